What follows belongs to an exercise in optimizing a design on an open flow for small area; a production flow would make more cautious choices.
Only simulation tests tie the RTL to the original design; equivalence was not proved.
Runs are listed by start time; runs that overlapped did not see each other's results, and the first one shown may already differ from the original design.
The series may have gaps, and a smaller design here may also do less where the tests do not look.

==> run.sh <==
#!/bin/bash
# synth_recipe.tcl (not shown) runs the flow's synth.tcl, then flattens the netlist and writes it again
# the make line also repeats each setting of config.mk as NAME=value (left out here)
make -C /OpenROAD-flow-scripts/flow DESIGN_CONFIG=/design/flow/config.mk WORK_HOME=/design/flow/orfs CLKGATE_MAP_FILE= SYNTH_SCRIPT=/design/flow/synth_recipe.tcl finish
==> config.mk <==
export PLATFORM = sky130hd
export DESIGN_NAME = aurora_rx_lane
export DESIGN_NICKNAME = aurora_rx_lane
export VERILOG_FILES = /design/flow/design.v
export SDC_FILE = /design/flow/constraint.sdc
export NUM_CORES = 4
export LEC_CHECK = 0
export CAP_MARGIN = 20
export CORE_MARGIN = 2
export CORE_UTILIZATION = 40
export SLEW_MARGIN = 20
==> constraint.sdc <==
create_clock -name core_clock -period 5.0 [get_ports {clk_rx_i}]
set_input_delay 1.0000 -clock core_clock [delete_from_list [all_inputs] [get_ports {clk_rx_i}]]
set_output_delay 1.0000 -clock core_clock [all_outputs]
set_load 0.01 [all_outputs]
==> design.v <==
module descrambler #
(
    parameter RX_DATA_WIDTH = 64
)
(
    data_in,
    data_out,
    enable,
    sync_info,
    clk, 
    rst
);
    input   [0:(RX_DATA_WIDTH+1)] data_in;   
    input                         enable;
    output  [(RX_DATA_WIDTH-1):0] data_out;
    output [1:0] sync_info;
    input              clk; 
    input              rst; 
    reg     [57:0]  descrambler;
    integer                            i;
    reg     [((RX_DATA_WIDTH*2)-7):0]  poly;
    reg     [0:(RX_DATA_WIDTH-1)]      tempData;
    reg     [(RX_DATA_WIDTH-1):0]      unscrambled_data_i;
    reg                                xorBit;
    wire    [0:63]                     data_scram;
    assign data_scram = data_in[2:65];
    assign sync_info = data_in[0:1];
    always @(descrambler,data_scram)
    begin
        poly = descrambler;
        for (i=0;i<=(RX_DATA_WIDTH-1);i=i+1)
        begin
            xorBit = data_scram[i] ^ poly[38] ^ poly[57];
            poly = {poly[((RX_DATA_WIDTH*2)-8):0],data_scram[i]};
            tempData[i] = xorBit;
        end
    end
    always @(posedge clk)
    begin
        if (rst) begin
            unscrambled_data_i <= 'h0;
            descrambler        <= {122{1'b1}};  
        end
        else if (enable) begin
            unscrambled_data_i <= tempData;
            descrambler        <= poly;
        end
    end
    assign data_out = unscrambled_data_i;
endmodule
module gearbox32to66 (
    input  wire        rst_i,
    input  wire        clk_i,
    input  wire [31:0] data32_i,
    input  wire        data32_valid_i,
    input  wire        slip_i,
    output reg  [65:0] data66_o,
    output reg         data66_valid_o
);
    reg [7:0]   gearbox_cnt;
    reg         shift_cnt;
    reg [127:0] buffer128;
    wire [6:0] lsb = 7'd62 - {1'b0, gearbox_cnt[4:0], 1'b0};
    always @(posedge clk_i or posedge rst_i) begin
        if (rst_i) begin
            buffer128      <= 128'd0;
            gearbox_cnt    <= 8'd0;
            data66_valid_o <= 1'b0;
            data66_o       <= 66'd0;
            shift_cnt      <= 1'b0;
        end else begin
            data66_valid_o <= 1'b0;
            if (data32_valid_i) begin
                shift_cnt <= ~shift_cnt;
                buffer128 <= {buffer128[95:0], data32_i};
                data66_o  <= buffer128[lsb +: 66];
                if (shift_cnt) begin
                    if (slip_i) begin
                        gearbox_cnt    <= gearbox_cnt;
                        data66_valid_o <= 1'b1;
                    end else if (gearbox_cnt == 8'd32) begin
                        gearbox_cnt    <= 8'd0;
                        data66_valid_o <= 1'b0;
                    end else begin
                        gearbox_cnt    <= gearbox_cnt + 8'd1;
                        data66_valid_o <= 1'b1;
                    end
                end
            end
        end
    end
endmodule
module aurora_rx_lane (
    input  wire        rst_n_i,
    input  wire        clk_rx_i,
    input  wire [1:0]  serdes_data_i,
    input  wire [1:0]  serdes_valid_i,
    input  wire        serdes_lock_i,
    input  wire        inv_rx_data,
    output reg  [63:0] rx_data_o,
    output reg  [1:0]  rx_header_o,
    output reg         rx_valid_o,
    output reg  [7:0]  rx_stat_o
);
    localparam [7:0] c_SLIP_SERDES_MAX = 8'd1;
    localparam [1:0] c_DATA_HEADER = 2'b01;
    localparam [1:0] c_CMD_HEADER  = 2'b10;
    localparam [7:0] c_SYNC_MAX    = 8'd32;
    localparam [7:0] c_VALID_WAIT  = 8'd16;
    wire rst = ~rst_n_i;
    reg         serdes_slip;
    reg  [32:0] serdes_data32_shift;
    reg  [31:0] serdes_data32;
    reg         serdes_data32_valid;
    reg  [5:0]  serdes_cnt;
    wire [31:0] serdes_data32_mask;
    wire [65:0] gearbox_data66;
    wire        gearbox_data66_valid;
    reg         gearbox_data66_valid_d;
    reg         gearbox_slip;
    reg  [65:0] scrambled_data66;
    reg         scrambled_data_valid;
    reg         scrambled_data_valid_d;
    wire [63:0] descrambled_data;
    wire [1:0]  descrambled_header;
    reg         descrambled_data_valid;
    reg  [7:0]  sync_cnt;
    reg  [3:0]  slip_cnt;
    reg  [7:0]  valid_cnt;
    always @(posedge clk_rx_i or negedge rst_n_i) begin
        if (!rst_n_i) begin
            serdes_data32       <= 32'd0;
            serdes_data32_shift <= 33'd0;
            serdes_data32_valid <= 1'b0;
            serdes_cnt          <= 6'd0;
        end else begin
            serdes_data32_valid <= 1'b0;
            if (serdes_valid_i == 2'b01) begin
                serdes_data32_shift <= {serdes_data32_shift[31:0], serdes_data_i[0]};
                serdes_cnt <= serdes_cnt + 6'd1;
            end else if (serdes_valid_i == 2'b11) begin
                serdes_data32_shift <= {serdes_data32_shift[30:0], serdes_data_i[0], serdes_data_i[1]};
                serdes_cnt <= serdes_cnt + 6'd2;
            end
            if (serdes_cnt == 6'd31) begin
                serdes_data32       <= serdes_data32_shift[31:0];
                serdes_data32_valid <= 1'b1;
                if (serdes_valid_i == 2'b11)
                    serdes_cnt <= 6'd1;
                else
                    serdes_cnt <= 6'd0;
            end else if (serdes_cnt == 6'd32) begin
                serdes_data32       <= serdes_data32_shift[32:1];
                serdes_data32_valid <= 1'b1;
                if (serdes_valid_i == 2'b11)
                    serdes_cnt <= 6'd2;
                else
                    serdes_cnt <= 6'd1;
            end
            if (serdes_slip)
                serdes_cnt <= serdes_cnt;
        end
    end
    assign serdes_data32_mask = inv_rx_data ? ~serdes_data32 : serdes_data32;
    gearbox32to66 gearbox32to66_cmp (
        .rst_i          (rst),
        .clk_i          (clk_rx_i),
        .data32_i       (serdes_data32_mask),
        .data32_valid_i (serdes_data32_valid),
        .slip_i         (gearbox_slip),
        .data66_o       (gearbox_data66),
        .data66_valid_o (gearbox_data66_valid)
    );
    always @(posedge clk_rx_i or negedge rst_n_i) begin
        if (!rst_n_i) begin
            sync_cnt             <= 8'd0;
            slip_cnt             <= 4'd0;
            serdes_slip          <= 1'b0;
            valid_cnt            <= 8'd0;
            scrambled_data66     <= 66'd0;
            scrambled_data_valid <= 1'b0;
            gearbox_slip         <= 1'b0;
        end else begin
            serdes_slip          <= 1'b0;
            scrambled_data_valid <= 1'b0;
            if (gearbox_data66_valid) begin
                gearbox_slip <= 1'b0;  
                if (valid_cnt < c_VALID_WAIT)
                    valid_cnt <= valid_cnt + 8'd1;
                if ((gearbox_data66[65:64] == c_DATA_HEADER) ||
                    (gearbox_data66[65:64] == c_CMD_HEADER)) begin
                    if (sync_cnt < c_SYNC_MAX)
                        sync_cnt <= sync_cnt + 8'd1;
                end else if (valid_cnt == c_VALID_WAIT) begin
                    sync_cnt <= 8'd0;
                    if ({4'd0, slip_cnt} == c_SLIP_SERDES_MAX) begin
                        gearbox_slip <= 1'b1;
                        serdes_slip  <= 1'b0;
                        slip_cnt     <= 4'd0;
                    end else begin
                        serdes_slip <= 1'b1;
                        slip_cnt    <= slip_cnt + 4'd1;
                    end
                    valid_cnt <= 8'd0;
                end
                if (sync_cnt == c_SYNC_MAX) begin
                    scrambled_data66     <= gearbox_data66;
                    scrambled_data_valid <= 1'b1;
                end
            end
        end
    end
    descrambler descrambler_cmp (
        .data_in   (scrambled_data66),
        .data_out  (descrambled_data),
        .enable    (scrambled_data_valid),
        .sync_info (descrambled_header),
        .clk       (clk_rx_i),
        .rst       (rst)
    );
    always @(posedge clk_rx_i or negedge rst_n_i) begin
        if (!rst_n_i) begin
            descrambled_data_valid <= 1'b0;
            scrambled_data_valid_d <= 1'b0;
            gearbox_data66_valid_d <= 1'b0;
            rx_data_o              <= 64'd0;
            rx_header_o            <= 2'b00;
            rx_valid_o             <= 1'b0;
        end else begin
            gearbox_data66_valid_d <= gearbox_data66_valid;
            if (gearbox_data66_valid_d)
                scrambled_data_valid_d <= scrambled_data_valid;
            descrambled_data_valid <= scrambled_data_valid & scrambled_data_valid_d;
            if (descrambled_data_valid) begin
                rx_data_o   <= descrambled_data;
                rx_header_o <= descrambled_header;
            end
            rx_valid_o <= descrambled_data_valid;
        end
    end
    always @(posedge clk_rx_i or negedge rst_n_i) begin
        if (!rst_n_i) begin
            rx_stat_o <= 8'd0;
        end else begin
            rx_stat_o    <= 8'd0;
            rx_stat_o[0] <= serdes_lock_i;  
            if (sync_cnt == c_SYNC_MAX)
                rx_stat_o[1] <= 1'b1;  
        end
    end
endmodule
==> impl_metrics.tcl, run 1 <==
set metrics [dict create \
    hold_buffers 0 \
    grt_max_degree 115 \
    use_met1_pct 28.1 \
    cts_inserted_buffers 61 \
    grt_pass1_vias 19700 \
    drt_iter0_drc 1717 \
    place_ws_ns 1.87 \
    dieArea_mm2 0.0766 \
    r2r_cells 6 \
    grt_setup_unrepaired "false" \
    ys_seq_area_share_pct 45.0 \
    avgSynthCellArea_um2 11.6 \
    grt.busiest_layer "met2" \
    cp_num_cells 6 \
    critPathMaxStageDelay_ns 1.07 \
    clk_latency_ns 0.64 \
    arrival_ns 3.65 \
    fmax_mhz 316 \
    maxSlewHeadroom_pct 30.9 \
    antenna_found_initial 1 \
    worstPathCellList "inv_2 -> buf_4 -> mux4_2 -> nor2_1 -> a311o_1 -> o221ai_1" \
    tritoncts "yes" \
    mostFrequentLayoutCells "430 x dfrtp_1, 294 x mux2_2, 264 x nand2_1" \
    endpoint_kind "flip-flop" \
    ant_nets 0 \
    post-cts-setup-buffers 0 \
    finalSetupViolations 0 \
    fin_crit_ns 3.16 \
    start_util_pct 40.6 \
    dp_hpwl_um 55500 \
    vias_per_cell 5.61 \
    netlist_area_mm2 0.0297 \
    async_flop_share_pct 78.2 \
    yosys_warnings 3 \
    timing.final.crit_share_pct 63.2 \
    num_vias 20000 \
    synth_edf_count 0 \
    endpoint "gearbox32to66_cmp.data66_o[56]$_DFFE_PN0P_" \
    ios 83 \
    std_cell_rows 99 \
    io_buffers 76 \
    crit_start "gearbox32to66_cmp.gearbox_cnt[1]$_DFFE_PN0P_" \
    run_status "complete, no violations" \
    area_growth_syn_to_layout_pct 11.9 \
    drive_gt1_share_pct 22.7 \
    synth.distinct_cells 69 \
    final_max_slew_viol_count 0 \
    grtUsageMet2_pct 32.9 \
    cts_root_buf "clkbuf_16" \
    cts.sinks 559 \
    wire_per_inst_um 21.9 \
    critPathRequiredTime_ns 5.49 \
    htree_levels 2 \
    fin_skew_ns 0.0373 \
    worst-setup-path-type "flip-flop to flip-flop" \
    timing.final.hold_violations 0 \
    hp-class "input port to async pin" \
    critPathSlowestCell "dfrtp_4" \
    cp_max_fo 81 \
    synth_cells 2566 \
    cap_viol_max_count 0 \
    tightest_slew_ns 1.04 \
    path_delay_family "flip-flops" \
    worst-path-buf-inv 2 \
    final_common_cell "dfrtp_1" \
    place.gp.congestion 0.892 \
    synth_seq_cells 559 \
    clk_pin_slew_worst_paths_ns 0.06 \
    nets 2564 \
    cts_buffer_depth 3 \
    final_core_util_pct 45.4 \
    fin_ws_ns 1.84 \
    setup.worst_path.start_class "flip-flop" \
    fin_tns_setup_ns 0 \
    grtUsageMet3_pct 3.11 \
    grt_pass1_wl_um 123000 \
    reg2reg_to "gearbox32to66_cmp.data66_o[56]$_DFFE_PN0P_" \
    grt_usage_pct 20.3 \
    synth_top_flop_cell "dfrtp_1" \
    die_w_um 277 \
    totalWireLength_um 78000 \
    r2r_slack_ns 1.84 \
    reg2reg_from "gearbox32to66_cmp.gearbox_cnt[1]$_DFFE_PN0P_" \
    first_pass_iters 7 \
    coreArea_mm2 0.0733 \
    overflow 0 \
    drc_errors 0 \
    cts_resized 0 \
    die_y_um 277 \
]
-- cells in the mapped netlist, types with 40 or more instances --
library cell  instances  area [µm²]
a21oi_1              92         460
buf_2                40         200
clkbuf_1            101         379
dfrtp_1             437       10900
dfxtp_1             122        2440
mux2_2              294        3310
mux2i_1             250        2500
mux4_2              129        2910
nand2_1             265         995
nor2_1              168         631
nor2b_1              80         500
o21ai_0              60         300
xnor2_1             171        1500
-- worst reg2reg max path: cells and delay by family (launching register included) --
family	cells	cell delay, ns
multiplexers	1	0.53
AO/OA/AOI/OAI	2	0.34
buffers and inverters	2	0.93
flip-flops	1	1.07
AND/OR/NAND/NOR	1	0.14
-- worst min-delay path by stage --
stage                                startpoint                   endpoint  slack (ns)  cells past startpoint
3_5_place_dp           valid_cnt[5]$_DFFE_PN0P_   valid_cnt[5]$_DFFE_PN0P_        0.36                      0
6_report                                rst_n_i  rx_data_o[30]$_DFFE_PN0P_        0.37                      1
3_3_place_gp           valid_cnt[5]$_DFFE_PN0P_   valid_cnt[5]$_DFFE_PN0P_        0.36                      0
4_1_cts                valid_cnt[7]$_DFFE_PN0P_   valid_cnt[7]$_DFFE_PN0P_        0.37                      0
2_1_floorplan  descrambled_data_valid$_DFF_PN0_       rx_valid_o$_DFF_PN0_        0.39                      0
5_1_grt                valid_cnt[5]$_DFFE_PN0P_   valid_cnt[5]$_DFFE_PN0P_        0.38                      0
-- state kept, by name, indices dropped and copies added (netlist names), 2 cells and up --
register                            flops
gearbox32to66_cmp.buffer128           128
gearbox32to66_cmp.data66_o             66
scrambled_data66                       66
descrambler_cmp.unscrambled_data_i     64
rx_data_o                              64
descrambler_cmp.descrambler            58
serdes_data32_shift                    33
serdes_data32                          32
gearbox32to66_cmp.gearbox_cnt           8
sync_cnt                                8
valid_cnt                               8
serdes_cnt                              6
slip_cnt                                4
rx_header_o                             2
rx_stat_o                               2
-- layer usage --
metal | routed length [µm] | vias up
met4 | 2210 | 0
met3 | 4290 | 122
met5 | 0 | -
met1 | 34700 | 9979
met2 | 36900 | 650
li1 | - | 9231
-- layout make-up --
cell class,instances,area (µm²)
multi-input combinational,1781,15200
timing repair buffer,115,1160
tap,959,1200
sequential,559,13400
antenna,1,2.50
clock buffer,90,1800
clock inverter,26,378
fill,6724,40000
inverter,29,109
-- cells by family after synthesis --
family | Yosys count | share of synthesized area (%)
compound gates | 336 | 7.36
xor+xnor | 178 | 5.24
fa+ha+maj | 9 | 0.379
buf+inv | 231 | 3.87
flops | 559 | 45.0
mux | 684 | 29.8
other cells | 1 | 0.0126
simple gates | 568 | 8.33
-- through the flow --
stage               instances  hold slack, ns  area [µm²]
finish                   3560           0.371       33300
global placement         3440           0.359       31000
detailed placement       3442           0.361       31100
floorplan                2571           0.389       29800
global route             3559           0.385       33300
CTS                      3558           0.375       33300
Power of run 1 is not shown: the default activity estimate is doubtful for this run.
==> run 2, diff against run 1 <==
==> design.v (replaced) <==
module aurora_rx_lane (
    input  wire        rst_n_i,
    input  wire        clk_rx_i,
    input  wire [1:0]  serdes_data_i,
    input  wire [1:0]  serdes_valid_i,
    input  wire        serdes_lock_i,
    input  wire        inv_rx_data,
    output wire [63:0] rx_data_o,
    output wire [1:0]  rx_header_o,
    output wire        rx_valid_o,
    output wire [7:0]  rx_stat_o
);
    reg  [32:0] sd_shift;
    reg  [5:0]  sd_cnt;
    reg         serdes_slip;
    wire em = (sd_cnt == 6'd31) || (sd_cnt == 6'd32);    
    always @(posedge clk_rx_i) begin
        if (serdes_valid_i == 2'b01)
            sd_shift <= {sd_shift[31:0], serdes_data_i[0]};
        else if (serdes_valid_i == 2'b11)
            sd_shift <= {sd_shift[30:0], serdes_data_i[0], serdes_data_i[1]};
    end
    always @(posedge clk_rx_i or negedge rst_n_i) begin
        if (!rst_n_i) begin
            sd_cnt <= 6'd0;
        end else begin
            if (serdes_valid_i == 2'b01)
                sd_cnt <= sd_cnt + 6'd1;
            else if (serdes_valid_i == 2'b11)
                sd_cnt <= sd_cnt + 6'd2;
            if (sd_cnt == 6'd31)
                sd_cnt <= (serdes_valid_i == 2'b11) ? 6'd1 : 6'd0;
            else if (sd_cnt == 6'd32)
                sd_cnt <= (serdes_valid_i == 2'b11) ? 6'd2 : 6'd1;
            if (serdes_slip)
                sd_cnt <= sd_cnt;
        end
    end
    reg  [32:0] wr;       
    reg         wsh;
    reg         winv;
    reg         act;      
    reg  [4:0]  q;        
    wire first = act && (q[3:0] == 4'd15);     
    wire evw   = act && (q == 5'd31);          
    always @(posedge clk_rx_i) begin
        if (em) begin
            wr  <= sd_shift;
            wsh <= (sd_cnt == 6'd32);
        end else begin
            wr  <= {wr[30:0], 2'b00};
        end
        if (first)
            winv <= inv_rx_data;
    end
    always @(posedge clk_rx_i or negedge rst_n_i) begin
        if (!rst_n_i) begin
            act <= 1'b0;
            q   <= 5'd15;
        end else begin
            if (act) begin
                q <= q + 5'd1;
                if (q[3:0] == 4'd14)
                    act <= 1'b0;
            end
            if (em)
                act <= 1'b1;
        end
    end
    wire       pinv = first ? inv_rx_data : winv;
    wire [1:0] pair = (wsh ? wr[32:31] : wr[31:30]) ^ {pinv, pinv};
    reg [129:0] sw;
    always @(posedge clk_rx_i) begin
        if (act)
            sw[129:30] <= sw[127:28];
    end
    always @(posedge clk_rx_i or negedge rst_n_i) begin
        if (!rst_n_i)
            sw[29:28] <= 2'b00;
        else if (act)
            sw[29:28] <= sw[27:26];
    end
    always @(posedge clk_rx_i) begin
        if (act)
            sw[27:0] <= {sw[25:0], pair};
    end
    reg  [5:0] gcnt;
    reg        g_valid;
    reg        gearbox_slip;
    always @(posedge clk_rx_i or negedge rst_n_i) begin
        if (!rst_n_i) begin
            gcnt    <= 6'd0;
            g_valid <= 1'b0;
        end else begin
            g_valid <= 1'b0;
            if (evw) begin
                if (gearbox_slip) begin
                    g_valid <= 1'b1;
                end else if (gcnt == 6'd32) begin
                    gcnt    <= 6'd0;
                end else begin
                    gcnt    <= gcnt + 6'd1;
                    g_valid <= 1'b1;
                end
            end
        end
    end
    reg  [1:0] hdr;
    reg        h1, h2, h3;
    wire       hcap = act && (q == gcnt[4:0]);
    always @(posedge clk_rx_i or negedge rst_n_i) begin
        if (!rst_n_i)
            hdr <= 2'b00;
        else if (hcap)
            hdr <= sw[65:64];
    end
    always @(posedge clk_rx_i) begin
        if (act) begin
            h1 <= hcap;
            h2 <= h1;
            h3 <= h2;
        end
    end
    wire ld = act && h3;
    reg  [65:0] outr;
    integer i;
    always @(posedge clk_rx_i) begin
        if (ld) begin
            outr[65:64] <= sw[71:70];
            for (i = 0; i < 64; i = i + 1)
                outr[63-i] <= sw[69-i] ^ sw[(i >= 39) ? (108-i) : (110-i)]
                                      ^ sw[(i >= 58) ? (127-i) : (129-i)];
        end
    end
    reg  [5:0] sync_cnt;
    reg        slip_cnt;
    reg  [4:0] valid_cnt;
    reg        dlv_prev;
    reg        vflag;
    reg  [1:0] stat;
    wire sync32 = (sync_cnt == 6'd32);
    always @(posedge clk_rx_i or negedge rst_n_i) begin
        if (!rst_n_i) begin
            sync_cnt     <= 6'd0;
            slip_cnt     <= 1'b0;
            serdes_slip  <= 1'b0;
            valid_cnt    <= 5'd0;
            gearbox_slip <= 1'b0;
            dlv_prev     <= 1'b0;
            vflag        <= 1'b0;
            stat         <= 2'b00;
        end else begin
            serdes_slip <= 1'b0;
            if (q == 5'd3)
                vflag <= 1'b0;
            if (g_valid) begin
                gearbox_slip <= 1'b0;
                dlv_prev     <= sync32;
                vflag        <= sync32 & dlv_prev;
                if (valid_cnt != 5'd16)
                    valid_cnt <= valid_cnt + 5'd1;
                if (hdr[1] ^ hdr[0]) begin
                    if (!sync32)
                        sync_cnt <= sync_cnt + 6'd1;
                end else if (valid_cnt == 5'd16) begin
                    sync_cnt <= 6'd0;
                    if (slip_cnt) begin
                        gearbox_slip <= 1'b1;
                        slip_cnt     <= 1'b0;
                    end else begin
                        serdes_slip <= 1'b1;
                        slip_cnt    <= 1'b1;
                    end
                    valid_cnt <= 5'd0;
                end
            end
            stat <= {sync32, serdes_lock_i};
        end
    end
    assign rx_data_o   = outr[63:0];
    assign rx_header_o = outr[65:64];
    assign rx_valid_o  = vflag & (q == 5'd3);
    assign rx_stat_o   = {6'd0, stat};
endmodule
==> run 2 against run 1 <==
Still clean. Sequential cell count down 253. First-iteration DRC count is 79% lower. Clock skew shrank 0.019 ns. Cell count down 66%. Via count is 72% lower. Critical path type is now flip-flop to output port.
==> impl_metrics.tcl, run 2 <==
set metrics [dict create \
    mostFrequentLayoutCells "231 x edfxtp_1, 137 x xnor2_1, 75 x clkdlybuf4s50_1" \
    num_vias 5598 \
    totalWireLength_um 18600 \
    arrival_ns 2.15 \
    ios 83 \
    dpl_cell_area_mm2 0.0131 \
    fin_crit_ns 3.15 \
    cts_root_buf "clkbuf_16" \
    tightest_slew_ns 0.934 \
    grt_setup_unrepaired "false" \
    ys_seq_area_share_pct 72.3 \
    maxSlewHeadroom_pct 37.7 \
    path_delay_family "flip-flops" \
    clk_latency_ns 0.57 \
    synth_xor_area_share_pct 10.8 \
    setup.worst_path.start_class "flip-flop" \
    cts_resized 0 \
    synth_area_leader_cell "edfxtp_1" \
    worst-path-buf-inv 1 \
    netlist.area_leader.share_pct 58.0 \
    synth_top_family_by_area "XOR/XNOR gates" \
    synth_cells 704 \
    area_growth_syn_to_layout_pct 18.6 \
    yosys-mux-area-fraction_pct 8.02 \
    die_w_um 177 \
    std_cell_rows 63 \
    final_max_slew_viol_count 0 \
    critPathMaxStageDelay_ns 0.58 \
    fin_area_mm2 0.0142 \
    worst-setup-path-type "flip-flop to output port" \
    hp-class "input port to async pin" \
    netlist_area_mm2 0.0120 \
    fin_tns_setup_ns 0 \
    antenna_found_initial 0 \
    overflow 0 \
    timing.final.hold_violations 0 \
    fin_ws_ns 1.85 \
    final_common_cell "edfxtp_1" \
    largest_reg_flops 130 \
    netlist_top_cells_count "231 x edfxtp_1, 137 x xnor2_1, 38 x mux2_1, 37 x dfrtp_1, 34 x dfxtp_1" \
    cp_max_fo 5 \
    async_flop_share_pct 13.4 \
    drc_errors 0 \
    worstPathCellList "ha_1 -> and4b_1 -> clkdlybuf4s50_1" \
    hold_buffers 0 \
    grt_max_degree 77 \
    critPathSlowestCell "dfstp_2" \
    fill_cells 2591 \
    start_util_pct 40.5 \
    run_status "complete, no violations" \
    fmax_mhz 317 \
    grt_pass1_wl_um 29800 \
    cts_buffer_depth 3 \
    first_pass_iters 4 \
    synth_seq_cells 306 \
    endpoint_kind "output port" \
    clk_pin_slew_worst_paths_ns 0.06 \
    synth_area_leaders "edfxtp_1 58%, xnor2_1 10%, dfrtp_1 7.7%, dfxtp_1 5.7%, mux2_1 3.6%" \
    drt_iter0_drc 369 \
    synth_top_flop_cell "edfxtp_1" \
    regMostFlops "sw" \
    num_antenna_cells 0 \
    yosys.cell_count.top_type "edfxtp_1" \
    drive_gt1_share_pct 12.5 \
    post-cts-setup-buffers 0 \
    yosys_warnings 1 \
    synth_compound_area_share_pct 2.07 \
    dieArea_mm2 0.0313 \
    coreArea_mm2 0.0296 \
    place_ws_ns 2.06 \
    finalSetupViolations 0 \
    die_y_um 177 \
    cts_inserted_buffers 31 \
    avgSynthCellArea_um2 17.0 \
    synth.distinct_cells 56 \
    wire_per_inst_um 15.3 \
    synth-simple-area-share_pct 3.62 \
    critPathRequiredTime_ns 4.00 \
    cts.sinks 306 \
    timing.final.crit_share_pct 63.0 \
    fin_skew_ns 0.0180 \
    grt_usage_pct 12.2 \
    hold_slack_ns 0.387 \
    grt_pass1_vias 5545 \
    cap_viol_max_count 0 \
    io_buffers 76 \
    vias_per_cell 4.61 \
    synthAdderAreaFrac_pct 1.36 \
    tritoncts "yes" \
    dp_hpwl_um 12200 \
    htree_levels 1 \
    top_regs "sw (130), outr (66)" \
    nets 820 \
    ant_nets 0 \
    place.gp.congestion 0.739 \
    synth_edf_count 231 \
]
-- run 2: path summary, 6_finish.rpt --
kind | start | endpoint | slack (ns) | cells after the start
min in group core_clock | sw[4]$_DFFE_PP_ | sw[6]$_DFFE_PP_ | 0.41 | 0
worst min register to register | sw[4]$_DFFE_PP_ | sw[6]$_DFFE_PP_ | 0.41 | 0
max in group asynchronous | rst_n_i | q[1]$_DFFE_PN1P_ | 4.05 | 2
worst max register to register | act$_DFF_PN0_ | outr[47]$_DFFE_PP_ | 2.26 | 2
worst max-delay path | q[1]$_DFFE_PN1P_ | rx_valid_o | 1.85 | 3
worst min-delay path | rst_n_i | sync_cnt[0]$_DFFE_PN0P_ | 0.39 | 1
-- run 2: per-stage QoR --
| stage | std cells | utilization (%) |
|---|---|---|
| after CTS | 1213 | 47.9 |
| after detailed placement | 1155 | 44.4 |
| after global placement | 1155 | 44.4 |
| after global routing | 1214 | 48.0 |
| after floorplan | 709 | - |
| final | 1214 | 48.0 |
-- run 2: cell families after synthesis --
group / count (synthesis)
flops: 306
compound gates: 38
simple gates: 79
xor+xnor: 147
mux: 77
buf+inv: 43
other cells: 1
fa+ha+maj: 13
-- run 2: cell type report --
type / count / area, µm² / area share (%)
Sequential cell: 306 / 8650 / 61.0
Multi-Input combinational cell: 360 / 3110 / 21.9
Clock buffer: 40 / 860 / 6.06
Timing Repair Buffer: 82 / 813 / 5.73
Tap cell: 390 / 488 / 3.44
Clock inverter: 18 / 188 / 1.32
Inverter: 18 / 72.6 / 0.512
-- run 2: per-layer routing --
metal	track usage, %	share of wire, %	vias up
li1	-	-	2720
met1	16.5	45	2749
met2	20.0	48	100
met3	2.28	4.2	29
met4	3.37	2.1	0
met5	0	0	-
Power of run 2 is not shown: the default activity estimate is doubtful for this run.
==> run 3, diff against run 2 <==
--- a/config.mk
+++ b/config.mk
@@ -9,3 +9,5 @@
 export CORE_MARGIN = 2
-export CORE_UTILIZATION = 40
+export CORE_UTILIZATION = 65
+export CTS_BUF_LIST = sky130_fd_sc_hd__clkbuf_8
+export CTS_CLUSTER_SIZE = 20
 export SLEW_MARGIN = 20
==> run 3 against run 2 <==
Non-clock buffer count fell by 1. Design area fell by 2.6%. Die area fell by 38%. Via count rose by 4.4%. Worst hold slack improved by 0.034 ns. Register-to-register slack improved by 0.02 ns. Clock skew rose by 0.00070 ns. Utilization rose by 29 points. Global-route usage rose by 8.4 points. Sequential cell count did not move. Critical endpoint unchanged. Largest cell class unchanged.
==> impl_metrics.tcl, run 3 <==
set metrics [dict create \
    fin_tns_setup_ns 0 \
    tritoncts "yes" \
    wire_per_inst_um 18.0 \
    final_common_cell "edfxtp_1" \
    run_status "complete, no violations" \
    overflow 0 \
    drive_gt1_share_pct 13.1 \
    crit_start "q[1]$_DFFE_PN1P_" \
    synth_area_leaders "edfxtp_1 58%, xnor2_1 10%, dfrtp_1 7.7%, dfxtp_1 5.7%, mux2_1 3.6%" \
    async_flop_share_pct 13.4 \
    synthAdderAreaFrac_pct 1.36 \
    yosys.cell_count.top_type "edfxtp_1" \
    largest_reg_flops 130 \
    cap_viol_max_count 0 \
    reg2reg_from "act$_DFF_PN0_" \
    fmax_mhz 321 \
    cp_max_fo 5 \
    arrival_ns 2.11 \
    hold_buffers 0 \
    avgSynthCellArea_um2 17.0 \
    synth_top_flop_cell "edfxtp_1" \
    synth-simple-area-share_pct 3.62 \
    cts.sinks 306 \
    dp_hpwl_um 12400 \
    htree_levels 2 \
    post-cts-setup-buffers 0 \
    timing.final.crit_share_pct 62.2 \
    cts_root_buf "clkbuf_8" \
    final_max_slew_viol_count 0 \
    reg2reg_to "outr[24]$_DFFE_PP_" \
    r2r_cells 2 \
    dieArea_mm2 0.0195 \
    cts_inserted_buffers 47 \
    fill_cells 1076 \
    std_cell_rows 49 \
    totalWireLength_um 19400 \
    ios 83 \
    hold_slack_ns 0.421 \
    synth_compound_area_share_pct 2.07 \
    fin_skew_ns 0.0187 \
    worstHoldEndpoint "sw[3]$_DFFE_PP_" \
    finalSetupViolations 0 \
    grt_usage_pct 20.5 \
    worst-setup-path-type "flip-flop to output port" \
    endpoint_kind "output port" \
    hold_depth 0 \
    place.gp.congestion 0.777 \
    grt_pass1_vias 6099 \
    start_util_pct 66.3 \
    synth_top_family_by_area "XOR/XNOR gates" \
    critPathRequiredTime_ns 4.00 \
    min-delay-start "sw[1]$_DFFE_PP_" \
    netlist.area_leader.share_pct 58.0 \
    top_regs "sw (130), outr (66)" \
    synth_area_leader_cell "edfxtp_1" \
    die_w_um 140 \
    synth_edf_count 231 \
    io_buffers 76 \
    hp-class "flip-flop to flip-flop" \
    die_y_um 140 \
    ant_nets 0 \
    synth_xor_area_share_pct 10.8 \
    num_vias 5842 \
    netlist_top_cells_count "231 x edfxtp_1, 137 x xnor2_1, 38 x mux2_1, 37 x dfrtp_1, 34 x dfxtp_1" \
    grt_pass1_wl_um 31400 \
    area_growth_syn_to_layout_pct 15.6 \
    maxSlewHeadroom_pct 36.3 \
    r2r_slack_ns 2.28 \
    fin_crit_ns 3.11 \
    yosys_warnings 1 \
    tightest_slew_ns 0.955 \
    timing.final.hold_violations 0 \
    regMostFlops "sw" \
    grt_setup_unrepaired "false" \
    grt_max_degree 76 \
    coreArea_mm2 0.0180 \
    drt_iter0_drc 429 \
    cts_resized 0 \
    antenna_found_initial 0 \
    nets 835 \
    multi_input_area_mm2 0.00311 \
    drc_errors 0 \
    setup.worst_path.start_class "flip-flop" \
    mostFrequentLayoutCells "231 x edfxtp_1, 137 x xnor2_1, 75 x clkdlybuf4s50_1" \
    vias_per_cell 5.41 \
    ys_seq_area_share_pct 72.3 \
    netlist_area_mm2 0.0120 \
    num_antenna_cells 0 \
    cts_buffer_depth 3 \
    clk_pin_slew_worst_paths_ns 0.06 \
    yosys-mux-area-fraction_pct 8.02 \
    synth.distinct_cells 56 \
    first_pass_iters 7 \
    seq_area_mm2 0.00865 \
    synth_cells 704 \
    synth_seq_cells 306 \
    clk_latency_ns 0.54 \
]
[run 3: cell type report]
cell class                 instances  area share (%)
inverter                          18           0.525
tap                              229            2.07
clock buffer                      53            5.28
timing repair buffer              81            5.74
clock inverter                    32            1.28
sequential                       306            62.6
multi-input combinational        360            22.5
[run 3: how the worst max path moves through the flow]
stage	end	depth (start not counted)
after detailed placement	sd_cnt[5]$_DFFE_PN0P_	6
after global placement	sd_cnt[5]$_DFFE_PN0P_	6
final	rx_valid_o	3
after global routing	rx_valid_o	3
after floorplan	outr[0]$_DFFE_PP_	2
after CTS	rx_valid_o	3
[run 3: cell families after synthesis]
| logic type | count (synthesis) |
|---|---|
| adder cells (fa/ha/maj) | 13 |
| XOR/XNOR | 147 |
| buffers and inverters | 43 |
| flip-flops | 306 |
| AO/OA/AOI/OAI | 38 |
| multiplexers | 77 |
| other | 1 |
| AND/OR/NAND/NOR | 79 |
[run 3: layer usage]
| metal | vias up | GRT usage (%) | part of all wire [%] |
|---|---|---|---|
| met3 | 31 | 3.89 | 4.3 |
| met2 | 141 | 35.6 | 52 |
| li1 | 2754 | - | - |
| met5 | - | 0 | 0 |
| met1 | 2916 | 26.3 | 42 |
| met4 | 0 | 7.11 | 1.7 |
[run 3: critical path, stage by stage, from the launching register on]
cell and delay, ns:
dfstp_2 0.58, ha_1 0.25, and4b_1 0.22, clkdlybuf4s50_1 0.53
[run 3: metrics by stage]
stage	worst slack, ns	util, %	instances	area [µm²]
after detailed placement	2.00	71.7	994	12900
after global routing	1.81	76.7	1079	13800
after floorplan	0.749	-	709	12000
after CTS	1.85	76.7	1079	13800
final	1.89	76.7	1079	13800
after global placement	2.10	71.7	994	12900
Power of run 3 is not shown: the default activity estimate is doubtful for this run.
==> run 4, diff against run 3 <==
--- a/config.mk
+++ b/config.mk
@@ -10,4 +10,5 @@
 export CORE_UTILIZATION = 65
-export CTS_BUF_LIST = sky130_fd_sc_hd__clkbuf_8
-export CTS_CLUSTER_SIZE = 20
+export CTS_BUF_LIST = sky130_fd_sc_hd__clkbuf_16 sky130_fd_sc_hd__clkbuf_4
+export CTS_CLUSTER_DIAMETER = 60
+export CTS_CLUSTER_SIZE = 12
 export SLEW_MARGIN = 20
==> run 4 against run 3 <==
Setup slack better by 0.022 ns. Clock skew grew 0.0034 ns. First-iteration DRC count grew 2.6%. Critical path type unchanged.
==> impl_metrics.tcl, run 4 <==
set metrics [dict create \
    run_status "complete, no violations" \
    critPathRequiredTime_ns 4.00 \
    grt_pass1_vias 5920 \
    r2r_slack_ns 2.28 \
    synth_top_family_by_area "XOR/XNOR gates" \
    avgSynthCellArea_um2 17.0 \
    start_util_pct 66.3 \
    synth_top_flop_cell "edfxtp_1" \
    totalWireLength_um 19200 \
    hold_buffers 0 \
    std_cell_rows 49 \
    reg2reg_from "act$_DFF_PN0_" \
    fin_tns_setup_ns 0 \
    clk_pin_slew_worst_paths_ns 0.06 \
    yosys-mux-area-fraction_pct 8.02 \
    vias_per_cell 5.45 \
    htree_levels 1 \
    cts_buffer_depth 3 \
    yosys_warnings 1 \
    crit_start "q[0]$_DFFE_PN1P_" \
    grt_setup_unrepaired "false" \
    overflow 0 \
    multi_input_area_mm2 0.00311 \
    grt_pass1_wl_um 30900 \
    drc_errors 0 \
    antenna_found_initial 0 \
    critPathSlowestCell "dfstp_2" \
    tightest_slew_ns 0.929 \
    cts.sinks 306 \
    final_max_slew_viol_count 0 \
    finalSetupViolations 0 \
    fill_cells 1074 \
    io_buffers 76 \
    synth_seq_cells 306 \
    grt_max_degree 76 \
    final_common_cell "edfxtp_1" \
    top_regs "sw (130), outr (66)" \
    seq_area_mm2 0.00865 \
    worst-setup-path-type "flip-flop to output port" \
    wire_per_inst_um 18.3 \
    netlist_area_mm2 0.0120 \
    synth_area_leaders "edfxtp_1 58%, xnor2_1 10%, dfrtp_1 7.7%, dfxtp_1 5.7%, mux2_1 3.6%" \
    cts_root_buf "clkbuf_16" \
    maxSlewHeadroom_pct 38.1 \
    num_antenna_cells 0 \
    timing.final.hold_violations 0 \
    grt_usage_pct 20.0 \
    cap_viol_max_count 0 \
    fin_skew_ns 0.0220 \
    critPathMaxStageDelay_ns 0.58 \
    fin_crit_ns 3.09 \
    mostFrequentLayoutCells "231 x edfxtp_1, 137 x xnor2_1, 75 x clkdlybuf4s50_1" \
    die_w_um 140 \
    drt_iter0_drc 440 \
    regMostFlops "sw" \
    endpoint_kind "output port" \
    synthAdderAreaFrac_pct 1.36 \
    drive_gt1_share_pct 13.0 \
    endpoint "rx_valid_o" \
    reg2reg_to "outr[55]$_DFFE_PP_" \
    cts_inserted_buffers 29 \
    synth_area_leader_cell "edfxtp_1" \
    synth_compound_area_share_pct 2.07 \
    largest_reg_flops 130 \
    r2r_cells 2 \
    num_vias 5711 \
    hp-class "flip-flop to flip-flop" \
    async_flop_share_pct 13.4 \
    nets 817 \
    synth_edf_count 231 \
    synth_xor_area_share_pct 10.8 \
    area_growth_syn_to_layout_pct 15.6 \
    ys_seq_area_share_pct 72.3 \
    post-cts-setup-buffers 0 \
    fmax_mhz 324 \
    arrival_ns 2.09 \
    synth_cells 704 \
    cts_resized 0 \
    place.gp.congestion 0.777 \
    yosys.cell_count.top_type "edfxtp_1" \
    netlist.area_leader.share_pct 58.0 \
    worstPathCellList "ha_1 -> and4b_1 -> clkdlybuf4s50_1" \
    first_pass_iters 4 \
    die_y_um 140 \
    dp_hpwl_um 12400 \
    coreArea_mm2 0.0180 \
    dieArea_mm2 0.0195 \
    synth-simple-area-share_pct 3.62 \
    timing.final.crit_share_pct 61.8 \
    clk_latency_ns 0.54 \
    ios 83 \
    synth.distinct_cells 56 \
    setup.worst_path.start_class "flip-flop" \
    cp_max_fo 5 \
    netlist_top_cells_count "231 x edfxtp_1, 137 x xnor2_1, 38 x mux2_1, 37 x dfrtp_1, 34 x dfxtp_1" \
    ant_nets 0 \
    tritoncts "yes" \
]
## run 4: cell counts after synthesis
Identical to the previous run, type by type.
## run 4: cell families after synthesis
family                   Yosys count
adder cells (fa/ha/maj)           13
buffers and inverters             43
multiplexers                      77
flip-flops                       306
AND/OR/NAND/NOR                   79
other                              1
XOR/XNOR                         147
AO/OA/AOI/OAI                     38
## run 4: critical path, delay by kind of cell (launching register included)
family	cells	cell delay [ns]
flops	1	0.58
fa+ha+maj	1	0.24
simple gates	1	0.21
buf+inv	1	0.53
## run 4: layout make-up
class | instances | share of cell area (%)
flip-flops and latches | 306 | 62.6
multi-input cells | 360 | 22.5
clock inverters | 2 | 0.118
inverters | 18 | 0.525
well taps | 229 | 2.07
repair buffers | 81 | 5.74
clock buffers | 51 | 6.44
## run 4: layer usage
layer	wire (µm)	share of wire, %	track usage, %
met4	226	1.2	4.05
met1	8140	42	26.1
met5	0	0	0
met2	10100	53	35.9
met3	717	3.7	3.20
## run 4: worst min path at each step
stage                     slack [ns]              end             from  cells past startpoint
after detailed placement        0.41  sw[6]$_DFFE_PP_  sw[4]$_DFFE_PP_                      0
after global placement          0.41  sw[3]$_DFFE_PP_  sw[1]$_DFFE_PP_                      0
final                           0.42  sw[6]$_DFFE_PP_  sw[4]$_DFFE_PP_                      0
after floorplan                 0.40     h2$_DFFE_PP_     h1$_DFFE_PP_                      0
after global routing            0.44  sw[6]$_DFFE_PP_  sw[4]$_DFFE_PP_                      0
after CTS                       0.42  sw[6]$_DFFE_PP_  sw[4]$_DFFE_PP_                      0
## run 4: metrics by stage
step | setup slack (ns) | area (µm²) | hold WS (ns) | util [%] | instances
detailed placement | 2.00 | 12900 | 0.408 | 71.7 | 994
CTS | 1.87 | 13800 | 0.422 | 76.7 | 1047
global placement | 2.10 | 12900 | 0.407 | 71.7 | 994
finish | 1.91 | 13800 | 0.419 | 76.7 | 1047
floorplan | 0.749 | 12000 | 0.400 | - | 709
global route | 1.82 | 13800 | 0.438 | 76.7 | 1047
Power of run 4 is not shown: the default activity estimate is doubtful for this run.
==> run 5, diff against run 4 <==
--- a/design.v
+++ b/design.v
@@ -12,3 +12,4 @@
 );
-    reg  [32:0] sd_shift;
+    reg  [16:0] sd0, sd1;
+    reg         sd_par;
     reg  [5:0]  sd_cnt;
@@ -16,7 +17,11 @@
     wire em = (sd_cnt == 6'd31) || (sd_cnt == 6'd32);    
+    wire two  = (serdes_valid_i == 2'b11);
+    wire one  = (serdes_valid_i == 2'b01);
+    wire en0  = two || (one && !sd_par);
+    wire en1  = two || (one &&  sd_par);
+    wire in0  = (two && sd_par)  ? serdes_data_i[1] : serdes_data_i[0];
+    wire in1  = (two && !sd_par) ? serdes_data_i[1] : serdes_data_i[0];
     always @(posedge clk_rx_i) begin
-        if (serdes_valid_i == 2'b01)
-            sd_shift <= {sd_shift[31:0], serdes_data_i[0]};
-        else if (serdes_valid_i == 2'b11)
-            sd_shift <= {sd_shift[30:0], serdes_data_i[0], serdes_data_i[1]};
+        if (en0) sd0 <= {sd0[15:0], in0};
+        if (en1) sd1 <= {sd1[15:0], in1};
     end
@@ -25,11 +30,14 @@
             sd_cnt <= 6'd0;
+            sd_par <= 1'b0;
         end else begin
-            if (serdes_valid_i == 2'b01)
+            if (one)
+                sd_par <= ~sd_par;
+            if (one)
                 sd_cnt <= sd_cnt + 6'd1;
-            else if (serdes_valid_i == 2'b11)
+            else if (two)
                 sd_cnt <= sd_cnt + 6'd2;
             if (sd_cnt == 6'd31)
-                sd_cnt <= (serdes_valid_i == 2'b11) ? 6'd1 : 6'd0;
+                sd_cnt <= two ? 6'd1 : 6'd0;
             else if (sd_cnt == 6'd32)
-                sd_cnt <= (serdes_valid_i == 2'b11) ? 6'd2 : 6'd1;
+                sd_cnt <= two ? 6'd2 : 6'd1;
             if (serdes_slip)
@@ -38,4 +46,5 @@
     end
-    reg  [32:0] wr;       
-    reg         wsh;
+    reg  [16:0] wr0, wr1;
+    reg         wa_is1;
+    reg         woff;
     reg         winv;
@@ -47,6 +56,9 @@
         if (em) begin
-            wr  <= sd_shift;
-            wsh <= (sd_cnt == 6'd32);
+            wr0    <= sd0;
+            wr1    <= sd1;
+            wa_is1 <= ~sd_par ^ (sd_cnt == 6'd32);
+            woff   <= (sd_cnt == 6'd32);
         end else begin
-            wr  <= {wr[30:0], 2'b00};
+            wr0 <= {wr0[15:0], 1'b0};
+            wr1 <= {wr1[15:0], 1'b0};
         end
@@ -69,4 +81,7 @@
     end
+    wire wb_top0 = woff ? wr0[16] : wr0[15];
+    wire wb_top1 = woff ? wr1[16] : wr1[15];
+    wire [1:0] wpair = wa_is1 ? {wb_top0, wr1[15]} : {wb_top1, wr0[15]};
     wire       pinv = first ? inv_rx_data : winv;
-    wire [1:0] pair = (wsh ? wr[32:31] : wr[31:30]) ^ {pinv, pinv};
+    wire [1:0] pair = wpair ^ {pinv, pinv};
     reg [129:0] sw;
==> flow/run.sh (new file) <==
#!/bin/bash
# Own flow: the standard layout (standard.sh), with two changes made through
# ORFS's own variables: the port buffers are sky130_fd_sc_hd__buf_1, and the
# clock tree uses smaller clock buffers with larger sink clusters and no dummy
# loads. Each ORFS step logs to orfs/logs/; make's output goes to flow_make.log.
set -euo pipefail
export BUFFER_PORTS_ARGS="-buffer_cell sky130_fd_sc_hd__buf_1"
export CTS_ARGS="-sink_clustering_enable -repair_clock_nets -buf_list sky130_fd_sc_hd__clkbuf_8 -sink_clustering_size ${CTS_SIZE:-20} -sink_clustering_max_diameter ${CTS_DIAM:-60} -dont_use_dummy_load"
bash standard.sh > flow_make.log 2>&1
==> standard.sh (new file) <==
#!/bin/bash
# synth_recipe.tcl (not shown) runs the flow's synth.tcl, then flattens the netlist and writes it again
# the make line also repeats each setting of config.mk as NAME=value (left out here)
make -C /OpenROAD-flow-scripts/flow DESIGN_CONFIG=/design/flow/config.mk WORK_HOME=/design/flow/orfs CLKGATE_MAP_FILE= SYNTH_SCRIPT=/design/flow/synth_recipe.tcl "${@:-finish}"
--- a/config.mk
+++ b/config.mk
@@ -10,5 +10,2 @@
 export CORE_UTILIZATION = 65
-export CTS_BUF_LIST = sky130_fd_sc_hd__clkbuf_16 sky130_fd_sc_hd__clkbuf_4
-export CTS_CLUSTER_DIAMETER = 60
-export CTS_CLUSTER_SIZE = 12
 export SLEW_MARGIN = 20
removed: run.sh
==> run 5 against run 4 <==
Still clean on timing, DRC and antenna. Die area shrank 2.4%. Register-to-register slack worse by 0.09 ns. Worst hold slack improved by 0.0036 ns. Utilization down 5.2 points. Setup slack better by 0.28 ns. Sequential share of layout area is 7.8 points higher. First-iteration DRC count shrank 25%. Fmax is 9.8% higher. Clock skew increased by 0.0095 ns. Synthesized cell count fell by 3.1%. Global-route usage fell by 1.1 points. Routed wire length shrank 8.1%.
==> impl_metrics.tcl, run 5 <==
set metrics [dict create \
    dp.cells 971 \
    fin_tns_setup_ns 0 \
    run_status "complete, no violations" \
    totalWireLength_um 17600 \
    fin_skew_ns 0.0315 \
    reg2reg_to "outr[50]$_DFFE_PP_" \
    netlist_area_mm2 0.0117 \
    endpoint_kind "flip-flop" \
    clk_pin_slew_worst_paths_ns 0.12 \
    final_common_cell "edfxtp_1" \
    overflow 0 \
    fin_crit_ns 2.81 \
    die_y_um 138 \
    synth_seq_cells 310 \
    async_flop_share_pct 13.5 \
    cts.sinks 310 \
    ant_nets 0 \
    drc_errors 0 \
    std_cell_rows 48 \
    seq_area_mm2 0.00876 \
    hold_buffers 0 \
    clk_latency_ns 0.53 \
    regMostFlops "sw" \
    synth_edf_count 233 \
    arrival_ns 3.02 \
    worst-setup-path-type "flip-flop to flip-flop" \
    largest_reg_flops 130 \
    synth_area_leader_cell "edfxtp_1" \
    dpl_cell_area_mm2 0.0122 \
    worstHoldEndpoint "sw[6]$_DFFE_PP_" \
    first_pass_iters 5 \
    fin_area_mm2 0.0124 \
    synth.distinct_cells 56 \
    dieArea_mm2 0.0190 \
    finalSetupViolations 0 \
    reg2reg_from "act$_DFF_PN0_" \
    drive_gt1_share_pct 6.01 \
    cts_buffer_depth 3 \
    multi_input_area_mm2 0.00275 \
    yosys_warnings 1 \
    netlist_top_cells_count "233 x edfxtp_1, 138 x xnor2_1, 38 x dfrtp_1, 35 x dfxtp_1, 32 x mux2_1" \
    top_regs "sw (130), outr (66)" \
    start_util_pct 66.9 \
    synth_top_flop_cell "edfxtp_1" \
    wire_per_inst_um 17.8 \
    num_vias 5440 \
    grt_max_degree 76 \
    drt_iter0_drc 330 \
    synth_area_leaders "edfxtp_1 60%, xnor2_1 10%, dfrtp_1 8.2%, dfxtp_1 6.0%, mux2_1 3.1%" \
    final_max_slew_viol_count 0 \
    mostFrequentLayoutCells "233 x edfxtp_1, 138 x xnor2_1, 75 x buf_1" \
    post-cts-setup-buffers 0 \
    grt_pass1_wl_um 27700 \
    critPathRequiredTime_ns 5.21 \
    timing.final.crit_share_pct 56.2 \
    hp-class "flip-flop to flip-flop" \
    hold_depth 0 \
    avgSynthCellArea_um2 17.1 \
    grt_setup_unrepaired "false" \
    crit_start "act$_DFF_PN0_" \
    ios 83 \
    place.gp.congestion 0.773 \
    htree_levels 1 \
    num_antenna_cells 0 \
    tritoncts "yes" \
    cts_root_buf "clkbuf_8" \
    setup.worst_path.start_class "flip-flop" \
    yosys.cell_count.top_type "edfxtp_1" \
    cp_max_fo 75 \
    r2r_slack_ns 2.19 \
    netlist.area_leader.share_pct 60.0 \
    tightest_slew_ns 1.02 \
    grt_pass1_vias 5481 \
    dp_hpwl_um 11700 \
    maxSlewHeadroom_pct 31.9 \
    fin_cells 991 \
    synth_cells 682 \
    cts_resized 0 \
    r2r_cells 2 \
    grt_usage_pct 18.9 \
    timing.final.hold_violations 0 \
    vias_per_cell 5.49 \
    min-delay-start "sw[4]$_DFFE_PP_" \
    io_buffers 76 \
    hold_slack_ns 0.422 \
    fmax_mhz 356 \
    die_w_um 138 \
    ys_seq_area_share_pct 75.1 \
    nets 789 \
    antenna_found_initial 0 \
    area_growth_syn_to_layout_pct 6.74 \
    cts_inserted_buffers 20 \
    cap_viol_max_count 0 \
    coreArea_mm2 0.0174 \
    fill_cells 1126 \
]
==> run 5: per-layer routing <==
metal | global-route usage (%) | routed length [µm] | part of all wire (%)
met1 | 25.1 | 7530 | 43
met2 | 33.7 | 9190 | 52
met3 | 2.81 | 689 | 3.9
met4 | 3.51 | 208 | 1.2
met5 | 0 | 0 | 0
==> run 5: cell families (layout without fill, tap and decap cells) <==
group / Yosys count / after routing / share of synthesized area [%]
flip-flops: 310 / 310 / 75.1
XOR/XNOR: 148 / 148 / 11.1
AND/OR/NAND/NOR: 84 / 84 / 3.79
multiplexers: 48 / 48 / 4.78
AO/OA/AOI/OAI: 40 / 40 / 2.30
buffers and inverters: 38 / 117 / 1.52
adder cells (fa/ha/maj): 13 / 13 / 1.40
other: 1 / 6 / 0.0322
==> run 5: area by class of cell <==
class	instances	area share [%]
flip-flops and latches	310	70.4
clock buffers	20	2.21
multi-input cells	339	22.1
inverters	17	0.513
repair buffers	80	2.56
well taps	225	2.26
==> run 5: worst max-delay path: stages (launching register included) <==
cell	delay (ns)
dfrtp_4	1.03
and2_2	0.98
buf_4	0.46
==> run 5: worst max path at each step <==
stage                         end  slack, ns  cells after the start
6_report       outr[50]$_DFFE_PP_       2.19                      2
5_1_grt        outr[32]$_DFFE_PP_       1.96                      2
3_5_place_dp   outr[32]$_DFFE_PP_       2.11                      2
2_1_floorplan   outr[0]$_DFFE_PP_       0.77                      2
3_3_place_gp   outr[32]$_DFFE_PP_       2.23                      2
4_1_cts        outr[52]$_DFFE_PP_       2.13                      2
==> run 5: per-stage QoR <==
| step | util, % | worst slack [ns] |
|---|---|---|
| 2_1_floorplan | - | 0.768 |
| 3_3_place_gp | 69.9 | 2.23 |
| 3_5_place_dp | 69.9 | 2.11 |
| 4_1_cts | 71.4 | 2.13 |
| 5_1_grt | 71.5 | 1.96 |
| 6_report | 71.5 | 2.19 |
Power of run 5 is not shown: the default activity estimate is doubtful for this run.
==> run 6, diff against run 5 <==
--- a/flow/run.sh
+++ b/flow/run.sh
@@ -7,3 +7,3 @@
 export BUFFER_PORTS_ARGS="-buffer_cell sky130_fd_sc_hd__buf_1"
-export CTS_ARGS="-sink_clustering_enable -repair_clock_nets -buf_list sky130_fd_sc_hd__clkbuf_8 -sink_clustering_size ${CTS_SIZE:-20} -sink_clustering_max_diameter ${CTS_DIAM:-60} -dont_use_dummy_load"
+export CTS_ARGS="-sink_clustering_enable -repair_clock_nets -buf_list sky130_fd_sc_hd__clkbuf_8 -sink_clustering_size ${CTS_SIZE:-16} -sink_clustering_max_diameter ${CTS_DIAM:-50} -dont_use_dummy_load"
 bash standard.sh > flow_make.log 2>&1
==> run 6 against run 5 <==
Routed wire length increased by 0.97%. Sequential cell count unchanged. Via count is 1.1% higher. Critical endpoint is now outr[33]$_DFFE_PP_. Clock skew rose by 0.00080 ns. Cell count increased by 0.71%.
==> impl_metrics.tcl, run 6 <==
set metrics [dict create \
    regMostFlops "sw" \
    worst-path-buf-inv 1 \
    area_growth_syn_to_layout_pct 7.54 \
    finalSetupViolations 0 \
    grt_usage_pct 19.1 \
    maxSlewHeadroom_pct 32.0 \
    arrival_ns 3.07 \
    timing.final.hold_violations 0 \
    synth_area_leader_cell "edfxtp_1" \
    path_delay_family "flip-flops" \
    grt_pass1_wl_um 28000 \
    final_core_util_pct 72.0 \
    critPathRequiredTime_ns 5.21 \
    antenna_found_initial 0 \
    setup.worst_path.start_class "flip-flop" \
    post-cts-setup-buffers 0 \
    wire_per_inst_um 17.8 \
    worst-setup-path-type "flip-flop to flip-flop" \
    fin_ws_ns 2.14 \
    synth_seq_cells 310 \
    endpoint_kind "flip-flop" \
    ant_nets 0 \
    dieArea_mm2 0.0190 \
    cts_resized 0 \
    num_vias 5500 \
    clk_latency_ns 0.56 \
    netlist_top_cells_count "233 x edfxtp_1, 138 x xnor2_1, 38 x dfrtp_1, 35 x dfxtp_1, 32 x mux2_1" \
    top_regs "sw (130), outr (66)" \
    first_pass_iters 4 \
    synth_top_flop_cell "edfxtp_1" \
    grt_max_degree 76 \
    place.gp.congestion 0.773 \
    drc_errors 0 \
    overflow 0 \
    synth.distinct_cells 56 \
    fin_crit_ns 2.86 \
    die_y_um 138 \
    synth_edf_count 233 \
    htree_levels 1 \
    grt_pass1_vias 5535 \
    dp_hpwl_um 11700 \
    drive_gt1_share_pct 6.86 \
    vias_per_cell 5.51 \
    final_max_slew_viol_count 0 \
    cp_max_fo 75 \
    totalWireLength_um 17800 \
    tritoncts "yes" \
    tightest_slew_ns 1.02 \
    multi_input_area_mm2 0.00275 \
    cts_root_buf "clkbuf_8" \
    largest_reg_flops 130 \
    grtUsageMet3_pct 3.03 \
    timing.final.crit_share_pct 57.2 \
    drt_iter0_drc 354 \
    dpl_cell_area_mm2 0.0122 \
    yosys_warnings 1 \
    mostFrequentLayoutCells "233 x edfxtp_1, 138 x xnor2_1, 75 x buf_1" \
    async_flop_share_pct 13.5 \
    std_cell_rows 48 \
    netlist.area_leader.share_pct 60.0 \
    fill_cells 1125 \
    nets 796 \
    use_met1_pct 25.2 \
    fmax_mhz 349 \
    place_ws_ns 2.11 \
    fin_tns_setup_ns 0 \
    run_status "complete, no violations" \
    grtUsageMet2_pct 33.7 \
    ios 83 \
    hp-class "flip-flop to flip-flop" \
    hold_buffers 0 \
    start_util_pct 66.9 \
    cts_inserted_buffers 27 \
    final_common_cell "edfxtp_1" \
    critPathSlowestCell "dfrtp_4" \
    synth_cells 682 \
    ys_seq_area_share_pct 75.1 \
    clk_pin_slew_worst_paths_ns 0.09 \
    fin_area_mm2 0.0125 \
    coreArea_mm2 0.0174 \
    cts.sinks 310 \
    yosys.cell_count.top_type "edfxtp_1" \
    io_buffers 76 \
    cap_viol_max_count 0 \
    worstPathCellList "and2_2 -> buf_4" \
    seq_area_mm2 0.00876 \
    die_w_um 138 \
    cts_buffer_depth 3 \
    grt_setup_unrepaired "false" \
    grt.busiest_layer "met2" \
    num_antenna_cells 0 \
    netlist_area_mm2 0.0117 \
    critPathMaxStageDelay_ns 1.02 \
    fin_skew_ns 0.0323 \
    synth_area_leaders "edfxtp_1 60%, xnor2_1 10%, dfrtp_1 8.2%, dfxtp_1 6.0%, mux2_1 3.1%" \
    avgSynthCellArea_um2 17.1 \
]
[run 6: cell counts after synthesis]
Identical to the previous run, type by type.
[run 6: kinds of logic (layout without fill, tap and decap cells)]
kind of cell	Yosys count	after routing	share of synthesized area, %
DFF	310	310	75.1
and+or+nand+nor	84	84	3.79
other	1	6	0.0322
xor gates and xnor gates	148	148	11.1
adders and majority gates	13	13	1.40
buffers and inverters	38	124	1.52
muxes	48	48	4.78
AOI/OAI and AO/OA	40	40	2.30
[run 6: final timing paths]
check | start | endpoint | slack, ns | depth (start not counted)
worst max-delay path | act$_DFF_PN0_ | outr[33]$_DFFE_PP_ | 2.14 | 2
worst max register to register | act$_DFF_PN0_ | outr[33]$_DFFE_PP_ | 2.14 | 2
min in group asynchronous | rst_n_i | sync_cnt[5]$_DFFE_PN0P_ | 0.60 | 1
worst min-delay path | wr0[4]$_DFF_P_ | wr0[5]$_DFF_P_ | 0.41 | 1
max in group asynchronous | rst_n_i | act$_DFF_PN0_ | 3.70 | 1
worst min register to register | wr0[4]$_DFF_P_ | wr0[5]$_DFF_P_ | 0.41 | 1
[run 6: layout make-up]
class	count	area share, %
Sequential cell	310	69.8
Multi-Input combinational cell	339	21.9
Clock buffer	27	2.96
Timing Repair Buffer	80	2.52
Tap cell	225	2.25
Inverter	17	0.509
[run 6: stage by stage]
stage	std cells	hold slack, ns
6_report	998	0.406
5_1_grt	998	0.394
4_1_cts	998	0.396
3_5_place_dp	971	0.407
3_3_place_gp	971	0.405
2_1_floorplan	687	0.400
[run 6: layer usage]
layer | up-vias | wire length [µm]
li1 | 2598 | -
met1 | 2750 | 7520
met2 | 126 | 9090
met3 | 26 | 805
met4 | 0 | 366
met5 | - | 0
Power of run 6 is not shown: the default activity estimate is doubtful for this run.
==> run 7, diff against run 6 <==
--- a/design.v
+++ b/design.v
@@ -86,6 +86,6 @@
     wire [1:0] pair = wpair ^ {pinv, pinv};
-    reg [129:0] sw;
-    always @(posedge clk_rx_i) begin
-        if (act)
-            sw[129:30] <= sw[127:28];
+    reg [65:0] sw;
+    always @(posedge clk_rx_i) begin
+        if (act)
+            sw[65:30] <= sw[63:28];
     end
@@ -138,12 +138,19 @@
     end
+    reg  [5:0] bc;
+    always @(posedge clk_rx_i) begin
+        if (act)
+            bc <= (hcap && !gcnt[5]) ? 6'd31 : (bc == 6'd32) ? 6'd0 : bc + 6'd1;
+    end
+    wire d0 = sw[5] ^ ((bc <= 6'd20) ? sw[46] : sw[44]) ^ ((bc <= 6'd29) ? sw[65] : sw[63]);
+    wire d1 = sw[4] ^ ((bc <= 6'd19) ? sw[45] : sw[43]) ^ ((bc <= 6'd29) ? sw[64] : sw[62]);
+    reg [65:0] ds;
+    always @(posedge clk_rx_i) begin
+        if (act)
+            ds <= {ds[63:0], (bc == 6'd0) ? sw[5:4] : {d0, d1}};
+    end
     wire ld = act && h3;
     reg  [65:0] outr;
-    integer i;
-    always @(posedge clk_rx_i) begin
-        if (ld) begin
-            outr[65:64] <= sw[71:70];
-            for (i = 0; i < 64; i = i + 1)
-                outr[63-i] <= sw[69-i] ^ sw[(i >= 39) ? (108-i) : (110-i)]
-                                      ^ sw[(i >= 58) ? (127-i) : (129-i)];
-        end
+    always @(posedge clk_rx_i) begin
+        if (ld)
+            outr <= ds;
     end
--- a/flow/run.sh
+++ b/flow/run.sh
@@ -7,3 +7,3 @@
 export BUFFER_PORTS_ARGS="-buffer_cell sky130_fd_sc_hd__buf_1"
-export CTS_ARGS="-sink_clustering_enable -repair_clock_nets -buf_list sky130_fd_sc_hd__clkbuf_8 -sink_clustering_size ${CTS_SIZE:-16} -sink_clustering_max_diameter ${CTS_DIAM:-50} -dont_use_dummy_load"
+export CTS_ARGS="-sink_clustering_enable -repair_clock_nets -buf_list sky130_fd_sc_hd__clkbuf_8 -sink_clustering_size ${CTS_SIZE:-20} -sink_clustering_max_diameter ${CTS_DIAM:-60} -dont_use_dummy_load"
 bash standard.sh > flow_make.log 2>&1
==> run 7 against run 6 <==
Register-to-register slack lost 0.07 ns. Area after synthesis shrank 4.0%. Still clean. Largest cell class unchanged. Cell count shrank 1.4%. Routed wire length shrank 10%. Sequential share of layout area grew 5.5 points. Non-clock buffer count grew 1. Die area shrank 3.9%. Critical endpoint is now sd_cnt[4]$_DFFE_PN0P_. Design area shrank 4.7%. Setup slack lost 0.066 ns. Global-route usage shrank 1.2 points.
==> impl_metrics.tcl, run 7 <==
set metrics [dict create \
    synthAdderAreaFrac_pct 1.90 \
    endpoint_kind "flip-flop" \
    dp_hpwl_um 10100 \
    grt_max_degree 92 \
    grt_setup_unrepaired "false" \
    synth_area_leader_cell "edfxtp_1" \
    clk_pin_slew_worst_paths_ns 0.11 \
    cts.sinks 318 \
    worstPathCellList "ha_1 -> and3_1 -> nand3_2 -> nor2b_4 -> inv_2 -> or4_1 -> o21ai_1" \
    worst-path-buf-inv 1 \
    synth_top_flop_cell "edfxtp_1" \
    worst-setup-path-type "flip-flop to flip-flop" \
    drive_gt1_share_pct 5.76 \
    fin_crit_ns 2.93 \
    hold_buffers 0 \
    cts_root_buf "clkbuf_8" \
    start_util_pct 67.0 \
    synth_seq_cells 318 \
    ant_nets 0 \
    fin_skew_ns 0.0719 \
    coreArea_mm2 0.0167 \
    fmax_mhz 342 \
    hp-class "flip-flop to flip-flop" \
    antenna_found_initial 0 \
    area_growth_syn_to_layout_pct 6.67 \
    tritoncts "yes" \
    netlist.area_leader.share_pct 64.6 \
    synth_edf_count 241 \
    cts_inserted_buffers 20 \
    drt_iter0_drc 396 \
    finalSetupViolations 0 \
    maxSlewHeadroom_pct 47.8 \
    cap_viol_max_count 0 \
    synth-simple-area-share_pct 8.15 \
    ios 83 \
    die_y_um 135 \
    dieArea_mm2 0.0183 \
    min-delay-start "sw[30]$_DFFE_PP_" \
    final_common_cell "edfxtp_1" \
    critPathMaxStageDelay_ns 0.67 \
    overflow 0 \
    top_regs "ds (66), outr (66), sw (66)" \
    mostFrequentLayoutCells "241 x edfxtp_1, 121 x nand2_1, 75 x buf_1" \
    synth_area_leaders "edfxtp_1 65%, dfrtp_1 8.5%, dfxtp_1 6.3%, nand2_1 4.1%, ha_1 1.9%" \
    synth_top_family_by_area "simple AND/OR/NAND/NOR gates" \
    num_antenna_cells 0 \
    fin_tns_setup_ns 0 \
    crit_start "sd_cnt[1]$_DFFE_PN0P_" \
    reg2reg_from "sd_cnt[1]$_DFFE_PN0P_" \
    arrival_ns 3.34 \
    yosys_warnings 1 \
    yosys.cell_count.top_type "edfxtp_1" \
    first_pass_iters 4 \
    totalWireLength_um 16000 \
    hold_slack_ns 0.377 \
    die_w_um 135 \
    post-cts-setup-buffers 0 \
    critPathSlowestCell "nor2b_4" \
    wire_per_inst_um 16.3 \
    synth_xor_area_share_pct 2.03 \
    num_vias 5400 \
    netlist_area_mm2 0.0112 \
    synth_cells 685 \
    tightest_slew_ns 0.781 \
    ys_seq_area_share_pct 80.3 \
    yosys-mux-area-fraction_pct 1.82 \
    cts_resized 0 \
    synth_compound_area_share_pct 3.41 \
    grt_usage_pct 17.9 \
    clk_latency_ns 0.53 \
    nets 791 \
    run_status "complete, no violations" \
    async_flop_share_pct 13.2 \
    place.gp.congestion 0.793 \
    critPathRequiredTime_ns 5.41 \
    std_cell_rows 47 \
    timing.final.crit_share_pct 58.6 \
    io_buffers 76 \
    grt_pass1_wl_um 26100 \
    path_delay_family "simple AND/OR/NAND/NOR gates" \
    netlist_top_cells_count "241 x edfxtp_1, 121 x nand2_1, 38 x dfrtp_1, 35 x dfxtp_1, 24 x inv_1" \
    timing.final.hold_violations 0 \
    grt_pass1_vias 5157 \
    htree_levels 1 \
    vias_per_cell 5.49 \
    setup.worst_path.start_class "flip-flop" \
    drc_errors 0 \
    cts_buffer_depth 3 \
    synth.distinct_cells 61 \
    avgSynthCellArea_um2 16.3 \
    cp_max_fo 41 \
    final_max_slew_viol_count 0 \
    fin_cells 984 \
    dp.cells 963 \
]
[run 7: worst paths after layout]
path                                    endpoint  slack [ns]  cells after the start
setup / recovery           sd_cnt[4]$_DFFE_PN0P_        2.07                      7
hold / removal                  sw[32]$_DFFE_PP_        0.38                      0
setup reg to reg           sd_cnt[4]$_DFFE_PN0P_        2.07                      7
hold reg to reg                 sw[32]$_DFFE_PP_        0.38                      0
max in group asynchronous       q[3]$_DFFE_PN1P_        4.04                      2
min in group asynchronous     sd_par$_DFFE_PN0P_        0.52                      2
[run 7: per-layer routing]
| layer | wire length, µm | global-route usage, % | part of all wire [%] |
|---|---|---|---|
| met5 | 0 | 0 | 0 |
| met4 | 215 | 3.82 | 1.3 |
| met3 | 790 | 2.66 | 4.9 |
| met2 | 7510 | 28.0 | 47 |
| met1 | 7490 | 27.5 | 47 |
[run 7: area by class of cell]
cell class              instances  area [µm²]
clock buffers                  20         275
fillers                      1076        4760
inverters                      26        97.6
multi-input cells             319        1960
flip-flops and latches        318        9000
well taps                     220         275
repair buffers                 81         337
[run 7: worst reg2reg max path, cell delays in order, from the launching register on]
cell and delay [ns]:
dfrtp_1 0.45, ha_1 0.24, and3_1 0.20, nand3_2 0.11, nor2b_4 0.67, inv_2 0.50, or4_1 0.60, o21ai_1 0.09
[run 7: cell families (layout without fill, tap and decap cells)]
kind of cell / count (synthesis) / in the layout
DFF: 318 / 318
xor gates and xnor gates: 26 / 26
AOI/OAI and AO/OA: 61 / 61
buffers and inverters: 53 / 127
muxes: 18 / 18
other: 1 / 6
and+or+nand+nor: 191 / 191
adders and majority gates: 17 / 17
[run 7: per-stage QoR]
step	utilization [%]	worst slack, ns	area, µm²
detailed placement	69.7	2.06	11600
floorplan	-	0.679	11200
global route	71.5	1.79	11900
CTS	71.4	2.03	11900
global placement	69.7	2.16	11600
finish	71.5	2.07	11900
Power of run 7 is not shown: the default activity estimate is doubtful for this run.
==> run 8, diff against run 7 <==
--- a/design.v
+++ b/design.v
@@ -123,3 +123,2 @@
     reg  [1:0] hdr;
-    reg        h1, h2, h3;
     wire       hcap = act && (q == gcnt[4:0]);
@@ -130,9 +129,2 @@
             hdr <= sw[65:64];
-    end
-    always @(posedge clk_rx_i) begin
-        if (act) begin
-            h1 <= hcap;
-            h2 <= h1;
-            h3 <= h2;
-        end
     end
@@ -150,3 +142,3 @@
     end
-    wire ld = act && h3;
+    wire ld = act && (bc == 6'd0);
     reg  [65:0] outr;
==> run 8 against run 7 <==
Still clean. First-iteration DRC count rose by 16%. Area after synthesis fell by 1.2%. Synthesized cell count fell by 0.58%. Fmax fell by 1.7%. Clock skew fell by 0.022 ns. Cell count fell by 0.51%. Design area fell by 1.1%. Global-route usage fell by 0.20 points. Routed wire length fell by 3.6%. Register-to-register slack got worse by 0.05 ns. Die area fell by 1.2%. Critical endpoint unchanged. Largest cell class unchanged.
==> impl_metrics.tcl, run 8 <==
set metrics [dict create \
    totalWireLength_um 15400 \
    start_util_pct 66.7 \
    netlist.area_leader.share_pct 64.6 \
    synth_top_family_by_area "simple AND/OR/NAND/NOR gates" \
    synth_top_flop_cell "edfxtp_1" \
    cap_viol_max_count 0 \
    synth-simple-area-share_pct 8.06 \
    dieArea_mm2 0.0181 \
    overflow 0 \
    cts_resized 0 \
    htree_levels 1 \
    drive_gt1_share_pct 5.53 \
    reg2reg_to "sd_cnt[4]$_DFFE_PN0P_" \
    num_vias 5342 \
    place.gp.congestion 0.816 \
    synth_edf_count 238 \
    netlist_area_mm2 0.0111 \
    yosys-mux-area-fraction_pct 1.56 \
    grt_pass1_wl_um 25600 \
    cts.sinks 315 \
    yosys.cell_count.top_type "edfxtp_1" \
    ant_nets 0 \
    antenna_found_initial 0 \
    coreArea_mm2 0.0166 \
    clk_pin_slew_worst_paths_ns 0.11 \
    run_status "complete, no violations" \
    mostFrequentLayoutCells "238 x edfxtp_1, 118 x nand2_1, 75 x buf_1" \
    synth_cells 681 \
    critPathSlowestCell "nor2b_4" \
    vias_per_cell 5.46 \
    tritoncts "yes" \
    first_pass_iters 5 \
    synth.distinct_cells 62 \
    fin_crit_ns 2.98 \
    r2r_slack_ns 2.02 \
    synth_area_leaders "edfxtp_1 65%, dfrtp_1 8.6%, dfxtp_1 6.3%, nand2_1 4.0%, ha_1 1.9%" \
    clk_latency_ns 0.53 \
    cts_root_buf "clkbuf_8" \
    async_flop_share_pct 13.3 \
    worst-setup-path-type "flip-flop to flip-flop" \
    area_growth_syn_to_layout_pct 6.78 \
    endpoint_kind "flip-flop" \
    die_w_um 134 \
    reg2reg_from "sd_cnt[0]$_DFFE_PN0P_" \
    final_max_slew_viol_count 0 \
    fmax_mhz 336 \
    critPathRequiredTime_ns 5.45 \
    dp_hpwl_um 9470 \
    post-cts-setup-buffers 0 \
    min-delay-start "wr0[1]$_DFF_P_" \
    synth_compound_area_share_pct 3.65 \
    hold_buffers 0 \
    critPathMaxStageDelay_ns 0.70 \
    setup.worst_path.start_class "flip-flop" \
    top_regs "ds (66), outr (66), sw (66)" \
    hp-class "flip-flop to flip-flop" \
    maxSlewHeadroom_pct 39.7 \
    worst-path-buf-inv 1 \
    grt_usage_pct 17.7 \
    wire_per_inst_um 15.8 \
    yosys_warnings 1 \
    finalSetupViolations 0 \
    avgSynthCellArea_um2 16.2 \
    netlist_top_cells_count "238 x edfxtp_1, 118 x nand2_1, 38 x dfrtp_1, 35 x dfxtp_1, 22 x inv_1" \
    nets 786 \
    io_buffers 76 \
    hold_depth 2 \
    die_y_um 134 \
    cts_inserted_buffers 20 \
    worstPathCellList "ha_1 -> and3_1 -> nand3_1 -> nor2b_4 -> inv_2 -> or4_1 -> o21ai_1" \
    cp_max_fo 41 \
    drc_errors 0 \
    num_antenna_cells 0 \
    synthAdderAreaFrac_pct 1.92 \
    grt_setup_unrepaired "false" \
    synth_area_leader_cell "edfxtp_1" \
    grt_max_degree 77 \
    final_common_cell "edfxtp_1" \
    cts_buffer_depth 3 \
    timing.final.crit_share_pct 59.6 \
    worstHoldEndpoint "wr0[2]$_DFF_P_" \
    ys_seq_area_share_pct 80.5 \
    path_delay_family "simple AND/OR/NAND/NOR gates" \
    ios 83 \
    fin_tns_setup_ns 0 \
    std_cell_rows 47 \
    synth_seq_cells 315 \
    drt_iter0_drc 458 \
    fin_skew_ns 0.0496 \
    arrival_ns 3.43 \
    r2r_cells 7 \
    grt_pass1_vias 5067 \
    synth_xor_area_share_pct 2.06 \
    tightest_slew_ns 0.905 \
    timing.final.hold_violations 0 \
]
## run 8: cell types whose count changed after synthesis, moves of 3 or more
cell / previous run / this run
nand3_1: 9 / 12
nand2_1: 121 / 118
edfxtp_1: 241 / 238
clkbuf_1: 10 / 13
## run 8: worst max path at each step
stage                          startpoint               endpoint  cells past startpoint
floorplan                   act$_DFF_PN0_      outr[0]$_DFFE_PP_                      2
CTS                 sd_cnt[0]$_DFFE_PN0P_  sd_cnt[4]$_DFFE_PN0P_                      7
finish              sd_cnt[0]$_DFFE_PN0P_  sd_cnt[4]$_DFFE_PN0P_                      7
global route        sd_cnt[1]$_DFFE_PN0P_  sd_cnt[5]$_DFFE_PN0P_                      7
detailed placement  sd_cnt[0]$_DFFE_PN0P_  sd_cnt[4]$_DFFE_PN0P_                      7
global placement    sd_cnt[0]$_DFFE_PN0P_  sd_cnt[4]$_DFFE_PN0P_                      7
## run 8: final cells by class
cell class / count / area, µm²
fillers: 1085 / 4770
multi-input cells: 318 / 1930
repair buffers: 81 / 324
flip-flops and latches: 315 / 8910
inverters: 25 / 93.8
clock buffers: 20 / 275
well taps: 220 / 275
## run 8: stage by stage
stage | utilization, % | setup slack [ns] | instance area (µm²) | hold slack [ns] | instances
after floorplan | - | 0.712 | 11100 | 0.392 | 686
after global placement | 69.5 | 2.12 | 11500 | 0.393 | 959
after detailed placement | 69.5 | 2.01 | 11500 | 0.403 | 959
after CTS | 71.2 | 1.98 | 11800 | 0.367 | 979
after global routing | 71.2 | 1.73 | 11800 | 0.375 | 979
final | 71.2 | 2.02 | 11800 | 0.362 | 979
## run 8: cell families (layout without fill, tap and decap cells)
logic type / after synthesis / after routing
mux: 15 / 15
buf+inv: 53 / 126
flops: 315 / 315
simple gates: 191 / 191
other cells: 1 / 6
xor+xnor: 26 / 26
compound gates: 63 / 63
fa+ha+maj: 17 / 17
## run 8: worst reg2reg max path, stage by stage, from the launching register on
cell     delay (ns)
dfrtp_1        0.44
ha_1           0.25
and3_1         0.19
nand3_1        0.16
nor2b_4        0.70
inv_2          0.51
or4_1          0.57
o21ai_1        0.09
## run 8: routing by layer
layer	global-route usage (%)	part of all wire [%]	vias up
li1	-	-	2576
met1	26.8	48	2613
met2	27.9	46	130
met3	2.53	4.7	23
met4	4.56	1.7	0
met5	0	0	-
Power of run 8 is not shown: the default activity estimate is doubtful for this run.
==> run 9, diff against run 8 <==
--- a/design.v
+++ b/design.v
@@ -55,10 +55,7 @@
     always @(posedge clk_rx_i) begin
+        wr0 <= ({17{em}} & sd0) | ({17{~em}} & {wr0[15:0], 1'b0});
+        wr1 <= ({17{em}} & sd1) | ({17{~em}} & {wr1[15:0], 1'b0});
         if (em) begin
-            wr0    <= sd0;
-            wr1    <= sd1;
             wa_is1 <= ~sd_par ^ (sd_cnt == 6'd32);
             woff   <= (sd_cnt == 6'd32);
-        end else begin
-            wr0 <= {wr0[15:0], 1'b0};
-            wr1 <= {wr1[15:0], 1'b0};
         end
@@ -137,8 +134,9 @@
     wire d1 = sw[4] ^ ((bc <= 6'd19) ? sw[45] : sw[43]) ^ ((bc <= 6'd29) ? sw[64] : sw[62]);
-    reg [65:0] ds;
+    wire [1:0] dpair = (bc == 6'd0) ? sw[5:4] : {d0, d1};
+    reg [63:0] ds;
     always @(posedge clk_rx_i) begin
         if (act)
-            ds <= {ds[63:0], (bc == 6'd0) ? sw[5:4] : {d0, d1}};
+            ds <= {ds[61:0], dpair};
     end
-    wire ld = act && (bc == 6'd0);
+    wire ld = act && (bc == 6'd32);
     reg  [65:0] outr;
@@ -146,3 +144,3 @@
         if (ld)
-            outr <= ds;
+            outr <= {ds, dpair};
     end
==> run 9 against run 8 <==
Synthesized cell count decreased by 10%. Area after synthesis decreased by 0.33%. Cell count decreased by 6.8%. Critical path depth decreased by 2. Critical endpoint is now outr[38]$_DFFE_PP_. Largest cell class unchanged. Highest routed layer unchanged.
==> impl_metrics.tcl, run 9 <==
set metrics [dict create \
    post-cts-setup-buffers 0 \
    netlist.area_leader.share_pct 64.3 \
    setup.worst_path.start_class "flip-flop" \
    hp-class "input port to async pin" \
    dpl_cell_area_mm2 0.0115 \
    reg2reg_from "bc[0]$_SDFFCE_PP1P_" \
    final_core_util_pct 71.0 \
    cts_root_buf "clkbuf_8" \
    finalSetupViolations 0 \
    final_common_cell "edfxtp_1" \
    tritoncts "yes" \
    yosys.cell_count.top_type "edfxtp_1" \
    cp_num_cells 5 \
    grt_usage_pct 18.0 \
    reg2reg_to "outr[38]$_DFFE_PP_" \
    num_antenna_cells 0 \
    synth_edf_count 236 \
    timing.final.crit_share_pct 58.2 \
    cts_buffer_depth 3 \
    maxSlewHeadroom_pct 29.1 \
    yosys_warnings 1 \
    overflow 0 \
    r2r_slack_ns 2.09 \
    synth_top_family_by_area "multiplexers" \
    run_status "complete, no violations" \
    cts_resized 0 \
    synth.distinct_cells 58 \
    cap_viol_max_count 0 \
    fin_area_mm2 0.0118 \
    synth_top_flop_cell "edfxtp_1" \
    netlist_area_mm2 0.0110 \
    seq_area_mm2 0.00885 \
    io_buffers 76 \
    r2r_cells 5 \
    clk_pin_slew_worst_paths_ns 0.11 \
    highest_layer "met4" \
    synth_xor_area_share_pct 2.07 \
    wire_per_inst_um 17.4 \
    async_flop_share_pct 13.4 \
    dp_hpwl_um 10100 \
    top_regs "outr (66), sw (66), ds (64)" \
    nets 719 \
    synth_cells 611 \
    avgSynthCellArea_um2 18.0 \
    die_y_um 134 \
    grt_pass1_vias 5003 \
    totalWireLength_um 15900 \
    fill_cells 1126 \
    wl_met2_um 7740 \
    synth_seq_cells 313 \
    ios 83 \
    fmax_mhz 344 \
    path_delay_family "simple AND/OR/NAND/NOR gates" \
    wl_met1_um 7150 \
    hold_buffers 0 \
    critPathSlowestCell "and3_2" \
    multi_input_area_mm2 0.00197 \
    first_pass_iters 4 \
    die_w_um 134 \
    tightest_slew_ns 1.06 \
    worst-path-buf-inv 2 \
    mostFrequentLayoutCells "236 x edfxtp_1, 75 x buf_1, 40 x mux2_2" \
    num_vias 5036 \
    cts.sinks 313 \
    fin_skew_ns 0.0158 \
    grt_pass1_wl_um 25700 \
    coreArea_mm2 0.0166 \
    synth_area_leader_cell "edfxtp_1" \
    fin_crit_ns 2.91 \
    endpoint_kind "flip-flop" \
    ant_nets 0 \
    dieArea_mm2 0.0180 \
    grt_max_degree 86 \
    worst-setup-path-type "flip-flop to flip-flop" \
    endpoint "outr[38]$_DFFE_PP_" \
    grt_setup_unrepaired "false" \
    antenna_found_initial 0 \
    htree_levels 1 \
    fin_tns_setup_ns 0 \
    ys_seq_area_share_pct 80.2 \
    drive_gt1_share_pct 11.4 \
    synthAdderAreaFrac_pct 1.93 \
    critPathRequiredTime_ns 5.21 \
    cts_inserted_buffers 19 \
    drc_errors 0 \
    timing.final.hold_violations 0 \
    yosys-mux-area-fraction_pct 5.19 \
    area_growth_syn_to_layout_pct 6.79 \
    drt_iter0_drc 284 \
    worstPathCellList "inv_1 -> ha_1 -> nor4b_1 -> and3_2 -> buf_4" \
    critPathMaxStageDelay_ns 0.96 \
    synth-simple-area-share_pct 4.72 \
    final_max_slew_viol_count 0 \
    synth_area_leaders "edfxtp_1 64%, dfrtp_1 8.6%, dfxtp_1 6.4%, mux2_2 4.1%, ha_1 1.9%" \
    cp_max_fo 46 \
    synth_compound_area_share_pct 3.70 \
    clk_latency_ns 0.52 \
    vias_per_cell 5.52 \
    std_cell_rows 47 \
    dr_wl_met3_um 776 \
    arrival_ns 3.12 \
    place.gp.congestion 0.763 \
    crit_start "bc[0]$_SDFFCE_PP1P_" \
    netlist_top_cells_count "236 x edfxtp_1, 40 x mux2_2, 38 x dfrtp_1, 35 x dfxtp_1, 25 x nand2_1" \
    start_util_pct 66.5 \
]
[run 9: routing by layer]
metal	vias up	global-route usage, %
li1	2408	-
met4	0	4.39
met1	2493	25.2
met2	112	30.1
met5	-	0
met3	23	3.40
[run 9: per-stage QoR]
stage | setup WS [ns] | std cells | hold slack, ns
5_1_grt | 1.84 | 912 | 0.278
2_1_floorplan | 0.664 | 616 | 0.400
3_3_place_gp | 2.26 | 893 | 0.401
4_1_cts | 2.08 | 912 | 0.278
3_5_place_dp | 2.10 | 893 | 0.405
6_report | 2.09 | 912 | 0.310
[run 9: how the worst min path moves through the flow]
stage / to / startpoint / cells after the start / slack, ns
after floorplan: outr[64]$_DFFE_PP_ / ds[62]$_DFFE_PP_ / 0 / 0.40
after global placement: sw[32]$_DFFE_PP_ / sw[30]$_DFFE_PP_ / 0 / 0.40
after detailed placement: sw[56]$_DFFE_PP_ / sw[54]$_DFFE_PP_ / 0 / 0.40
after CTS: sd_cnt[1]$_DFFE_PN0P_ / rst_n_i / 1 / 0.28
after global routing: sd_cnt[1]$_DFFE_PN0P_ / rst_n_i / 1 / 0.28
final: sd_cnt[1]$_DFFE_PN0P_ / rst_n_i / 1 / 0.31
[run 9: cell type report]
type | count | area share (%)
Tap cell | 220 | 2.34
Sequential cell | 313 | 75.2
Clock buffer | 19 | 2.22
Inverter | 22 | 0.702
Multi-Input combinational cell | 256 | 16.8
Timing Repair Buffer | 82 | 2.82
[run 9: kinds of logic after synthesis]
| kind of cell | count (synthesis) |
|---|---|
| xor gates and xnor gates | 26 |
| adders and majority gates | 17 |
| muxes | 50 |
| AOI/OAI and AO/OA | 60 |
| other | 1 |
| DFF | 313 |
| buffers and inverters | 47 |
| and+or+nand+nor | 97 |
Power of run 9 is not shown: the default activity estimate is doubtful for this run.
==> run 10, diff against run 9 <==
--- a/flow/run.sh
+++ b/flow/run.sh
@@ -7,3 +7,3 @@
 export BUFFER_PORTS_ARGS="-buffer_cell sky130_fd_sc_hd__buf_1"
-export CTS_ARGS="-sink_clustering_enable -repair_clock_nets -buf_list sky130_fd_sc_hd__clkbuf_8 -sink_clustering_size ${CTS_SIZE:-20} -sink_clustering_max_diameter ${CTS_DIAM:-60} -dont_use_dummy_load"
+export CTS_ARGS="-sink_clustering_enable -repair_clock_nets -buf_list sky130_fd_sc_hd__clkbuf_8 -sink_clustering_size ${CTS_SIZE:-18} -sink_clustering_max_diameter ${CTS_DIAM:-60} -dont_use_dummy_load"
 bash standard.sh > flow_make.log 2>&1
==> run 10 against run 9 <==
Still clean on timing, DRC and antenna. Non-clock buffer count is the same. Global-route usage about the same. First-iteration DRC count up 3.9%. Clock skew is 0.021 ns higher. Via count up 0.42%. Clock-buffer cell count up 2. Die area unchanged. Sequential share of layout area shrank 0.18 points. Critical endpoint is now outr[63]$_DFFE_PP_. Largest cell class unchanged.
==> impl_metrics.tcl, run 10 <==
set metrics [dict create \
    fin_crit_ns 2.89 \
    first_pass_iters 5 \
    async_flop_share_pct 13.4 \
    reg2reg_from "bc[0]$_SDFFCE_PP1P_" \
    dp_hpwl_um 10100 \
    maxSlewHeadroom_pct 30.5 \
    io_buffers 76 \
    top_regs "outr (66), sw (66), ds (64)" \
    cts_inserted_buffers 21 \
    r2r_slack_ns 2.11 \
    fin_skew_ns 0.0367 \
    synth_edf_count 236 \
    critPathRequiredTime_ns 5.21 \
    r2r_cells 5 \
    worstPathCellList "inv_1 -> ha_1 -> nor4b_1 -> and3_2 -> buf_4" \
    mostFrequentLayoutCells "236 x edfxtp_1, 75 x buf_1, 40 x mux2_2" \
    reg2reg_to "outr[63]$_DFFE_PP_" \
    synth_cells 611 \
    tightest_slew_ns 1.04 \
    grt_pass1_vias 4989 \
    num_antenna_cells 0 \
    tritoncts "yes" \
    std_cell_rows 47 \
    wire_per_inst_um 17.3 \
    ant_nets 0 \
    synth_area_leaders "edfxtp_1 64%, dfrtp_1 8.6%, dfxtp_1 6.4%, mux2_2 4.1%, ha_1 1.9%" \
    final_max_slew_viol_count 0 \
    nets 721 \
    overflow 0 \
    multi_input_area_mm2 0.00197 \
    cts.sinks 313 \
    yosys.cell_count.top_type "edfxtp_1" \
    clk_latency_ns 0.53 \
    fin_tns_setup_ns 0 \
    grt_usage_pct 18.0 \
    netlist_top_cells_count "236 x edfxtp_1, 40 x mux2_2, 38 x dfrtp_1, 35 x dfxtp_1, 25 x nand2_1" \
    place.gp.congestion 0.763 \
    setup.worst_path.start_class "flip-flop" \
    fill_cells 1114 \
    arrival_ns 3.11 \
    grt_pass1_wl_um 25700 \
    synth.distinct_cells 58 \
    netlist.area_leader.share_pct 64.3 \
    post-cts-setup-buffers 0 \
    synth_seq_cells 313 \
    hp-class "input port to async pin" \
    coreArea_mm2 0.0166 \
    final_common_cell "edfxtp_1" \
    clk_pin_slew_worst_paths_ns 0.11 \
    timing.final.hold_violations 0 \
    critPathMaxStageDelay_ns 0.96 \
    drt_iter0_drc 295 \
    seq_area_mm2 0.00885 \
    area_growth_syn_to_layout_pct 7.04 \
    drive_gt1_share_pct 11.7 \
    critPathSlowestCell "and3_2" \
    run_status "complete, no violations" \
    start_util_pct 66.5 \
    cts_root_buf "clkbuf_8" \
    grt_setup_unrepaired "false" \
    timing.final.crit_share_pct 57.9 \
    netlist_area_mm2 0.0110 \
    cap_viol_max_count 0 \
    finalSetupViolations 0 \
    synth_area_leader_cell "edfxtp_1" \
    grt_max_degree 86 \
    cp_max_fo 46 \
    dieArea_mm2 0.0180 \
    totalWireLength_um 15900 \
    yosys_warnings 1 \
    vias_per_cell 5.53 \
    fmax_mhz 346 \
    antenna_found_initial 0 \
    synth_top_flop_cell "edfxtp_1" \
    cts_resized 0 \
    ios 83 \
    avgSynthCellArea_um2 18.0 \
    hold_buffers 0 \
    die_w_um 134 \
    ys_seq_area_share_pct 80.2 \
    die_y_um 134 \
    drc_errors 0 \
    endpoint_kind "flip-flop" \
    num_vias 5057 \
    cts_buffer_depth 3 \
    worst-setup-path-type "flip-flop to flip-flop" \
    htree_levels 1 \
]
==> run 10: final cells by class <==
cell class	instances	area share (%)
Multi-Input combinational cell	256	16.7
Timing Repair Buffer	82	2.81
Tap cell	220	2.33
Sequential cell	313	75.0
Inverter	22	0.700
Clock buffer	21	2.45
==> run 10: worst max path at each step <==
stage                         from            endpoint  slack, ns  cells after the start
3_5_place_dp   bc[0]$_SDFFCE_PP1P_  outr[55]$_DFFE_PP_       2.10                      5
3_3_place_gp   bc[0]$_SDFFCE_PP1P_  outr[65]$_DFFE_PP_       2.26                      5
6_report       bc[0]$_SDFFCE_PP1P_  outr[63]$_DFFE_PP_       2.11                      5
5_1_grt        bc[0]$_SDFFCE_PP1P_  outr[49]$_DFFE_PP_       1.84                      5
2_1_floorplan        act$_DFF_PN0_   outr[0]$_DFFE_PP_       0.66                      2
4_1_cts        bc[0]$_SDFFCE_PP1P_  outr[24]$_DFFE_PP_       2.07                      5
==> run 10: kinds of logic (layout without fill, tap and decap cells) <==
family	count (synthesis)	in the layout	share of synthesized area, %
AOI/OAI and AO/OA	60	60	3.70
xor gates and xnor gates	26	26	2.07
adders and majority gates	17	17	1.93
buffers and inverters	47	125	2.13
DFF	313	313	80.2
muxes	50	50	5.19
other	1	6	0.0340
and+or+nand+nor	97	97	4.72
==> run 10: through the flow <==
stage	setup WS, ns	instances	hold WS [ns]	utilization (%)	instance area [µm²]
5_1_grt	1.84	914	0.271	71.1	11800
4_1_cts	2.07	914	0.262	71.1	11800
3_5_place_dp	2.10	893	0.405	69.4	11500
3_3_place_gp	2.26	893	0.401	69.4	11500
6_report	2.11	914	0.299	71.1	11800
2_1_floorplan	0.664	616	0.400	-	11000
==> run 10: critical path, delay by kind of cell (launching register included) <==
| kind | cells | cell delay, ns |
|---|---|---|
| buffers and inverters | 2 | 0.55 |
| and+or+nand+nor | 2 | 1.35 |
| DFF | 1 | 0.47 |
| adders and majority gates | 1 | 0.19 |
==> run 10: layer usage <==
| layer | track usage [%] | wire (µm) |
|---|---|---|
| met1 | 25.1 | 6970 |
| met4 | 5.03 | 359 |
| met5 | 0 | 0 |
| met2 | 30.0 | 7720 |
| met3 | 3.21 | 803 |
Power of run 10 is not shown: the default activity estimate is doubtful for this run.
==> run 11, diff against run 10 <==
--- a/flow/run.sh
+++ b/flow/run.sh
@@ -7,3 +7,3 @@
 export BUFFER_PORTS_ARGS="-buffer_cell sky130_fd_sc_hd__buf_1"
-export CTS_ARGS="-sink_clustering_enable -repair_clock_nets -buf_list sky130_fd_sc_hd__clkbuf_8 -sink_clustering_size ${CTS_SIZE:-18} -sink_clustering_max_diameter ${CTS_DIAM:-60} -dont_use_dummy_load"
+export CTS_ARGS="-sink_clustering_enable -repair_clock_nets -buf_list sky130_fd_sc_hd__clkbuf_8 -sink_clustering_size ${CTS_SIZE:-24} -sink_clustering_max_diameter ${CTS_DIAM:-45} -dont_use_dummy_load"
 bash standard.sh > flow_make.log 2>&1
==> run 11 against run 10 <==
Still clean on timing, DRC and antenna. Fmax is 0.27% lower. Critical path type unchanged. Critical path depth stayed put. Routed wire length is 0.50% higher. Global-route usage is 0.14 points higher. Cell count is 0.98% higher. Setup slack worse by 0.0080 ns. Sequential share of layout area is 0.78 points lower. Sequential cell count stayed put. Register-to-register slack hardly changed.
==> impl_metrics.tcl, run 11 <==
set metrics [dict create \
    start_util_pct 66.5 \
    critPathRequiredTime_ns 5.23 \
    std_cell_rows 47 \
    r2r_cells 5 \
    netlist_top_cells_count "236 x edfxtp_1, 40 x mux2_2, 38 x dfrtp_1, 35 x dfxtp_1, 25 x nand2_1" \
    fin_cells 923 \
    final_common_cell "edfxtp_1" \
    yosys_warnings 1 \
    fin_crit_ns 2.90 \
    htree_levels 1 \
    hold_buffers 0 \
    r2r_slack_ns 2.10 \
    cts_buffer_depth 3 \
    first_pass_iters 5 \
    ios 83 \
    totalWireLength_um 15900 \
    drt_iter0_drc 264 \
    grt_pass1_wl_um 25900 \
    timing.final.hold_violations 0 \
    nets 730 \
    tightest_slew_ns 1.06 \
    clk_latency_ns 0.58 \
    yosys.cell_count.top_type "edfxtp_1" \
    die_y_um 134 \
    drc_errors 0 \
    io_buffers 76 \
    netlist.area_leader.share_pct 64.3 \
    finalSetupViolations 0 \
    top_regs "outr (66), sw (66), ds (64)" \
    synth.distinct_cells 58 \
    synth_area_leader_cell "edfxtp_1" \
    cap_viol_max_count 0 \
    fin_area_mm2 0.0119 \
    cts.sinks 313 \
    num_antenna_cells 0 \
    final_max_slew_viol_count 0 \
    fin_tns_setup_ns 0 \
    worst-setup-path-type "flip-flop to flip-flop" \
    wire_per_inst_um 17.3 \
    ys_seq_area_share_pct 80.2 \
    die_w_um 134 \
    endpoint_kind "flip-flop" \
    setup.worst_path.start_class "flip-flop" \
    reg2reg_to "outr[65]$_DFFE_PP_" \
    tritoncts "yes" \
    clk_pin_slew_worst_paths_ns 0.08 \
    mostFrequentLayoutCells "236 x edfxtp_1, 75 x buf_1, 40 x mux2_2" \
    drive_gt1_share_pct 12.8 \
    netlist_area_mm2 0.0110 \
    fmax_mhz 345 \
    synth_seq_cells 313 \
    arrival_ns 3.13 \
    timing.final.crit_share_pct 58.0 \
    dpl_cell_area_mm2 0.0115 \
    num_vias 5064 \
    post-cts-setup-buffers 0 \
    maxSlewHeadroom_pct 29.7 \
    avgSynthCellArea_um2 18.0 \
    coreArea_mm2 0.0166 \
    fin_skew_ns 0.0542 \
    dieArea_mm2 0.0180 \
    grt_setup_unrepaired "false" \
    vias_per_cell 5.49 \
    grt_pass1_vias 5074 \
    synth_cells 611 \
    place.gp.congestion 0.763 \
    grt_usage_pct 18.2 \
    grt_max_degree 86 \
    reg2reg_from "bc[0]$_SDFFCE_PP1P_" \
    async_flop_share_pct 13.4 \
    dp.cells 893 \
    area_growth_syn_to_layout_pct 8.16 \
    synth_area_leaders "edfxtp_1 64%, dfrtp_1 8.6%, dfxtp_1 6.4%, mux2_2 4.1%, ha_1 1.9%" \
    run_status "complete, no violations" \
    overflow 0 \
    cp_max_fo 46 \
    dp_hpwl_um 10100 \
    cts_root_buf "clkbuf_8" \
    antenna_found_initial 0 \
    hp-class "input port to async pin" \
    synth_edf_count 236 \
    cts_inserted_buffers 30 \
    ant_nets 0 \
    synth_top_flop_cell "edfxtp_1" \
    cts_resized 0 \
]
## run 11: cell counts after synthesis
No cell type changed its count.
## run 11: worst max path at each step
| stage | endpoint | slack, ns | start | cells after the start |
|---|---|---|---|---|
| after detailed placement | outr[55]$_DFFE_PP_ | 2.10 | bc[0]$_SDFFCE_PP1P_ | 5 |
| after global routing | outr[65]$_DFFE_PP_ | 1.84 | bc[0]$_SDFFCE_PP1P_ | 5 |
| after global placement | outr[65]$_DFFE_PP_ | 2.26 | bc[0]$_SDFFCE_PP1P_ | 5 |
| after floorplan | outr[0]$_DFFE_PP_ | 0.66 | act$_DFF_PN0_ | 2 |
| final | outr[65]$_DFFE_PP_ | 2.10 | bc[0]$_SDFFCE_PP1P_ | 5 |
| after CTS | outr[65]$_DFFE_PP_ | 2.07 | bc[0]$_SDFFCE_PP1P_ | 5 |
## run 11: cell type report
class                           instances  area, µm²
Clock buffer                           30        413
Fill cell                            1104       4660
Inverter                               22       82.6
Multi-Input combinational cell        256       1970
Sequential cell                       313       8850
Tap cell                              220        275
Timing Repair Buffer                   82        332
## run 11: critical path, stage by stage (launching register included)
cell      delay [ns]
edfxtp_1        0.46
inv_1           0.13
ha_1            0.19
nor4b_1         0.39
and3_2          0.96
buf_4           0.43
## run 11: cells by family (layout without fill, tap and decap cells)
logic type,count (synthesis),after routing,share of synthesized area [%]
AND/OR/NAND/NOR,97,97,4.72
XOR/XNOR,26,26,2.07
flip-flops,313,313,80.2
multiplexers,50,50,5.19
other,1,6,0.0340
adder cells (fa/ha/maj),17,17,1.93
buffers and inverters,47,134,2.13
AO/OA/AOI/OAI,60,60,3.70
## run 11: per-layer routing
metal | up-vias | global-route usage, % | share of wire (%)
met5 | - | 0 | 0
met4 | 0 | 5.32 | 1.7
met3 | 27 | 3.59 | 5.5
met2 | 125 | 29.9 | 48
met1 | 2485 | 25.3 | 45
li1 | 2427 | - | -
## run 11: stage by stage
stage	hold WS [ns]	util (%)	setup slack, ns
floorplan	0.400	-	0.664
global placement	0.401	69.4	2.26
detailed placement	0.405	69.4	2.10
CTS	0.251	71.9	2.07
global route	0.255	71.9	1.84
finish	0.278	71.9	2.10
Power of run 11 is not shown: the default activity estimate is doubtful for this run.
==> run 12, diff against run 11 <==
--- a/design.v
+++ b/design.v
@@ -146,2 +146,4 @@
     end
+    localparam [5:0] SYNC_MAX   = 6'd56;
+    localparam [4:0] VALID_WAIT = 5'd23;
     reg  [5:0] sync_cnt;
@@ -152,3 +154,4 @@
     reg  [1:0] stat;
-    wire sync32 = (sync_cnt == 6'd32);
+    wire sync32  = (sync_cnt == SYNC_MAX);
+    wire vwait   = (valid_cnt == VALID_WAIT);
     always @(posedge clk_rx_i or negedge rst_n_i) begin
@@ -171,8 +174,8 @@
                 vflag        <= sync32 & dlv_prev;
-                if (valid_cnt != 5'd16)
-                    valid_cnt <= valid_cnt + 5'd1;
+                if (!vwait)
+                    valid_cnt <= {valid_cnt[3:0], ~(valid_cnt[4] ^ valid_cnt[2])};
                 if (hdr[1] ^ hdr[0]) begin
                     if (!sync32)
-                        sync_cnt <= sync_cnt + 6'd1;
-                end else if (valid_cnt == 5'd16) begin
+                        sync_cnt <= {sync_cnt[4:0], ~(sync_cnt[5] ^ sync_cnt[4])};
+                end else if (vwait) begin
                     sync_cnt <= 6'd0;
--- a/flow/run.sh
+++ b/flow/run.sh
@@ -7,3 +7,3 @@
 export BUFFER_PORTS_ARGS="-buffer_cell sky130_fd_sc_hd__buf_1"
-export CTS_ARGS="-sink_clustering_enable -repair_clock_nets -buf_list sky130_fd_sc_hd__clkbuf_8 -sink_clustering_size ${CTS_SIZE:-24} -sink_clustering_max_diameter ${CTS_DIAM:-45} -dont_use_dummy_load"
+export CTS_ARGS="-sink_clustering_enable -repair_clock_nets -buf_list sky130_fd_sc_hd__clkbuf_8 -sink_clustering_size ${CTS_SIZE:-20} -sink_clustering_max_diameter ${CTS_DIAM:-60} -dont_use_dummy_load"
 bash standard.sh > flow_make.log 2>&1
==> run 12 against run 11 <==
Still clean on timing, DRC and antenna. Die area fell by 0.89%. Routed wire length fell by 3.7%. Via count rose by 1.8%. Sequential cell count did not move. Clock-buffer cell count fell by 11. Area after synthesis fell by 0.92%. Cell count rose by 4.0%. Clock skew fell by 0.029 ns. Setup slack improved by 0.16 ns. Fmax rose by 6.0%. Sequential share of layout area rose by 1.4 points. Critical path type is now flip-flop to output port.
==> impl_metrics.tcl, run 12 <==
set metrics [dict create \
    run_status "complete, no violations" \
    synth_area_leaders "edfxtp_1 65%, dfrtp_1 8.7%, dfxtp_1 6.4%, nand2_1 4.1%, ha_1 1.5%" \
    fin_tns_setup_ns 0 \
    cts_buffer_depth 3 \
    dp_hpwl_um 9580 \
    final_core_util_pct 70.8 \
    timing.final.hold_violations 0 \
    final_max_slew_viol_count 0 \
    synth_cells 657 \
    cts_resized 0 \
    die_w_um 134 \
    place.gp.congestion 0.835 \
    grt_pass1_vias 5039 \
    die_y_um 134 \
    grt_max_degree 93 \
    cp_max_fo 5 \
    tritoncts "yes" \
    netlist_area_mm2 0.0109 \
    num_vias 5155 \
    num_antenna_cells 0 \
    maxSlewHeadroom_pct 40.4 \
    ys_seq_area_share_pct 81.0 \
    synth_seq_cells 313 \
    overflow 0 \
    critPathRequiredTime_ns 4.00 \
    hold_buffers 0 \
    cts.sinks 313 \
    synth.distinct_cells 61 \
    clk_pin_slew_worst_paths_ns 0.11 \
    grt_pass1_wl_um 25100 \
    synth_area_leader_cell "edfxtp_1" \
    grt_usage_pct 17.6 \
    htree_levels 1 \
    yosys.cell_count.top_type "edfxtp_1" \
    arrival_ns 1.74 \
    coreArea_mm2 0.0165 \
    mostFrequentLayoutCells "236 x edfxtp_1, 119 x nand2_1, 75 x buf_1" \
    antenna_found_initial 0 \
    first_pass_iters 4 \
    finalSetupViolations 0 \
    ant_nets 0 \
    final_common_cell "edfxtp_1" \
    synth_edf_count 236 \
    dieArea_mm2 0.0179 \
    nets 763 \
    fmax_mhz 365 \
    timing.final.crit_share_pct 54.8 \
    vias_per_cell 5.37 \
    drc_errors 0 \
    endpoint_kind "output port" \
    totalWireLength_um 15300 \
    ios 83 \
    post-cts-setup-buffers 0 \
    worst-setup-path-type "flip-flop to output port" \
    clk_latency_ns 0.53 \
    fin_skew_ns 0.0255 \
    r2r_cells 7 \
    area_growth_syn_to_layout_pct 7.09 \
    top_regs "outr (66), sw (66), ds (64)" \
    cts_inserted_buffers 19 \
    async_flop_share_pct 13.4 \
    cap_viol_max_count 0 \
    synth_top_flop_cell "edfxtp_1" \
    worstPathCellList "ha_1 -> and4b_1 -> buf_1" \
    cts_root_buf "clkbuf_8" \
    critPathMaxStageDelay_ns 0.60 \
    setup.worst_path.start_class "flip-flop" \
    wire_per_inst_um 16.0 \
    drive_gt1_share_pct 6.76 \
    yosys_warnings 1 \
    fin_crit_ns 2.74 \
    grt_setup_unrepaired "false" \
    drt_iter0_drc 390 \
    hp-class "flip-flop to flip-flop" \
    start_util_pct 66.1 \
    io_buffers 76 \
    hold_depth 2 \
    std_cell_rows 47 \
    netlist.area_leader.share_pct 64.9 \
    tightest_slew_ns 0.894 \
    netlist_top_cells_count "236 x edfxtp_1, 119 x nand2_1, 38 x dfrtp_1, 35 x dfxtp_1, 23 x inv_1" \
    critPathSlowestCell "dfstp_2" \
    avgSynthCellArea_um2 16.6 \
    fill_cells 1090 \
]
-- run 12: final cells by class --
| type | count | area (µm²) | area share [%] |
|---|---|---|---|
| clock buffers | 19 | 262 | 2.24 |
| inverters | 24 | 90.1 | 0.770 |
| multi-input cells | 302 | 1870 | 16.0 |
| flip-flops and latches | 313 | 8850 | 75.6 |
| well taps | 220 | 275 | 2.35 |
| repair buffers | 82 | 348 | 2.97 |
-- run 12: path summary, 6_finish.rpt --
path | startpoint | endpoint | slack [ns]
worst max-delay path | q[0]$_DFFE_PN1P_ | rx_valid_o | 2.26
worst min-delay path | wr1[14]$_DFF_P_ | wr1[15]$_DFF_P_ | 0.41
worst max register to register | bc[0]$_SDFFCE_PP1P_ | outr[1]$_DFFE_PP_ | 2.41
worst min register to register | wr1[14]$_DFF_P_ | wr1[15]$_DFF_P_ | 0.41
max in group asynchronous | rst_n_i | act$_DFF_PN0_ | 3.74
min in group asynchronous | rst_n_i | sync_cnt[2]$_DFFE_PN0P_ | 0.59
-- run 12: logic make-up (layout without fill, tap and decap cells) --
logic type / count (synthesis) / count (layout) / share of synthesized area [%]
flip-flops: 313 / 313 / 81.0
AND/OR/NAND/NOR: 188 / 188 / 7.78
buffers and inverters: 47 / 125 / 2.05
AO/OA/AOI/OAI: 42 / 42 / 2.81
multiplexers: 29 / 29 / 2.94
XOR/XNOR: 24 / 24 / 1.92
adder cells (fa/ha/maj): 13 / 13 / 1.49
other: 1 / 6 / 0.0343
-- run 12: layer usage --
layer	vias to the layer above	share of wire [%]	global-route usage [%]
li1	2488	-	-
met5	-	0	0
met3	25	4.6	2.78
met2	120	48	29.1
met4	0	1.9	4.96
met1	2522	46	25.0
-- run 12: worst max-delay path, delay by kind of cell, from the launching register on --
family	cells	cell delay [ns]
flip-flops	1	0.60
AND/OR/NAND/NOR	1	0.24
adder cells (fa/ha/maj)	1	0.21
buffers and inverters	1	0.17
-- run 12: metrics by stage --
step | hold WS [ns] | setup slack, ns | std cells | cell area (µm²)
2_1_floorplan | 0.392 | 0.664 | 662 | 10900
3_3_place_gp | 0.393 | 2.21 | 940 | 11400
3_5_place_dp | 0.399 | 2.13 | 940 | 11400
4_1_cts | 0.423 | 2.08 | 959 | 11700
5_1_grt | 0.439 | 2.16 | 960 | 11700
6_report | 0.412 | 2.26 | 960 | 11700
Power of run 12 is not shown: the default activity estimate is doubtful for this run.
==> run 13, diff against run 12 <==
--- a/flow/run.sh
+++ b/flow/run.sh
@@ -7,3 +7,3 @@
 export BUFFER_PORTS_ARGS="-buffer_cell sky130_fd_sc_hd__buf_1"
-export CTS_ARGS="-sink_clustering_enable -repair_clock_nets -buf_list sky130_fd_sc_hd__clkbuf_8 -sink_clustering_size ${CTS_SIZE:-20} -sink_clustering_max_diameter ${CTS_DIAM:-60} -dont_use_dummy_load"
+export CTS_ARGS="-sink_clustering_enable -repair_clock_nets -buf_list sky130_fd_sc_hd__clkbuf_8 -sink_clustering_size ${CTS_SIZE:-20} -sink_clustering_max_diameter ${CTS_DIAM:-80} -dont_use_dummy_load"
 bash standard.sh > flow_make.log 2>&1
==> run 13 against run 12 <==
Still clean on timing, DRC and antenna. Fmax is essentially flat. Sequential share of layout area unchanged. Die area stayed put. Global-route usage about the same. Register-to-register slack improved by 0.02 ns. First-iteration DRC count fell by 13%. Routed wire length rose by 0.25%. Synthesized cell count stayed put. Largest cell class unchanged.
==> impl_metrics.tcl, run 13 <==
set metrics [dict create \
    run_status "complete, no violations" \
    cp_max_fo 5 \
    cap_viol_max_count 0 \
    drc_errors 0 \
    final_common_cell "edfxtp_1" \
    avgSynthCellArea_um2 16.6 \
    die_w_um 134 \
    wire_per_inst_um 16.0 \
    timing.final.hold_violations 0 \
    critPathRequiredTime_ns 4.00 \
    tightest_slew_ns 0.891 \
    setup.worst_path.start_class "flip-flop" \
    synth_area_leaders "edfxtp_1 65%, dfrtp_1 8.7%, dfxtp_1 6.4%, nand2_1 4.1%, ha_1 1.5%" \
    worst-setup-path-type "flip-flop to output port" \
    maxSlewHeadroom_pct 40.6 \
    netlist_area_mm2 0.0109 \
    clk_pin_slew_worst_paths_ns 0.11 \
    io_buffers 76 \
    antenna_found_initial 0 \
    fin_tns_setup_ns 0 \
    synth_top_flop_cell "edfxtp_1" \
    htree_levels 1 \
    num_vias 5168 \
    synth_seq_cells 313 \
    fin_crit_ns 2.74 \
    synth_area_leader_cell "edfxtp_1" \
    synth_cells 657 \
    cts_inserted_buffers 19 \
    yosys.cell_count.top_type "edfxtp_1" \
    endpoint_kind "output port" \
    start_util_pct 66.1 \
    grt_pass1_wl_um 25100 \
    dpl_cell_area_mm2 0.0114 \
    hold_slack_ns 0.410 \
    fill_cells 1094 \
    final_max_slew_viol_count 0 \
    post-cts-setup-buffers 0 \
    cts_root_buf "clkbuf_8" \
    seq_area_mm2 0.00885 \
    overflow 0 \
    vias_per_cell 5.38 \
    grt_setup_unrepaired "false" \
    std_cell_rows 47 \
    clk_latency_ns 0.52 \
    timing.final.crit_share_pct 54.8 \
    cts_buffer_depth 3 \
    dp_hpwl_um 9580 \
    finalSetupViolations 0 \
    drt_iter0_drc 340 \
    num_antenna_cells 0 \
    netlist.area_leader.share_pct 64.9 \
    netlist_top_cells_count "236 x edfxtp_1, 119 x nand2_1, 38 x dfrtp_1, 35 x dfxtp_1, 23 x inv_1" \
    hp-class "flip-flop to flip-flop" \
    arrival_ns 1.74 \
    synth_edf_count 236 \
    nets 763 \
    drive_gt1_share_pct 6.76 \
    grt_max_degree 93 \
    ys_seq_area_share_pct 81.0 \
    multi_input_area_mm2 0.00187 \
    mostFrequentLayoutCells "236 x edfxtp_1, 119 x nand2_1, 75 x buf_1" \
    coreArea_mm2 0.0165 \
    grt_pass1_vias 5031 \
    fin_cells 960 \
    fin_skew_ns 0.0318 \
    totalWireLength_um 15400 \
    synth.distinct_cells 61 \
    cts_resized 0 \
    grt_usage_pct 17.7 \
    dieArea_mm2 0.0179 \
    async_flop_share_pct 13.4 \
    place.gp.congestion 0.835 \
    cts.sinks 313 \
    yosys_warnings 1 \
    area_growth_syn_to_layout_pct 7.09 \
    die_y_um 134 \
    dp.cells 940 \
    hold_buffers 0 \
    fin_area_mm2 0.0117 \
    fmax_mhz 365 \
    first_pass_iters 4 \
    ios 83 \
    tritoncts "yes" \
    ant_nets 0 \
    top_regs "outr (66), sw (66), ds (64)" \
]
==> run 13: cell counts in the layout (fill, tap and decap cells not counted) <==
No cell type changed its count.
==> run 13: layer usage <==
layer	global-route usage, %	wire length, µm	vias up
li1	-	-	2489
met2	29.5	7370	127
met1	25.0	7090	2535
met3	2.82	703	17
met4	4.31	217	0
met5	0	0	-
==> run 13: worst max-delay path, stage by stage, from the launching register on <==
cell     delay [ns]
dfstp_2        0.60
ha_1           0.21
and4b_1        0.24
buf_1          0.17
==> run 13: worst paths after layout <==
kind / to / from / slack, ns / cells past startpoint
max in group asynchronous: act$_DFF_PN0_ / rst_n_i / 3.75 / 1
min reg2reg: wr1[6]$_DFF_P_ / wr1[5]$_DFF_P_ / 0.41 / 2
max: rx_valid_o / q[1]$_DFFE_PN1P_ / 2.26 / 3
min: wr1[6]$_DFF_P_ / wr1[5]$_DFF_P_ / 0.41 / 2
min in group asynchronous: sw[29]$_DFFE_PN0P_ / rst_n_i / 0.60 / 1
max reg2reg: outr[43]$_DFFE_PP_ / bc[0]$_SDFFCE_PP1P_ / 2.43 / 6
==> run 13: cells by family after synthesis <==
group                    share of synthesized area, %
flip-flops                                       81.0
adder cells (fa/ha/maj)                          1.49
AND/OR/NAND/NOR                                  7.78
AO/OA/AOI/OAI                                    2.81
XOR/XNOR                                         1.92
multiplexers                                     2.94
buffers and inverters                            2.05
other                                          0.0343
==> run 13: cell type report <==
class / instances / share of cell area, %
Multi-Input combinational cell: 302 / 16.0
Timing Repair Buffer: 82 / 2.97
Sequential cell: 313 / 75.6
Tap cell: 220 / 2.35
Inverter: 24 / 0.770
Clock buffer: 19 / 2.24
==> run 13: through the flow <==
| stage | setup WS [ns] | utilization, % |
|---|---|---|
| 6_report | 2.26 | 70.8 |
| 5_1_grt | 2.16 | 70.8 |
| 2_1_floorplan | 0.664 | - |
| 4_1_cts | 2.08 | 70.6 |
| 3_5_place_dp | 2.13 | 69.1 |
| 3_3_place_gp | 2.21 | 69.1 |
Power of run 13 is not shown: the default activity estimate is doubtful for this run.
==> run 14, diff against run 13 <==
--- a/flow/run.sh
+++ b/flow/run.sh
@@ -7,3 +7,3 @@
 export BUFFER_PORTS_ARGS="-buffer_cell sky130_fd_sc_hd__buf_1"
-export CTS_ARGS="-sink_clustering_enable -repair_clock_nets -buf_list sky130_fd_sc_hd__clkbuf_8 -sink_clustering_size ${CTS_SIZE:-20} -sink_clustering_max_diameter ${CTS_DIAM:-80} -dont_use_dummy_load"
+export CTS_ARGS="-sink_clustering_enable -repair_clock_nets -buf_list sky130_fd_sc_hd__clkbuf_8 -sink_clustering_size ${CTS_SIZE:-22} -sink_clustering_max_diameter ${CTS_DIAM:-60} -dont_use_dummy_load"
 bash standard.sh > flow_make.log 2>&1
==> run 14 against run 13 <==
Still clean on timing, DRC and antenna. Sequential cell count unchanged. Setup slack got worse by 0.0015 ns. Die area unchanged. Clock skew grew 0.039 ns. Clock-buffer cell count did not move. Fmax about the same. Routed wire length fell by 0.21%. Register-to-register slack better by 0.02 ns. First-iteration DRC count increased by 16%. Area after synthesis stayed put. Critical path type unchanged.
==> impl_metrics.tcl, run 14 <==
set metrics [dict create \
    final_max_slew_viol_count 0 \
    grt_setup_unrepaired "false" \
    hold_buffers 0 \
    dp_hpwl_um 9580 \
    synth_cells 657 \
    timing.final.crit_share_pct 54.8 \
    hp-class "flip-flop to flip-flop" \
    endpoint_kind "output port" \
    maxSlewHeadroom_pct 40.1 \
    grt_usage_pct 17.5 \
    first_pass_iters 4 \
    synth_area_leader_cell "edfxtp_1" \
    fin_tns_setup_ns 0 \
    fin_crit_ns 2.74 \
    async_flop_share_pct 13.4 \
    tritoncts "yes" \
    die_w_um 134 \
    critPathSlowestCell "dfstp_2" \
    critPathRequiredTime_ns 4.00 \
    worstPathCellList "ha_1 -> and4b_1 -> buf_1" \
    vias_per_cell 5.40 \
    avgSynthCellArea_um2 16.6 \
    std_cell_rows 47 \
    yosys.cell_count.top_type "edfxtp_1" \
    run_status "complete, no violations" \
    cts_buffer_depth 3 \
    drc_errors 0 \
    overflow 0 \
    yosys_warnings 1 \
    drive_gt1_share_pct 6.76 \
    fin_skew_ns 0.0712 \
    worst-setup-path-type "flip-flop to output port" \
    wire_per_inst_um 16.0 \
    post-cts-setup-buffers 0 \
    antenna_found_initial 0 \
    timing.final.hold_violations 0 \
    netlist.area_leader.share_pct 64.9 \
    drt_iter0_drc 394 \
    grt_pass1_wl_um 25000 \
    netlist_top_cells_count "236 x edfxtp_1, 119 x nand2_1, 38 x dfrtp_1, 35 x dfxtp_1, 23 x inv_1" \
    fmax_mhz 365 \
    htree_levels 1 \
    place.gp.congestion 0.835 \
    synth_edf_count 236 \
    synth.distinct_cells 61 \
    num_antenna_cells 0 \
    dp.cells 940 \
    cts_resized 0 \
    ys_seq_area_share_pct 81.0 \
    coreArea_mm2 0.0165 \
    fin_cells 960 \
    clk_pin_slew_worst_paths_ns 0.12 \
    tightest_slew_ns 0.898 \
    start_util_pct 66.1 \
    clk_latency_ns 0.53 \
    grt_pass1_vias 5039 \
    finalSetupViolations 0 \
    ant_nets 0 \
    critPathMaxStageDelay_ns 0.60 \
    setup.worst_path.start_class "flip-flop" \
    die_y_um 134 \
    grt_max_degree 93 \
    io_buffers 76 \
    cap_viol_max_count 0 \
    cts_inserted_buffers 19 \
    area_growth_syn_to_layout_pct 7.09 \
    arrival_ns 1.74 \
    netlist_area_mm2 0.0109 \
    synth_top_flop_cell "edfxtp_1" \
    mostFrequentLayoutCells "236 x edfxtp_1, 119 x nand2_1, 75 x buf_1" \
    final_common_cell "edfxtp_1" \
    cts.sinks 313 \
    top_regs "outr (66), sw (66), ds (64)" \
    fill_cells 1092 \
    nets 763 \
    totalWireLength_um 15300 \
    ios 83 \
    synth_seq_cells 313 \
    dieArea_mm2 0.0179 \
    cts_root_buf "clkbuf_8" \
    num_vias 5186 \
    synth_area_leaders "edfxtp_1 65%, dfrtp_1 8.7%, dfxtp_1 6.4%, nand2_1 4.1%, ha_1 1.5%" \
    cp_max_fo 5 \
]
[run 14: cell counts after synthesis]
Identical to the previous run, type by type.
[run 14: cells by family (layout without fill, tap and decap cells)]
kind of cell,Yosys count,in the layout,share of synthesized area [%]
compound gates,42,42,2.81
xor+xnor,24,24,1.92
fa+ha+maj,13,13,1.49
buf+inv,47,125,2.05
flops,313,313,81.0
mux,29,29,2.94
other cells,1,6,0.0343
simple gates,188,188,7.78
[run 14: final cells by class]
type                    count  area (µm²)  share of cell area, %
repair buffers             82         348                   2.97
well taps                 220         275                   2.35
clock buffers              19         262                   2.24
flip-flops and latches    313        8850                   75.6
multi-input cells         302        1870                   16.0
inverters                  24        90.1                  0.770
[run 14: per-layer routing]
layer / global-route usage [%] / wire (µm) / share of wire [%]
met5: 0 / 0 / 0
met3: 2.78 / 720 / 4.7
met4: 4.43 / 233 / 1.5
met1: 24.6 / 7030 / 46
met2: 29.4 / 7360 / 48
[run 14: worst paths after layout]
check                      slack [ns]            endpoint                start  cells past startpoint
hold reg to reg                  0.39    sw[41]$_DFFE_PP_     sw[39]$_DFFE_PP_                      0
hold / removal                   0.39    sw[41]$_DFFE_PP_     sw[39]$_DFFE_PP_                      0
max in group asynchronous        3.71       act$_DFF_PN0_              rst_n_i                      1
setup / recovery                 2.26          rx_valid_o     q[1]$_DFFE_PN1P_                      3
setup reg to reg                 2.45  outr[25]$_DFFE_PP_  bc[0]$_SDFFCE_PP1P_                      6
min in group asynchronous        0.59  sw[29]$_DFFE_PN0P_              rst_n_i                      1
[run 14: worst max-delay path: cells and delay by family, from the launching register on]
family,cells,cell delay (ns)
adder cells (fa/ha/maj),1,0.21
buffers and inverters,1,0.16
flip-flops,1,0.60
AND/OR/NAND/NOR,1,0.23
[run 14: metrics by stage]
step           area [µm²]  hold slack, ns  util [%]  setup WS (ns)
5_1_grt             11700           0.408      70.8           2.15
2_1_floorplan       10900           0.392         -          0.664
6_report            11700           0.389      70.8           2.26
3_3_place_gp        11400           0.393      69.1           2.21
3_5_place_dp        11400           0.399      69.1           2.13
4_1_cts             11700           0.398      70.6           2.11
Power of run 14 is not shown: the default activity estimate is doubtful for this run.
==> run 15, diff against run 14 <==
--- a/flow/run.sh
+++ b/flow/run.sh
@@ -6,4 +6,5 @@
 set -euo pipefail
+export SKIP_REPAIR_TIE_FANOUT=1
 export BUFFER_PORTS_ARGS="-buffer_cell sky130_fd_sc_hd__buf_1"
-export CTS_ARGS="-sink_clustering_enable -repair_clock_nets -buf_list sky130_fd_sc_hd__clkbuf_8 -sink_clustering_size ${CTS_SIZE:-22} -sink_clustering_max_diameter ${CTS_DIAM:-60} -dont_use_dummy_load"
+export CTS_ARGS="-sink_clustering_enable -repair_clock_nets -buf_list sky130_fd_sc_hd__clkbuf_8 -sink_clustering_size ${CTS_SIZE:-20} -sink_clustering_max_diameter ${CTS_DIAM:-60} -dont_use_dummy_load"
 bash standard.sh > flow_make.log 2>&1
==> run 15 against run 14 <==
Still clean on timing, DRC and antenna. Critical path depth stayed put. Setup slack better by 0.025 ns. Clock-buffer cell count up 1. Clock skew shrank 0.024 ns. Non-clock buffer count is the same. Global-route usage is 0.32 points lower. Sequential cell count unchanged. Via count decreased by 0.64%. Worst hold slack gained 0.0067 ns. First-iteration DRC count decreased by 9.9%. Cell count is 0.42% lower. Die area unchanged. Largest cell class unchanged.
==> impl_metrics.tcl, run 15 <==
set metrics [dict create \
    tightest_slew_ns 0.944 \
    vias_per_cell 5.39 \
    cts_resized 0 \
    endpoint_kind "output port" \
    place.gp.congestion 0.783 \
    multi_input_area_mm2 0.00186 \
    area_growth_syn_to_layout_pct 6.93 \
    fin_skew_ns 0.0474 \
    ios 83 \
    timing.final.hold_violations 0 \
    drc_errors 0 \
    nets 759 \
    drt_iter0_drc 355 \
    critPathRequiredTime_ns 4.00 \
    cp_max_fo 5 \
    drive_gt1_share_pct 6.93 \
    synth_top_flop_cell "edfxtp_1" \
    cts_buffer_depth 3 \
    worstHoldEndpoint "sw[49]$_DFFE_PP_" \
    netlist_area_mm2 0.0109 \
    top_regs "outr (66), sw (66), ds (64)" \
    ant_nets 0 \
    netlist_top_cells_count "236 x edfxtp_1, 119 x nand2_1, 38 x dfrtp_1, 35 x dfxtp_1, 23 x inv_1" \
    coreArea_mm2 0.0165 \
    num_vias 5153 \
    hold_depth 0 \
    hold_buffers 0 \
    cap_viol_max_count 0 \
    cts_inserted_buffers 20 \
    maxSlewHeadroom_pct 37.1 \
    grt_pass1_vias 4961 \
    final_core_util_pct 70.7 \
    avgSynthCellArea_um2 16.6 \
    ys_seq_area_share_pct 81.0 \
    dp.cells 936 \
    synth.distinct_cells 61 \
    cts_root_buf "clkbuf_8" \
    place_ws_ns 2.33 \
    dieArea_mm2 0.0179 \
    start_util_pct 66.1 \
    run_status "complete, no violations" \
    fin_ws_ns 2.29 \
    clk_pin_slew_worst_paths_ns 0.12 \
    die_y_um 134 \
    tritoncts "yes" \
    netlist.area_leader.share_pct 64.9 \
    arrival_ns 1.71 \
    r2r_cells 5 \
    antenna_found_initial 0 \
    mostFrequentLayoutCells "236 x edfxtp_1, 119 x nand2_1, 75 x buf_1" \
    clk_latency_ns 0.53 \
    fmax_mhz 368 \
    totalWireLength_um 15200 \
    wire_per_inst_um 15.9 \
    fill_cells 1102 \
    timing.final.crit_share_pct 54.3 \
    fin_cells 956 \
    finalSetupViolations 0 \
    synth_seq_cells 313 \
    final_common_cell "edfxtp_1" \
    worst-setup-path-type "flip-flop to output port" \
    fin_crit_ns 2.71 \
    io_buffers 76 \
    yosys_warnings 1 \
    grt_pass1_wl_um 24600 \
    dp_hpwl_um 9220 \
    overflow 0 \
    final_max_slew_viol_count 0 \
    reg2reg_to "outr[20]$_DFFE_PP_" \
    grt_setup_unrepaired "false" \
    yosys.cell_count.top_type "edfxtp_1" \
    num_antenna_cells 0 \
    synth_area_leader_cell "edfxtp_1" \
    setup.worst_path.start_class "flip-flop" \
    cts.sinks 313 \
    std_cell_rows 47 \
    seq_area_mm2 0.00885 \
    fin_tns_setup_ns 0 \
    min-delay-start "sw[47]$_DFFE_PP_" \
    async_flop_share_pct 13.4 \
    post-cts-setup-buffers 0 \
    r2r_slack_ns 2.35 \
    hp-class "flip-flop to flip-flop" \
    htree_levels 1 \
    grt_max_degree 94 \
    die_w_um 134 \
    synth_area_leaders "edfxtp_1 65%, dfrtp_1 8.7%, dfxtp_1 6.4%, nand2_1 4.1%, ha_1 1.5%" \
    first_pass_iters 4 \
    grt_usage_pct 17.2 \
    synth_cells 657 \
    reg2reg_from "bc[0]$_SDFFCE_PP1P_" \
    synth_edf_count 236 \
]
## run 15: critical path, stage by stage (launching register included)
cell and delay [ns]:
dfstp_2 0.61, ha_1 0.21, and4b_1 0.22, buf_1 0.17
## run 15: through the flow
step / instance area [µm²] / hold slack (ns)
3_3_place_gp: 11400 / 0.394
3_5_place_dp: 11400 / 0.404
6_report: 11700 / 0.396
4_1_cts: 11700 / 0.398
2_1_floorplan: 10900 / 0.392
5_1_grt: 11700 / 0.400
## run 15: cells by family after synthesis
logic type / count (synthesis) / share of synthesized area, %
flops: 313 / 81.0
other cells: 1 / 0.0343
xor+xnor: 24 / 1.92
buf+inv: 47 / 2.05
simple gates: 188 / 7.78
fa+ha+maj: 13 / 1.49
mux: 29 / 2.94
compound gates: 42 / 2.81
## run 15: worst max-delay path by stage
| stage | startpoint | cells after the start | slack [ns] | endpoint |
|---|---|---|---|---|
| 3_5_place_dp | bc[0]$_SDFFCE_PP1P_ | 5 | 2.33 | outr[34]$_DFFE_PP_ |
| 5_1_grt | bc[0]$_SDFFCE_PP1P_ | 5 | 2.08 | outr[10]$_DFFE_PP_ |
| 2_1_floorplan | act$_DFF_PN0_ | 2 | 0.66 | outr[0]$_DFFE_PP_ |
| 6_report | q[0]$_DFFE_PN1P_ | 3 | 2.29 | rx_valid_o |
| 3_3_place_gp | bc[0]$_SDFFCE_PP1P_ | 5 | 2.47 | outr[32]$_DFFE_PP_ |
| 4_1_cts | q[0]$_DFFE_PN1P_ | 3 | 2.24 | rx_valid_o |
## run 15: area by class of cell
cell class	count	area share, %
well taps	220	2.36
flip-flops and latches	313	75.8
multi-input cells	297	15.9
repair buffers	82	2.87
inverters	24	0.771
clock buffers	20	2.36
## run 15: metal layers
metal  up-vias  GRT usage, %  routed length (µm)
met5         -             0                   0
met1      2536          25.1                7130
met3        24          2.85                 616
met2       102          27.8                7230
li1       2491             -                   -
met4         0          4.49                 233
Power of run 15 is not shown: the default activity estimate is doubtful for this run.
==> run 16, diff against run 15 <==
==> flow/run.sh (replaced) <==
#!/bin/bash
# Own flow: the standard layout (standard.sh), with three changes made through
# ORFS's own variables: the port buffers are sky130_fd_sc_hd__buf_1; the constant
# outputs keep synthesis's single tie cell (no tie fanout repair); and the clock
# tree uses clkbuf_8 buffers with larger sink clusters and no dummy loads.
# Each ORFS step logs to orfs/logs/; make's output goes to flow_make.log.
set -euo pipefail
export SKIP_REPAIR_TIE_FANOUT=1
export BUFFER_PORTS_ARGS="-buffer_cell sky130_fd_sc_hd__buf_1"
export CTS_ARGS="-sink_clustering_enable -repair_clock_nets -buf_list sky130_fd_sc_hd__clkbuf_8 -sink_clustering_size 20 -sink_clustering_max_diameter 60 -dont_use_dummy_load"
bash standard.sh > flow_make.log 2>&1
==> run 16 against run 15 <==
Worst hold slack unchanged. Cell count unchanged. Critical path type unchanged. Global-route usage unchanged.
==> impl_metrics.tcl, run 16 <==
set metrics [dict create \
    antenna_found_initial 0 \
    wire_per_inst_um 15.9 \
    r2r_slack_ns 2.35 \
    fin_skew_ns 0.0474 \
    top_regs "outr (66), sw (66), ds (64)" \
    totalWireLength_um 15200 \
    first_pass_iters 4 \
    timing.final.hold_violations 0 \
    fin_tns_setup_ns 0 \
    grt_pass1_wl_um 24600 \
    die_w_um 134 \
    cts_resized 0 \
    fmax_mhz 368 \
    final_max_slew_viol_count 0 \
    cp_max_fo 5 \
    endpoint_kind "output port" \
    start_util_pct 66.1 \
    netlist_area_mm2 0.0109 \
    std_cell_rows 47 \
    r2r_cells 5 \
    synth_cells 657 \
    finalSetupViolations 0 \
    cts_root_buf "clkbuf_8" \
    grt_max_degree 94 \
    io_buffers 76 \
    avgSynthCellArea_um2 16.6 \
    tightest_slew_ns 0.944 \
    ant_nets 0 \
    arrival_ns 1.71 \
    cts_inserted_buffers 20 \
    die_y_um 134 \
    grt_pass1_vias 4961 \
    ys_seq_area_share_pct 81.0 \
    synth_seq_cells 313 \
    post-cts-setup-buffers 0 \
    drt_iter0_drc 355 \
    run_status "complete, no violations" \
    vias_per_cell 5.39 \
    final_common_cell "edfxtp_1" \
    area_growth_syn_to_layout_pct 6.93 \
    coreArea_mm2 0.0165 \
    worst-setup-path-type "flip-flop to output port" \
    drc_errors 0 \
    netlist_top_cells_count "236 x edfxtp_1, 119 x nand2_1, 38 x dfrtp_1, 35 x dfxtp_1, 23 x inv_1" \
    synth.distinct_cells 61 \
    yosys_warnings 1 \
    hp-class "flip-flop to flip-flop" \
    drive_gt1_share_pct 6.93 \
    num_vias 5153 \
    critPathRequiredTime_ns 4.00 \
    synth_area_leaders "edfxtp_1 65%, dfrtp_1 8.7%, dfxtp_1 6.4%, nand2_1 4.1%, ha_1 1.5%" \
    ios 83 \
    fin_crit_ns 2.71 \
    htree_levels 1 \
    mostFrequentLayoutCells "236 x edfxtp_1, 119 x nand2_1, 75 x buf_1" \
    setup.worst_path.start_class "flip-flop" \
    grt_usage_pct 17.2 \
    num_antenna_cells 0 \
    clk_pin_slew_worst_paths_ns 0.12 \
    hold_depth 0 \
    yosys.cell_count.top_type "edfxtp_1" \
    synth_area_leader_cell "edfxtp_1" \
    overflow 0 \
    cap_viol_max_count 0 \
    place.gp.congestion 0.783 \
    tritoncts "yes" \
    dieArea_mm2 0.0179 \
    synth_top_flop_cell "edfxtp_1" \
    hold_buffers 0 \
    timing.final.crit_share_pct 54.3 \
    maxSlewHeadroom_pct 37.1 \
    dp_hpwl_um 9220 \
    fill_cells 1102 \
    clk_latency_ns 0.53 \
    netlist.area_leader.share_pct 64.9 \
    synth_edf_count 236 \
    async_flop_share_pct 13.4 \
    nets 759 \
    grt_setup_unrepaired "false" \
    cts.sinks 313 \
    cts_buffer_depth 3 \
]
## run 16: worst max-delay path, stage by stage (launching register included)
cell and delay (ns):
dfstp_2 0.61, ha_1 0.21, and4b_1 0.22, buf_1 0.17
## run 16: layout make-up
type                    count  area (µm²)  area share [%]
multi-input cells         297        1860            15.9
flip-flops and latches    313        8850            75.8
inverters                  24        90.1           0.771
clock buffers              20         275            2.36
well taps                 220         275            2.36
repair buffers             82         335            2.87
## run 16: final timing paths
| path | startpoint | endpoint |
|---|---|---|
| worst max-delay path | q[0]$_DFFE_PN1P_ | rx_valid_o |
| worst min-delay path | sw[47]$_DFFE_PP_ | sw[49]$_DFFE_PP_ |
| worst max register to register | bc[0]$_SDFFCE_PP1P_ | outr[20]$_DFFE_PP_ |
| worst min register to register | sw[47]$_DFFE_PP_ | sw[49]$_DFFE_PP_ |
| max in group asynchronous | rst_n_i | act$_DFF_PN0_ |
| min in group asynchronous | rst_n_i | sw[29]$_DFFE_PN0P_ |
## run 16: through the flow
step	cells	utilization [%]	setup WS, ns	instance area, µm²	hold WS [ns]
3_3_place_gp	936	69.0	2.47	11400	0.394
4_1_cts	956	70.7	2.24	11700	0.398
5_1_grt	956	70.7	2.08	11700	0.400
6_report	956	70.7	2.29	11700	0.396
3_5_place_dp	936	69.0	2.33	11400	0.404
2_1_floorplan	657	-	0.664	10900	0.392
## run 16: cell families after synthesis
group           Yosys count  share of synthesized area (%)
compound gates           42                           2.81
xor+xnor                 24                           1.92
mux                      29                           2.94
fa+ha+maj                13                           1.49
other cells               1                         0.0343
buf+inv                  47                           2.05
flops                   313                           81.0
simple gates            188                           7.78
## run 16: per-layer routing
layer / wire length, µm / GRT usage (%) / up-vias
li1: - / - / 2491
met1: 7130 / 25.1 / 2536
met2: 7230 / 27.8 / 102
met3: 616 / 2.85 / 24
met4: 233 / 4.49 / 0
met5: 0 / 0 / -
Power of run 16 is not shown: the default activity estimate is doubtful for this run.
==> run 17, diff against run 16 <==
--- a/design.v
+++ b/design.v
@@ -27,3 +27,3 @@
     end
-    always @(posedge clk_rx_i or negedge rst_n_i) begin
+    always @(posedge clk_rx_i) begin
         if (!rst_n_i) begin
@@ -64,3 +64,3 @@
     end
-    always @(posedge clk_rx_i or negedge rst_n_i) begin
+    always @(posedge clk_rx_i) begin
         if (!rst_n_i) begin
@@ -88,3 +88,3 @@
     end
-    always @(posedge clk_rx_i or negedge rst_n_i) begin
+    always @(posedge clk_rx_i) begin
         if (!rst_n_i)
@@ -101,3 +101,3 @@
     reg        gearbox_slip;
-    always @(posedge clk_rx_i or negedge rst_n_i) begin
+    always @(posedge clk_rx_i) begin
         if (!rst_n_i) begin
@@ -121,3 +121,3 @@
     wire       hcap = act && (q == gcnt[4:0]);
-    always @(posedge clk_rx_i or negedge rst_n_i) begin
+    always @(posedge clk_rx_i) begin
         if (!rst_n_i)
@@ -156,3 +156,3 @@
     wire vwait   = (valid_cnt == VALID_WAIT);
-    always @(posedge clk_rx_i or negedge rst_n_i) begin
+    always @(posedge clk_rx_i) begin
         if (!rst_n_i) begin
@@ -164,8 +164,4 @@
             dlv_prev     <= 1'b0;
-            vflag        <= 1'b0;
-            stat         <= 2'b00;
         end else begin
             serdes_slip <= 1'b0;
-            if (q == 5'd3)
-                vflag <= 1'b0;
             if (g_valid) begin
@@ -173,3 +169,2 @@
                 dlv_prev     <= sync32;
-                vflag        <= sync32 & dlv_prev;
                 if (!vwait)
@@ -191,2 +186,13 @@
             end
+        end
+    end
+    always @(posedge clk_rx_i or negedge rst_n_i) begin
+        if (!rst_n_i) begin
+            vflag <= 1'b0;
+            stat  <= 2'b00;
+        end else begin
+            if (q == 5'd3)
+                vflag <= 1'b0;
+            if (g_valid)
+                vflag <= sync32 & dlv_prev;
             stat <= {sync32, serdes_lock_i};
==> run 17 against run 16 <==
Utilization up 0.080 points. Synthesized cell count shrank 6.7%. Still clean on timing, DRC and antenna. Via count shrank 4.2%. Largest cell class unchanged. First-iteration DRC count fell by 7.6%. Highest routed layer unchanged. Sequential share of layout area decreased by 1.3 points. Setup slack got worse by 0.24 ns. Global-route usage down 0.30 points.
==> impl_metrics.tcl, run 17 <==
set metrics [dict create \
    synth.distinct_cells 55 \
    finalSetupViolations 0 \
    synth_xor_area_share_pct 2.01 \
    fin_crit_ns 2.95 \
    timing.final.hold_violations 0 \
    synth_edf_count 236 \
    avgSynthCellArea_um2 17.7 \
    std_cell_rows 47 \
    synth_area_leaders "edfxtp_1 65%, dfxtp_1 14%, mux2_2 3.6%, mux2i_1 1.6%, ha_1 1.5%" \
    place.gp.congestion 0.818 \
    cts_buffer_depth 3 \
    arrival_ns 3.15 \
    overflow 0 \
    cap_viol_max_count 0 \
    cts_resized 0 \
    synth_top_family_by_area "simple AND/OR/NAND/NOR gates" \
    fmax_mhz 339 \
    final_common_cell "edfxtp_1" \
    yosys.cell_count.top_type "edfxtp_1" \
    synth_area_leader_cell "edfxtp_1" \
    coreArea_mm2 0.0164 \
    area_growth_syn_to_layout_pct 7.20 \
    seq_area_mm2 0.00865 \
    die_w_um 133 \
    timing.final.crit_share_pct 59.0 \
    maxSlewHeadroom_pct 45.8 \
    synth-simple-area-share_pct 5.59 \
    cts_root_buf "clkbuf_8" \
    synth_seq_cells 313 \
    run_status "complete, no violations" \
    drive_gt1_share_pct 11.1 \
    fill_cells 1068 \
    htree_levels 1 \
    ios 83 \
    ant_nets 0 \
    yosys-mux-area-fraction_pct 5.42 \
    multi_input_area_mm2 0.00200 \
    grt_setup_unrepaired "false" \
    cts.sinks 313 \
    grt_pass1_wl_um 24000 \
    drt_iter0_drc 328 \
    critPathRequiredTime_ns 5.19 \
    dpl_cell_area_mm2 0.0113 \
    top_regs "outr (66), sw (66), ds (64)" \
    drc_errors 0 \
    clk_pin_slew_worst_paths_ns 0.11 \
    dp_hpwl_um 9110 \
    dieArea_mm2 0.0177 \
    vias_per_cell 5.41 \
    post-cts-setup-buffers 0 \
    num_vias 4935 \
    cts_inserted_buffers 20 \
    fin_area_mm2 0.0116 \
    fin_tns_setup_ns 0 \
    wire_per_inst_um 16.3 \
    netlist.area_leader.share_pct 65.4 \
    setup.worst_path.start_class "flip-flop" \
    hold_buffers 0 \
    tritoncts "yes" \
    start_util_pct 66.0 \
    hp-class "flip-flop to flip-flop" \
    synth_top_flop_cell "edfxtp_1" \
    num_antenna_cells 0 \
    grt_pass1_vias 4762 \
    async_flop_share_pct 0.958 \
    grt_max_degree 89 \
    clk_latency_ns 0.53 \
    yosys_warnings 1 \
    netlist_top_cells_count "236 x edfxtp_1, 74 x dfxtp_1, 35 x mux2_2, 20 x nand2_1, 20 x nor2_1" \
    mostFrequentLayoutCells "236 x edfxtp_1, 76 x buf_1, 73 x dfxtp_1" \
    worst-setup-path-type "flip-flop to flip-flop" \
    ys_seq_area_share_pct 79.8 \
    die_y_um 133 \
    final_max_slew_viol_count 0 \
    netlist_area_mm2 0.0108 \
    tightest_slew_ns 0.813 \
    nets 715 \
    grt_usage_pct 16.9 \
    synth_cells 613 \
    first_pass_iters 4 \
    totalWireLength_um 14900 \
    io_buffers 76 \
    fin_skew_ns 0.0563 \
    antenna_found_initial 0 \
    synthAdderAreaFrac_pct 1.50 \
    cp_max_fo 36 \
    endpoint_kind "flip-flop" \
    synth_compound_area_share_pct 3.87 \
]
==> run 17: area by class of cell <==
cell class                 count  area share (%)
clock buffer                  20            2.37
sequential                   313            74.5
inverter                      17           0.550
timing repair buffer          82            3.02
multi-input combinational    260            17.2
tap                          220            2.37
==> run 17: stage by stage <==
stage / cells / utilization [%] / setup slack [ns] / hold WS (ns)
floorplan: 613 / - / 0.427 / 0.400
global placement: 891 / 68.9 / 2.21 / 0.403
detailed placement: 891 / 68.9 / 2.08 / 0.405
CTS: 911 / 70.6 / 2.07 / 0.391
global route: 912 / 70.8 / 1.76 / 0.410
finish: 912 / 70.8 / 2.05 / 0.415
==> run 17: routing by layer <==
| metal | part of all wire [%] | vias to the layer above | GRT usage (%) |
|---|---|---|---|
| met1 | 48 | 2401 | 25.2 |
| met5 | 0 | - | 0 |
| met2 | 46 | 104 | 26.5 |
| met3 | 4.0 | 26 | 2.91 |
| met4 | 2.5 | 0 | 4.54 |
| li1 | - | 2404 | - |
==> run 17: logic make-up after synthesis <==
family / count (synthesis)
buffers and inverters: 40
xor gates and xnor gates: 24
other: 1
muxes: 53
adders and majority gates: 13
AOI/OAI and AO/OA: 60
and+or+nand+nor: 109
DFF: 313
==> run 17: final timing paths <==
kind	startpoint	slack [ns]	endpoint	cells past startpoint
min reg2reg	sw[0]$_DFFE_PP_	0.41	sw[2]$_DFFE_PP_	0
min	sw[0]$_DFFE_PP_	0.41	sw[2]$_DFFE_PP_	0
max reg2reg	bc[0]$_SDFFCE_PP1P_	2.05	outr[39]$_DFFE_PP_	5
min in group asynchronous	rst_n_i	0.43	stat[0]$_DFF_PN0_	2
max in group asynchronous	rst_n_i	4.33	vflag$_DFFE_PN0P_	2
max	bc[0]$_SDFFCE_PP1P_	2.05	outr[39]$_DFFE_PP_	5
==> run 17: critical path: stages (launching register included) <==
cell	delay, ns
edfxtp_1	0.47
inv_1	0.12
ha_1	0.20
nor4b_1	0.53
and3_2	0.80
buf_4	0.49
Power of run 17 is not shown: the default activity estimate is doubtful for this run.
==> run 18, diff against run 17 <==
--- a/design.v
+++ b/design.v
@@ -55,4 +55,6 @@
     always @(posedge clk_rx_i) begin
-        wr0 <= ({17{em}} & sd0) | ({17{~em}} & {wr0[15:0], 1'b0});
-        wr1 <= ({17{em}} & sd1) | ({17{~em}} & {wr1[15:0], 1'b0});
+        wr0[16]   <= em ? sd0[16] : wr0[15];
+        wr1[16]   <= em ? sd1[16] : wr1[15];
+        wr0[15:0] <= ({16{em}} & sd0[15:0]) | {wr0[14:0], 1'b0};
+        wr1[15:0] <= ({16{em}} & sd1[15:0]) | {wr1[14:0], 1'b0};
         if (em) begin
==> run 18 against run 17 <==
Still clean on timing, DRC and antenna. Cell count is 0.55% lower. Routed wire length is 0.50% lower. Utilization is 0.84 points higher. Setup slack worse by 0.10 ns. Synthesized cell count is 0.33% lower. Critical path depth stayed put. Sequential cell count stayed put. Fmax is 3.3% lower. First-iteration DRC count is 16% lower. Die area is 1.1% lower. Sequential share of layout area is 0.99 points higher. Non-clock buffer count is 1 lower.
==> impl_metrics.tcl, run 18 <==
set metrics [dict create \
    setup.worst_path.start_class "flip-flop" \
    die_y_um 132 \
    area_growth_syn_to_layout_pct 6.98 \
    arrival_ns 3.27 \
    cts_buffer_depth 3 \
    synth_cells 611 \
    synth_area_leader_cell "edfxtp_1" \
    yosys_warnings 1 \
    dp_hpwl_um 9270 \
    grt_max_degree 88 \
    synth_compound_area_share_pct 5.82 \
    worst-setup-path-type "flip-flop to flip-flop" \
    fin_tns_setup_ns 0 \
    synthAdderAreaFrac_pct 1.52 \
    overflow 0 \
    top_regs "outr (66), sw (66), ds (64)" \
    wire_per_inst_um 16.3 \
    antenna_found_initial 0 \
    vias_per_cell 5.43 \
    yosys-mux-area-fraction_pct 2.45 \
    tightest_slew_ns 1.05 \
    run_status "complete, no violations" \
    cts_inserted_buffers 20 \
    netlist.area_leader.share_pct 66.2 \
    post-cts-setup-buffers 0 \
    nets 714 \
    mostFrequentLayoutCells "236 x edfxtp_1, 76 x buf_1, 73 x dfxtp_1" \
    fin_crit_ns 3.05 \
    synth_edf_count 236 \
    synth_seq_cells 313 \
    totalWireLength_um 14800 \
    synth-simple-area-share_pct 5.56 \
    ios 83 \
    coreArea_mm2 0.0160 \
    fmax_mhz 328 \
    synth.distinct_cells 56 \
    finalSetupViolations 0 \
    cts.sinks 313 \
    std_cell_rows 46 \
    htree_levels 1 \
    first_pass_iters 4 \
    cap_viol_max_count 0 \
    ant_nets 0 \
    grt_pass1_wl_um 24000 \
    hold_buffers 0 \
    ys_seq_area_share_pct 80.7 \
    seq_area_mm2 0.00865 \
    cts_resized 0 \
    synth_top_flop_cell "edfxtp_1" \
    yosys.cell_count.top_type "edfxtp_1" \
    r2r_slack_ns 1.95 \
    synth_xor_area_share_pct 2.04 \
    clk_latency_ns 0.51 \
    start_util_pct 66.9 \
    drt_iter0_drc 274 \
    endpoint_kind "flip-flop" \
    netlist_area_mm2 0.0107 \
    timing.final.hold_violations 0 \
    netlist_top_cells_count "236 x edfxtp_1, 74 x dfxtp_1, 30 x a21o_1, 18 x mux2i_1, 18 x nand2_1" \
    cp_max_fo 44 \
    hp-class "flip-flop to flip-flop" \
    fill_cells 1031 \
    critPathRequiredTime_ns 5.21 \
    avgSynthCellArea_um2 17.5 \
    timing.final.crit_share_pct 61.1 \
    num_antenna_cells 0 \
    drc_errors 0 \
    synth_area_leaders "edfxtp_1 66%, dfxtp_1 14%, a21o_1 2.1%, mux2i_1 1.7%, ha_1 1.5%" \
    io_buffers 76 \
    maxSlewHeadroom_pct 30.0 \
    dieArea_mm2 0.0175 \
    die_w_um 132 \
    fin_skew_ns 0.0424 \
    synth_top_family_by_area "compound AO/OA/AOI/OAI gates" \
    grt_pass1_vias 4848 \
    num_vias 4925 \
    place.gp.congestion 0.873 \
    grt_usage_pct 17.0 \
    drive_gt1_share_pct 5.79 \
    clk_pin_slew_worst_paths_ns 0.11 \
    multi_input_area_mm2 0.00187 \
    final_max_slew_viol_count 0 \
    async_flop_share_pct 0.958 \
    tritoncts "yes" \
    cts_root_buf "clkbuf_8" \
    final_common_cell "edfxtp_1" \
    grt_setup_unrepaired "false" \
]
==> run 18: metal layers <==
layer  part of all wire [%]  track usage [%]  vias up
met4                    1.4             4.42        0
met5                      0                0        -
met3                    4.8             3.04       15
met2                     45             26.7      121
li1                       -                -     2405
met1                     49             25.1     2384
==> run 18: cell type report <==
class	instances	share of cell area, %
clock buffer	20	2.40
inverter	19	0.633
multi-input combinational	258	16.3
sequential	313	75.5
tap	216	2.36
timing repair buffer	81	2.82
==> run 18: critical path, cell delays in order (launching register included) <==
cell and delay [ns]:
edfxtp_1 0.49, inv_1 0.13, ha_1 0.21, nor4b_1 0.54, and3_2 0.93, buf_4 0.44
==> run 18: worst paths after layout <==
kind                                startpoint            endpoint  cells past startpoint
min in group asynchronous              rst_n_i   stat[1]$_DFF_PN0_                      1
min                           sw[17]$_DFFE_PP_    sw[19]$_DFFE_PP_                      0
max                        bc[0]$_SDFFCE_PP1P_  outr[20]$_DFFE_PP_                      5
max in group asynchronous              rst_n_i   vflag$_DFFE_PN0P_                      2
max reg2reg                bc[0]$_SDFFCE_PP1P_  outr[20]$_DFFE_PP_                      5
min reg2reg                   sw[17]$_DFFE_PP_    sw[19]$_DFFE_PP_                      0
==> run 18: kinds of logic after synthesis <==
| logic type | Yosys count |
|---|---|
| DFF | 313 |
| and+or+nand+nor | 107 |
| AOI/OAI and AO/OA | 88 |
| buffers and inverters | 40 |
| xor gates and xnor gates | 25 |
| muxes | 24 |
| adders and majority gates | 13 |
| other | 1 |
==> run 18: stage by stage <==
| stage | area [µm²] | std cells | hold slack (ns) | setup slack, ns | util [%] |
|---|---|---|---|---|---|
| after floorplan | 10700 | 611 | 0.382 | 0.607 | - |
| after global placement | 11200 | 887 | 0.384 | 2.11 | 69.9 |
| after detailed placement | 11200 | 887 | 0.390 | 1.93 | 69.9 |
| after CTS | 11500 | 907 | 0.375 | 1.93 | 71.6 |
| after global routing | 11500 | 907 | 0.382 | 1.71 | 71.6 |
| final | 11500 | 907 | 0.390 | 1.95 | 71.6 |
Power of run 18 is not shown: the default activity estimate is doubtful for this run.
==> run 19, diff against run 18 <==
--- a/design.v
+++ b/design.v
@@ -16,3 +16,5 @@
     reg         serdes_slip;
-    wire em = (sd_cnt == 6'd31) || (sd_cnt == 6'd32);    
+    wire cnt32 = sd_cnt[5];
+    wire cnt31 = &sd_cnt[4:0];
+    wire em = cnt31 || cnt32;    
     wire two  = (serdes_valid_i == 2'b11);
@@ -38,6 +40,4 @@
                 sd_cnt <= sd_cnt + 6'd2;
-            if (sd_cnt == 6'd31)
-                sd_cnt <= two ? 6'd1 : 6'd0;
-            else if (sd_cnt == 6'd32)
-                sd_cnt <= two ? 6'd2 : 6'd1;
+            if (em)
+                sd_cnt <= {4'd0, two & cnt32, two ^ cnt32};
             if (serdes_slip)
@@ -60,4 +60,4 @@
         if (em) begin
-            wa_is1 <= ~sd_par ^ (sd_cnt == 6'd32);
-            woff   <= (sd_cnt == 6'd32);
+            wa_is1 <= ~sd_par ^ cnt32;
+            woff   <= cnt32;
         end
@@ -112,3 +112,3 @@
                     g_valid <= 1'b1;
-                end else if (gcnt == 6'd32) begin
+                end else if (gcnt[5]) begin    
                     gcnt    <= 6'd0;
@@ -132,6 +132,7 @@
         if (act)
-            bc <= (hcap && !gcnt[5]) ? 6'd31 : (bc == 6'd32) ? 6'd0 : bc + 6'd1;
-    end
-    wire d0 = sw[5] ^ ((bc <= 6'd20) ? sw[46] : sw[44]) ^ ((bc <= 6'd29) ? sw[65] : sw[63]);
-    wire d1 = sw[4] ^ ((bc <= 6'd19) ? sw[45] : sw[43]) ^ ((bc <= 6'd29) ? sw[64] : sw[62]);
+            bc <= (hcap && !gcnt[5]) ? 6'd31 : bc[5] ? 6'd0 : bc + 6'd1;
+    end
+    wire lt30 = !bc[5] && (bc[4:0] <= 5'd29);
+    wire d0 = sw[5] ^ ((!bc[5] && bc[4:0] <= 5'd20) ? sw[46] : sw[44]) ^ (lt30 ? sw[65] : sw[63]);
+    wire d1 = sw[4] ^ ((!bc[5] && bc[4:0] <= 5'd19) ? sw[45] : sw[43]) ^ (lt30 ? sw[64] : sw[62]);
     wire [1:0] dpair = (bc == 6'd0) ? sw[5:4] : {d0, d1};
@@ -142,3 +143,3 @@
     end
-    wire ld = act && (bc == 6'd32);
+    wire ld = act && bc[5];
     reg  [65:0] outr;
==> run 19 against run 18 <==
Still clean on timing, DRC and antenna. Routed wire length fell by 2.0%. Fmax rose by 17%. Design area fell by 0.75%. Sequential cell count did not move. Critical path depth fell by 2. Clock-buffer cell count did not move. First-iteration DRC count rose by 9.5%. Critical path type is now flip-flop to output port.
==> impl_metrics.tcl, run 19 <==
set metrics [dict create \
    finalSetupViolations 0 \
    first_pass_iters 4 \
    synth_area_leader_cell "edfxtp_1" \
    synth_edf_count 236 \
    r2r_cells 2 \
    yosys-mux-area-fraction_pct 1.46 \
    io_buffers 76 \
    std_cell_rows 46 \
    synth_top_family_by_area "compound AO/OA/AOI/OAI gates" \
    grt_setup_unrepaired "false" \
    cts_buffer_depth 3 \
    netlist_area_mm2 0.0106 \
    hp-class "flip-flop to flip-flop" \
    cts_inserted_buffers 20 \
    post-cts-setup-buffers 0 \
    cts_root_buf "clkbuf_8" \
    area_growth_syn_to_layout_pct 7.03 \
    dr_wl_met3_um 519 \
    tritoncts "yes" \
    htree_levels 1 \
    mostFrequentLayoutCells "236 x edfxtp_1, 76 x buf_1, 73 x dfxtp_1" \
    grt_pass1_wl_um 23700 \
    die_w_um 132 \
    critPathRequiredTime_ns 4.00 \
    worst-path-buf-inv 1 \
    synth_xor_area_share_pct 1.72 \
    avgSynthCellArea_um2 17.3 \
    run_status "complete, no violations" \
    ant_nets 0 \
    fin_ws_ns 2.38 \
    wl_met1_um 6790 \
    dpl_cell_area_mm2 0.0111 \
    worst-setup-path-type "flip-flop to output port" \
    maxSlewHeadroom_pct 37.6 \
    arrival_ns 1.62 \
    dieArea_mm2 0.0174 \
    endpoint_kind "output port" \
    synth-simple-area-share_pct 6.03 \
    nets 713 \
    cap_viol_max_count 0 \
    fin_crit_ns 2.62 \
    synth_top_flop_cell "edfxtp_1" \
    critPathMaxStageDelay_ns 0.45 \
    num_antenna_cells 0 \
    dp_hpwl_um 9050 \
    cts.sinks 313 \
    drive_gt1_share_pct 5.21 \
    async_flop_share_pct 0.958 \
    drt_iter0_drc 300 \
    overflow 0 \
    synth_cells 614 \
    drc_errors 0 \
    coreArea_mm2 0.0159 \
    fin_skew_ns 0.0357 \
    synth_compound_area_share_pct 6.22 \
    start_util_pct 66.6 \
    synthAdderAreaFrac_pct 1.41 \
    antenna_found_initial 0 \
    netlist_top_cells_count "236 x edfxtp_1, 74 x dfxtp_1, 31 x a21o_1, 25 x nand2_1, 21 x nor2b_1" \
    cp_num_cells 3 \
    worstPathCellList "ha_1 -> and4b_1 -> buf_1" \
    netlist.area_leader.share_pct 66.7 \
    fin_area_mm2 0.0114 \
    place_ws_ns 2.38 \
    path_delay_family "flip-flops" \
    critPathSlowestCell "dfxtp_1" \
    fin_tns_setup_ns 0 \
    grt_max_degree 81 \
    final_common_cell "edfxtp_1" \
    die_y_um 132 \
    fmax_mhz 382 \
    yosys_warnings 1 \
    timing.final.crit_share_pct 52.4 \
    cp_max_fo 5 \
    synth_seq_cells 313 \
    place.gp.congestion 0.746 \
    setup.worst_path.start_class "flip-flop" \
    clk_latency_ns 0.53 \
    final_max_slew_viol_count 0 \
    timing.final.hold_violations 0 \
    grt_usage_pct 16.8 \
    grt_pass1_vias 4922 \
    cts_resized 0 \
    tightest_slew_ns 0.935 \
    hold_buffers 0 \
    synth_area_leaders "edfxtp_1 67%, dfxtp_1 14%, a21o_1 2.2%, ha_1 1.4%, nor2b_1 1.2%" \
    hold_depth 0 \
    vias_per_cell 5.48 \
    highest_layer "met4" \
    totalWireLength_um 14500 \
    wire_per_inst_um 16.0 \
    ios 83 \
    num_vias 4971 \
    synth.distinct_cells 53 \
    top_regs "outr (66), sw (66), ds (64)" \
    wl_met2_um 6880 \
    yosys.cell_count.top_type "edfxtp_1" \
    ys_seq_area_share_pct 81.4 \
    clk_pin_slew_worst_paths_ns 0.11 \
]
==> run 19: through the flow <==
step | hold WS (ns) | utilization (%) | cells
6_report | 0.404 | 71.3 | 907
2_1_floorplan | 0.382 | - | 614
3_3_place_gp | 0.384 | 69.6 | 887
4_1_cts | 0.400 | 71.3 | 907
5_1_grt | 0.402 | 71.3 | 907
3_5_place_dp | 0.388 | 69.6 | 887
==> run 19: metal layers <==
| layer | GRT usage (%) | up-vias |
|---|---|---|
| li1 | - | 2402 |
| met1 | 23.6 | 2440 |
| met2 | 27.8 | 106 |
| met3 | 2.81 | 23 |
| met4 | 4.71 | 0 |
| met5 | 0 | - |
==> run 19: final cells by class <==
class,count,area (µm²)
multi-input combinational,261,1790
clock buffer,20,275
fill,1060,4570
inverter,16,60.1
sequential,313,8650
tap,216,270
timing repair buffer,81,323
==> run 19: final timing paths <==
check                                      to  slack, ns              start
setup / recovery                   rx_valid_o       2.38  q[1]$_SDFFE_PN1P_
hold / removal               sw[50]$_DFFE_PP_       0.40   sw[48]$_DFFE_PP_
setup reg to reg           outr[65]$_DFFE_PP_       2.46     act$_SDFF_PN0_
hold reg to reg              sw[50]$_DFFE_PP_       0.40   sw[48]$_DFFE_PP_
max in group asynchronous   vflag$_DFFE_PN0P_       3.91            rst_n_i
min in group asynchronous   stat[0]$_DFF_PN0_       0.45            rst_n_i
==> run 19: cells by family (layout without fill, tap and decap cells) <==
group / count (synthesis) / in the layout
simple gates: 117 / 117
buf+inv: 40 / 117
mux: 14 / 14
flops: 313 / 313
compound gates: 97 / 97
xor+xnor: 20 / 20
fa+ha+maj: 12 / 12
other cells: 1 / 1
Power of run 19 is not shown: the default activity estimate is doubtful for this run.
==> run 20, diff against run 19 <==
--- a/design.v
+++ b/design.v
@@ -121,3 +121,3 @@
     end
-    reg  [1:0] hdr;
+    reg        hvalid;    
     wire       hcap = act && (q == gcnt[4:0]);
@@ -125,5 +125,5 @@
         if (!rst_n_i)
-            hdr <= 2'b00;
+            hvalid <= 1'b0;
         else if (hcap)
-            hdr <= sw[65:64];
+            hvalid <= sw[65] ^ sw[64];
     end
@@ -174,3 +174,3 @@
                     valid_cnt <= {valid_cnt[3:0], ~(valid_cnt[4] ^ valid_cnt[2])};
-                if (hdr[1] ^ hdr[0]) begin
+                if (hvalid) begin
                     if (!sync32)
==> run 20 against run 19 <==
Sequential share of layout area fell by 0.084 points. Utilization up 0.17 points. Largest cell class unchanged. Clock skew grew 0.026 ns. Area after synthesis fell by 0.21%. Clock-buffer cell count stayed put. Design area decreased by 0.12%. Routed wire length grew 1.4%.
==> impl_metrics.tcl, run 20 <==
set metrics [dict create \
    fin_ws_ns 2.39 \
    async_flop_share_pct 0.962 \
    place.gp.congestion 0.859 \
    synth_xor_area_share_pct 1.65 \
    use_met1_pct 24.1 \
    grt_pass1_vias 4700 \
    synth_top_flop_cell "edfxtp_1" \
    hold_buffers 0 \
    cts_buffer_depth 3 \
    final_max_slew_viol_count 0 \
    synth_area_leader_cell "edfxtp_1" \
    synth-simple-area-share_pct 6.00 \
    critPathRequiredTime_ns 4.00 \
    cap_viol_max_count 0 \
    fin_tns_setup_ns 0 \
    wire_per_inst_um 16.2 \
    crit_start "q[0]$_SDFFE_PN1P_" \
    std_cell_rows 46 \
    mostFrequentLayoutCells "236 x edfxtp_1, 76 x buf_1, 72 x dfxtp_1" \
    nets 711 \
    num_antenna_cells 0 \
    seq_area_mm2 0.00863 \
    top_regs "outr (66), sw (66), ds (64)" \
    r2r_cells 9 \
    dieArea_mm2 0.0173 \
    fill_cells 1021 \
    synth_seq_cells 312 \
    synth_edf_count 236 \
    cp_max_fo 5 \
    grt_usage_pct 16.8 \
    fmax_mhz 383 \
    ant_nets 0 \
    die_w_um 132 \
    critPathSlowestCell "dfxtp_1" \
    maxSlewHeadroom_pct 38.5 \
    synth_compound_area_share_pct 6.06 \
    avgSynthCellArea_um2 17.3 \
    grt.busiest_layer "met2" \
    synth_cells 611 \
    drc_errors 0 \
    clk_latency_ns 0.51 \
    num_vias 4983 \
    cts_resized 0 \
    yosys_warnings 1 \
    netlist_top_cells_count "236 x edfxtp_1, 73 x dfxtp_1, 30 x a21o_1, 27 x nand2_1, 19 x and2_1" \
    die_y_um 132 \
    coreArea_mm2 0.0159 \
    synth_top_family_by_area "compound AO/OA/AOI/OAI gates" \
    drt_iter0_drc 392 \
    yosys-mux-area-fraction_pct 1.75 \
    netlist.area_leader.share_pct 66.9 \
    yosys.cell_count.top_type "edfxtp_1" \
    worstPathCellList "ha_1 -> and4b_1 -> buf_1" \
    start_util_pct 66.7 \
    final_common_cell "edfxtp_1" \
    htree_levels 1 \
    antenna_found_initial 0 \
    arrival_ns 1.61 \
    synth_area_leaders "edfxtp_1 67%, dfxtp_1 14%, a21o_1 2.1%, ha_1 1.4%, mux2i_1 1.3%" \
    synthAdderAreaFrac_pct 1.42 \
    dp.cells 885 \
    dp_hpwl_um 9020 \
    synth.distinct_cells 54 \
    finalSetupViolations 0 \
    vias_per_cell 5.51 \
    run_status "complete, no violations" \
    post-cts-setup-buffers 0 \
    io_buffers 76 \
    overflow 0 \
    endpoint_kind "output port" \
    fin_area_mm2 0.0114 \
    min-delay-start "wr1[6]$_DFF_P_" \
    grt_pass1_wl_um 23400 \
    tritoncts "yes" \
    setup.worst_path.start_class "flip-flop" \
    ios 83 \
    dpl_cell_area_mm2 0.0111 \
    timing.final.crit_share_pct 52.3 \
    grtUsageMet2_pct 26.9 \
    place_ws_ns 2.60 \
    critPathMaxStageDelay_ns 0.45 \
    hold_depth 1 \
    fin_crit_ns 2.61 \
    clk_pin_slew_worst_paths_ns 0.11 \
    grt_max_degree 77 \
    totalWireLength_um 14700 \
    grtUsageMet3_pct 2.97 \
    multi_input_area_mm2 0.00179 \
    drive_gt1_share_pct 5.22 \
    tightest_slew_ns 0.923 \
    fin_skew_ns 0.0617 \
    area_growth_syn_to_layout_pct 7.13 \
    cts.sinks 312 \
    cts_root_buf "clkbuf_8" \
    hp-class "flip-flop to flip-flop" \
    fin_cells 905 \
    reg2reg_from "sd_cnt[0]$_SDFFE_PN0P_" \
    timing.final.hold_violations 0 \
    ys_seq_area_share_pct 81.4 \
    worst-setup-path-type "flip-flop to output port" \
    grt_setup_unrepaired "false" \
    cts_inserted_buffers 20 \
    netlist_area_mm2 0.0106 \
    first_pass_iters 4 \
]
## run 20: cell count changes after synthesis, sizes merged, moves of 3 or more
| cell | change |
|---|---|
| and2 | +7 |
| and3 | -5 |
| buf | +5 |
| clkbuf | -5 |
| o21a | -5 |
| a21oi | -3 |
| mux2i | +3 |
| nor2b | -3 |
## run 20: final timing paths
kind                                          endpoint  slack [ns]
max in group asynchronous            vflag$_DFFE_PN0P_        4.28
worst min-delay path                    wr1[7]$_DFF_P_        0.41
worst max register to register  sd_cnt[2]$_SDFFE_PN0P_        2.63
worst max-delay path                        rx_valid_o        2.39
worst min register to register          wr1[7]$_DFF_P_        0.41
min in group asynchronous            stat[0]$_DFF_PN0_        0.45
## run 20: critical path: cells and delay by family (launching register included)
family | cells | cell delay, ns
fa+ha+maj | 1 | 0.26
simple gates | 1 | 0.22
flops | 1 | 0.45
buf+inv | 1 | 0.15
## run 20: area by class of cell
cell class	count	share of cell area [%]
tap	216	2.38
clock buffer	20	2.42
multi-input combinational	259	15.8
inverter	16	0.529
sequential	312	76.0
timing repair buffer	82	2.91
## run 20: per-layer routing
metal	routed length, µm	share of wire [%]
met1	6860	47
met2	6870	47
met3	607	4.1
met4	347	2.4
met5	0	0
## run 20: cells by family (layout without fill, tap and decap cells)
group                      count (synthesis)  count (layout)
and+or+nand+nor                          117             117
buffers and inverters                     40             118
other                                      1               1
AOI/OAI and AO/OA                         92              92
DFF                                      312             312
adders and majority gates                 12              12
muxes                                     17              17
xor gates and xnor gates                  20              20
## run 20: metrics by stage
step	hold slack [ns]	util, %
floorplan	0.382	-
global placement	0.384	69.8
detailed placement	0.389	69.8
CTS	0.417	71.5
global route	0.417	71.5
finish	0.409	71.5
Power of run 20 is not shown: the default activity estimate is doubtful for this run.

[afterwards: timing with drivers on the ports]
The results above use ideal ports. As a check the final layouts listed here were re-extracted and re-timed, cells and wires unchanged.
Step 1 assumes that a clkbuf_16 drives the clock port and a buf_2 every other input.
Step 2, shift: input delay + t, output delay - t, t = (earliest + latest rising clock arrival at the registers) / 2. This alone moves slack from input paths to output paths.
Three values: no drivers, after step 1, after step 2; two values: the first two.
run	shift t [ns]	setup WS [ns]	hold WS [ns]	worst slew at a driven data input, ns	cell pins on the clock port's net
run 1	0.693	1.838 / 1.838 / 1.838	0.371 / 0.367 / 0.373	0.06	1
run 2	0.598	1.848 / 1.804 / 2.079	0.387 / 0.363 / 0.412	0.03	1
run 3	0.571	1.889 / 1.852 / 1.996	0.421 / 0.421 / 0.421	0.05	1
run 4	0.572	1.911 / 1.869 / 2.001	0.419 / 0.419 / 0.419	0.05	1
run 5	0.548	2.188 / 2.188 / 2.188	0.422 / 0.422 / 0.422	0.05	1
run 6	0.578	2.138 / 2.138 / 2.138	0.406 / 0.406 / 0.406	0.05	1
run 7	0.536	2.072 / 2.072 / 2.072	0.377 / 0.377 / 0.377	0.05	1
run 8	0.539	2.020 / 2.020 / 2.020	0.362 / 0.362 / 0.362	0.03	1
run 9	0.551	2.089 / 2.089 / 2.089	0.310 / 0.299 / 0.424	0.04	1
run 10	0.552	2.106 / 2.106 / 2.106	0.299 / 0.285 / 0.428	0.04	1
run 11	0.590	2.098 / 2.098 / 2.098	0.278 / 0.265 / 0.384	0.04	1
run 12	0.549	2.262 / 2.225 / 2.410	0.412 / 0.412 / 0.412	0.04	1
run 13	0.546	2.262 / 2.222 / 2.428	0.410 / 0.410 / 0.410	0.04	1
run 14	0.539	2.260 / 2.219 / 2.448	0.389 / 0.389 / 0.389	0.04	1
run 15	0.546	2.285 / 2.243 / 2.352	0.396 / 0.396 / 0.396	0.03	1
run 16	0.546	2.285 / 2.243 / 2.352	0.396 / 0.396 / 0.396	0.03	1
run 17	0.538	2.048 / 2.048 / 2.048	0.415 / 0.415 / 0.415	0.03	1
run 18	0.535	1.947 / 1.947 / 1.947	0.390 / 0.390 / 0.390	0.05	1
run 19	0.547	2.380 / 2.342 / 2.455	0.404 / 0.404 / 0.404	0.03	1
run 20	0.530	2.386 / 2.347 / 2.633	0.409 / 0.409 / 0.409	0.03	1
After both steps every run listed still meets setup and hold.
